Background: an optimization exercise with open tools, aiming at small area. Do not read the settings as production practice. Where RTL was checked, it was by simulation tests only, not by an equivalence proof against the original. The runs stand in the order in which they began. Some may have run side by side, so a run need not build on the results above it, and the first need not be the original design. Not every run is shown, and edits may drop behaviour that the tests do not exercise. Only the layout flow was run in run 3; the RTL was not checked for function there. Power is estimated from default activity; no workload was simulated.

### flow/constraint.sdc
create_clock -name core_clock -period 8.0 [get_ports {clk}]
set_input_delay 1.6000 -clock core_clock [delete_from_list [all_inputs] [get_ports {clk}]]
set_output_delay 1.6000 -clock core_clock [all_outputs]
set_load 0.01 [all_outputs]
### flow/run.sh
#!/bin/bash
# synth_recipe.tcl (not shown) runs the flow's synth.tcl, then flattens the netlist and writes it again
# the make line also repeats each setting of config.mk as NAME=value (left out here)
make -C /OpenROAD-flow-scripts/flow DESIGN_CONFIG=/design/flow/config.mk WORK_HOME=/design/flow/orfs CLKGATE_MAP_FILE= SYNTH_SCRIPT=/design/flow/synth_recipe.tcl finish
### flow/design.v
`resetall
`default_nettype none
module pulse_merge #
(
    parameter INPUT_WIDTH = 2,
    parameter COUNT_WIDTH = 4
)
(
    input  wire                   clk,
    input  wire                   rst,
    input  wire [INPUT_WIDTH-1:0] pulse_in,
    output wire [COUNT_WIDTH-1:0] count_out,
    output wire                   pulse_out
);
reg [COUNT_WIDTH-1:0] count_reg, count_next;
reg pulse_reg, pulse_next;
assign count_out = count_reg;
assign pulse_out = pulse_reg;
integer i;
always @* begin
    count_next = count_reg;
    pulse_next = count_reg > 0;
    if (count_reg > 0) begin
        count_next = count_reg - 1;
    end
    for (i = 0; i < INPUT_WIDTH; i = i + 1) begin
        count_next = count_next + pulse_in[i];
    end
end
always @(posedge clk) begin
    if (rst) begin
        count_reg <= {COUNT_WIDTH{1'b0}};
        pulse_reg <= 1'b0;
    end else begin
        count_reg <= count_next;
        pulse_reg <= pulse_next;
    end
end
endmodule
`resetall
`resetall
`default_nettype none
module pcie_tlp_demux #
(
    parameter PORTS = 2,
    parameter TLP_DATA_WIDTH = 256,
    parameter TLP_STRB_WIDTH = TLP_DATA_WIDTH/32,
    parameter TLP_HDR_WIDTH = 128,
    parameter SEQ_NUM_WIDTH = 6,
    parameter IN_TLP_SEG_COUNT = 1,
    parameter OUT_TLP_SEG_COUNT = IN_TLP_SEG_COUNT,
    parameter FIFO_ENABLE = 1,
    parameter FIFO_DEPTH = 2048,
    parameter FIFO_WATERMARK = FIFO_DEPTH/2
)
(
    input  wire                                              clk,
    input  wire                                              rst,
    input  wire [TLP_DATA_WIDTH-1:0]                         in_tlp_data,
    input  wire [TLP_STRB_WIDTH-1:0]                         in_tlp_strb,
    input  wire [IN_TLP_SEG_COUNT*TLP_HDR_WIDTH-1:0]         in_tlp_hdr,
    input  wire [IN_TLP_SEG_COUNT*SEQ_NUM_WIDTH-1:0]         in_tlp_seq,
    input  wire [IN_TLP_SEG_COUNT*3-1:0]                     in_tlp_bar_id,
    input  wire [IN_TLP_SEG_COUNT*8-1:0]                     in_tlp_func_num,
    input  wire [IN_TLP_SEG_COUNT*4-1:0]                     in_tlp_error,
    input  wire [IN_TLP_SEG_COUNT-1:0]                       in_tlp_valid,
    input  wire [IN_TLP_SEG_COUNT-1:0]                       in_tlp_sop,
    input  wire [IN_TLP_SEG_COUNT-1:0]                       in_tlp_eop,
    output wire                                              in_tlp_ready,
    output wire [PORTS*TLP_DATA_WIDTH-1:0]                   out_tlp_data,
    output wire [PORTS*TLP_STRB_WIDTH-1:0]                   out_tlp_strb,
    output wire [PORTS*OUT_TLP_SEG_COUNT*TLP_HDR_WIDTH-1:0]  out_tlp_hdr,
    output wire [PORTS*OUT_TLP_SEG_COUNT*SEQ_NUM_WIDTH-1:0]  out_tlp_seq,
    output wire [PORTS*OUT_TLP_SEG_COUNT*3-1:0]              out_tlp_bar_id,
    output wire [PORTS*OUT_TLP_SEG_COUNT*8-1:0]              out_tlp_func_num,
    output wire [PORTS*OUT_TLP_SEG_COUNT*4-1:0]              out_tlp_error,
    output wire [PORTS*OUT_TLP_SEG_COUNT-1:0]                out_tlp_valid,
    output wire [PORTS*OUT_TLP_SEG_COUNT-1:0]                out_tlp_sop,
    output wire [PORTS*OUT_TLP_SEG_COUNT-1:0]                out_tlp_eop,
    input  wire [PORTS-1:0]                                  out_tlp_ready,
    output wire [IN_TLP_SEG_COUNT*TLP_HDR_WIDTH-1:0]         match_tlp_hdr,
    output wire [IN_TLP_SEG_COUNT*3-1:0]                     match_tlp_bar_id,
    output wire [IN_TLP_SEG_COUNT*8-1:0]                     match_tlp_func_num,
    input  wire                                              enable,
    input  wire [IN_TLP_SEG_COUNT-1:0]                       drop,
    input  wire [PORTS*IN_TLP_SEG_COUNT-1:0]                 select,
    output wire [PORTS-1:0]                                  fifo_half_full,
    output wire [PORTS-1:0]                                  fifo_watermark
);
parameter CL_PORTS = $clog2(PORTS);
parameter TLP_SEG_DATA_WIDTH = TLP_DATA_WIDTH / IN_TLP_SEG_COUNT;
parameter TLP_SEG_STRB_WIDTH = TLP_STRB_WIDTH / IN_TLP_SEG_COUNT;
parameter SEG_SEL_WIDTH = $clog2(IN_TLP_SEG_COUNT);
initial begin
    if (!FIFO_ENABLE && IN_TLP_SEG_COUNT != OUT_TLP_SEG_COUNT) begin
        $error("Error: Output FIFO must be enabled for segment count adaptation (instance %m)");
        $finish;
    end
    if (TLP_HDR_WIDTH != 128) begin
        $error("Error: TLP segment header width must be 128 (instance %m)");
        $finish;
    end
    if (TLP_STRB_WIDTH*32 != TLP_DATA_WIDTH) begin
        $error("Error: PCIe interface requires dword (32-bit) granularity (instance %m)");
        $finish;
    end
end
reg [CL_PORTS-1:0] select_reg, select_ctl, select_next;
reg drop_reg, drop_ctl, drop_next;
reg frame_reg, frame_ctl, frame_next;
reg [TLP_DATA_WIDTH-1:0] out_tlp_data_reg, out_tlp_data_next;
reg [TLP_STRB_WIDTH-1:0] out_tlp_strb_reg, out_tlp_strb_next;
reg [IN_TLP_SEG_COUNT*TLP_HDR_WIDTH-1:0] out_tlp_hdr_reg, out_tlp_hdr_next;
reg [IN_TLP_SEG_COUNT*SEQ_NUM_WIDTH-1:0] out_tlp_seq_reg, out_tlp_seq_next;
reg [IN_TLP_SEG_COUNT*3-1:0] out_tlp_bar_id_reg, out_tlp_bar_id_next;
reg [IN_TLP_SEG_COUNT*8-1:0] out_tlp_func_num_reg, out_tlp_func_num_next;
reg [IN_TLP_SEG_COUNT*4-1:0] out_tlp_error_reg, out_tlp_error_next;
reg [PORTS*IN_TLP_SEG_COUNT-1:0] out_tlp_valid_reg, out_tlp_valid_next;
reg [IN_TLP_SEG_COUNT-1:0] out_tlp_sop_reg, out_tlp_sop_next;
reg [IN_TLP_SEG_COUNT-1:0] out_tlp_eop_reg, out_tlp_eop_next;
wire [PORTS-1:0] out_tlp_ready_int;
assign in_tlp_ready = (!out_tlp_valid_reg || &out_tlp_ready_int) && enable;
assign match_tlp_hdr = in_tlp_hdr;
assign match_tlp_bar_id = in_tlp_bar_id;
assign match_tlp_func_num = in_tlp_func_num;
generate
genvar n;
if (1) begin
    assign out_tlp_data = {PORTS{out_tlp_data_reg}};
    assign out_tlp_strb = {PORTS{out_tlp_strb_reg}};
    assign out_tlp_hdr = {PORTS{out_tlp_hdr_reg}};
    assign out_tlp_seq = {PORTS{out_tlp_seq_reg}};
    assign out_tlp_bar_id = {PORTS{out_tlp_bar_id_reg}};
    assign out_tlp_func_num = {PORTS{out_tlp_func_num_reg}};
    assign out_tlp_error = {PORTS{out_tlp_error_reg}};
    assign out_tlp_valid = out_tlp_valid_reg;
    assign out_tlp_sop = {PORTS{out_tlp_sop_reg}};
    assign out_tlp_eop = {PORTS{out_tlp_eop_reg}};
    assign out_tlp_ready_int = out_tlp_ready;
    assign fifo_half_full = 0;
    assign fifo_watermark = 0;
end
endgenerate
integer seg, port;
always @* begin
    select_next = select_reg;
    drop_next = drop_reg;
    frame_next = frame_reg;
    out_tlp_data_next = out_tlp_data_reg;
    out_tlp_strb_next = out_tlp_strb_reg;
    out_tlp_hdr_next = out_tlp_hdr_reg;
    out_tlp_seq_next = out_tlp_seq_reg;
    out_tlp_bar_id_next = out_tlp_bar_id_reg;
    out_tlp_func_num_next = out_tlp_func_num_reg;
    out_tlp_error_next = out_tlp_error_reg;
    out_tlp_valid_next = out_tlp_valid_reg;
    for (port = 0; port < PORTS; port = port + 1) begin
        if (out_tlp_ready_int[port]) begin
            out_tlp_valid_next[IN_TLP_SEG_COUNT*port +: IN_TLP_SEG_COUNT] = 0;
        end
    end
    out_tlp_sop_next = out_tlp_sop_reg;
    out_tlp_eop_next = out_tlp_eop_reg;
    if (in_tlp_ready) begin
        out_tlp_data_next = in_tlp_data;
        out_tlp_strb_next = in_tlp_strb;
        out_tlp_hdr_next = in_tlp_hdr;
        out_tlp_seq_next = in_tlp_seq;
        out_tlp_bar_id_next = in_tlp_bar_id;
        out_tlp_func_num_next = in_tlp_func_num;
        out_tlp_error_next = in_tlp_error;
        out_tlp_sop_next = in_tlp_sop;
        out_tlp_eop_next = in_tlp_eop;
        for (seg = 0; seg < IN_TLP_SEG_COUNT; seg = seg + 1) begin
            if (in_tlp_valid[seg]) begin
                if (in_tlp_sop[seg]) begin
                    frame_next = 1'b1;
                    select_next = 0;
                    drop_next = 1'b1;
                    for (port = 0; port < PORTS; port = port + 1) begin
                        if (select[IN_TLP_SEG_COUNT*port + seg]) begin
                            select_next = port;
                            drop_next = 1'b0;
                        end
                    end
                    if (drop[seg]) begin
                        drop_next = 1'b1;
                    end
                end
                if (frame_next && !drop_next) begin
                    out_tlp_valid_next[IN_TLP_SEG_COUNT*select_next + seg] = 1'b1;
                end
                if (in_tlp_eop[seg]) begin
                    frame_next = 1'b0;
                    drop_next = 1'b0;
                end
            end
        end
    end
end
always @(posedge clk) begin
    select_reg <= select_next;
    drop_reg <= drop_next;
    frame_reg <= frame_next;
    out_tlp_data_reg <= out_tlp_data_next;
    out_tlp_strb_reg <= out_tlp_strb_next;
    out_tlp_hdr_reg <= out_tlp_hdr_next;
    out_tlp_seq_reg <= out_tlp_seq_next;
    out_tlp_bar_id_reg <= out_tlp_bar_id_next;
    out_tlp_func_num_reg <= out_tlp_func_num_next;
    out_tlp_error_reg <= out_tlp_error_next;
    out_tlp_valid_reg <= out_tlp_valid_next;
    out_tlp_sop_reg <= out_tlp_sop_next;
    out_tlp_eop_reg <= out_tlp_eop_next;
    if (rst) begin
        select_reg <= 0;
        drop_reg <= 1'b0;
        frame_reg <= 1'b0;
        out_tlp_valid_reg <= 0;
    end
end
endmodule
`resetall
`resetall
`default_nettype none
module pcie_axi_master_rd #
(
    parameter TLP_DATA_WIDTH = 256,
    parameter TLP_STRB_WIDTH = TLP_DATA_WIDTH/32,
    parameter TLP_HDR_WIDTH = 128,
    parameter TLP_SEG_COUNT = 1,
    parameter AXI_DATA_WIDTH = TLP_DATA_WIDTH,
    parameter AXI_ADDR_WIDTH = 64,
    parameter AXI_STRB_WIDTH = (AXI_DATA_WIDTH/8),
    parameter AXI_ID_WIDTH = 8,
    parameter AXI_MAX_BURST_LEN = 256,
    parameter TLP_FORCE_64_BIT_ADDR = 0
)
(
    input  wire                                    clk,
    input  wire                                    rst,
    input  wire [TLP_SEG_COUNT*TLP_HDR_WIDTH-1:0]  rx_req_tlp_hdr,
    input  wire [TLP_SEG_COUNT-1:0]                rx_req_tlp_valid,
    input  wire [TLP_SEG_COUNT-1:0]                rx_req_tlp_sop,
    input  wire [TLP_SEG_COUNT-1:0]                rx_req_tlp_eop,
    output wire                                    rx_req_tlp_ready,
    output wire [TLP_DATA_WIDTH-1:0]               tx_cpl_tlp_data,
    output wire [TLP_STRB_WIDTH-1:0]               tx_cpl_tlp_strb,
    output wire [TLP_SEG_COUNT*TLP_HDR_WIDTH-1:0]  tx_cpl_tlp_hdr,
    output wire [TLP_SEG_COUNT-1:0]                tx_cpl_tlp_valid,
    output wire [TLP_SEG_COUNT-1:0]                tx_cpl_tlp_sop,
    output wire [TLP_SEG_COUNT-1:0]                tx_cpl_tlp_eop,
    input  wire                                    tx_cpl_tlp_ready,
    output wire [AXI_ID_WIDTH-1:0]                 m_axi_arid,
    output wire [AXI_ADDR_WIDTH-1:0]               m_axi_araddr,
    output wire [7:0]                              m_axi_arlen,
    output wire [2:0]                              m_axi_arsize,
    output wire [1:0]                              m_axi_arburst,
    output wire                                    m_axi_arlock,
    output wire [3:0]                              m_axi_arcache,
    output wire [2:0]                              m_axi_arprot,
    output wire                                    m_axi_arvalid,
    input  wire                                    m_axi_arready,
    input  wire [AXI_ID_WIDTH-1:0]                 m_axi_rid,
    input  wire [AXI_DATA_WIDTH-1:0]               m_axi_rdata,
    input  wire [1:0]                              m_axi_rresp,
    input  wire                                    m_axi_rlast,
    input  wire                                    m_axi_rvalid,
    output wire                                    m_axi_rready,
    input  wire [15:0]                             completer_id,
    input  wire [2:0]                              max_payload_size,
    output wire                                    status_error_cor,
    output wire                                    status_error_uncor
);
parameter AXI_WORD_WIDTH = AXI_STRB_WIDTH;
parameter AXI_WORD_SIZE = AXI_DATA_WIDTH/AXI_WORD_WIDTH;
parameter AXI_BURST_SIZE = $clog2(AXI_STRB_WIDTH);
parameter AXI_MAX_BURST_SIZE = AXI_MAX_BURST_LEN*AXI_WORD_WIDTH;
parameter PAYLOAD_MAX = AXI_MAX_BURST_SIZE < 4096 ? $clog2(AXI_MAX_BURST_SIZE/128) : 5;
parameter TLP_DATA_WIDTH_BYTES = TLP_DATA_WIDTH/8;
parameter TLP_DATA_WIDTH_DWORDS = TLP_DATA_WIDTH/32;
parameter OFFSET_WIDTH = $clog2(TLP_DATA_WIDTH_DWORDS);
initial begin
    if (TLP_SEG_COUNT != 1) begin
        $error("Error: TLP segment count must be 1 (instance %m)");
        $finish;
    end
    if (TLP_HDR_WIDTH != 128) begin
        $error("Error: TLP segment header width must be 128 (instance %m)");
        $finish;
    end
    if (TLP_STRB_WIDTH*32 != TLP_DATA_WIDTH) begin
        $error("Error: PCIe interface requires dword (32-bit) granularity (instance %m)");
        $finish;
    end
    if (AXI_DATA_WIDTH != TLP_DATA_WIDTH) begin
        $error("Error: AXI interface width must match PCIe interface width (instance %m)");
        $finish;
    end
    if (AXI_STRB_WIDTH * 8 != AXI_DATA_WIDTH) begin
        $error("Error: AXI interface requires byte (8-bit) granularity (instance %m)");
        $finish;
    end
    if (AXI_MAX_BURST_LEN < 1 || AXI_MAX_BURST_LEN > 256) begin
        $error("Error: AXI_MAX_BURST_LEN must be between 1 and 256 (instance %m)");
        $finish;
    end
    if (AXI_MAX_BURST_SIZE < 128) begin
        $error("Error: AXI max burst size must be at least 128 bytes (instance %m)");
        $finish;
    end
end
localparam [2:0]
    TLP_FMT_3DW = 3'b000,
    TLP_FMT_4DW = 3'b001,
    TLP_FMT_3DW_DATA = 3'b010,
    TLP_FMT_4DW_DATA = 3'b011,
    TLP_FMT_PREFIX = 3'b100;
localparam [2:0]
    CPL_STATUS_SC  = 3'b000,  
    CPL_STATUS_UR  = 3'b001,  
    CPL_STATUS_CRS = 3'b010,  
    CPL_STATUS_CA  = 3'b100;  
localparam [1:0]
    AXI_STATE_IDLE = 2'd0,
    AXI_STATE_START = 2'd1,
    AXI_STATE_WAIT_END = 2'd2;
reg [1:0] axi_state_reg, axi_state_next;
localparam [1:0]
    TLP_STATE_IDLE = 2'd0,
    TLP_STATE_HEADER = 2'd1,
    TLP_STATE_TRANSFER = 2'd2,
    TLP_STATE_CPL = 2'd3;
reg [1:0] tlp_state_reg, tlp_state_next;
reg transfer_in_save;
reg tlp_cmd_ready;
reg [AXI_ADDR_WIDTH-1:0] axi_addr_reg, axi_addr_next;
reg [12:0] op_count_reg, op_count_next;
reg [10:0] op_dword_count_reg, op_dword_count_next;
reg [10:0] tlp_dword_count_reg, tlp_dword_count_next;
reg [3:0] first_be_reg, first_be_next;
reg [3:0] last_be_reg, last_be_next;
reg [6:0] tlp_lower_addr_reg, tlp_lower_addr_next;
reg [12:0] tlp_len_reg, tlp_len_next;
reg [OFFSET_WIDTH-1:0] offset_reg, offset_next;
reg [10:0] dword_count_reg, dword_count_next;
reg [9:0] input_cycle_count_reg, input_cycle_count_next;
reg [9:0] output_cycle_count_reg, output_cycle_count_next;
reg input_active_reg, input_active_next;
reg bubble_cycle_reg, bubble_cycle_next;
reg last_cycle_reg, last_cycle_next;
reg last_tlp_reg, last_tlp_next;
reg [2:0] status_reg, status_next;
reg [15:0] requester_id_reg, requester_id_next;
reg [9:0] tag_reg, tag_next;
reg [2:0] tc_reg, tc_next;
reg [2:0] attr_reg, attr_next;
reg [6:0] tlp_cmd_lower_addr_reg, tlp_cmd_lower_addr_next;
reg [12:0] tlp_cmd_byte_len_reg, tlp_cmd_byte_len_next;
reg [10:0] tlp_cmd_dword_len_reg, tlp_cmd_dword_len_next;
reg [9:0] tlp_cmd_input_cycle_len_reg, tlp_cmd_input_cycle_len_next;
reg [9:0] tlp_cmd_output_cycle_len_reg, tlp_cmd_output_cycle_len_next;
reg [OFFSET_WIDTH-1:0] tlp_cmd_offset_reg, tlp_cmd_offset_next;
reg [2:0] tlp_cmd_status_reg, tlp_cmd_status_next;
reg [15:0] tlp_cmd_requester_id_reg, tlp_cmd_requester_id_next;
reg [9:0] tlp_cmd_tag_reg, tlp_cmd_tag_next;
reg [2:0] tlp_cmd_tc_reg, tlp_cmd_tc_next;
reg [2:0] tlp_cmd_attr_reg, tlp_cmd_attr_next;
reg tlp_cmd_bubble_cycle_reg, tlp_cmd_bubble_cycle_next;
reg tlp_cmd_last_reg, tlp_cmd_last_next;
reg tlp_cmd_valid_reg, tlp_cmd_valid_next;
reg [10:0] max_payload_size_dw_reg;
reg [2:0] rx_req_tlp_hdr_fmt;
reg [4:0] rx_req_tlp_hdr_type;
reg [2:0] rx_req_tlp_hdr_tc;
reg rx_req_tlp_hdr_ln;
reg rx_req_tlp_hdr_th;
reg rx_req_tlp_hdr_td;
reg rx_req_tlp_hdr_ep;
reg [2:0] rx_req_tlp_hdr_attr;
reg [1:0] rx_req_tlp_hdr_at;
reg [10:0] rx_req_tlp_hdr_length;
reg [15:0] rx_req_tlp_hdr_requester_id;
reg [9:0] rx_req_tlp_hdr_tag;
reg [7:0] rx_req_tlp_hdr_last_be;
reg [7:0] rx_req_tlp_hdr_first_be;
reg [63:0] rx_req_tlp_hdr_addr;
reg [1:0] rx_req_tlp_hdr_ph;
reg [1:0] rx_req_first_be_offset;
reg [1:0] rx_req_last_be_offset;
reg [2:0] rx_req_single_dword_len;
reg [127:0] cpl_tlp_hdr;
reg rx_req_tlp_ready_reg, rx_req_tlp_ready_next;
reg [AXI_ADDR_WIDTH-1:0] m_axi_araddr_reg, m_axi_araddr_next;
reg [7:0] m_axi_arlen_reg, m_axi_arlen_next;
reg m_axi_arvalid_reg, m_axi_arvalid_next;
reg m_axi_rready_reg, m_axi_rready_next;
reg [AXI_DATA_WIDTH-1:0] save_axi_rdata_reg;
wire [AXI_DATA_WIDTH-1:0] shift_axi_rdata = {m_axi_rdata, save_axi_rdata_reg} >> ((AXI_STRB_WIDTH/4-offset_reg)*32);
reg status_error_cor_reg, status_error_cor_next;
reg status_error_uncor_reg, status_error_uncor_next;
reg  [TLP_DATA_WIDTH-1:0]               tx_cpl_tlp_data_int;
reg  [TLP_STRB_WIDTH-1:0]               tx_cpl_tlp_strb_int;
reg  [TLP_SEG_COUNT*TLP_HDR_WIDTH-1:0]  tx_cpl_tlp_hdr_int;
reg  [TLP_SEG_COUNT-1:0]                tx_cpl_tlp_valid_int;
reg  [TLP_SEG_COUNT-1:0]                tx_cpl_tlp_sop_int;
reg  [TLP_SEG_COUNT-1:0]                tx_cpl_tlp_eop_int;
reg                                     tx_cpl_tlp_ready_int_reg;
wire                                    tx_cpl_tlp_ready_int_early;
assign rx_req_tlp_ready = rx_req_tlp_ready_reg;
assign m_axi_arid = {AXI_ID_WIDTH{1'b0}};
assign m_axi_araddr = m_axi_araddr_reg;
assign m_axi_arlen = m_axi_arlen_reg;
assign m_axi_arsize = AXI_BURST_SIZE;
assign m_axi_arburst = 2'b01;
assign m_axi_arlock = 1'b0;
assign m_axi_arcache = 4'b0011;
assign m_axi_arprot = 3'b010;
assign m_axi_arvalid = m_axi_arvalid_reg;
assign m_axi_rready = m_axi_rready_reg;
assign status_error_cor = status_error_cor_reg;
assign status_error_uncor = status_error_uncor_reg;
always @* begin
    axi_state_next = AXI_STATE_IDLE;
    rx_req_tlp_ready_next = 1'b0;
    m_axi_araddr_next = m_axi_araddr_reg;
    m_axi_arlen_next = m_axi_arlen_reg;
    m_axi_arvalid_next = m_axi_arvalid_reg && !m_axi_arready;
    axi_addr_next = axi_addr_reg;
    op_count_next = op_count_reg;
    op_dword_count_next = op_dword_count_reg;
    tlp_dword_count_next = tlp_dword_count_reg;
    first_be_next = first_be_reg;
    last_be_next = last_be_reg;
    tlp_cmd_lower_addr_next = tlp_cmd_lower_addr_reg;
    tlp_cmd_byte_len_next = tlp_cmd_byte_len_reg;
    tlp_cmd_dword_len_next = tlp_cmd_dword_len_reg;
    tlp_cmd_input_cycle_len_next = tlp_cmd_input_cycle_len_reg;
    tlp_cmd_output_cycle_len_next = tlp_cmd_output_cycle_len_reg;
    tlp_cmd_offset_next = tlp_cmd_offset_reg;
    tlp_cmd_status_next = tlp_cmd_status_reg;
    tlp_cmd_requester_id_next = tlp_cmd_requester_id_reg;
    tlp_cmd_tag_next = tlp_cmd_tag_reg;
    tlp_cmd_attr_next = tlp_cmd_attr_reg;
    tlp_cmd_tc_next = tlp_cmd_tc_reg;
    tlp_cmd_bubble_cycle_next = tlp_cmd_bubble_cycle_reg;
    tlp_cmd_last_next = tlp_cmd_last_reg;
    tlp_cmd_valid_next = tlp_cmd_valid_reg && !tlp_cmd_ready;
    status_error_cor_next = 1'b0;
    status_error_uncor_next = 1'b0;
    rx_req_tlp_hdr_fmt = rx_req_tlp_hdr[127:125];  
    rx_req_tlp_hdr_type = rx_req_tlp_hdr[124:120];  
    rx_req_tlp_hdr_tag[9] = rx_req_tlp_hdr[119];  
    rx_req_tlp_hdr_tc = rx_req_tlp_hdr[118:116];  
    rx_req_tlp_hdr_tag[8] = rx_req_tlp_hdr[115];  
    rx_req_tlp_hdr_attr[2] = rx_req_tlp_hdr[114];  
    rx_req_tlp_hdr_ln = rx_req_tlp_hdr[113];  
    rx_req_tlp_hdr_th = rx_req_tlp_hdr[112];  
    rx_req_tlp_hdr_td = rx_req_tlp_hdr[111];  
    rx_req_tlp_hdr_ep = rx_req_tlp_hdr[110];  
    rx_req_tlp_hdr_attr[1:0] = rx_req_tlp_hdr[109:108];  
    rx_req_tlp_hdr_at = rx_req_tlp_hdr[107:106];  
    rx_req_tlp_hdr_length = {rx_req_tlp_hdr[105:96] == 0, rx_req_tlp_hdr[105:96]};  
    rx_req_tlp_hdr_requester_id = rx_req_tlp_hdr[95:80];  
    rx_req_tlp_hdr_tag[7:0] = rx_req_tlp_hdr[79:72];  
    rx_req_tlp_hdr_last_be = rx_req_tlp_hdr[71:68];  
    rx_req_tlp_hdr_first_be = rx_req_tlp_hdr[67:64];  
    if (rx_req_tlp_hdr_fmt[0] || TLP_FORCE_64_BIT_ADDR) begin
        rx_req_tlp_hdr_addr = {rx_req_tlp_hdr[63:2], 2'b00};  
        rx_req_tlp_hdr_ph = rx_req_tlp_hdr[1:0];  
    end else begin
        rx_req_tlp_hdr_addr = {rx_req_tlp_hdr[63:34], 2'b00};  
        rx_req_tlp_hdr_ph = rx_req_tlp_hdr[33:32];  
    end
    casez (rx_req_tlp_hdr_first_be)
        4'b0000: rx_req_single_dword_len = 3'd1;
        4'b0001: rx_req_single_dword_len = 3'd1;
        4'b0010: rx_req_single_dword_len = 3'd1;
        4'b0100: rx_req_single_dword_len = 3'd1;
        4'b1000: rx_req_single_dword_len = 3'd1;
        4'b0011: rx_req_single_dword_len = 3'd2;
        4'b0110: rx_req_single_dword_len = 3'd2;
        4'b1100: rx_req_single_dword_len = 3'd2;
        4'b01z1: rx_req_single_dword_len = 3'd3;
        4'b1z10: rx_req_single_dword_len = 3'd3;
        4'b1zz1: rx_req_single_dword_len = 3'd4;
        default: rx_req_single_dword_len = 3'd1;
    endcase
    casez (rx_req_tlp_hdr_first_be)
        4'b0000: rx_req_first_be_offset = 2'b00;
        4'bzzz1: rx_req_first_be_offset = 2'b00;
        4'bzz10: rx_req_first_be_offset = 2'b01;
        4'bz100: rx_req_first_be_offset = 2'b10;
        4'b1000: rx_req_first_be_offset = 2'b11;
        default: rx_req_first_be_offset = 2'b00;
    endcase
    casez (rx_req_tlp_hdr_last_be)
        4'b0000: rx_req_last_be_offset = 2'b00;
        4'b1zzz: rx_req_last_be_offset = 2'b00;
        4'b01zz: rx_req_last_be_offset = 2'b01;
        4'b001z: rx_req_last_be_offset = 2'b10;
        4'b0001: rx_req_last_be_offset = 2'b11;
        default: rx_req_last_be_offset = 2'b00;
    endcase
    case (axi_state_reg)
        AXI_STATE_IDLE: begin
            rx_req_tlp_ready_next = (!m_axi_arvalid_reg || m_axi_arready) && !tlp_cmd_valid_reg;
            axi_addr_next = {rx_req_tlp_hdr_addr[63:2], rx_req_first_be_offset};
            op_dword_count_next = rx_req_tlp_hdr_length;
            if (rx_req_tlp_hdr_length == 1) begin
                op_count_next = rx_req_single_dword_len;
            end else begin
                op_count_next = (rx_req_tlp_hdr_length << 2) - rx_req_first_be_offset - rx_req_last_be_offset;
            end
            first_be_next = rx_req_tlp_hdr_first_be;
            last_be_next = op_dword_count_next == 1 ? rx_req_tlp_hdr_first_be : rx_req_tlp_hdr_last_be;
            if (rx_req_tlp_ready && rx_req_tlp_valid && rx_req_tlp_sop) begin
                tlp_cmd_status_next = CPL_STATUS_SC;
                tlp_cmd_requester_id_next = rx_req_tlp_hdr_requester_id;
                tlp_cmd_tag_next = rx_req_tlp_hdr_tag;
                tlp_cmd_tc_next = rx_req_tlp_hdr_tc;
                tlp_cmd_attr_next = rx_req_tlp_hdr_attr;
                if (!rx_req_tlp_hdr_fmt[1] && rx_req_tlp_hdr_type == 5'b00000) begin
                    rx_req_tlp_ready_next = 1'b0;
                    axi_state_next = AXI_STATE_START;
                end else begin
                    if ((rx_req_tlp_hdr_fmt[0] && rx_req_tlp_hdr_type & 5'b11000 == 5'b10000) || (rx_req_tlp_hdr_fmt[1] && rx_req_tlp_hdr_type == 5'b00000)) begin
                        status_error_uncor_next = 1'b1;
                    end else if (!rx_req_tlp_hdr_fmt[0] && (rx_req_tlp_hdr_type == 5'b01010 || rx_req_tlp_hdr_type == 5'b01011)) begin
                        status_error_cor_next = 1'b1;
                    end else begin
                        status_error_cor_next = 1'b1;
                        tlp_cmd_status_next = CPL_STATUS_UR;
                        tlp_cmd_byte_len_next = 12'd0;
                        tlp_cmd_dword_len_next = 10'd0;
                        tlp_cmd_valid_next = 1'b1;
                    end
                    if (rx_req_tlp_eop) begin
                        axi_state_next = AXI_STATE_IDLE;
                    end else begin
                        rx_req_tlp_ready_next = 1'b1;
                        axi_state_next = AXI_STATE_WAIT_END;
                    end
                end
            end else begin
                axi_state_next = AXI_STATE_IDLE;
            end
        end
        AXI_STATE_START: begin
            if (!tlp_cmd_valid_reg && !m_axi_arvalid) begin
                if (op_dword_count_reg <= max_payload_size_dw_reg) begin
                    tlp_dword_count_next = op_dword_count_reg;
                    tlp_cmd_last_next = 1'b1;
                    axi_addr_next[AXI_ADDR_WIDTH-1:12] = axi_addr_reg[AXI_ADDR_WIDTH-1:12];
                    axi_addr_next[11:0] = 12'd0;
                end else begin
                    tlp_dword_count_next = max_payload_size_dw_reg - axi_addr_reg[6:2];
                    tlp_cmd_last_next = 1'b0;
                    axi_addr_next[AXI_ADDR_WIDTH-1:12] = axi_addr_reg[AXI_ADDR_WIDTH-1:12];
                    axi_addr_next[11:0] = {{axi_addr_reg[11:7], 5'd0} + max_payload_size_dw_reg, 2'b00};
                end
                op_count_next = op_count_reg - (tlp_dword_count_next << 2) + axi_addr_reg[1:0];
                op_dword_count_next = op_dword_count_reg - tlp_dword_count_next;
                tlp_cmd_input_cycle_len_next = (tlp_dword_count_next + axi_addr_reg[OFFSET_WIDTH+2-1:2] - 1) >> (AXI_BURST_SIZE-2);
                tlp_cmd_output_cycle_len_next = (tlp_dword_count_next - 1) >> (AXI_BURST_SIZE-2);
                tlp_cmd_lower_addr_next = axi_addr_reg;
                tlp_cmd_byte_len_next = op_count_reg;
                tlp_cmd_dword_len_next = tlp_dword_count_next;
                tlp_cmd_offset_next = -axi_addr_reg[OFFSET_WIDTH+2-1:2];
                tlp_cmd_bubble_cycle_next = axi_addr_reg[OFFSET_WIDTH+2-1:2] != 0;
                tlp_cmd_valid_next = 1'b1;
                m_axi_araddr_next = axi_addr_reg;
                m_axi_arlen_next = (tlp_dword_count_next + axi_addr_reg[OFFSET_WIDTH+2-1:2] - 1) >> (AXI_BURST_SIZE-2);
                m_axi_arvalid_next = 1;
                if (!tlp_cmd_last_next) begin
                    axi_state_next = AXI_STATE_START;
                end else begin
                    axi_state_next = AXI_STATE_IDLE;
                end
            end else begin
                axi_state_next = AXI_STATE_START;
            end
        end
        AXI_STATE_WAIT_END: begin
            rx_req_tlp_ready_next = 1'b1;
            if (rx_req_tlp_ready && rx_req_tlp_valid) begin
                if (rx_req_tlp_eop) begin
                    rx_req_tlp_ready_next = (!m_axi_arvalid_reg || m_axi_arready) && !tlp_cmd_valid_reg;
                    axi_state_next = AXI_STATE_IDLE;
                end else begin
                    axi_state_next = AXI_STATE_WAIT_END;
                end
            end else begin
                axi_state_next = AXI_STATE_WAIT_END;
            end
        end
    endcase
end
always @* begin
    tlp_state_next = TLP_STATE_IDLE;
    transfer_in_save = 1'b0;
    tlp_cmd_ready = 1'b0;
    m_axi_rready_next = 1'b0;
    tlp_lower_addr_next = tlp_lower_addr_reg;
    tlp_len_next = tlp_len_reg;
    dword_count_next = dword_count_reg;
    offset_next = offset_reg;
    input_cycle_count_next = input_cycle_count_reg;
    output_cycle_count_next = output_cycle_count_reg;
    input_active_next = input_active_reg;
    bubble_cycle_next = bubble_cycle_reg;
    last_cycle_next = last_cycle_reg;
    last_tlp_next = last_tlp_reg;
    status_next = status_reg;
    requester_id_next = requester_id_reg;
    tag_next = tag_reg;
    tc_next = tc_reg;
    attr_next = attr_reg;
    cpl_tlp_hdr[127:125] = (status_reg == CPL_STATUS_SC) ? TLP_FMT_3DW_DATA : TLP_FMT_3DW;  
    cpl_tlp_hdr[124:120] = 5'b01010;  
    cpl_tlp_hdr[119] = tag_reg[9];  
    cpl_tlp_hdr[118:116] = tc_reg;  
    cpl_tlp_hdr[115] = tag_reg[8];  
    cpl_tlp_hdr[114] = attr_reg[2];  
    cpl_tlp_hdr[113] = 1'b0;  
    cpl_tlp_hdr[112] = 1'b0;  
    cpl_tlp_hdr[111] = 1'b0;  
    cpl_tlp_hdr[110] = 1'b0;  
    cpl_tlp_hdr[109:108] = attr_reg[1:0];  
    cpl_tlp_hdr[107:106] = 2'b00;  
    cpl_tlp_hdr[105:96] = dword_count_reg;  
    cpl_tlp_hdr[95:80] = completer_id;  
    cpl_tlp_hdr[79:77] = status_reg;  
    cpl_tlp_hdr[76] = 1'b0;  
    cpl_tlp_hdr[75:64] = tlp_len_reg;  
    cpl_tlp_hdr[63:48] = requester_id_reg;  
    cpl_tlp_hdr[47:40] = tag_reg[7:0];  
    cpl_tlp_hdr[39] = 1'b0;
    cpl_tlp_hdr[38:32] = tlp_lower_addr_reg;  
    cpl_tlp_hdr[31:0] = 32'd0;
    tx_cpl_tlp_data_int = shift_axi_rdata;
    tx_cpl_tlp_strb_int = 0;
    tx_cpl_tlp_hdr_int = cpl_tlp_hdr;
    tx_cpl_tlp_valid_int = 0;
    tx_cpl_tlp_sop_int = 0;
    tx_cpl_tlp_eop_int = 0;
    case (tlp_state_reg)
        TLP_STATE_IDLE: begin
            m_axi_rready_next = 1'b0;
            tlp_lower_addr_next = tlp_cmd_lower_addr_reg;
            tlp_len_next = tlp_cmd_byte_len_reg;
            dword_count_next = tlp_cmd_dword_len_reg;
            offset_next = tlp_cmd_offset_reg;
            input_cycle_count_next = tlp_cmd_input_cycle_len_reg;
            output_cycle_count_next = tlp_cmd_output_cycle_len_reg;
            input_active_next = 1'b1;
            bubble_cycle_next = tlp_cmd_bubble_cycle_reg;
            last_cycle_next = tlp_cmd_output_cycle_len_reg == 0;
            last_tlp_next = tlp_cmd_last_reg;
            status_next = tlp_cmd_status_reg;
            requester_id_next = tlp_cmd_requester_id_reg;
            tag_next = tlp_cmd_tag_reg;
            tc_next = tlp_cmd_tc_reg;
            attr_next = tlp_cmd_attr_reg;
            if (tlp_cmd_valid_reg) begin
                tlp_cmd_ready = 1'b1;
                if (status_next == CPL_STATUS_SC) begin
                    m_axi_rready_next = tx_cpl_tlp_ready_int_early;
                    tlp_state_next = TLP_STATE_HEADER;
                end else begin
                    tlp_state_next = TLP_STATE_CPL;
                end
            end else begin
                tlp_state_next = TLP_STATE_IDLE;
            end
        end
        TLP_STATE_HEADER: begin
                m_axi_rready_next = tx_cpl_tlp_ready_int_early && input_active_reg;
                if (tx_cpl_tlp_ready_int_reg && ((m_axi_rready && m_axi_rvalid) || !input_active_reg)) begin
                    transfer_in_save = m_axi_rready && m_axi_rvalid;
                    if (bubble_cycle_reg) begin
                        if (input_active_reg) begin
                            input_cycle_count_next = input_cycle_count_reg - 1;
                            input_active_next = input_cycle_count_reg > 0;
                        end
                        bubble_cycle_next = 1'b0;
                        m_axi_rready_next = tx_cpl_tlp_ready_int_early && input_active_next;
                        tlp_state_next = TLP_STATE_HEADER;
                    end else begin
                        dword_count_next = dword_count_reg - TLP_STRB_WIDTH;
                        if (input_active_reg) begin
                            input_cycle_count_next = input_cycle_count_reg - 1;
                            input_active_next = input_cycle_count_reg > 0;
                        end
                        output_cycle_count_next = output_cycle_count_reg - 1;
                        last_cycle_next = output_cycle_count_next == 0;
                        tx_cpl_tlp_data_int = shift_axi_rdata;
                        if (dword_count_reg >= TLP_STRB_WIDTH) begin
                            tx_cpl_tlp_strb_int = {TLP_STRB_WIDTH{1'b1}};
                        end else begin
                            tx_cpl_tlp_strb_int = {TLP_STRB_WIDTH{1'b1}} >> (TLP_STRB_WIDTH - dword_count_reg);
                        end
                        tx_cpl_tlp_hdr_int = cpl_tlp_hdr;
                        tx_cpl_tlp_valid_int = 1'b1;
                        tx_cpl_tlp_sop_int = 1'b1;
                        tx_cpl_tlp_eop_int = 1'b0;
                        if (last_cycle_reg) begin
                            tx_cpl_tlp_eop_int = 1'b1;
                            tlp_lower_addr_next = tlp_cmd_lower_addr_reg;
                            tlp_len_next = tlp_cmd_byte_len_reg;
                            dword_count_next = tlp_cmd_dword_len_reg;
                            offset_next = tlp_cmd_offset_reg;
                            input_cycle_count_next = tlp_cmd_input_cycle_len_reg;
                            output_cycle_count_next = tlp_cmd_output_cycle_len_reg;
                            input_active_next = 1'b1;
                            bubble_cycle_next = tlp_cmd_bubble_cycle_reg;
                            last_cycle_next = tlp_cmd_output_cycle_len_reg == 0;
                            last_tlp_next = tlp_cmd_last_reg;
                            status_next = tlp_cmd_status_reg;
                            requester_id_next = tlp_cmd_requester_id_reg;
                            tag_next = tlp_cmd_tag_reg;
                            tc_next = tlp_cmd_tc_reg;
                            attr_next = tlp_cmd_attr_reg;
                            if (tlp_cmd_valid_reg) begin
                                tlp_cmd_ready = 1'b1;
                                m_axi_rready_next = tx_cpl_tlp_ready_int_early;
                                tlp_state_next = TLP_STATE_HEADER;
                            end else begin
                                m_axi_rready_next = 1'b0;
                                tlp_state_next = TLP_STATE_IDLE;
                            end
                        end else begin
                            m_axi_rready_next = tx_cpl_tlp_ready_int_early && input_active_next;
                            tlp_state_next = TLP_STATE_TRANSFER;
                        end
                    end
                end else begin
                    tlp_state_next = TLP_STATE_HEADER;
                end
        end
        TLP_STATE_TRANSFER: begin
            m_axi_rready_next = tx_cpl_tlp_ready_int_early && input_active_reg;
            if (tx_cpl_tlp_ready_int_reg && ((m_axi_rready && m_axi_rvalid) || !input_active_reg)) begin
                transfer_in_save = 1'b1;
                dword_count_next = dword_count_reg - AXI_STRB_WIDTH/4;
                if (input_active_reg) begin
                    input_cycle_count_next = input_cycle_count_reg - 1;
                    input_active_next = input_cycle_count_reg > 0;
                end
                output_cycle_count_next = output_cycle_count_reg - 1;
                last_cycle_next = output_cycle_count_next == 0;
                tx_cpl_tlp_data_int = shift_axi_rdata;
                if (dword_count_reg >= TLP_STRB_WIDTH) begin
                    tx_cpl_tlp_strb_int = {TLP_STRB_WIDTH{1'b1}};
                end else begin
                    tx_cpl_tlp_strb_int = {TLP_STRB_WIDTH{1'b1}} >> (TLP_STRB_WIDTH - dword_count_reg);
                end
                tx_cpl_tlp_hdr_int = cpl_tlp_hdr;
                tx_cpl_tlp_valid_int = 1'b1;
                tx_cpl_tlp_sop_int = 1'b0;
                tx_cpl_tlp_eop_int = 1'b0;
                if (last_cycle_reg) begin
                    tx_cpl_tlp_eop_int = 1'b1;
                    tlp_lower_addr_next = tlp_cmd_lower_addr_reg;
                    tlp_len_next = tlp_cmd_byte_len_reg;
                    dword_count_next = tlp_cmd_dword_len_reg;
                    offset_next = tlp_cmd_offset_reg;
                    input_cycle_count_next = tlp_cmd_input_cycle_len_reg;
                    output_cycle_count_next = tlp_cmd_output_cycle_len_reg;
                    input_active_next = 1'b1;
                    bubble_cycle_next = tlp_cmd_bubble_cycle_reg;
                    last_cycle_next = tlp_cmd_output_cycle_len_reg == 0;
                    last_tlp_next = tlp_cmd_last_reg;
                    status_next = tlp_cmd_status_reg;
                    requester_id_next = tlp_cmd_requester_id_reg;
                    tag_next = tlp_cmd_tag_reg;
                    tc_next = tlp_cmd_tc_reg;
                    attr_next = tlp_cmd_attr_reg;
                    if (tlp_cmd_valid_reg) begin
                        tlp_cmd_ready = 1'b1;
                        m_axi_rready_next = tx_cpl_tlp_ready_int_early;
                        tlp_state_next = TLP_STATE_HEADER;
                    end else begin
                        m_axi_rready_next = 1'b0;
                        tlp_state_next = TLP_STATE_IDLE;
                    end
                end else begin
                    m_axi_rready_next = tx_cpl_tlp_ready_int_early && input_active_next;
                    tlp_state_next = TLP_STATE_TRANSFER;
                end
            end else begin
                tlp_state_next = TLP_STATE_TRANSFER;
            end
        end
        TLP_STATE_CPL: begin
            tx_cpl_tlp_strb_int = 0;
            tx_cpl_tlp_hdr_int = cpl_tlp_hdr;
            tx_cpl_tlp_valid_int = 1'b1;
            tx_cpl_tlp_sop_int = 1'b1;
            tx_cpl_tlp_eop_int = 1'b1;
            if (tx_cpl_tlp_ready_int_reg) begin
                tlp_lower_addr_next = tlp_cmd_lower_addr_reg;
                tlp_len_next = tlp_cmd_byte_len_reg;
                dword_count_next = tlp_cmd_dword_len_reg;
                offset_next = tlp_cmd_offset_reg;
                input_cycle_count_next = tlp_cmd_input_cycle_len_reg;
                output_cycle_count_next = tlp_cmd_output_cycle_len_reg;
                input_active_next = 1'b1;
                bubble_cycle_next = tlp_cmd_bubble_cycle_reg;
                last_cycle_next = tlp_cmd_output_cycle_len_reg == 0;
                last_tlp_next = tlp_cmd_last_reg;
                status_next = tlp_cmd_status_reg;
                requester_id_next = tlp_cmd_requester_id_reg;
                tag_next = tlp_cmd_tag_reg;
                tc_next = tlp_cmd_tc_reg;
                attr_next = tlp_cmd_attr_reg;
                if (tlp_cmd_valid_reg) begin
                    tlp_cmd_ready = 1'b1;
                    m_axi_rready_next = tx_cpl_tlp_ready_int_early;
                    tlp_state_next = TLP_STATE_HEADER;
                end else begin
                    m_axi_rready_next = 1'b0;
                    tlp_state_next = TLP_STATE_IDLE;
                end
            end else begin
                tlp_state_next = TLP_STATE_CPL;
            end
        end
    endcase
end
always @(posedge clk) begin
    axi_state_reg <= axi_state_next;
    tlp_state_reg <= tlp_state_next;
    axi_addr_reg <= axi_addr_next;
    op_count_reg <= op_count_next;
    op_dword_count_reg <= op_dword_count_next;
    tlp_dword_count_reg <= tlp_dword_count_next;
    first_be_reg <= first_be_next;
    last_be_reg <= last_be_next;
    tlp_lower_addr_reg <= tlp_lower_addr_next;
    tlp_len_reg <= tlp_len_next;
    dword_count_reg <= dword_count_next;
    offset_reg <= offset_next;
    input_cycle_count_reg <= input_cycle_count_next;
    output_cycle_count_reg <= output_cycle_count_next;
    input_active_reg <= input_active_next;
    bubble_cycle_reg <= bubble_cycle_next;
    last_cycle_reg <= last_cycle_next;
    last_tlp_reg <= last_tlp_next;
    status_reg <= status_next;
    requester_id_reg <= requester_id_next;
    tag_reg <= tag_next;
    tc_reg <= tc_next;
    attr_reg <= attr_next;
    tlp_cmd_lower_addr_reg <= tlp_cmd_lower_addr_next;
    tlp_cmd_byte_len_reg <= tlp_cmd_byte_len_next;
    tlp_cmd_dword_len_reg <= tlp_cmd_dword_len_next;
    tlp_cmd_input_cycle_len_reg <= tlp_cmd_input_cycle_len_next;
    tlp_cmd_output_cycle_len_reg <= tlp_cmd_output_cycle_len_next;
    tlp_cmd_offset_reg <= tlp_cmd_offset_next;
    tlp_cmd_status_reg <= tlp_cmd_status_next;
    tlp_cmd_requester_id_reg <= tlp_cmd_requester_id_next;
    tlp_cmd_tag_reg <= tlp_cmd_tag_next;
    tlp_cmd_tc_reg <= tlp_cmd_tc_next;
    tlp_cmd_attr_reg <= tlp_cmd_attr_next;
    tlp_cmd_bubble_cycle_reg <= tlp_cmd_bubble_cycle_next;
    tlp_cmd_last_reg <= tlp_cmd_last_next;
    tlp_cmd_valid_reg <= tlp_cmd_valid_next;
    rx_req_tlp_ready_reg <= rx_req_tlp_ready_next;
    m_axi_araddr_reg <= m_axi_araddr_next;
    m_axi_arlen_reg <= m_axi_arlen_next;
    m_axi_arvalid_reg <= m_axi_arvalid_next;
    m_axi_rready_reg <= m_axi_rready_next;
    max_payload_size_dw_reg <= 11'd32 << (max_payload_size > PAYLOAD_MAX ? PAYLOAD_MAX : max_payload_size);
    status_error_cor_reg <= status_error_cor_next;
    status_error_uncor_reg <= status_error_uncor_next;
    if (transfer_in_save) begin
        save_axi_rdata_reg <= m_axi_rdata;
    end
    if (rst) begin
        axi_state_reg <= AXI_STATE_IDLE;
        tlp_state_reg <= TLP_STATE_IDLE;
        tlp_cmd_valid_reg <= 1'b0;
        rx_req_tlp_ready_reg <= 1'b0;
        m_axi_arvalid_reg <= 1'b0;
        m_axi_rready_reg <= 1'b0;
        status_error_cor_reg <= 1'b0;
        status_error_uncor_reg <= 1'b0;
    end
end
reg [TLP_DATA_WIDTH-1:0]               tx_cpl_tlp_data_reg;
reg [TLP_STRB_WIDTH-1:0]               tx_cpl_tlp_strb_reg;
reg [TLP_SEG_COUNT*TLP_HDR_WIDTH-1:0]  tx_cpl_tlp_hdr_reg;
reg [TLP_SEG_COUNT-1:0]                tx_cpl_tlp_valid_reg, tx_cpl_tlp_valid_next;
reg [TLP_SEG_COUNT-1:0]                tx_cpl_tlp_sop_reg;
reg [TLP_SEG_COUNT-1:0]                tx_cpl_tlp_eop_reg;
reg [TLP_DATA_WIDTH-1:0]               temp_tx_cpl_tlp_data_reg;
reg [TLP_STRB_WIDTH-1:0]               temp_tx_cpl_tlp_strb_reg;
reg [TLP_SEG_COUNT*TLP_HDR_WIDTH-1:0]  temp_tx_cpl_tlp_hdr_reg;
reg [TLP_SEG_COUNT-1:0]                temp_tx_cpl_tlp_valid_reg, temp_tx_cpl_tlp_valid_next;
reg [TLP_SEG_COUNT-1:0]                temp_tx_cpl_tlp_sop_reg;
reg [TLP_SEG_COUNT-1:0]                temp_tx_cpl_tlp_eop_reg;
reg store_axis_int_to_output;
reg store_axis_int_to_temp;
reg store_axis_temp_to_output;
assign tx_cpl_tlp_data   = tx_cpl_tlp_data_reg;
assign tx_cpl_tlp_strb   = tx_cpl_tlp_strb_reg;
assign tx_cpl_tlp_hdr    = tx_cpl_tlp_hdr_reg;
assign tx_cpl_tlp_valid  = tx_cpl_tlp_valid_reg;
assign tx_cpl_tlp_sop    = tx_cpl_tlp_sop_reg;
assign tx_cpl_tlp_eop    = tx_cpl_tlp_eop_reg;
assign tx_cpl_tlp_ready_int_early = tx_cpl_tlp_ready || (!temp_tx_cpl_tlp_valid_reg && !tx_cpl_tlp_valid_reg);
always @* begin
    tx_cpl_tlp_valid_next = tx_cpl_tlp_valid_reg;
    temp_tx_cpl_tlp_valid_next = temp_tx_cpl_tlp_valid_reg;
    store_axis_int_to_output = 1'b0;
    store_axis_int_to_temp = 1'b0;
    store_axis_temp_to_output = 1'b0;
    if (tx_cpl_tlp_ready_int_reg) begin
        if (tx_cpl_tlp_ready || !tx_cpl_tlp_valid_reg) begin
            tx_cpl_tlp_valid_next = tx_cpl_tlp_valid_int;
            store_axis_int_to_output = 1'b1;
        end else begin
            temp_tx_cpl_tlp_valid_next = tx_cpl_tlp_valid_int;
            store_axis_int_to_temp = 1'b1;
        end
    end else if (tx_cpl_tlp_ready) begin
        tx_cpl_tlp_valid_next = temp_tx_cpl_tlp_valid_reg;
        temp_tx_cpl_tlp_valid_next = 1'b0;
        store_axis_temp_to_output = 1'b1;
    end
end
always @(posedge clk) begin
    tx_cpl_tlp_valid_reg <= tx_cpl_tlp_valid_next;
    tx_cpl_tlp_ready_int_reg <= tx_cpl_tlp_ready_int_early;
    temp_tx_cpl_tlp_valid_reg <= temp_tx_cpl_tlp_valid_next;
    if (store_axis_int_to_output) begin
        tx_cpl_tlp_data_reg <= tx_cpl_tlp_data_int;
        tx_cpl_tlp_strb_reg <= tx_cpl_tlp_strb_int;
        tx_cpl_tlp_hdr_reg <= tx_cpl_tlp_hdr_int;
        tx_cpl_tlp_sop_reg <= tx_cpl_tlp_sop_int;
        tx_cpl_tlp_eop_reg <= tx_cpl_tlp_eop_int;
    end else if (store_axis_temp_to_output) begin
        tx_cpl_tlp_data_reg <= temp_tx_cpl_tlp_data_reg;
        tx_cpl_tlp_strb_reg <= temp_tx_cpl_tlp_strb_reg;
        tx_cpl_tlp_hdr_reg <= temp_tx_cpl_tlp_hdr_reg;
        tx_cpl_tlp_sop_reg <= temp_tx_cpl_tlp_sop_reg;
        tx_cpl_tlp_eop_reg <= temp_tx_cpl_tlp_eop_reg;
    end
    if (store_axis_int_to_temp) begin
        temp_tx_cpl_tlp_data_reg <= tx_cpl_tlp_data_int;
        temp_tx_cpl_tlp_strb_reg <= tx_cpl_tlp_strb_int;
        temp_tx_cpl_tlp_hdr_reg <= tx_cpl_tlp_hdr_int;
        temp_tx_cpl_tlp_sop_reg <= tx_cpl_tlp_sop_int;
        temp_tx_cpl_tlp_eop_reg <= tx_cpl_tlp_eop_int;
    end
    if (rst) begin
        tx_cpl_tlp_valid_reg <= 1'b0;
        tx_cpl_tlp_ready_int_reg <= 1'b0;
        temp_tx_cpl_tlp_valid_reg <= 1'b0;
    end
end
endmodule
`resetall
`resetall
`default_nettype none
module pcie_axi_master_wr #
(
    parameter TLP_DATA_WIDTH = 256,
    parameter TLP_HDR_WIDTH = 128,
    parameter TLP_SEG_COUNT = 1,
    parameter AXI_DATA_WIDTH = TLP_DATA_WIDTH,
    parameter AXI_ADDR_WIDTH = 64,
    parameter AXI_STRB_WIDTH = (AXI_DATA_WIDTH/8),
    parameter AXI_ID_WIDTH = 8,
    parameter AXI_MAX_BURST_LEN = 256,
    parameter TLP_FORCE_64_BIT_ADDR = 0
)
(
    input  wire                                    clk,
    input  wire                                    rst,
    input  wire [TLP_DATA_WIDTH-1:0]               rx_req_tlp_data,
    input  wire [TLP_SEG_COUNT*TLP_HDR_WIDTH-1:0]  rx_req_tlp_hdr,
    input  wire [TLP_SEG_COUNT-1:0]                rx_req_tlp_valid,
    input  wire [TLP_SEG_COUNT-1:0]                rx_req_tlp_sop,
    input  wire [TLP_SEG_COUNT-1:0]                rx_req_tlp_eop,
    output wire                                    rx_req_tlp_ready,
    output wire [AXI_ID_WIDTH-1:0]                 m_axi_awid,
    output wire [AXI_ADDR_WIDTH-1:0]               m_axi_awaddr,
    output wire [7:0]                              m_axi_awlen,
    output wire [2:0]                              m_axi_awsize,
    output wire [1:0]                              m_axi_awburst,
    output wire                                    m_axi_awlock,
    output wire [3:0]                              m_axi_awcache,
    output wire [2:0]                              m_axi_awprot,
    output wire                                    m_axi_awvalid,
    input  wire                                    m_axi_awready,
    output wire [AXI_DATA_WIDTH-1:0]               m_axi_wdata,
    output wire [AXI_STRB_WIDTH-1:0]               m_axi_wstrb,
    output wire                                    m_axi_wlast,
    output wire                                    m_axi_wvalid,
    input  wire                                    m_axi_wready,
    input  wire [AXI_ID_WIDTH-1:0]                 m_axi_bid,
    input  wire [1:0]                              m_axi_bresp,
    input  wire                                    m_axi_bvalid,
    output wire                                    m_axi_bready,
    output wire                                    status_error_uncor
);
parameter AXI_WORD_WIDTH = AXI_STRB_WIDTH;
parameter AXI_WORD_SIZE = AXI_DATA_WIDTH/AXI_WORD_WIDTH;
parameter AXI_BURST_SIZE = $clog2(AXI_STRB_WIDTH);
parameter AXI_MAX_BURST_SIZE = AXI_MAX_BURST_LEN*AXI_WORD_WIDTH;
parameter TLP_DATA_WIDTH_BYTES = TLP_DATA_WIDTH/8;
parameter TLP_DATA_WIDTH_DWORDS = TLP_DATA_WIDTH/32;
parameter OFFSET_WIDTH = $clog2(TLP_DATA_WIDTH_DWORDS);
parameter OUTPUT_FIFO_ADDR_WIDTH = 5;
initial begin
    if (TLP_SEG_COUNT != 1) begin
        $error("Error: TLP segment count must be 1 (instance %m)");
        $finish;
    end
    if (TLP_HDR_WIDTH != 128) begin
        $error("Error: TLP segment header width must be 128 (instance %m)");
        $finish;
    end
    if (AXI_DATA_WIDTH != TLP_DATA_WIDTH) begin
        $error("Error: AXI interface width must match PCIe interface width (instance %m)");
        $finish;
    end
    if (AXI_STRB_WIDTH * 8 != AXI_DATA_WIDTH) begin
        $error("Error: AXI interface requires byte (8-bit) granularity (instance %m)");
        $finish;
    end
    if (AXI_MAX_BURST_LEN < 1 || AXI_MAX_BURST_LEN > 256) begin
        $error("Error: AXI_MAX_BURST_LEN must be between 1 and 256 (instance %m)");
        $finish;
    end
end
localparam [2:0]
    TLP_FMT_3DW = 3'b000,
    TLP_FMT_4DW = 3'b001,
    TLP_FMT_3DW_DATA = 3'b010,
    TLP_FMT_4DW_DATA = 3'b011,
    TLP_FMT_PREFIX = 3'b100;
localparam [1:0]
    STATE_IDLE = 2'd0,
    STATE_TRANSFER = 2'd1,
    STATE_WAIT_END = 2'd2;
reg [1:0] state_reg, state_next;
reg [AXI_ADDR_WIDTH-1:0] axi_addr_reg, axi_addr_next;
reg [10:0] op_dword_count_reg, op_dword_count_next;
reg [10:0] tr_dword_count_reg, tr_dword_count_next;
reg [12:0] input_cycle_count_reg, input_cycle_count_next;
reg [12:0] output_cycle_count_reg, output_cycle_count_next;
reg input_active_reg, input_active_next;
reg first_cycle_reg, first_cycle_next;
reg last_cycle_reg, last_cycle_next;
reg [3:0] type_reg, type_next;
reg [3:0] first_be_reg, first_be_next;
reg [3:0] last_be_reg, last_be_next;
reg [OFFSET_WIDTH-1:0] offset_reg, offset_next;
reg [OFFSET_WIDTH-1:0] last_cycle_offset_reg, last_cycle_offset_next;
reg [2:0] rx_req_tlp_hdr_fmt;
reg [4:0] rx_req_tlp_hdr_type;
reg [2:0] rx_req_tlp_hdr_tc;
reg rx_req_tlp_hdr_ln;
reg rx_req_tlp_hdr_th;
reg rx_req_tlp_hdr_td;
reg rx_req_tlp_hdr_ep;
reg [2:0] rx_req_tlp_hdr_attr;
reg [1:0] rx_req_tlp_hdr_at;
reg [10:0] rx_req_tlp_hdr_length;
reg [15:0] rx_req_tlp_hdr_requester_id;
reg [9:0] rx_req_tlp_hdr_tag;
reg [7:0] rx_req_tlp_hdr_last_be;
reg [7:0] rx_req_tlp_hdr_first_be;
reg [63:0] rx_req_tlp_hdr_addr;
reg [1:0] rx_req_tlp_hdr_ph;
reg rx_req_tlp_ready_reg, rx_req_tlp_ready_next;
reg [AXI_ADDR_WIDTH-1:0] m_axi_awaddr_reg, m_axi_awaddr_next;
reg [7:0] m_axi_awlen_reg, m_axi_awlen_next;
reg m_axi_awvalid_reg, m_axi_awvalid_next;
reg [TLP_DATA_WIDTH-1:0] save_tlp_data_reg;
wire [TLP_DATA_WIDTH-1:0] shift_tlp_data = {rx_req_tlp_data, save_tlp_data_reg} >> ((TLP_DATA_WIDTH_DWORDS-offset_reg)*32);
reg status_error_uncor_reg, status_error_uncor_next;
reg  [AXI_DATA_WIDTH-1:0]  m_axi_wdata_int;
reg  [AXI_STRB_WIDTH-1:0]  m_axi_wstrb_int;
reg                        m_axi_wvalid_int;
reg                        m_axi_wlast_int;
wire                       m_axi_wready_int;
assign rx_req_tlp_ready = rx_req_tlp_ready_reg;
assign m_axi_awid = {AXI_ID_WIDTH{1'b0}};
assign m_axi_awaddr = m_axi_awaddr_reg;
assign m_axi_awlen = m_axi_awlen_reg;
assign m_axi_awsize = $clog2(AXI_STRB_WIDTH);
assign m_axi_awburst = 2'b01;
assign m_axi_awlock = 1'b0;
assign m_axi_awcache = 4'b0011;
assign m_axi_awprot = 3'b010;
assign m_axi_awvalid = m_axi_awvalid_reg;
assign m_axi_bready = 1'b1;
assign status_error_uncor = status_error_uncor_reg;
always @* begin
    state_next = STATE_IDLE;
    type_next = type_reg;
    axi_addr_next = axi_addr_reg;
    op_dword_count_next = op_dword_count_reg;
    tr_dword_count_next = tr_dword_count_reg;
    input_cycle_count_next = input_cycle_count_reg;
    output_cycle_count_next = output_cycle_count_reg;
    input_active_next = input_active_reg;
    first_cycle_next = first_cycle_reg;
    last_cycle_next = last_cycle_reg;
    first_be_next = first_be_reg;
    last_be_next = last_be_reg;
    offset_next = offset_reg;
    last_cycle_offset_next = last_cycle_offset_reg;
    rx_req_tlp_ready_next = 1'b0;
    m_axi_awaddr_next = m_axi_awaddr_reg;
    m_axi_awlen_next = m_axi_awlen_reg;
    m_axi_awvalid_next = m_axi_awvalid_reg && !m_axi_awready;
    m_axi_wdata_int = shift_tlp_data;
    m_axi_wstrb_int = {AXI_STRB_WIDTH{1'b1}};
    m_axi_wvalid_int = 1'b0;
    m_axi_wlast_int = 1'b0;
    status_error_uncor_next = 1'b0;
    rx_req_tlp_hdr_fmt = rx_req_tlp_hdr[127:125];  
    rx_req_tlp_hdr_type = rx_req_tlp_hdr[124:120];  
    rx_req_tlp_hdr_tag[9] = rx_req_tlp_hdr[119];  
    rx_req_tlp_hdr_tc = rx_req_tlp_hdr[118:116];  
    rx_req_tlp_hdr_tag[8] = rx_req_tlp_hdr[115];  
    rx_req_tlp_hdr_attr[2] = rx_req_tlp_hdr[114];  
    rx_req_tlp_hdr_ln = rx_req_tlp_hdr[113];  
    rx_req_tlp_hdr_th = rx_req_tlp_hdr[112];  
    rx_req_tlp_hdr_td = rx_req_tlp_hdr[111];  
    rx_req_tlp_hdr_ep = rx_req_tlp_hdr[110];  
    rx_req_tlp_hdr_attr[1:0] = rx_req_tlp_hdr[109:108];  
    rx_req_tlp_hdr_at = rx_req_tlp_hdr[107:106];  
    rx_req_tlp_hdr_length = {rx_req_tlp_hdr[105:96] == 0, rx_req_tlp_hdr[105:96]};  
    rx_req_tlp_hdr_requester_id = rx_req_tlp_hdr[95:80];  
    rx_req_tlp_hdr_tag[7:0] = rx_req_tlp_hdr[79:72];  
    rx_req_tlp_hdr_last_be = rx_req_tlp_hdr[71:68];  
    rx_req_tlp_hdr_first_be = rx_req_tlp_hdr[67:64];  
    if (rx_req_tlp_hdr_fmt[0] || TLP_FORCE_64_BIT_ADDR) begin
        rx_req_tlp_hdr_addr = {rx_req_tlp_hdr[63:2], 2'b00};  
        rx_req_tlp_hdr_ph = rx_req_tlp_hdr[1:0];  
    end else begin
        rx_req_tlp_hdr_addr = {rx_req_tlp_hdr[63:34], 2'b00};  
        rx_req_tlp_hdr_ph = rx_req_tlp_hdr[33:32];  
    end
    case (state_reg)
        STATE_IDLE: begin
            rx_req_tlp_ready_next = (!m_axi_awvalid_reg || m_axi_awready) && m_axi_wready_int;
            axi_addr_next = rx_req_tlp_hdr_addr;
            op_dword_count_next = rx_req_tlp_hdr_length;
            first_be_next = rx_req_tlp_hdr_first_be;
            last_be_next = op_dword_count_next == 1 ? rx_req_tlp_hdr_first_be : rx_req_tlp_hdr_last_be;
            if (rx_req_tlp_ready && rx_req_tlp_valid && rx_req_tlp_sop) begin
                if (op_dword_count_next <= AXI_MAX_BURST_SIZE/4) begin
                    tr_dword_count_next = op_dword_count_next;
                    m_axi_awlen_next = (tr_dword_count_next + axi_addr_next[OFFSET_WIDTH+2-1:2] - 1) >> (AXI_BURST_SIZE-2);
                end else begin
                    tr_dword_count_next = AXI_MAX_BURST_SIZE/4 - axi_addr_next[OFFSET_WIDTH+2-1:2];
                    m_axi_awlen_next = (tr_dword_count_next - 1) >> (AXI_BURST_SIZE-2);
                end
                m_axi_awaddr_next = axi_addr_next;
                offset_next = axi_addr_next >> 2;
                first_cycle_next = 1'b1;
                input_cycle_count_next = (tr_dword_count_next - 1) >> (AXI_BURST_SIZE-2);
                output_cycle_count_next = m_axi_awlen_next;
                last_cycle_offset_next = offset_next + tr_dword_count_next;
                last_cycle_next = output_cycle_count_next == 0;
                input_active_next = input_cycle_count_next != 0;
                axi_addr_next = axi_addr_next + (tr_dword_count_next << 2);
                op_dword_count_next = op_dword_count_next - tr_dword_count_next;
                if (rx_req_tlp_hdr_fmt[1] && rx_req_tlp_hdr_type == 5'b00000 && !rx_req_tlp_hdr_ep) begin
                    m_axi_awvalid_next = 1'b1;
                    rx_req_tlp_ready_next = 1'b0;
                    state_next = STATE_TRANSFER;
                end else begin
                    status_error_uncor_next = 1'b1;
                    if (rx_req_tlp_eop) begin
                        state_next = STATE_IDLE;
                    end else begin
                        rx_req_tlp_ready_next = 1'b1;
                        state_next = STATE_WAIT_END;
                    end
                end
            end
        end
        STATE_TRANSFER: begin
            rx_req_tlp_ready_next = m_axi_wready_int && input_active_reg && !first_cycle_reg;
            if ((rx_req_tlp_ready && rx_req_tlp_valid) || !input_active_reg || first_cycle_reg) begin
                if (first_cycle_reg) begin
                    m_axi_wdata_int = {save_tlp_data_reg, {TLP_DATA_WIDTH{1'b0}}} >> ((TLP_DATA_WIDTH_DWORDS-offset_reg)*32);
                    rx_req_tlp_ready_next = m_axi_wready_int && input_active_reg;
                end else begin
                    m_axi_wdata_int = shift_tlp_data;
                end
                if (first_cycle_reg) begin
                    m_axi_wstrb_int = {{AXI_STRB_WIDTH-4{1'b1}}, first_be_reg} << (offset_reg*4);
                end else begin
                    m_axi_wstrb_int = {AXI_STRB_WIDTH{1'b1}};
                end
                if (input_active_reg && !first_cycle_reg) begin
                    input_cycle_count_next = input_cycle_count_reg - 1;
                    input_active_next = input_cycle_count_next != 0;
                end
                output_cycle_count_next = output_cycle_count_reg - 1;
                last_cycle_next = output_cycle_count_next == 0;
                if (last_cycle_reg) begin
                    if (op_dword_count_reg == 0) begin
                        if (last_cycle_offset_reg > 0) begin
                            m_axi_wstrb_int = m_axi_wstrb_int & {last_be_reg, {AXI_STRB_WIDTH-4{1'b1}}} >> (AXI_STRB_WIDTH-last_cycle_offset_reg*4);
                        end else begin
                            m_axi_wstrb_int = m_axi_wstrb_int & {last_be_reg, {AXI_STRB_WIDTH-4{1'b1}}};
                        end
                    end
                    m_axi_wlast_int = 1'b1;
                end
                m_axi_wvalid_int = 1'b1;
                first_cycle_next = 1'b0;
                if (!last_cycle_reg) begin
                    rx_req_tlp_ready_next = m_axi_wready_int && input_active_next;
                    state_next = STATE_TRANSFER;
                end else if (op_dword_count_reg > 0) begin
                    if (op_dword_count_reg <= AXI_MAX_BURST_SIZE/4) begin
                        tr_dword_count_next = op_dword_count_reg;
                        m_axi_awlen_next = (tr_dword_count_next + axi_addr_reg[OFFSET_WIDTH+2-1:2] - 1) >> (AXI_BURST_SIZE-2);
                    end else begin
                        tr_dword_count_next = AXI_MAX_BURST_SIZE/4 - axi_addr_reg[OFFSET_WIDTH+2-1:2];
                        m_axi_awlen_next = (tr_dword_count_next - 1) >> (AXI_BURST_SIZE-2);
                    end
                    m_axi_awaddr_next = axi_addr_reg;
                    input_cycle_count_next = (tr_dword_count_next - offset_reg - 1) >> (AXI_BURST_SIZE-2);
                    output_cycle_count_next = m_axi_awlen_next;
                    last_cycle_offset_next = axi_addr_reg[OFFSET_WIDTH+2-1:2] + tr_dword_count_next;
                    last_cycle_next = output_cycle_count_next == 0;
                    input_active_next = input_cycle_count_next != 0;
                    axi_addr_next = axi_addr_reg + (tr_dword_count_next << 2);
                    op_dword_count_next = op_dword_count_reg - tr_dword_count_next;
                    m_axi_awvalid_next = 1'b1;
                    rx_req_tlp_ready_next = m_axi_wready_int && input_active_next;
                    state_next = STATE_TRANSFER;
                end else begin
                    rx_req_tlp_ready_next = (!m_axi_awvalid_reg || m_axi_awready) && m_axi_wready_int;
                    state_next = STATE_IDLE;
                end
            end else begin
                state_next = STATE_TRANSFER;
            end
        end
        STATE_WAIT_END: begin
            rx_req_tlp_ready_next = 1'b1;
            if (rx_req_tlp_ready && rx_req_tlp_valid) begin
                if (rx_req_tlp_eop) begin
                    rx_req_tlp_ready_next = (!m_axi_awvalid_reg || m_axi_awready) && m_axi_wready_int;
                    state_next = STATE_IDLE;
                end else begin
                    state_next = STATE_WAIT_END;
                end
            end else begin
                state_next = STATE_WAIT_END;
            end
        end
    endcase
end
always @(posedge clk) begin
    state_reg <= state_next;
    axi_addr_reg <= axi_addr_next;
    op_dword_count_reg <= op_dword_count_next;
    tr_dword_count_reg <= tr_dword_count_next;
    input_cycle_count_reg <= input_cycle_count_next;
    output_cycle_count_reg <= output_cycle_count_next;
    input_active_reg <= input_active_next;
    first_cycle_reg <= first_cycle_next;
    last_cycle_reg <= last_cycle_next;
    type_reg <= type_next;
    first_be_reg <= first_be_next;
    last_be_reg <= last_be_next;
    offset_reg <= offset_next;
    last_cycle_offset_reg <= last_cycle_offset_next;
    rx_req_tlp_ready_reg <= rx_req_tlp_ready_next;
    m_axi_awaddr_reg <= m_axi_awaddr_next;
    m_axi_awlen_reg <= m_axi_awlen_next;
    m_axi_awvalid_reg <= m_axi_awvalid_next;
    status_error_uncor_reg <= status_error_uncor_next;
    if (rx_req_tlp_ready && rx_req_tlp_valid) begin
        save_tlp_data_reg <= rx_req_tlp_data;
    end
    if (rst) begin
        state_reg <= STATE_IDLE;
        rx_req_tlp_ready_reg <= 1'b0;
        m_axi_awvalid_reg <= 1'b0;
        status_error_uncor_reg <= 1'b0;
    end
end
reg [AXI_DATA_WIDTH-1:0] m_axi_wdata_reg;
reg [AXI_STRB_WIDTH-1:0] m_axi_wstrb_reg;
reg                      m_axi_wlast_reg;
reg                      m_axi_wvalid_reg;
reg [OUTPUT_FIFO_ADDR_WIDTH+1-1:0] out_fifo_wr_ptr_reg;
reg [OUTPUT_FIFO_ADDR_WIDTH+1-1:0] out_fifo_rd_ptr_reg;
reg out_fifo_half_full_reg;
wire out_fifo_full = out_fifo_wr_ptr_reg == (out_fifo_rd_ptr_reg ^ {1'b1, {OUTPUT_FIFO_ADDR_WIDTH{1'b0}}});
wire out_fifo_empty = out_fifo_wr_ptr_reg == out_fifo_rd_ptr_reg;
(* ram_style = "distributed", ramstyle = "no_rw_check, mlab" *)
reg [AXI_DATA_WIDTH-1:0] out_fifo_wdata[2**OUTPUT_FIFO_ADDR_WIDTH-1:0];
(* ram_style = "distributed", ramstyle = "no_rw_check, mlab" *)
reg [AXI_STRB_WIDTH-1:0] out_fifo_wstrb[2**OUTPUT_FIFO_ADDR_WIDTH-1:0];
(* ram_style = "distributed", ramstyle = "no_rw_check, mlab" *)
reg                      out_fifo_wlast[2**OUTPUT_FIFO_ADDR_WIDTH-1:0];
assign m_axi_wready_int = !out_fifo_half_full_reg;
assign m_axi_wdata  = m_axi_wdata_reg;
assign m_axi_wstrb  = m_axi_wstrb_reg;
assign m_axi_wvalid = m_axi_wvalid_reg;
assign m_axi_wlast  = m_axi_wlast_reg;
always @(posedge clk) begin
    m_axi_wvalid_reg <= m_axi_wvalid_reg && !m_axi_wready;
    out_fifo_half_full_reg <= $unsigned(out_fifo_wr_ptr_reg - out_fifo_rd_ptr_reg) >= 2**(OUTPUT_FIFO_ADDR_WIDTH-1);
    if (!out_fifo_full && m_axi_wvalid_int) begin
        out_fifo_wdata[out_fifo_wr_ptr_reg[OUTPUT_FIFO_ADDR_WIDTH-1:0]] <= m_axi_wdata_int;
        out_fifo_wstrb[out_fifo_wr_ptr_reg[OUTPUT_FIFO_ADDR_WIDTH-1:0]] <= m_axi_wstrb_int;
        out_fifo_wlast[out_fifo_wr_ptr_reg[OUTPUT_FIFO_ADDR_WIDTH-1:0]] <= m_axi_wlast_int;
        out_fifo_wr_ptr_reg <= out_fifo_wr_ptr_reg + 1;
    end
    if (!out_fifo_empty && (!m_axi_wvalid_reg || m_axi_wready)) begin
        m_axi_wdata_reg <= out_fifo_wdata[out_fifo_rd_ptr_reg[OUTPUT_FIFO_ADDR_WIDTH-1:0]];
        m_axi_wstrb_reg <= out_fifo_wstrb[out_fifo_rd_ptr_reg[OUTPUT_FIFO_ADDR_WIDTH-1:0]];
        m_axi_wlast_reg <= out_fifo_wlast[out_fifo_rd_ptr_reg[OUTPUT_FIFO_ADDR_WIDTH-1:0]];
        m_axi_wvalid_reg <= 1'b1;
        out_fifo_rd_ptr_reg <= out_fifo_rd_ptr_reg + 1;
    end
    if (rst) begin
        out_fifo_wr_ptr_reg <= 0;
        out_fifo_rd_ptr_reg <= 0;
        m_axi_wvalid_reg <= 1'b0;
    end
end
endmodule
`resetall
`resetall
`timescale 1ns / 1ps
`default_nettype none
module pcie_axi_master #
(
    parameter TLP_DATA_WIDTH = 64,
    parameter TLP_STRB_WIDTH = TLP_DATA_WIDTH/32,
    parameter TLP_HDR_WIDTH = 128,
    parameter TLP_SEG_COUNT = 1,
    parameter AXI_DATA_WIDTH = TLP_DATA_WIDTH,
    parameter AXI_ADDR_WIDTH = 64,
    parameter AXI_STRB_WIDTH = (AXI_DATA_WIDTH/8),
    parameter AXI_ID_WIDTH = 8,
    parameter AXI_MAX_BURST_LEN = 256,
    parameter TLP_FORCE_64_BIT_ADDR = 0
)
(
    input  wire                                    clk,
    input  wire                                    rst,
    input  wire [TLP_DATA_WIDTH-1:0]               rx_req_tlp_data,
    input  wire [TLP_SEG_COUNT*TLP_HDR_WIDTH-1:0]  rx_req_tlp_hdr,
    input  wire [TLP_SEG_COUNT-1:0]                rx_req_tlp_valid,
    input  wire [TLP_SEG_COUNT-1:0]                rx_req_tlp_sop,
    input  wire [TLP_SEG_COUNT-1:0]                rx_req_tlp_eop,
    output wire                                    rx_req_tlp_ready,
    output wire [TLP_DATA_WIDTH-1:0]               tx_cpl_tlp_data,
    output wire [TLP_STRB_WIDTH-1:0]               tx_cpl_tlp_strb,
    output wire [TLP_SEG_COUNT*TLP_HDR_WIDTH-1:0]  tx_cpl_tlp_hdr,
    output wire [TLP_SEG_COUNT-1:0]                tx_cpl_tlp_valid,
    output wire [TLP_SEG_COUNT-1:0]                tx_cpl_tlp_sop,
    output wire [TLP_SEG_COUNT-1:0]                tx_cpl_tlp_eop,
    input  wire                                    tx_cpl_tlp_ready,
    output wire [AXI_ID_WIDTH-1:0]                 m_axi_awid,
    output wire [AXI_ADDR_WIDTH-1:0]               m_axi_awaddr,
    output wire [7:0]                              m_axi_awlen,
    output wire [2:0]                              m_axi_awsize,
    output wire [1:0]                              m_axi_awburst,
    output wire                                    m_axi_awlock,
    output wire [3:0]                              m_axi_awcache,
    output wire [2:0]                              m_axi_awprot,
    output wire                                    m_axi_awvalid,
    input  wire                                    m_axi_awready,
    output wire [AXI_DATA_WIDTH-1:0]               m_axi_wdata,
    output wire [AXI_STRB_WIDTH-1:0]               m_axi_wstrb,
    output wire                                    m_axi_wlast,
    output wire                                    m_axi_wvalid,
    input  wire                                    m_axi_wready,
    input  wire [AXI_ID_WIDTH-1:0]                 m_axi_bid,
    input  wire [1:0]                              m_axi_bresp,
    input  wire                                    m_axi_bvalid,
    output wire                                    m_axi_bready,
    output wire [AXI_ID_WIDTH-1:0]                 m_axi_arid,
    output wire [AXI_ADDR_WIDTH-1:0]               m_axi_araddr,
    output wire [7:0]                              m_axi_arlen,
    output wire [2:0]                              m_axi_arsize,
    output wire [1:0]                              m_axi_arburst,
    output wire                                    m_axi_arlock,
    output wire [3:0]                              m_axi_arcache,
    output wire [2:0]                              m_axi_arprot,
    output wire                                    m_axi_arvalid,
    input  wire                                    m_axi_arready,
    input  wire [AXI_ID_WIDTH-1:0]                 m_axi_rid,
    input  wire [AXI_DATA_WIDTH-1:0]               m_axi_rdata,
    input  wire [1:0]                              m_axi_rresp,
    input  wire                                    m_axi_rlast,
    input  wire                                    m_axi_rvalid,
    output wire                                    m_axi_rready,
    input  wire [15:0]                             completer_id,
    input  wire [2:0]                              max_payload_size,
    output wire                                    status_error_cor,
    output wire                                    status_error_uncor
);
wire [1:0] status_error_uncor_int;
wire [TLP_DATA_WIDTH-1:0]               read_rx_req_tlp_data;
wire [TLP_SEG_COUNT*TLP_HDR_WIDTH-1:0]  read_rx_req_tlp_hdr;
wire [TLP_SEG_COUNT-1:0]                read_rx_req_tlp_valid;
wire [TLP_SEG_COUNT-1:0]                read_rx_req_tlp_sop;
wire [TLP_SEG_COUNT-1:0]                read_rx_req_tlp_eop;
wire                                    read_rx_req_tlp_ready;
wire [TLP_DATA_WIDTH-1:0]               write_rx_req_tlp_data;
wire [TLP_SEG_COUNT*TLP_HDR_WIDTH-1:0]  write_rx_req_tlp_hdr;
wire [TLP_SEG_COUNT-1:0]                write_rx_req_tlp_valid;
wire [TLP_SEG_COUNT-1:0]                write_rx_req_tlp_sop;
wire [TLP_SEG_COUNT-1:0]                write_rx_req_tlp_eop;
wire                                    write_rx_req_tlp_ready;
wire [TLP_SEG_COUNT*TLP_HDR_WIDTH-1:0] match_tlp_hdr;
wire [TLP_SEG_COUNT*2-1:0] select;
generate
    genvar n;
    for (n = 0; n < TLP_SEG_COUNT; n = n + 1) begin
        assign select[n*2+1] = match_tlp_hdr[n*TLP_HDR_WIDTH+120 +: 8] == 8'b010_00000 ||
            match_tlp_hdr[n*TLP_HDR_WIDTH+120 +: 8] == 8'b011_00000;
        assign select[n*2+0] = !select[n*2+1];
    end
endgenerate
pcie_tlp_demux #(
    .PORTS(2),
    .TLP_DATA_WIDTH(TLP_DATA_WIDTH),
    .TLP_STRB_WIDTH(TLP_STRB_WIDTH),
    .TLP_HDR_WIDTH(TLP_HDR_WIDTH),
    .IN_TLP_SEG_COUNT(TLP_SEG_COUNT),
    .OUT_TLP_SEG_COUNT(TLP_SEG_COUNT),
    .FIFO_ENABLE(0)
)
pcie_tlp_demux_inst (
    .clk(clk),
    .rst(rst),
    .in_tlp_data(rx_req_tlp_data),
    .in_tlp_strb(0),
    .in_tlp_hdr(rx_req_tlp_hdr),
    .in_tlp_bar_id(0),
    .in_tlp_func_num(0),
    .in_tlp_error(0),
    .in_tlp_valid(rx_req_tlp_valid),
    .in_tlp_sop(rx_req_tlp_sop),
    .in_tlp_eop(rx_req_tlp_eop),
    .in_tlp_ready(rx_req_tlp_ready),
    .out_tlp_data({write_rx_req_tlp_data, read_rx_req_tlp_data}),
    .out_tlp_strb(),
    .out_tlp_hdr({write_rx_req_tlp_hdr, read_rx_req_tlp_hdr}),
    .out_tlp_bar_id(),
    .out_tlp_func_num(),
    .out_tlp_error(),
    .out_tlp_valid({write_rx_req_tlp_valid, read_rx_req_tlp_valid}),
    .out_tlp_sop({write_rx_req_tlp_sop, read_rx_req_tlp_sop}),
    .out_tlp_eop({write_rx_req_tlp_eop, read_rx_req_tlp_eop}),
    .out_tlp_ready({write_rx_req_tlp_ready, read_rx_req_tlp_ready}),
    .match_tlp_hdr(match_tlp_hdr),
    .match_tlp_bar_id(),
    .match_tlp_func_num(),
    .enable(1'b1),
    .drop({TLP_SEG_COUNT{1'b0}}),
    .select(select),
    .fifo_half_full(),
    .fifo_watermark()
);
pcie_axi_master_rd #(
    .TLP_DATA_WIDTH(TLP_DATA_WIDTH),
    .TLP_STRB_WIDTH(TLP_STRB_WIDTH),
    .TLP_HDR_WIDTH(TLP_HDR_WIDTH),
    .TLP_SEG_COUNT(TLP_SEG_COUNT),
    .AXI_DATA_WIDTH(AXI_DATA_WIDTH),
    .AXI_ADDR_WIDTH(AXI_ADDR_WIDTH),
    .AXI_STRB_WIDTH(AXI_STRB_WIDTH),
    .AXI_ID_WIDTH(AXI_ID_WIDTH),
    .AXI_MAX_BURST_LEN(AXI_MAX_BURST_LEN),
    .TLP_FORCE_64_BIT_ADDR(TLP_FORCE_64_BIT_ADDR)
)
pcie_axi_master_rd_inst (
    .clk(clk),
    .rst(rst),
    .rx_req_tlp_hdr(read_rx_req_tlp_hdr),
    .rx_req_tlp_valid(read_rx_req_tlp_valid),
    .rx_req_tlp_sop(read_rx_req_tlp_sop),
    .rx_req_tlp_eop(read_rx_req_tlp_eop),
    .rx_req_tlp_ready(read_rx_req_tlp_ready),
    .tx_cpl_tlp_data(tx_cpl_tlp_data),
    .tx_cpl_tlp_strb(tx_cpl_tlp_strb),
    .tx_cpl_tlp_hdr(tx_cpl_tlp_hdr),
    .tx_cpl_tlp_valid(tx_cpl_tlp_valid),
    .tx_cpl_tlp_sop(tx_cpl_tlp_sop),
    .tx_cpl_tlp_eop(tx_cpl_tlp_eop),
    .tx_cpl_tlp_ready(tx_cpl_tlp_ready),
    .m_axi_arid(m_axi_arid),
    .m_axi_araddr(m_axi_araddr),
    .m_axi_arlen(m_axi_arlen),
    .m_axi_arsize(m_axi_arsize),
    .m_axi_arburst(m_axi_arburst),
    .m_axi_arlock(m_axi_arlock),
    .m_axi_arcache(m_axi_arcache),
    .m_axi_arprot(m_axi_arprot),
    .m_axi_arvalid(m_axi_arvalid),
    .m_axi_arready(m_axi_arready),
    .m_axi_rid(m_axi_rid),
    .m_axi_rdata(m_axi_rdata),
    .m_axi_rresp(m_axi_rresp),
    .m_axi_rlast(m_axi_rlast),
    .m_axi_rvalid(m_axi_rvalid),
    .m_axi_rready(m_axi_rready),
    .completer_id(completer_id),
    .max_payload_size(max_payload_size),
    .status_error_cor(status_error_cor),
    .status_error_uncor(status_error_uncor_int[0])
);
pcie_axi_master_wr #(
    .TLP_DATA_WIDTH(TLP_DATA_WIDTH),
    .TLP_HDR_WIDTH(TLP_HDR_WIDTH),
    .TLP_SEG_COUNT(TLP_SEG_COUNT),
    .AXI_DATA_WIDTH(AXI_DATA_WIDTH),
    .AXI_ADDR_WIDTH(AXI_ADDR_WIDTH),
    .AXI_STRB_WIDTH(AXI_STRB_WIDTH),
    .AXI_ID_WIDTH(AXI_ID_WIDTH),
    .AXI_MAX_BURST_LEN(AXI_MAX_BURST_LEN),
    .TLP_FORCE_64_BIT_ADDR(TLP_FORCE_64_BIT_ADDR)
)
pcie_axi_master_wr_inst (
    .clk(clk),
    .rst(rst),
    .rx_req_tlp_data(write_rx_req_tlp_data),
    .rx_req_tlp_hdr(write_rx_req_tlp_hdr),
    .rx_req_tlp_valid(write_rx_req_tlp_valid),
    .rx_req_tlp_sop(write_rx_req_tlp_sop),
    .rx_req_tlp_eop(write_rx_req_tlp_eop),
    .rx_req_tlp_ready(write_rx_req_tlp_ready),
    .m_axi_awid(m_axi_awid),
    .m_axi_awaddr(m_axi_awaddr),
    .m_axi_awlen(m_axi_awlen),
    .m_axi_awsize(m_axi_awsize),
    .m_axi_awburst(m_axi_awburst),
    .m_axi_awlock(m_axi_awlock),
    .m_axi_awcache(m_axi_awcache),
    .m_axi_awprot(m_axi_awprot),
    .m_axi_awvalid(m_axi_awvalid),
    .m_axi_awready(m_axi_awready),
    .m_axi_wdata(m_axi_wdata),
    .m_axi_wstrb(m_axi_wstrb),
    .m_axi_wlast(m_axi_wlast),
    .m_axi_wvalid(m_axi_wvalid),
    .m_axi_wready(m_axi_wready),
    .m_axi_bid(m_axi_bid),
    .m_axi_bresp(m_axi_bresp),
    .m_axi_bvalid(m_axi_bvalid),
    .m_axi_bready(m_axi_bready),
    .status_error_uncor(status_error_uncor_int[1])
);
pulse_merge #(
    .INPUT_WIDTH(2),
    .COUNT_WIDTH(4)
)
status_error_uncor_pm_inst (
    .clk(clk),
    .rst(rst),
    .pulse_in(status_error_uncor_int),
    .count_out(),
    .pulse_out(status_error_uncor)
);
endmodule
`resetall
### flow/config.mk
export PLATFORM = sky130hd
export DESIGN_NAME = pcie_axi_master
export DESIGN_NICKNAME = pcie_axi_master
export VERILOG_FILES = /design/flow/design.v
export SDC_FILE = /design/flow/constraint.sdc
export NUM_CORES = 4
export LEC_CHECK = 0
export CAP_MARGIN = 20
export CORE_MARGIN = 2
export CORE_UTILIZATION = 40
export SLEW_MARGIN = 20
==> results of run 1 <==
## report_power, final
group,total [W],internal [W],switching (W),leakage (nW)
logic,0.00382,0.00183,0.00199,15.6
clock network,0.0166,0.00948,0.00711,5.63
registers,0.0210,0.0207,0.000286,33.3
total,0.0414,0.0320,0.00939,54.6
## layout make-up
type	count	area share (%)
clock inverter	203	1.075
tap	4751	3.550
timing repair buffer	834	5.004
antenna	8	0.01195
clock buffer	467	5.854
sequential	3534	63.09
inverter	114	0.2682
multi-input combinational	3568	21.15
## through the flow
| stage | hold slack (ns) | util (%) | instance area, sq um | setup slack, ns | total power (W) |
|---|---|---|---|---|---|
| 4_1_cts | 0.4131 | 47.07 | 167300 | 2.039 | 0.04180 |
| 3_3_place_gp | 0.4006 | 43.78 | 155600 | 2.077 | 0.02519 |
| 3_5_place_dp | 0.4045 | 43.80 | 155700 | 2.034 | 0.02526 |
| 6_report | 0.4153 | 47.12 | 167500 | 1.941 | 0.04143 |
| 2_1_floorplan | 0.4003 | - | 142900 | 1.209 | 0.02399 |
| 5_1_grt | 0.4208 | 47.12 | 167500 | 1.487 | 0.04284 |
## path summary, 6_finish.rpt
kind | from | endpoint | slack [ns] | cells after the start
min reg2reg | register | pcie_axi_master_rd_inst.requester_id_reg[1]$_DFFE_PP_ | 0.42 | 0
max | pcie_tlp_demux_inst.out_tlp_hdr_reg[100]$_DFFE_PN_ | pcie_axi_master_wr_inst.axi_addr_reg[63]$_DFFE_PP_ | 1.94 | 17
min | register | pcie_axi_master_rd_inst.requester_id_reg[1]$_DFFE_PP_ | 0.42 | 0
max reg2reg | pcie_tlp_demux_inst.out_tlp_hdr_reg[100]$_DFFE_PN_ | pcie_axi_master_wr_inst.axi_addr_reg[63]$_DFFE_PP_ | 1.94 | 17
## layer usage
metal  global-route usage [%]  part of all wire, %  vias to the layer above
li1                         -                    -                    31830
met1                    26.97                   40                    39440
met2                    35.13                   51                     2681
met3                    2.937                  6.3                      540
met4                    5.491                  2.8                        8
met5                        0                0.013                        -
## cell families after synthesis
kind of cell | count (synthesis) | share of synthesized area, %
flip-flops | 3534 | 74.11
AND/OR/NAND/NOR | 1367 | 4.470
multiplexers | 1030 | 13.83
AO/OA/AOI/OAI | 663 | 2.821
buffers and inverters | 575 | 1.831
XOR/XNOR | 280 | 1.726
adder cells (fa/ha/maj) | 133 | 1.209
other | 2 | 0.005268
## cell usage in the layout (no fill, tap or decap), types with 30 or more instances in the layout
| cell | count |
|---|---|
| a211oi_1 | 57 |
| buf_4 | 143 |
| a21o_1 | 32 |
| nor4_1 | 30 |
| edfxtp_1 | 3486 |
| xnor2_1 | 151 |
| nand3_1 | 110 |
| nor2_1 | 305 |
| and3_1 | 72 |
| buf_12 | 36 |
| nor2b_1 | 31 |
| nor2_4 | 34 |
| xor2_1 | 128 |
| dfxtp_1 | 43 |
| clkdlybuf4s50_1 | 648 |
| ha_1 | 125 |
| clkinv_2 | 52 |
| conb_1 | 95 |
| mux2_2 | 218 |
| mux2i_1 | 81 |
| nand2_1 | 524 |
| nor3_1 | 72 |
| clkinv_1 | 100 |
| a21oi_1 | 160 |
| mux4_2 | 730 |
| o21ai_0 | 185 |
| clkbuf_16 | 378 |
| clkbuf_1 | 88 |
| inv_1 | 109 |
==> results.json, run 1 <==
{
  "number_of_placed_instances_taps_included": 12800,
  "critical_path.top_delay_family": "compound AO/OA/AOI/OAI gates",
  "cts.reportedPaths.clkPinSlew_ns": 0.06,
  "cts_setup_buffers": 0,
  "grt_pass1_wl_mm": 539.3,
  "cts_max_level": 5,
  "timing.critical_path.buf_inv": 1,
  "clock_skew_ns": 0.07480,
  "status": "timing/DRC/antenna clean",
  "syn_avg_cell_area_sq_um": 18.80,
  "yosys_warnings": 8,
  "worst_pin_slew_ns": 1.338,
  "multi_input_comb_area_sq_mm": 0.03541,
  "port_buffers": 649,
  "worstHoldPathType": "reg -> reg",
  "p_leak_nw": 54.55,
  "worst_ep_required_time_ns": 8.62,
  "synth.top_cells.by_count": "3486 x edfxtp_1, 730 x mux4_2, 527 x nand2_1",
  "area_growth_syn_to_layout_pct": 17.48,
  "yosys.cell_count.top_type": "edfxtp_1",
  "final-setup-viol-count": 0,
  "power_density_mw_per_mm2": 247.4,
  "number_of_hold_repair_buffers_added_at_the_cts_stage": 0,
  "gr-usage-all-layers_pct": 20.36,
  "cpMostUsedCell": "o21a_1",
  "instances_no_fill": 13480,
  "report.final.hold_viol_count": 0,
  "slew_headroom_pct": 10.81,
  "die_h_um": 601.0,
  "antenna_found_initial": 20,
  "flip_flop_count_of_the_largest_register_after_layout": 2048,
  "dieWidth_um": 601.0,
  "core_region_area_sq_mm": 0.3554,
  "synth_async_sr_flop_share_pct": 0,
  "cp_slowest_stage_delay_ns": 0.64,
  "dp.final_hpwl_mm": 217.4,
  "clk_root_buffer_cell": "clkbuf_16",
  "detail_route.drc_violations": 0,
  "rsz0062_at_grt": "no",
  "synth-main-ff-cell": "edfxtp_1",
  "gp_congestion": 0.8764,
  "resize_count_post_cts": 0,
  "clock_sink_count": 3534,
  "synthDominantAreaCellType": "edfxtp_1",
  "floorplan.initialDensity_pct": 40.11,
  "clock_tree_from_tritoncts": "built",
  "highest_attainable_clock_frequency_mhz": 165.1,
  "cts_max_path_buffers": 4,
  "max_cap_violations": 0,
  "post-route-min-period_ns": 6.059,
  "tritoncts.num_buffers": 368,
  "slew_viol_final": 0,
  "slowest_library_cell_on_the_worst_path": "edfxtp_1",
  "post_synth_instance_area_sq_mm": 0.1426,
  "detail_route.first_pass.iterations": 6,
  "worstSetupEndpointType": "register",
  "grt_pass1_vias": 75420,
  "yosys-top-cells-area": "edfxtp_1 73%, mux4_2 12%, mux2_2 1.7%, nand2_1 1.4%, ha_1 1.1%",
  "worst_setup_path_start_kind": "register",
  "cp_max_fo": 12,
  "crit_chain": "nor4_4, nand4_1, nor2_2, xor2_2, nand2_1, o21a_1, ha_1, o21a_1, o21ai_0, o31ai_1, a31oi_1, a21boi_1, buf_4, o2111ai_1, nor3_1, nand3_1, o221ai_1",
  "timing.setup.tns_ns": 0,
  "worst_ep_arrival_time_ns": 6.68,
  "fillers": 29480,
  "layout-drive-gt1-share_pct": 20.32,
  "pin_count_of_the_biggest_net_entering_global_routing": 136,
  "die_area_sq_mm": 0.3612,
  "synth_edf_count": 3486,
  "layout_worst_path_cycle_share_pct": 75.73,
  "worst_path_class_setup": "reg -> reg",
  "synth.top_cell.area_share_pct": 73.43,
  "synth_sequential_area_ratio_pct": 74.11,
  "max-vdd-ir-drop_v": 0.0001868,
  "dr_total_vias": 74500,
  "route.final.wire_length_mm": 377.4,
  "wire_per_inst_um": 28.00,
  "ant_nets": 0,
  "synth_cells": 7584,
  "worst_skew_pair.late_latency_ns": 0.95,
  "final_nets": 8860,
  "final-seq-area_sq_mm": 0.1057,
  "placementRows": 219,
  "synth_seq_cells": 3534,
  "io-pin-count": 771,
  "yosys.cell_types.count": 99,
  "drt_iter0_drc": 7726,
  "grt_overflow_total": 0,
  "post_drt_via_cell_ratio": 5.527
}
==> run 2, diff against run 1 <==
==> flow/design.v (replaced) <==
`resetall
`default_nettype none
module pulse_merge
(
    input  wire clk,
    input  wire rst,
    input  wire pulse_in,
    output wire pulse_out
);
reg count_reg;
reg pulse_reg;
assign pulse_out = pulse_reg;
always @(posedge clk) begin
    if (rst) begin
        count_reg <= 1'b0;
        pulse_reg <= 1'b0;
    end else begin
        count_reg <= pulse_in;
        pulse_reg <= count_reg;
    end
end
endmodule
`resetall
`resetall
`default_nettype none
module pcie_tlp_demux #
(
    parameter PORTS = 2,
    parameter TLP_DATA_WIDTH = 256,
    parameter TLP_STRB_WIDTH = TLP_DATA_WIDTH/32,
    parameter TLP_HDR_WIDTH = 128,
    parameter SEQ_NUM_WIDTH = 6,
    parameter IN_TLP_SEG_COUNT = 1,
    parameter OUT_TLP_SEG_COUNT = IN_TLP_SEG_COUNT,
    parameter FIFO_ENABLE = 1,
    parameter FIFO_DEPTH = 2048,
    parameter FIFO_WATERMARK = FIFO_DEPTH/2
)
(
    input  wire                                              clk,
    input  wire                                              rst,
    input  wire [TLP_DATA_WIDTH-1:0]                         in_tlp_data,
    input  wire [TLP_STRB_WIDTH-1:0]                         in_tlp_strb,
    input  wire [IN_TLP_SEG_COUNT*TLP_HDR_WIDTH-1:0]         in_tlp_hdr,
    input  wire [IN_TLP_SEG_COUNT*SEQ_NUM_WIDTH-1:0]         in_tlp_seq,
    input  wire [IN_TLP_SEG_COUNT*3-1:0]                     in_tlp_bar_id,
    input  wire [IN_TLP_SEG_COUNT*8-1:0]                     in_tlp_func_num,
    input  wire [IN_TLP_SEG_COUNT*4-1:0]                     in_tlp_error,
    input  wire [IN_TLP_SEG_COUNT-1:0]                       in_tlp_valid,
    input  wire [IN_TLP_SEG_COUNT-1:0]                       in_tlp_sop,
    input  wire [IN_TLP_SEG_COUNT-1:0]                       in_tlp_eop,
    output wire                                              in_tlp_ready,
    output wire [PORTS*TLP_DATA_WIDTH-1:0]                   out_tlp_data,
    output wire [PORTS*TLP_STRB_WIDTH-1:0]                   out_tlp_strb,
    output wire [PORTS*OUT_TLP_SEG_COUNT*TLP_HDR_WIDTH-1:0]  out_tlp_hdr,
    output wire [PORTS*OUT_TLP_SEG_COUNT*SEQ_NUM_WIDTH-1:0]  out_tlp_seq,
    output wire [PORTS*OUT_TLP_SEG_COUNT*3-1:0]              out_tlp_bar_id,
    output wire [PORTS*OUT_TLP_SEG_COUNT*8-1:0]              out_tlp_func_num,
    output wire [PORTS*OUT_TLP_SEG_COUNT*4-1:0]              out_tlp_error,
    output wire [PORTS*OUT_TLP_SEG_COUNT-1:0]                out_tlp_valid,
    output wire [PORTS*OUT_TLP_SEG_COUNT-1:0]                out_tlp_sop,
    output wire [PORTS*OUT_TLP_SEG_COUNT-1:0]                out_tlp_eop,
    input  wire [PORTS-1:0]                                  out_tlp_ready,
    output wire [IN_TLP_SEG_COUNT*TLP_HDR_WIDTH-1:0]         match_tlp_hdr,
    output wire [IN_TLP_SEG_COUNT*3-1:0]                     match_tlp_bar_id,
    output wire [IN_TLP_SEG_COUNT*8-1:0]                     match_tlp_func_num,
    input  wire                                              enable,
    input  wire [IN_TLP_SEG_COUNT-1:0]                       drop,
    input  wire [PORTS*IN_TLP_SEG_COUNT-1:0]                 select,
    output wire [PORTS-1:0]                                  fifo_half_full,
    output wire [PORTS-1:0]                                  fifo_watermark
);
parameter CL_PORTS = $clog2(PORTS);
parameter TLP_SEG_DATA_WIDTH = TLP_DATA_WIDTH / IN_TLP_SEG_COUNT;
parameter TLP_SEG_STRB_WIDTH = TLP_STRB_WIDTH / IN_TLP_SEG_COUNT;
parameter SEG_SEL_WIDTH = $clog2(IN_TLP_SEG_COUNT);
initial begin
    if (!FIFO_ENABLE && IN_TLP_SEG_COUNT != OUT_TLP_SEG_COUNT) begin
        $error("Error: Output FIFO must be enabled for segment count adaptation (instance %m)");
        $finish;
    end
    if (TLP_HDR_WIDTH != 128) begin
        $error("Error: TLP segment header width must be 128 (instance %m)");
        $finish;
    end
    if (TLP_STRB_WIDTH*32 != TLP_DATA_WIDTH) begin
        $error("Error: PCIe interface requires dword (32-bit) granularity (instance %m)");
        $finish;
    end
end
reg [CL_PORTS-1:0] select_reg, select_ctl, select_next;
reg drop_reg, drop_ctl, drop_next;
reg frame_reg, frame_ctl, frame_next;
reg [TLP_DATA_WIDTH-1:0] out_tlp_data_reg, out_tlp_data_next;
reg [TLP_STRB_WIDTH-1:0] out_tlp_strb_reg, out_tlp_strb_next;
reg [IN_TLP_SEG_COUNT*TLP_HDR_WIDTH-1:0] out_tlp_hdr_reg, out_tlp_hdr_next;
reg [IN_TLP_SEG_COUNT*SEQ_NUM_WIDTH-1:0] out_tlp_seq_reg, out_tlp_seq_next;
reg [IN_TLP_SEG_COUNT*3-1:0] out_tlp_bar_id_reg, out_tlp_bar_id_next;
reg [IN_TLP_SEG_COUNT*8-1:0] out_tlp_func_num_reg, out_tlp_func_num_next;
reg [IN_TLP_SEG_COUNT*4-1:0] out_tlp_error_reg, out_tlp_error_next;
reg [PORTS*IN_TLP_SEG_COUNT-1:0] out_tlp_valid_reg, out_tlp_valid_next;
reg [IN_TLP_SEG_COUNT-1:0] out_tlp_sop_reg, out_tlp_sop_next;
reg [IN_TLP_SEG_COUNT-1:0] out_tlp_eop_reg, out_tlp_eop_next;
wire [PORTS-1:0] out_tlp_ready_int;
assign in_tlp_ready = (!out_tlp_valid_reg || &out_tlp_ready_int) && enable;
assign match_tlp_hdr = in_tlp_hdr;
assign match_tlp_bar_id = in_tlp_bar_id;
assign match_tlp_func_num = in_tlp_func_num;
generate
genvar n;
if (1) begin
    assign out_tlp_data = {PORTS{out_tlp_data_reg}};
    assign out_tlp_strb = {PORTS{out_tlp_strb_reg}};
    assign out_tlp_hdr = {PORTS{out_tlp_hdr_reg}};
    assign out_tlp_seq = {PORTS{out_tlp_seq_reg}};
    assign out_tlp_bar_id = {PORTS{out_tlp_bar_id_reg}};
    assign out_tlp_func_num = {PORTS{out_tlp_func_num_reg}};
    assign out_tlp_error = {PORTS{out_tlp_error_reg}};
    assign out_tlp_valid = out_tlp_valid_reg;
    assign out_tlp_sop = {PORTS{out_tlp_sop_reg}};
    assign out_tlp_eop = {PORTS{out_tlp_eop_reg}};
    assign out_tlp_ready_int = out_tlp_ready;
    assign fifo_half_full = 0;
    assign fifo_watermark = 0;
end
endgenerate
integer seg, port;
always @* begin
    select_next = select_reg;
    drop_next = drop_reg;
    frame_next = frame_reg;
    out_tlp_data_next = out_tlp_data_reg;
    out_tlp_strb_next = out_tlp_strb_reg;
    out_tlp_hdr_next = out_tlp_hdr_reg;
    out_tlp_seq_next = out_tlp_seq_reg;
    out_tlp_bar_id_next = out_tlp_bar_id_reg;
    out_tlp_func_num_next = out_tlp_func_num_reg;
    out_tlp_error_next = out_tlp_error_reg;
    out_tlp_valid_next = out_tlp_valid_reg;
    for (port = 0; port < PORTS; port = port + 1) begin
        if (out_tlp_ready_int[port]) begin
            out_tlp_valid_next[IN_TLP_SEG_COUNT*port +: IN_TLP_SEG_COUNT] = 0;
        end
    end
    out_tlp_sop_next = out_tlp_sop_reg;
    out_tlp_eop_next = out_tlp_eop_reg;
    if (in_tlp_ready) begin
        out_tlp_data_next = in_tlp_data;
        out_tlp_strb_next = in_tlp_strb;
        out_tlp_hdr_next = in_tlp_hdr;
        out_tlp_seq_next = in_tlp_seq;
        out_tlp_bar_id_next = in_tlp_bar_id;
        out_tlp_func_num_next = in_tlp_func_num;
        out_tlp_error_next = in_tlp_error;
        out_tlp_sop_next = in_tlp_sop;
        out_tlp_eop_next = in_tlp_eop;
        for (seg = 0; seg < IN_TLP_SEG_COUNT; seg = seg + 1) begin
            if (in_tlp_valid[seg]) begin
                if (in_tlp_sop[seg]) begin
                    frame_next = 1'b1;
                    select_next = 0;
                    drop_next = 1'b1;
                    for (port = 0; port < PORTS; port = port + 1) begin
                        if (select[IN_TLP_SEG_COUNT*port + seg]) begin
                            select_next = port;
                            drop_next = 1'b0;
                        end
                    end
                    if (drop[seg]) begin
                        drop_next = 1'b1;
                    end
                end
                if (frame_next && !drop_next) begin
                    out_tlp_valid_next[IN_TLP_SEG_COUNT*select_next + seg] = 1'b1;
                end
                if (in_tlp_eop[seg]) begin
                    frame_next = 1'b0;
                    drop_next = 1'b0;
                end
            end
        end
    end
end
always @(posedge clk) begin
    select_reg <= select_next;
    drop_reg <= drop_next;
    frame_reg <= frame_next;
    out_tlp_data_reg <= out_tlp_data_next;
    out_tlp_strb_reg <= out_tlp_strb_next;
    out_tlp_hdr_reg <= out_tlp_hdr_next;
    out_tlp_seq_reg <= out_tlp_seq_next;
    out_tlp_bar_id_reg <= out_tlp_bar_id_next;
    out_tlp_func_num_reg <= out_tlp_func_num_next;
    out_tlp_error_reg <= out_tlp_error_next;
    out_tlp_valid_reg <= out_tlp_valid_next;
    out_tlp_sop_reg <= out_tlp_sop_next;
    out_tlp_eop_reg <= out_tlp_eop_next;
    if (rst) begin
        select_reg <= 0;
        drop_reg <= 1'b0;
        frame_reg <= 1'b0;
        out_tlp_valid_reg <= 0;
    end
end
endmodule
`resetall
`resetall
`default_nettype none
module pcie_axi_master_rd #
(
    parameter TLP_DATA_WIDTH = 64,
    parameter TLP_STRB_WIDTH = TLP_DATA_WIDTH/32,
    parameter TLP_HDR_WIDTH = 128,
    parameter TLP_SEG_COUNT = 1,
    parameter AXI_DATA_WIDTH = TLP_DATA_WIDTH,
    parameter AXI_ADDR_WIDTH = 64,
    parameter AXI_STRB_WIDTH = (AXI_DATA_WIDTH/8),
    parameter AXI_ID_WIDTH = 8,
    parameter AXI_MAX_BURST_LEN = 256,
    parameter TLP_FORCE_64_BIT_ADDR = 0
)
(
    input  wire                                    clk,
    input  wire                                    rst,
    input  wire [TLP_SEG_COUNT*TLP_HDR_WIDTH-1:0]  rx_req_tlp_hdr,
    input  wire [TLP_SEG_COUNT-1:0]                rx_req_tlp_valid,
    input  wire [TLP_SEG_COUNT-1:0]                rx_req_tlp_sop,
    input  wire [TLP_SEG_COUNT-1:0]                rx_req_tlp_eop,
    output wire                                    rx_req_tlp_ready,
    output wire [TLP_DATA_WIDTH-1:0]               tx_cpl_tlp_data,
    output wire [TLP_STRB_WIDTH-1:0]               tx_cpl_tlp_strb,
    output wire [TLP_SEG_COUNT*TLP_HDR_WIDTH-1:0]  tx_cpl_tlp_hdr,
    output wire [TLP_SEG_COUNT-1:0]                tx_cpl_tlp_valid,
    output wire [TLP_SEG_COUNT-1:0]                tx_cpl_tlp_sop,
    output wire [TLP_SEG_COUNT-1:0]                tx_cpl_tlp_eop,
    input  wire                                    tx_cpl_tlp_ready,
    output wire [AXI_ID_WIDTH-1:0]                 m_axi_arid,
    output wire [AXI_ADDR_WIDTH-1:0]               m_axi_araddr,
    output wire [7:0]                              m_axi_arlen,
    output wire [2:0]                              m_axi_arsize,
    output wire [1:0]                              m_axi_arburst,
    output wire                                    m_axi_arlock,
    output wire [3:0]                              m_axi_arcache,
    output wire [2:0]                              m_axi_arprot,
    output wire                                    m_axi_arvalid,
    input  wire                                    m_axi_arready,
    input  wire [AXI_ID_WIDTH-1:0]                 m_axi_rid,
    input  wire [AXI_DATA_WIDTH-1:0]               m_axi_rdata,
    input  wire [1:0]                              m_axi_rresp,
    input  wire                                    m_axi_rlast,
    input  wire                                    m_axi_rvalid,
    output wire                                    m_axi_rready,
    input  wire [15:0]                             completer_id,
    input  wire [2:0]                              max_payload_size,
    output wire                                    status_error_cor,
    output wire                                    status_error_uncor
);
localparam [1:0]
    AXI_STATE_IDLE = 2'd0,
    AXI_STATE_START = 2'd1;
reg [1:0] axi_state_reg, axi_state_next;
localparam [1:0]
    TLP_STATE_IDLE = 2'd0,
    TLP_STATE_HEADER = 2'd1,
    TLP_STATE_TRANSFER = 2'd2;
reg [1:0] tlp_state_reg, tlp_state_next;
reg transfer_in_save;
reg tlp_cmd_ready;
reg [63:0] m_axi_araddr_reg, m_axi_araddr_next;
reg first_reg, first_next;
reg [12:0] op_count_reg, op_count_next;
reg [10:0] op_dword_count_reg, op_dword_count_next;
reg [6:0] tlp_lower_addr_reg, tlp_lower_addr_next;
reg [11:0] tlp_len_reg, tlp_len_next;
reg offset_reg, offset_next;
reg [10:0] dword_count_reg, dword_count_next;
reg [9:0] input_cycle_count_reg, input_cycle_count_next;
reg [9:0] output_cycle_count_reg, output_cycle_count_next;
reg input_active_reg, input_active_next;
reg bubble_cycle_reg, bubble_cycle_next;
reg last_cycle_reg, last_cycle_next;
reg [15:0] requester_id_reg, requester_id_next;
reg [9:0] tag_reg, tag_next;
reg [2:0] tc_reg, tc_next;
reg [2:0] attr_reg, attr_next;
reg [6:0] tlp_cmd_lower_addr_reg, tlp_cmd_lower_addr_next;
reg [11:0] tlp_cmd_byte_len_reg, tlp_cmd_byte_len_next;
reg [10:0] tlp_cmd_dword_len_reg, tlp_cmd_dword_len_next;
reg tlp_cmd_bubble_cycle_reg, tlp_cmd_bubble_cycle_next;
reg [15:0] tlp_cmd_requester_id_reg, tlp_cmd_requester_id_next;
reg [9:0] tlp_cmd_tag_reg, tlp_cmd_tag_next;
reg [2:0] tlp_cmd_tc_reg, tlp_cmd_tc_next;
reg [2:0] tlp_cmd_attr_reg, tlp_cmd_attr_next;
reg tlp_cmd_valid_reg, tlp_cmd_valid_next;
reg rx_req_tlp_ready_reg, rx_req_tlp_ready_next;
reg [7:0] m_axi_arlen_reg, m_axi_arlen_next;
reg m_axi_arvalid_reg, m_axi_arvalid_next;
reg m_axi_rready_reg, m_axi_rready_next;
reg [63:0] save_axi_rdata_reg;
wire [63:0] shift_axi_rdata = offset_reg ? {m_axi_rdata[31:0], save_axi_rdata_reg[63:32]} : m_axi_rdata;
wire [10:0] max_payload_size_dw = 11'd32 << (max_payload_size > 4 ? 3'd4 : max_payload_size);
wire        hdr_fmt0 = rx_req_tlp_hdr[125];
wire [9:0]  hdr_tag = {rx_req_tlp_hdr[119], rx_req_tlp_hdr[115], rx_req_tlp_hdr[79:72]};
wire [2:0]  hdr_tc = rx_req_tlp_hdr[118:116];
wire [2:0]  hdr_attr = {rx_req_tlp_hdr[114], rx_req_tlp_hdr[109:108]};
wire [10:0] hdr_length = {rx_req_tlp_hdr[105:96] == 0, rx_req_tlp_hdr[105:96]};
wire [15:0] hdr_requester_id = rx_req_tlp_hdr[95:80];
wire [3:0]  hdr_last_be = rx_req_tlp_hdr[71:68];
wire [3:0]  hdr_first_be = rx_req_tlp_hdr[67:64];
wire [63:2] hdr_addr = hdr_fmt0 ? rx_req_tlp_hdr[63:2] : {32'd0, rx_req_tlp_hdr[63:34]};
reg [1:0] first_be_offset;
reg [1:0] last_be_offset;
reg [2:0] single_dword_len;
reg [63:0] cur_addr;
reg [10:0] tlp_dword_count;
reg tlp_cmd_last;
reg [31:0] tmp;
reg  [63:0]  tx_cpl_tlp_data_int;
reg  [1:0]   tx_cpl_tlp_strb_int;
reg  [9:0]   tx_cpl_tlp_length_int;
reg          tx_cpl_tlp_valid_int;
reg          tx_cpl_tlp_sop_int;
reg          tx_cpl_tlp_eop_int;
reg          tx_cpl_tlp_ready_int_reg;
wire         tx_cpl_tlp_ready_int_early;
assign rx_req_tlp_ready = rx_req_tlp_ready_reg;
assign m_axi_arid = {AXI_ID_WIDTH{1'b0}};
assign m_axi_araddr = m_axi_araddr_reg;
assign m_axi_arlen = m_axi_arlen_reg;
assign m_axi_arsize = 3'd3;
assign m_axi_arburst = 2'b01;
assign m_axi_arlock = 1'b0;
assign m_axi_arcache = 4'b0011;
assign m_axi_arprot = 3'b010;
assign m_axi_arvalid = m_axi_arvalid_reg;
assign m_axi_rready = m_axi_rready_reg;
assign status_error_cor = 1'b0;
assign status_error_uncor = 1'b0;
always @* begin
    casez (hdr_first_be)
        4'b0000: single_dword_len = 3'd1;
        4'b0001: single_dword_len = 3'd1;
        4'b0010: single_dword_len = 3'd1;
        4'b0100: single_dword_len = 3'd1;
        4'b1000: single_dword_len = 3'd1;
        4'b0011: single_dword_len = 3'd2;
        4'b0110: single_dword_len = 3'd2;
        4'b1100: single_dword_len = 3'd2;
        4'b01z1: single_dword_len = 3'd3;
        4'b1z10: single_dword_len = 3'd3;
        4'b1zz1: single_dword_len = 3'd4;
        default: single_dword_len = 3'd1;
    endcase
    casez (hdr_first_be)
        4'b0000: first_be_offset = 2'b00;
        4'bzzz1: first_be_offset = 2'b00;
        4'bzz10: first_be_offset = 2'b01;
        4'bz100: first_be_offset = 2'b10;
        4'b1000: first_be_offset = 2'b11;
        default: first_be_offset = 2'b00;
    endcase
    casez (hdr_last_be)
        4'b0000: last_be_offset = 2'b00;
        4'b1zzz: last_be_offset = 2'b00;
        4'b01zz: last_be_offset = 2'b01;
        4'b001z: last_be_offset = 2'b10;
        4'b0001: last_be_offset = 2'b11;
        default: last_be_offset = 2'b00;
    endcase
end
always @* begin
    axi_state_next = AXI_STATE_IDLE;
    rx_req_tlp_ready_next = 1'b0;
    m_axi_araddr_next = m_axi_araddr_reg;
    first_next = first_reg;
    m_axi_arlen_next = m_axi_arlen_reg;
    m_axi_arvalid_next = m_axi_arvalid_reg && !m_axi_arready;
    op_count_next = op_count_reg;
    op_dword_count_next = op_dword_count_reg;
    tlp_cmd_lower_addr_next = tlp_cmd_lower_addr_reg;
    tlp_cmd_byte_len_next = tlp_cmd_byte_len_reg;
    tlp_cmd_dword_len_next = tlp_cmd_dword_len_reg;
    tlp_cmd_bubble_cycle_next = tlp_cmd_bubble_cycle_reg;
    tlp_cmd_requester_id_next = tlp_cmd_requester_id_reg;
    tlp_cmd_tag_next = tlp_cmd_tag_reg;
    tlp_cmd_tc_next = tlp_cmd_tc_reg;
    tlp_cmd_attr_next = tlp_cmd_attr_reg;
    tlp_cmd_valid_next = tlp_cmd_valid_reg && !tlp_cmd_ready;
    if (first_reg) begin
        cur_addr = m_axi_araddr_reg;
    end else begin
        cur_addr = {m_axi_araddr_reg[63:12], m_axi_araddr_reg[11:7] + max_payload_size_dw[9:5], 7'd0};
    end
    tlp_dword_count = 11'd0;
    tlp_cmd_last = 1'b0;
    tmp = 32'd0;
    case (axi_state_reg)
        AXI_STATE_IDLE: begin
            rx_req_tlp_ready_next = (!m_axi_arvalid_reg || m_axi_arready) && !tlp_cmd_valid_reg;
            if (rx_req_tlp_ready && rx_req_tlp_valid && rx_req_tlp_sop) begin
                m_axi_araddr_next = {hdr_addr[63:2], first_be_offset};
                first_next = 1'b1;
                op_dword_count_next = hdr_length;
                if (hdr_length == 1) begin
                    op_count_next = single_dword_len;
                end else begin
                    op_count_next = (hdr_length << 2) - first_be_offset - last_be_offset;
                end
                tlp_cmd_requester_id_next = hdr_requester_id;
                tlp_cmd_tag_next = hdr_tag;
                tlp_cmd_tc_next = hdr_tc;
                tlp_cmd_attr_next = hdr_attr;
                rx_req_tlp_ready_next = 1'b0;
                axi_state_next = AXI_STATE_START;
            end
        end
        AXI_STATE_START: begin
            if (!tlp_cmd_valid_reg && !m_axi_arvalid_reg) begin
                if (op_dword_count_reg <= max_payload_size_dw) begin
                    tlp_dword_count = op_dword_count_reg;
                    tlp_cmd_last = 1'b1;
                end else begin
                    tlp_dword_count = max_payload_size_dw - cur_addr[6:2];
                    tlp_cmd_last = 1'b0;
                end
                op_count_next = op_count_reg - (tlp_dword_count << 2) + cur_addr[1:0];
                op_dword_count_next = op_dword_count_reg - tlp_dword_count;
                tlp_cmd_lower_addr_next = cur_addr[6:0];
                tlp_cmd_byte_len_next = op_count_reg[11:0];
                tlp_cmd_dword_len_next = tlp_dword_count;
                tlp_cmd_bubble_cycle_next = cur_addr[2];
                tlp_cmd_valid_next = 1'b1;
                m_axi_araddr_next = cur_addr;
                first_next = 1'b0;
                tmp = (tlp_dword_count + cur_addr[2] - 1) >> 1;
                m_axi_arlen_next = tmp[7:0];
                m_axi_arvalid_next = 1'b1;
                if (!tlp_cmd_last) begin
                    axi_state_next = AXI_STATE_START;
                end else begin
                    axi_state_next = AXI_STATE_IDLE;
                end
            end else begin
                axi_state_next = AXI_STATE_START;
            end
        end
        default: begin
            axi_state_next = AXI_STATE_IDLE;
        end
    endcase
end
reg [10:0] tlp_cmd_dword_len_m1;
reg [9:0] tlp_cmd_input_cycle_len;
reg [9:0] tlp_cmd_output_cycle_len;
always @* begin
    tlp_cmd_dword_len_m1 = tlp_cmd_dword_len_reg - 1;
    tlp_cmd_output_cycle_len = tlp_cmd_dword_len_m1[10:1];
    tlp_cmd_input_cycle_len = tlp_cmd_bubble_cycle_reg ? tlp_cmd_dword_len_reg[10:1] : tlp_cmd_dword_len_m1[10:1];
end
always @* begin
    tlp_state_next = TLP_STATE_IDLE;
    transfer_in_save = 1'b0;
    tlp_cmd_ready = 1'b0;
    m_axi_rready_next = 1'b0;
    tlp_lower_addr_next = tlp_lower_addr_reg;
    tlp_len_next = tlp_len_reg;
    dword_count_next = dword_count_reg;
    offset_next = offset_reg;
    input_cycle_count_next = input_cycle_count_reg;
    output_cycle_count_next = output_cycle_count_reg;
    input_active_next = input_active_reg;
    bubble_cycle_next = bubble_cycle_reg;
    last_cycle_next = last_cycle_reg;
    requester_id_next = requester_id_reg;
    tag_next = tag_reg;
    tc_next = tc_reg;
    attr_next = attr_reg;
    tx_cpl_tlp_data_int = shift_axi_rdata;
    tx_cpl_tlp_strb_int = 2'b00;
    tx_cpl_tlp_valid_int = 1'b0;
    tx_cpl_tlp_sop_int = 1'b0;
    tx_cpl_tlp_eop_int = 1'b0;
    case (tlp_state_reg)
        TLP_STATE_IDLE: begin
            m_axi_rready_next = 1'b0;
            tlp_lower_addr_next = tlp_cmd_lower_addr_reg;
            tlp_len_next = tlp_cmd_byte_len_reg;
            dword_count_next = tlp_cmd_dword_len_reg;
            offset_next = tlp_cmd_bubble_cycle_reg;
            input_cycle_count_next = tlp_cmd_input_cycle_len;
            output_cycle_count_next = tlp_cmd_output_cycle_len;
            input_active_next = 1'b1;
            bubble_cycle_next = tlp_cmd_bubble_cycle_reg;
            last_cycle_next = tlp_cmd_output_cycle_len == 0;
            requester_id_next = tlp_cmd_requester_id_reg;
            tag_next = tlp_cmd_tag_reg;
            tc_next = tlp_cmd_tc_reg;
            attr_next = tlp_cmd_attr_reg;
            if (tlp_cmd_valid_reg) begin
                tlp_cmd_ready = 1'b1;
                m_axi_rready_next = tx_cpl_tlp_ready_int_early;
                tlp_state_next = TLP_STATE_HEADER;
            end else begin
                tlp_state_next = TLP_STATE_IDLE;
            end
        end
        TLP_STATE_HEADER, TLP_STATE_TRANSFER: begin
            m_axi_rready_next = tx_cpl_tlp_ready_int_early && input_active_reg;
            if (tx_cpl_tlp_ready_int_reg && ((m_axi_rready && m_axi_rvalid) || !input_active_reg)) begin
                transfer_in_save = tlp_state_reg == TLP_STATE_TRANSFER || (m_axi_rready && m_axi_rvalid);
                if (input_active_reg) begin
                    input_cycle_count_next = input_cycle_count_reg - 1;
                    input_active_next = input_cycle_count_reg != 0;
                end
                if (tlp_state_reg == TLP_STATE_HEADER && bubble_cycle_reg) begin
                    bubble_cycle_next = 1'b0;
                    m_axi_rready_next = tx_cpl_tlp_ready_int_early && input_active_next;
                    tlp_state_next = TLP_STATE_HEADER;
                end else begin
                    dword_count_next = dword_count_reg - 2;
                    output_cycle_count_next = output_cycle_count_reg - 1;
                    last_cycle_next = output_cycle_count_next == 0;
                    tx_cpl_tlp_data_int = shift_axi_rdata;
                    if (dword_count_reg >= 2) begin
                        tx_cpl_tlp_strb_int = 2'b11;
                    end else begin
                        tx_cpl_tlp_strb_int = 2'b11 >> (2 - dword_count_reg);
                    end
                    tx_cpl_tlp_valid_int = 1'b1;
                    tx_cpl_tlp_sop_int = tlp_state_reg == TLP_STATE_HEADER;
                    tx_cpl_tlp_eop_int = 1'b0;
                    if (last_cycle_reg) begin
                        tx_cpl_tlp_eop_int = 1'b1;
                        tlp_lower_addr_next = tlp_cmd_lower_addr_reg;
                        tlp_len_next = tlp_cmd_byte_len_reg;
                        dword_count_next = tlp_cmd_dword_len_reg;
                        offset_next = tlp_cmd_bubble_cycle_reg;
                        input_cycle_count_next = tlp_cmd_input_cycle_len;
                        output_cycle_count_next = tlp_cmd_output_cycle_len;
                        input_active_next = 1'b1;
                        bubble_cycle_next = tlp_cmd_bubble_cycle_reg;
                        last_cycle_next = tlp_cmd_output_cycle_len == 0;
                        requester_id_next = tlp_cmd_requester_id_reg;
                        tag_next = tlp_cmd_tag_reg;
                        tc_next = tlp_cmd_tc_reg;
                        attr_next = tlp_cmd_attr_reg;
                        if (tlp_cmd_valid_reg) begin
                            tlp_cmd_ready = 1'b1;
                            m_axi_rready_next = tx_cpl_tlp_ready_int_early;
                            tlp_state_next = TLP_STATE_HEADER;
                        end else begin
                            m_axi_rready_next = 1'b0;
                            tlp_state_next = TLP_STATE_IDLE;
                        end
                    end else begin
                        m_axi_rready_next = tx_cpl_tlp_ready_int_early && input_active_next;
                        tlp_state_next = TLP_STATE_TRANSFER;
                    end
                end
            end else begin
                tlp_state_next = tlp_state_reg;
            end
        end
        default: begin
            tlp_state_next = TLP_STATE_IDLE;
        end
    endcase
    tx_cpl_tlp_length_int = dword_count_reg[9:0];
end
always @(posedge clk) begin
    axi_state_reg <= axi_state_next;
    tlp_state_reg <= tlp_state_next;
    m_axi_araddr_reg <= m_axi_araddr_next;
    first_reg <= first_next;
    op_count_reg <= op_count_next;
    op_dword_count_reg <= op_dword_count_next;
    tlp_lower_addr_reg <= tlp_lower_addr_next;
    tlp_len_reg <= tlp_len_next;
    dword_count_reg <= dword_count_next;
    offset_reg <= offset_next;
    input_cycle_count_reg <= input_cycle_count_next;
    output_cycle_count_reg <= output_cycle_count_next;
    input_active_reg <= input_active_next;
    bubble_cycle_reg <= bubble_cycle_next;
    last_cycle_reg <= last_cycle_next;
    requester_id_reg <= requester_id_next;
    tag_reg <= tag_next;
    tc_reg <= tc_next;
    attr_reg <= attr_next;
    tlp_cmd_lower_addr_reg <= tlp_cmd_lower_addr_next;
    tlp_cmd_byte_len_reg <= tlp_cmd_byte_len_next;
    tlp_cmd_dword_len_reg <= tlp_cmd_dword_len_next;
    tlp_cmd_bubble_cycle_reg <= tlp_cmd_bubble_cycle_next;
    tlp_cmd_requester_id_reg <= tlp_cmd_requester_id_next;
    tlp_cmd_tag_reg <= tlp_cmd_tag_next;
    tlp_cmd_tc_reg <= tlp_cmd_tc_next;
    tlp_cmd_attr_reg <= tlp_cmd_attr_next;
    tlp_cmd_valid_reg <= tlp_cmd_valid_next;
    rx_req_tlp_ready_reg <= rx_req_tlp_ready_next;
    m_axi_arlen_reg <= m_axi_arlen_next;
    m_axi_arvalid_reg <= m_axi_arvalid_next;
    m_axi_rready_reg <= m_axi_rready_next;
    if (transfer_in_save) begin
        save_axi_rdata_reg <= m_axi_rdata;
    end
    if (rst) begin
        axi_state_reg <= AXI_STATE_IDLE;
        tlp_state_reg <= TLP_STATE_IDLE;
        tlp_cmd_valid_reg <= 1'b0;
        rx_req_tlp_ready_reg <= 1'b0;
        m_axi_arvalid_reg <= 1'b0;
        m_axi_rready_reg <= 1'b0;
    end
end
localparam OW = 1+1+2+10+7+12+16+10+3+3;
reg [63:0]   tx_cpl_tlp_data_reg;
reg [OW-1:0] tx_cpl_tlp_info_reg;
reg          tx_cpl_tlp_valid_reg, tx_cpl_tlp_valid_next;
reg [63:0]   temp_tx_cpl_tlp_data_reg;
reg [OW-1:0] temp_tx_cpl_tlp_info_reg;
reg          temp_tx_cpl_tlp_valid_reg, temp_tx_cpl_tlp_valid_next;
wire [OW-1:0] tx_cpl_tlp_info_int = {tx_cpl_tlp_sop_int, tx_cpl_tlp_eop_int, tx_cpl_tlp_strb_int,
    tx_cpl_tlp_length_int, tlp_lower_addr_reg, tlp_len_reg, requester_id_reg, tag_reg, tc_reg, attr_reg};
reg store_axis_int_to_output;
reg store_axis_int_to_temp;
reg store_axis_temp_to_output;
wire        o_sop, o_eop;
wire [1:0]  o_strb;
wire [9:0]  o_length;
wire [6:0]  o_lower_addr;
wire [11:0] o_byte_count;
wire [15:0] o_requester_id;
wire [9:0]  o_tag;
wire [2:0]  o_tc;
wire [2:0]  o_attr;
assign {o_sop, o_eop, o_strb, o_length, o_lower_addr, o_byte_count, o_requester_id, o_tag, o_tc, o_attr} = tx_cpl_tlp_info_reg;
assign tx_cpl_tlp_data   = tx_cpl_tlp_data_reg;
assign tx_cpl_tlp_strb   = o_strb;
assign tx_cpl_tlp_hdr    = {
    3'b010,              
    5'b01010,            
    o_tag[9],            
    o_tc,                
    o_tag[8],            
    o_attr[2],           
    1'b0,                
    1'b0,                
    1'b0,                
    1'b0,                
    o_attr[1:0],         
    2'b00,               
    o_length,            
    completer_id,        
    3'b000,              
    1'b0,                
    o_byte_count,        
    o_requester_id,      
    o_tag[7:0],          
    1'b0,
    o_lower_addr,        
    32'd0
};
assign tx_cpl_tlp_valid  = tx_cpl_tlp_valid_reg;
assign tx_cpl_tlp_sop    = o_sop;
assign tx_cpl_tlp_eop    = o_eop;
assign tx_cpl_tlp_ready_int_early = tx_cpl_tlp_ready || (!temp_tx_cpl_tlp_valid_reg && !tx_cpl_tlp_valid_reg);
always @* begin
    tx_cpl_tlp_valid_next = tx_cpl_tlp_valid_reg;
    temp_tx_cpl_tlp_valid_next = temp_tx_cpl_tlp_valid_reg;
    store_axis_int_to_output = 1'b0;
    store_axis_int_to_temp = 1'b0;
    store_axis_temp_to_output = 1'b0;
    if (tx_cpl_tlp_ready_int_reg) begin
        if (tx_cpl_tlp_ready || !tx_cpl_tlp_valid_reg) begin
            tx_cpl_tlp_valid_next = tx_cpl_tlp_valid_int;
            store_axis_int_to_output = 1'b1;
        end else begin
            temp_tx_cpl_tlp_valid_next = tx_cpl_tlp_valid_int;
            store_axis_int_to_temp = 1'b1;
        end
    end else if (tx_cpl_tlp_ready) begin
        tx_cpl_tlp_valid_next = temp_tx_cpl_tlp_valid_reg;
        temp_tx_cpl_tlp_valid_next = 1'b0;
        store_axis_temp_to_output = 1'b1;
    end
end
always @(posedge clk) begin
    tx_cpl_tlp_valid_reg <= tx_cpl_tlp_valid_next;
    tx_cpl_tlp_ready_int_reg <= tx_cpl_tlp_ready_int_early;
    temp_tx_cpl_tlp_valid_reg <= temp_tx_cpl_tlp_valid_next;
    if (store_axis_int_to_output) begin
        tx_cpl_tlp_data_reg <= tx_cpl_tlp_data_int;
        tx_cpl_tlp_info_reg <= tx_cpl_tlp_info_int;
    end else if (store_axis_temp_to_output) begin
        tx_cpl_tlp_data_reg <= temp_tx_cpl_tlp_data_reg;
        tx_cpl_tlp_info_reg <= temp_tx_cpl_tlp_info_reg;
    end
    if (store_axis_int_to_temp) begin
        temp_tx_cpl_tlp_data_reg <= tx_cpl_tlp_data_int;
        temp_tx_cpl_tlp_info_reg <= tx_cpl_tlp_info_int;
    end
    if (rst) begin
        tx_cpl_tlp_valid_reg <= 1'b0;
        tx_cpl_tlp_ready_int_reg <= 1'b0;
        temp_tx_cpl_tlp_valid_reg <= 1'b0;
    end
end
endmodule
`resetall
`resetall
`default_nettype none
module pcie_axi_master_wr #
(
    parameter TLP_DATA_WIDTH = 64,
    parameter TLP_HDR_WIDTH = 128,
    parameter TLP_SEG_COUNT = 1,
    parameter AXI_DATA_WIDTH = TLP_DATA_WIDTH,
    parameter AXI_ADDR_WIDTH = 64,
    parameter AXI_STRB_WIDTH = (AXI_DATA_WIDTH/8),
    parameter AXI_ID_WIDTH = 8,
    parameter AXI_MAX_BURST_LEN = 256,
    parameter TLP_FORCE_64_BIT_ADDR = 0
)
(
    input  wire                                    clk,
    input  wire                                    rst,
    input  wire [TLP_DATA_WIDTH-1:0]               rx_req_tlp_data,
    input  wire [TLP_SEG_COUNT*TLP_HDR_WIDTH-1:0]  rx_req_tlp_hdr,
    input  wire [TLP_SEG_COUNT-1:0]                rx_req_tlp_valid,
    input  wire [TLP_SEG_COUNT-1:0]                rx_req_tlp_sop,
    input  wire [TLP_SEG_COUNT-1:0]                rx_req_tlp_eop,
    output wire                                    rx_req_tlp_ready,
    output wire [AXI_ID_WIDTH-1:0]                 m_axi_awid,
    output wire [AXI_ADDR_WIDTH-1:0]               m_axi_awaddr,
    output wire [7:0]                              m_axi_awlen,
    output wire [2:0]                              m_axi_awsize,
    output wire [1:0]                              m_axi_awburst,
    output wire                                    m_axi_awlock,
    output wire [3:0]                              m_axi_awcache,
    output wire [2:0]                              m_axi_awprot,
    output wire                                    m_axi_awvalid,
    input  wire                                    m_axi_awready,
    output wire [AXI_DATA_WIDTH-1:0]               m_axi_wdata,
    output wire [AXI_STRB_WIDTH-1:0]               m_axi_wstrb,
    output wire                                    m_axi_wlast,
    output wire                                    m_axi_wvalid,
    input  wire                                    m_axi_wready,
    input  wire [AXI_ID_WIDTH-1:0]                 m_axi_bid,
    input  wire [1:0]                              m_axi_bresp,
    input  wire                                    m_axi_bvalid,
    output wire                                    m_axi_bready,
    output wire                                    status_error_uncor
);
localparam FIFO_DEPTH = 20;
localparam [1:0]
    STATE_IDLE = 2'd0,
    STATE_TRANSFER = 2'd1,
    STATE_WAIT_END = 2'd2;
reg [1:0] state_reg, state_next;
reg [10:0] op_dword_count_reg, op_dword_count_next;
reg [7:0] input_cycle_count_reg, input_cycle_count_next;
reg [7:0] output_cycle_count_reg, output_cycle_count_next;
reg input_active_reg, input_active_next;
reg first_cycle_reg, first_cycle_next;
reg last_cycle_reg, last_cycle_next;
reg [3:0] first_be_reg, first_be_next;
reg [3:0] last_be_reg, last_be_next;
reg offset_reg, offset_next;
reg last_cycle_offset_reg, last_cycle_offset_next;
reg rx_req_tlp_ready_reg, rx_req_tlp_ready_next;
reg [63:2] m_axi_awaddr_reg, m_axi_awaddr_next;
reg [7:0] m_axi_awlen_reg, m_axi_awlen_next;
reg m_axi_awvalid_reg, m_axi_awvalid_next;
reg [63:0] save_tlp_data_reg;
reg status_error_uncor_reg, status_error_uncor_next;
reg [10:0] tr_dword_count;
reg [31:0] tmp;
reg  [63:0] m_axi_wdata_int;
reg  [7:0]  m_axi_wstrb_int;
reg         m_axi_wvalid_int;
reg         m_axi_wlast_int;
wire        m_axi_wready_int;
wire        hdr_fmt0 = rx_req_tlp_hdr[125];
wire        hdr_ep = rx_req_tlp_hdr[110];
wire [10:0] hdr_length = {rx_req_tlp_hdr[105:96] == 0, rx_req_tlp_hdr[105:96]};
wire [3:0]  hdr_last_be = rx_req_tlp_hdr[71:68];
wire [3:0]  hdr_first_be = rx_req_tlp_hdr[67:64];
wire [63:2] hdr_addr = hdr_fmt0 ? rx_req_tlp_hdr[63:2] : {32'd0, rx_req_tlp_hdr[63:34]};
wire [63:2] next_addr = {m_axi_awaddr_reg[63:11] + 53'd1, m_axi_awaddr_reg[10:3], 1'b0};
assign rx_req_tlp_ready = rx_req_tlp_ready_reg;
assign m_axi_awid = {AXI_ID_WIDTH{1'b0}};
assign m_axi_awaddr = {m_axi_awaddr_reg, 2'b00};
assign m_axi_awlen = m_axi_awlen_reg;
assign m_axi_awsize = 3'd3;
assign m_axi_awburst = 2'b01;
assign m_axi_awlock = 1'b0;
assign m_axi_awcache = 4'b0011;
assign m_axi_awprot = 3'b010;
assign m_axi_awvalid = m_axi_awvalid_reg;
assign m_axi_bready = 1'b1;
assign status_error_uncor = status_error_uncor_reg;
always @* begin
    state_next = STATE_IDLE;
    op_dword_count_next = op_dword_count_reg;
    input_cycle_count_next = input_cycle_count_reg;
    output_cycle_count_next = output_cycle_count_reg;
    input_active_next = input_active_reg;
    first_cycle_next = first_cycle_reg;
    last_cycle_next = last_cycle_reg;
    first_be_next = first_be_reg;
    last_be_next = last_be_reg;
    offset_next = offset_reg;
    last_cycle_offset_next = last_cycle_offset_reg;
    rx_req_tlp_ready_next = 1'b0;
    m_axi_awaddr_next = m_axi_awaddr_reg;
    m_axi_awlen_next = m_axi_awlen_reg;
    m_axi_awvalid_next = m_axi_awvalid_reg && !m_axi_awready;
    m_axi_wdata_int = offset_reg ? {rx_req_tlp_data[31:0], save_tlp_data_reg[63:32]} : rx_req_tlp_data;
    m_axi_wstrb_int = 8'hff;
    m_axi_wvalid_int = 1'b0;
    m_axi_wlast_int = 1'b0;
    status_error_uncor_next = 1'b0;
    tr_dword_count = 11'd0;
    tmp = 32'd0;
    case (state_reg)
        STATE_IDLE: begin
            rx_req_tlp_ready_next = (!m_axi_awvalid_reg || m_axi_awready) && m_axi_wready_int;
            if (rx_req_tlp_ready && rx_req_tlp_valid && rx_req_tlp_sop) begin
                op_dword_count_next = hdr_length;
                first_be_next = hdr_first_be;
                last_be_next = hdr_length == 1 ? hdr_first_be : hdr_last_be;
                if (hdr_length <= 11'd512) begin
                    tr_dword_count = hdr_length;
                    tmp = (tr_dword_count + hdr_addr[2] - 1) >> 1;
                end else begin
                    tr_dword_count = 11'd512 - hdr_addr[2];
                    tmp = (tr_dword_count - 1) >> 1;
                end
                m_axi_awlen_next = tmp[7:0];
                m_axi_awaddr_next = hdr_addr;
                offset_next = hdr_addr[2];
                first_cycle_next = 1'b1;
                tmp = (tr_dword_count - 1) >> 1;
                input_cycle_count_next = tmp[7:0];
                output_cycle_count_next = m_axi_awlen_next;
                last_cycle_offset_next = hdr_addr[2] ^ tr_dword_count[0];
                last_cycle_next = m_axi_awlen_next == 0;
                input_active_next = tmp[12:0] != 0;
                op_dword_count_next = hdr_length - tr_dword_count;
                if (!hdr_ep) begin
                    m_axi_awvalid_next = 1'b1;
                    rx_req_tlp_ready_next = 1'b0;
                    state_next = STATE_TRANSFER;
                end else begin
                    status_error_uncor_next = 1'b1;
                    if (rx_req_tlp_eop) begin
                        state_next = STATE_IDLE;
                    end else begin
                        rx_req_tlp_ready_next = 1'b1;
                        state_next = STATE_WAIT_END;
                    end
                end
            end
        end
        STATE_TRANSFER: begin
            rx_req_tlp_ready_next = m_axi_wready_int && input_active_reg && !first_cycle_reg;
            if ((rx_req_tlp_ready && rx_req_tlp_valid) || !input_active_reg || first_cycle_reg) begin
                if (first_cycle_reg) begin
                    m_axi_wdata_int = offset_reg ? {save_tlp_data_reg[31:0], save_tlp_data_reg[63:32]} : save_tlp_data_reg;
                    rx_req_tlp_ready_next = m_axi_wready_int && input_active_reg;
                    m_axi_wstrb_int = offset_reg ? {first_be_reg, 4'b0000} : {4'b1111, first_be_reg};
                end
                if (input_active_reg && !first_cycle_reg) begin
                    input_cycle_count_next = input_cycle_count_reg - 1;
                    input_active_next = input_cycle_count_next != 0;
                end
                output_cycle_count_next = output_cycle_count_reg - 1;
                last_cycle_next = output_cycle_count_next == 0;
                if (last_cycle_reg) begin
                    if (op_dword_count_reg == 0) begin
                        if (last_cycle_offset_reg) begin
                            m_axi_wstrb_int = m_axi_wstrb_int & {4'b0000, last_be_reg};
                        end else begin
                            m_axi_wstrb_int = m_axi_wstrb_int & {last_be_reg, 4'b1111};
                        end
                    end
                    m_axi_wlast_int = 1'b1;
                end
                m_axi_wvalid_int = 1'b1;
                first_cycle_next = 1'b0;
                if (!last_cycle_reg) begin
                    rx_req_tlp_ready_next = m_axi_wready_int && input_active_next;
                    state_next = STATE_TRANSFER;
                end else if (op_dword_count_reg != 0) begin
                    if (op_dword_count_reg <= 11'd512) begin
                        tr_dword_count = op_dword_count_reg;
                    end else begin
                        tr_dword_count = 11'd512;
                    end
                    tmp = (tr_dword_count - 1) >> 1;
                    m_axi_awlen_next = tmp[7:0];
                    m_axi_awaddr_next = next_addr;
                    tmp = (tr_dword_count - offset_reg - 1) >> 1;
                    input_cycle_count_next = tmp[7:0];
                    output_cycle_count_next = m_axi_awlen_next;
                    last_cycle_offset_next = tr_dword_count[0];
                    last_cycle_next = m_axi_awlen_next == 0;
                    input_active_next = tmp[12:0] != 0;
                    op_dword_count_next = op_dword_count_reg - tr_dword_count;
                    m_axi_awvalid_next = 1'b1;
                    rx_req_tlp_ready_next = m_axi_wready_int && input_active_next;
                    state_next = STATE_TRANSFER;
                end else begin
                    rx_req_tlp_ready_next = (!m_axi_awvalid_reg || m_axi_awready) && m_axi_wready_int;
                    state_next = STATE_IDLE;
                end
            end else begin
                state_next = STATE_TRANSFER;
            end
        end
        STATE_WAIT_END: begin
            rx_req_tlp_ready_next = 1'b1;
            if (rx_req_tlp_ready && rx_req_tlp_valid) begin
                if (rx_req_tlp_eop) begin
                    rx_req_tlp_ready_next = (!m_axi_awvalid_reg || m_axi_awready) && m_axi_wready_int;
                    state_next = STATE_IDLE;
                end else begin
                    state_next = STATE_WAIT_END;
                end
            end else begin
                state_next = STATE_WAIT_END;
            end
        end
        default: begin
            state_next = STATE_IDLE;
        end
    endcase
end
always @(posedge clk) begin
    state_reg <= state_next;
    op_dword_count_reg <= op_dword_count_next;
    input_cycle_count_reg <= input_cycle_count_next;
    output_cycle_count_reg <= output_cycle_count_next;
    input_active_reg <= input_active_next;
    first_cycle_reg <= first_cycle_next;
    last_cycle_reg <= last_cycle_next;
    first_be_reg <= first_be_next;
    last_be_reg <= last_be_next;
    offset_reg <= offset_next;
    last_cycle_offset_reg <= last_cycle_offset_next;
    rx_req_tlp_ready_reg <= rx_req_tlp_ready_next;
    m_axi_awaddr_reg <= m_axi_awaddr_next;
    m_axi_awlen_reg <= m_axi_awlen_next;
    m_axi_awvalid_reg <= m_axi_awvalid_next;
    status_error_uncor_reg <= status_error_uncor_next;
    if (rx_req_tlp_ready && rx_req_tlp_valid) begin
        save_tlp_data_reg <= rx_req_tlp_data;
    end
    if (rst) begin
        state_reg <= STATE_IDLE;
        rx_req_tlp_ready_reg <= 1'b0;
        m_axi_awvalid_reg <= 1'b0;
        status_error_uncor_reg <= 1'b0;
    end
end
reg [63:0] m_axi_wdata_reg;
reg [7:0]  m_axi_wstrb_reg;
reg        m_axi_wlast_reg;
reg        m_axi_wvalid_reg;
reg [4:0] out_fifo_wr_ptr_reg;
reg [4:0] out_fifo_rd_ptr_reg;
reg [4:0] out_fifo_count_reg;
reg out_fifo_half_full_reg;
reg [72:0] out_fifo_mem [FIFO_DEPTH-1:0];
wire out_fifo_empty = out_fifo_count_reg == 0;
wire out_fifo_rd = !out_fifo_empty && (!m_axi_wvalid_reg || m_axi_wready);
assign m_axi_wready_int = !out_fifo_half_full_reg;
assign m_axi_wdata  = m_axi_wdata_reg;
assign m_axi_wstrb  = m_axi_wstrb_reg;
assign m_axi_wvalid = m_axi_wvalid_reg;
assign m_axi_wlast  = m_axi_wlast_reg;
integer i;
always @(posedge clk) begin
    for (i = 0; i < FIFO_DEPTH; i = i + 1) begin
        if (m_axi_wvalid_int && out_fifo_wr_ptr_reg == i) begin
            out_fifo_mem[i] <= {m_axi_wlast_int, m_axi_wstrb_int, m_axi_wdata_int};
        end
    end
end
always @(posedge clk) begin
    m_axi_wvalid_reg <= m_axi_wvalid_reg && !m_axi_wready;
    out_fifo_half_full_reg <= out_fifo_count_reg >= 16;
    if (m_axi_wvalid_int) begin
        out_fifo_wr_ptr_reg <= out_fifo_wr_ptr_reg == FIFO_DEPTH-1 ? 5'd0 : out_fifo_wr_ptr_reg + 5'd1;
    end
    out_fifo_count_reg <= out_fifo_count_reg + m_axi_wvalid_int - out_fifo_rd;
    if (out_fifo_rd) begin
        {m_axi_wlast_reg, m_axi_wstrb_reg, m_axi_wdata_reg} <= out_fifo_mem[out_fifo_rd_ptr_reg];
        m_axi_wvalid_reg <= 1'b1;
        out_fifo_rd_ptr_reg <= out_fifo_rd_ptr_reg == FIFO_DEPTH-1 ? 5'd0 : out_fifo_rd_ptr_reg + 5'd1;
    end
    if (rst) begin
        out_fifo_wr_ptr_reg <= 0;
        out_fifo_rd_ptr_reg <= 0;
        out_fifo_count_reg <= 0;
        m_axi_wvalid_reg <= 1'b0;
    end
end
endmodule
`resetall
`resetall
`timescale 1ns / 1ps
`default_nettype none
module pcie_axi_master #
(
    parameter TLP_DATA_WIDTH = 64,
    parameter TLP_STRB_WIDTH = TLP_DATA_WIDTH/32,
    parameter TLP_HDR_WIDTH = 128,
    parameter TLP_SEG_COUNT = 1,
    parameter AXI_DATA_WIDTH = TLP_DATA_WIDTH,
    parameter AXI_ADDR_WIDTH = 64,
    parameter AXI_STRB_WIDTH = (AXI_DATA_WIDTH/8),
    parameter AXI_ID_WIDTH = 8,
    parameter AXI_MAX_BURST_LEN = 256,
    parameter TLP_FORCE_64_BIT_ADDR = 0
)
(
    input  wire                                    clk,
    input  wire                                    rst,
    input  wire [TLP_DATA_WIDTH-1:0]               rx_req_tlp_data,
    input  wire [TLP_SEG_COUNT*TLP_HDR_WIDTH-1:0]  rx_req_tlp_hdr,
    input  wire [TLP_SEG_COUNT-1:0]                rx_req_tlp_valid,
    input  wire [TLP_SEG_COUNT-1:0]                rx_req_tlp_sop,
    input  wire [TLP_SEG_COUNT-1:0]                rx_req_tlp_eop,
    output wire                                    rx_req_tlp_ready,
    output wire [TLP_DATA_WIDTH-1:0]               tx_cpl_tlp_data,
    output wire [TLP_STRB_WIDTH-1:0]               tx_cpl_tlp_strb,
    output wire [TLP_SEG_COUNT*TLP_HDR_WIDTH-1:0]  tx_cpl_tlp_hdr,
    output wire [TLP_SEG_COUNT-1:0]                tx_cpl_tlp_valid,
    output wire [TLP_SEG_COUNT-1:0]                tx_cpl_tlp_sop,
    output wire [TLP_SEG_COUNT-1:0]                tx_cpl_tlp_eop,
    input  wire                                    tx_cpl_tlp_ready,
    output wire [AXI_ID_WIDTH-1:0]                 m_axi_awid,
    output wire [AXI_ADDR_WIDTH-1:0]               m_axi_awaddr,
    output wire [7:0]                              m_axi_awlen,
    output wire [2:0]                              m_axi_awsize,
    output wire [1:0]                              m_axi_awburst,
    output wire                                    m_axi_awlock,
    output wire [3:0]                              m_axi_awcache,
    output wire [2:0]                              m_axi_awprot,
    output wire                                    m_axi_awvalid,
    input  wire                                    m_axi_awready,
    output wire [AXI_DATA_WIDTH-1:0]               m_axi_wdata,
    output wire [AXI_STRB_WIDTH-1:0]               m_axi_wstrb,
    output wire                                    m_axi_wlast,
    output wire                                    m_axi_wvalid,
    input  wire                                    m_axi_wready,
    input  wire [AXI_ID_WIDTH-1:0]                 m_axi_bid,
    input  wire [1:0]                              m_axi_bresp,
    input  wire                                    m_axi_bvalid,
    output wire                                    m_axi_bready,
    output wire [AXI_ID_WIDTH-1:0]                 m_axi_arid,
    output wire [AXI_ADDR_WIDTH-1:0]               m_axi_araddr,
    output wire [7:0]                              m_axi_arlen,
    output wire [2:0]                              m_axi_arsize,
    output wire [1:0]                              m_axi_arburst,
    output wire                                    m_axi_arlock,
    output wire [3:0]                              m_axi_arcache,
    output wire [2:0]                              m_axi_arprot,
    output wire                                    m_axi_arvalid,
    input  wire                                    m_axi_arready,
    input  wire [AXI_ID_WIDTH-1:0]                 m_axi_rid,
    input  wire [AXI_DATA_WIDTH-1:0]               m_axi_rdata,
    input  wire [1:0]                              m_axi_rresp,
    input  wire                                    m_axi_rlast,
    input  wire                                    m_axi_rvalid,
    output wire                                    m_axi_rready,
    input  wire [15:0]                             completer_id,
    input  wire [2:0]                              max_payload_size,
    output wire                                    status_error_cor,
    output wire                                    status_error_uncor
);
wire [1:0] status_error_uncor_int;   
wire [TLP_DATA_WIDTH-1:0]               read_rx_req_tlp_data;
wire [TLP_SEG_COUNT*TLP_HDR_WIDTH-1:0]  read_rx_req_tlp_hdr;
wire [TLP_SEG_COUNT-1:0]                read_rx_req_tlp_valid;
wire [TLP_SEG_COUNT-1:0]                read_rx_req_tlp_sop;
wire [TLP_SEG_COUNT-1:0]                read_rx_req_tlp_eop;
wire                                    read_rx_req_tlp_ready;
wire [TLP_DATA_WIDTH-1:0]               write_rx_req_tlp_data;
wire [TLP_SEG_COUNT*TLP_HDR_WIDTH-1:0]  write_rx_req_tlp_hdr;
wire [TLP_SEG_COUNT-1:0]                write_rx_req_tlp_valid;
wire [TLP_SEG_COUNT-1:0]                write_rx_req_tlp_sop;
wire [TLP_SEG_COUNT-1:0]                write_rx_req_tlp_eop;
wire                                    write_rx_req_tlp_ready;
wire [TLP_SEG_COUNT*TLP_HDR_WIDTH-1:0] match_tlp_hdr;
wire [TLP_SEG_COUNT*2-1:0] select;
generate
    genvar n;
    for (n = 0; n < TLP_SEG_COUNT; n = n + 1) begin
        assign select[n*2+1] = match_tlp_hdr[n*TLP_HDR_WIDTH+126];
        assign select[n*2+0] = !select[n*2+1];
    end
endgenerate
pcie_tlp_demux #(
    .PORTS(2),
    .TLP_DATA_WIDTH(TLP_DATA_WIDTH),
    .TLP_STRB_WIDTH(TLP_STRB_WIDTH),
    .TLP_HDR_WIDTH(TLP_HDR_WIDTH),
    .IN_TLP_SEG_COUNT(TLP_SEG_COUNT),
    .OUT_TLP_SEG_COUNT(TLP_SEG_COUNT),
    .FIFO_ENABLE(0)
)
pcie_tlp_demux_inst (
    .clk(clk),
    .rst(rst),
    .in_tlp_data(rx_req_tlp_data),
    .in_tlp_strb(0),
    .in_tlp_hdr(rx_req_tlp_hdr),
    .in_tlp_bar_id(0),
    .in_tlp_func_num(0),
    .in_tlp_error(0),
    .in_tlp_valid(rx_req_tlp_valid),
    .in_tlp_sop(rx_req_tlp_sop),
    .in_tlp_eop(rx_req_tlp_eop),
    .in_tlp_ready(rx_req_tlp_ready),
    .out_tlp_data({write_rx_req_tlp_data, read_rx_req_tlp_data}),
    .out_tlp_strb(),
    .out_tlp_hdr({write_rx_req_tlp_hdr, read_rx_req_tlp_hdr}),
    .out_tlp_bar_id(),
    .out_tlp_func_num(),
    .out_tlp_error(),
    .out_tlp_valid({write_rx_req_tlp_valid, read_rx_req_tlp_valid}),
    .out_tlp_sop({write_rx_req_tlp_sop, read_rx_req_tlp_sop}),
    .out_tlp_eop({write_rx_req_tlp_eop, read_rx_req_tlp_eop}),
    .out_tlp_ready({write_rx_req_tlp_ready, read_rx_req_tlp_ready}),
    .match_tlp_hdr(match_tlp_hdr),
    .match_tlp_bar_id(),
    .match_tlp_func_num(),
    .enable(1'b1),
    .drop({TLP_SEG_COUNT{1'b0}}),
    .select(select),
    .fifo_half_full(),
    .fifo_watermark()
);
pcie_axi_master_rd #(
    .TLP_DATA_WIDTH(TLP_DATA_WIDTH),
    .TLP_STRB_WIDTH(TLP_STRB_WIDTH),
    .TLP_HDR_WIDTH(TLP_HDR_WIDTH),
    .TLP_SEG_COUNT(TLP_SEG_COUNT),
    .AXI_DATA_WIDTH(AXI_DATA_WIDTH),
    .AXI_ADDR_WIDTH(AXI_ADDR_WIDTH),
    .AXI_STRB_WIDTH(AXI_STRB_WIDTH),
    .AXI_ID_WIDTH(AXI_ID_WIDTH),
    .AXI_MAX_BURST_LEN(AXI_MAX_BURST_LEN),
    .TLP_FORCE_64_BIT_ADDR(TLP_FORCE_64_BIT_ADDR)
)
pcie_axi_master_rd_inst (
    .clk(clk),
    .rst(rst),
    .rx_req_tlp_hdr(read_rx_req_tlp_hdr),
    .rx_req_tlp_valid(read_rx_req_tlp_valid),
    .rx_req_tlp_sop(read_rx_req_tlp_sop),
    .rx_req_tlp_eop(read_rx_req_tlp_eop),
    .rx_req_tlp_ready(read_rx_req_tlp_ready),
    .tx_cpl_tlp_data(tx_cpl_tlp_data),
    .tx_cpl_tlp_strb(tx_cpl_tlp_strb),
    .tx_cpl_tlp_hdr(tx_cpl_tlp_hdr),
    .tx_cpl_tlp_valid(tx_cpl_tlp_valid),
    .tx_cpl_tlp_sop(tx_cpl_tlp_sop),
    .tx_cpl_tlp_eop(tx_cpl_tlp_eop),
    .tx_cpl_tlp_ready(tx_cpl_tlp_ready),
    .m_axi_arid(m_axi_arid),
    .m_axi_araddr(m_axi_araddr),
    .m_axi_arlen(m_axi_arlen),
    .m_axi_arsize(m_axi_arsize),
    .m_axi_arburst(m_axi_arburst),
    .m_axi_arlock(m_axi_arlock),
    .m_axi_arcache(m_axi_arcache),
    .m_axi_arprot(m_axi_arprot),
    .m_axi_arvalid(m_axi_arvalid),
    .m_axi_arready(m_axi_arready),
    .m_axi_rid(m_axi_rid),
    .m_axi_rdata(m_axi_rdata),
    .m_axi_rresp(m_axi_rresp),
    .m_axi_rlast(m_axi_rlast),
    .m_axi_rvalid(m_axi_rvalid),
    .m_axi_rready(m_axi_rready),
    .completer_id(completer_id),
    .max_payload_size(max_payload_size),
    .status_error_cor(status_error_cor),
    .status_error_uncor(status_error_uncor_int[0])
);
pcie_axi_master_wr #(
    .TLP_DATA_WIDTH(TLP_DATA_WIDTH),
    .TLP_HDR_WIDTH(TLP_HDR_WIDTH),
    .TLP_SEG_COUNT(TLP_SEG_COUNT),
    .AXI_DATA_WIDTH(AXI_DATA_WIDTH),
    .AXI_ADDR_WIDTH(AXI_ADDR_WIDTH),
    .AXI_STRB_WIDTH(AXI_STRB_WIDTH),
    .AXI_ID_WIDTH(AXI_ID_WIDTH),
    .AXI_MAX_BURST_LEN(AXI_MAX_BURST_LEN),
    .TLP_FORCE_64_BIT_ADDR(TLP_FORCE_64_BIT_ADDR)
)
pcie_axi_master_wr_inst (
    .clk(clk),
    .rst(rst),
    .rx_req_tlp_data(write_rx_req_tlp_data),
    .rx_req_tlp_hdr(write_rx_req_tlp_hdr),
    .rx_req_tlp_valid(write_rx_req_tlp_valid),
    .rx_req_tlp_sop(write_rx_req_tlp_sop),
    .rx_req_tlp_eop(write_rx_req_tlp_eop),
    .rx_req_tlp_ready(write_rx_req_tlp_ready),
    .m_axi_awid(m_axi_awid),
    .m_axi_awaddr(m_axi_awaddr),
    .m_axi_awlen(m_axi_awlen),
    .m_axi_awsize(m_axi_awsize),
    .m_axi_awburst(m_axi_awburst),
    .m_axi_awlock(m_axi_awlock),
    .m_axi_awcache(m_axi_awcache),
    .m_axi_awprot(m_axi_awprot),
    .m_axi_awvalid(m_axi_awvalid),
    .m_axi_awready(m_axi_awready),
    .m_axi_wdata(m_axi_wdata),
    .m_axi_wstrb(m_axi_wstrb),
    .m_axi_wlast(m_axi_wlast),
    .m_axi_wvalid(m_axi_wvalid),
    .m_axi_wready(m_axi_wready),
    .m_axi_bid(m_axi_bid),
    .m_axi_bresp(m_axi_bresp),
    .m_axi_bvalid(m_axi_bvalid),
    .m_axi_bready(m_axi_bready),
    .status_error_uncor(status_error_uncor_int[1])
);
pulse_merge
status_error_uncor_pm_inst (
    .clk(clk),
    .rst(rst),
    .pulse_in(status_error_uncor_int[1]),
    .pulse_out(status_error_uncor)
);
endmodule
`resetall
==> results.json, run 2 <==
{
  "cts_max_level": 5,
  "resize_count_post_cts": 0,
  "timing.hold.ws_ns": 0.4000,
  "final_common_cell": "edfxtp_1",
  "grt_pass1_vias": 55300,
  "synth.top_cell.area_share_pct": 75.33,
  "syn_avg_cell_area_sq_um": 16.35,
  "clk_root_buffer_cell": "clkbuf_16",
  "global_route.usage.met3_pct": 4.805,
  "global_route.usage.met1_pct": 30.55,
  "worstSetupEndpointType": "register",
  "cp_slowest_stage_delay_ns": 0.53,
  "globalRouteMet2Util_pct": 34.55,
  "power_frac_comb_pct": 13.7,
  "layout_worst_path_cycle_share_pct": 72.66,
  "synth-main-ff-cell": "edfxtp_1",
  "grt_pass1_wl_mm": 390.0,
  "detail_route.first_pass.iterations": 9,
  "highest_attainable_clock_frequency_mhz": 172.0,
  "drt_iter0_drc": 6828,
  "port_buffers": 606,
  "gr-usage-all-layers_pct": 21.81,
  "cts.reportedPaths.clkPinSlew_ns": 0.06,
  "synth_cells": 5901,
  "max-vdd-ir-drop_v": 0.0002722,
  "dr_total_vias": 56500,
  "critical_path.top_delay_family": "compound AO/OA/AOI/OAI gates",
  "worst_ep_required_time_ns": 8.64,
  "worst_ep_arrival_time_ns": 6.45,
  "worst_path_class_setup": "in -> reg",
  "fillers": 20340,
  "synth_async_sr_flop_share_pct": 0,
  "clock_tree_from_tritoncts": "built",
  "synth.top_cells.by_count": "2420 x edfxtp_1, 320 x nor2_1, 283 x a22oi_1",
  "pin_count_of_the_biggest_net_entering_global_routing": 130,
  "synthDominantAreaCellType": "edfxtp_1",
  "slowest_library_cell_on_the_worst_path": "o41ai_1",
  "final_nets": 7006,
  "gp_congestion": 0.8416,
  "worst_skew_pair.late_latency_ns": 0.94,
  "instances_no_fill": 9983,
  "core_region_area_sq_mm": 0.2401,
  "ant_nets": 0,
  "cts_max_path_buffers": 4,
  "worst_setup_path_start_kind": "input pin",
  "pwr-share-seq_pct": 47.8,
  "floorplan.initialDensity_pct": 40.18,
  "detail_route.drc_violations": 0,
  "timing.critical_path.buf_inv": 3,
  "flip_flop_count_of_the_largest_register_after_layout": 1460,
  "slew_headroom_pct": 19.65,
  "cpMostUsedCell": "ha_1",
  "post_drt_via_cell_ratio": 5.660,
  "dieWidth_um": 495.1,
  "cts_setup_buffers": 0,
  "synth_seq_cells": 2459,
  "rsz0062_at_grt": "no",
  "synth_edf_count": 2420,
  "cp_max_fo": 18,
  "dp.final_hpwl_mm": 157.9,
  "worst_pin_slew_ns": 1.205,
  "synth_sequential_area_ratio_pct": 76.14,
  "power_density_mw_per_mm2": 276.1,
  "final-seq-area_sq_mm": 0.07345,
  "die_area_sq_mm": 0.2451,
  "post-route-min-period_ns": 5.813,
  "max_cap_violations": 0,
  "grt_overflow_total": 0,
  "number_of_placed_instances_taps_included": 9499,
  "internal-power_w": 0.02365,
  "post_synth_instance_area_sq_mm": 0.09647,
  "clock_skew_ns": 0.07733,
  "grt-busiest-layer": "met2",
  "layout-drive-gt1-share_pct": 12.64,
  "antenna_found_initial": 28,
  "report.final.hold_viol_count": 0,
  "power.switching_fraction_pct": 25.55,
  "number_of_hold_repair_buffers_added_at_the_cts_stage": 0,
  "multi_input_comb_area_sq_mm": 0.02145,
  "worstHoldPathType": "reg -> reg",
  "yosys_warnings": 9,
  "crit_chain": "clkdlybuf4s50_1, or3_1, ha_1, o21ai_0, nand2_1, a221o_1, nand2_2, mux2_2, inv_1, ha_1, ha_1, inv_1, o21ai_0, a211oi_1, o41ai_1, and3_1, o31ai_2",
  "io-pin-count": 771,
  "route.final.wire_length_mm": 274.0,
  "wire_per_inst_um": 27.45,
  "placementRows": 180,
  "status": "timing/DRC/antenna clean",
  "area_growth_syn_to_layout_pct": 19.26,
  "layout_common_cells": "2420 x edfxtp_1, 605 x clkdlybuf4s50_1, 296 x nor2_1",
  "yosys.cell_types.count": 86,
  "clock_sink_count": 2459,
  "yosys.cell_count.top_type": "edfxtp_1",
  "die_h_um": 495.1,
  "final-setup-viol-count": 0,
  "power.clock.fraction_pct": 38.4,
  "power.net_switching_w": 0.008116,
  "p_leak_nw": 38.12,
  "yosys-top-cells-area": "edfxtp_1 75%, mux2_2 3.1%, a22oi_1 2.2%, a222oi_1 1.3%, ha_1 1.3%",
  "tritoncts.num_buffers": 280,
  "timing.setup.tns_ns": 0,
  "slew_viol_final": 0
}
## run 2: cell types whose count changed after synthesis, sizes merged, moves of 68 or more
cell    previous run  this run
edfxtp          3486      2420
a222oi             0       123
a22o               6        74
nand4             28       139
nand2            528       274
mux4             730         0
a221oi             4        87
a22oi             10       283
## run 2: metal layers
metal | vias to the layer above | routed length (um)
met5 | - | 135
met4 | 22 | 5644
met3 | 387 | 26540
met2 | 2680 | 127700
met1 | 28770 | 114100
li1 | 24650 | -
## run 2: area by class of cell
type / count / share of cell area, %
Sequential cell: 2459 / 63.84
Inverter: 100 / 0.3306
Tap cell: 3185 / 3.464
Clock buffer: 347 / 6.400
Timing Repair Buffer: 727 / 6.227
Clock inverter: 125 / 1.064
Multi-Input combinational cell: 3028 / 18.64
Antenna cell: 12 / 0.02610
## run 2: cell families after synthesis
group / share of synthesized area, %
simple gates: 6.128
fa+ha+maj: 1.375
buf+inv: 2.468
flops: 76.14
xor+xnor: 1.562
compound gates: 8.128
other cells: 0.007785
mux: 4.189
## run 2: power groups by stage
| stage | combinational, W | clock, W | sequential [W] |
|---|---|---|---|
| after CTS | 0.00440 | 0.0124 | 0.0152 |
| after detailed placement | 0.00438 | 0 | 0.0155 |
| after global routing | 0.00468 | 0.0129 | 0.0152 |
| after floorplan | 0.00212 | 0 | 0.0155 |
| final | 0.00437 | 0.0122 | 0.0152 |
| after global placement | 0.00432 | 0 | 0.0155 |
## run 2: per-stage QoR
step / power [W] / utilization [%] / setup slack [ns] / instance area (sq um)
floorplan: 0.01757 / - / 0.1686 / 96850
global placement: 0.01979 / 44.31 / 1.234 / 106400
detailed placement: 0.01986 / 44.32 / 1.280 / 106400
CTS: 0.03206 / 47.90 / 2.266 / 115000
global route: 0.03285 / 47.91 / 1.725 / 115000
finish: 0.03177 / 47.92 / 2.187 / 115000
## run 2: path summary, 6_finish.rpt
| path | start | endpoint | slack [ns] | depth (start not counted) |
|---|---|---|---|---|
| worst min-delay path | pcie_axi_master_wr_inst.out_fifo_count_reg[4]$_SDFF_PP0_ | pcie_axi_master_wr_inst.out_fifo_half_full_reg$_DFF_P_ | 0.40 | 0 |
| worst max-delay path | max_payload_size[0] | pcie_axi_master_rd_inst.op_count_reg[11]$_DFFE_PP_ | 2.19 | 17 |
| worst min register to register | pcie_axi_master_wr_inst.out_fifo_count_reg[4]$_SDFF_PP0_ | pcie_axi_master_wr_inst.out_fifo_half_full_reg$_DFF_P_ | 0.40 | 0 |
| worst max register to register | pcie_axi_master_rd_inst.op_dword_count_reg[5]$_DFFE_PP_ | pcie_axi_master_rd_inst.op_count_reg[11]$_DFFE_PP_ | 3.29 | 15 |
## run 2: worst reg2reg max path, stage by stage, from the launching register on
cell and delay (ns):
edfxtp_1 0.51, ha_1 0.34, o21ai_0 0.17, nand2_1 0.08, a221o_1 0.42, nand2_2 0.37, mux2_2 0.40, inv_1 0.17
ha_1 0.27, ha_1 0.29, inv_1 0.06, o21ai_0 0.35, a211oi_1 0.19, o41ai_1 0.53, and3_1 0.23, o31ai_2 0.06
==> run 3, diff against run 2 <==
--- a/flow/design.v
+++ b/flow/design.v
@@ -273,19 +273,17 @@
 reg [6:0] tlp_lower_addr_reg, tlp_lower_addr_next;
 reg [11:0] tlp_len_reg, tlp_len_next;
 reg offset_reg, offset_next;
-reg [10:0] dword_count_reg, dword_count_next;
-reg [9:0] input_cycle_count_reg, input_cycle_count_next;
-reg [9:0] output_cycle_count_reg, output_cycle_count_next;
-reg input_active_reg, input_active_next;
+reg [9:0] dword_count_reg, dword_count_next;
 reg bubble_cycle_reg, bubble_cycle_next;
-reg last_cycle_reg, last_cycle_next;
+wire last_cycle_reg = dword_count_reg <= 2;
+wire input_active_reg = !(offset_reg && !bubble_cycle_reg && dword_count_reg == 1);
 reg [15:0] requester_id_reg, requester_id_next;
 reg [9:0] tag_reg, tag_next;
 reg [2:0] tc_reg, tc_next;
 reg [2:0] attr_reg, attr_next;
 reg [6:0] tlp_cmd_lower_addr_reg, tlp_cmd_lower_addr_next;
 reg [11:0] tlp_cmd_byte_len_reg, tlp_cmd_byte_len_next;
-reg [10:0] tlp_cmd_dword_len_reg, tlp_cmd_dword_len_next;
+reg [9:0] tlp_cmd_dword_len_reg, tlp_cmd_dword_len_next;
 reg tlp_cmd_bubble_cycle_reg, tlp_cmd_bubble_cycle_next;
 reg [15:0] tlp_cmd_requester_id_reg, tlp_cmd_requester_id_next;
 reg [9:0] tlp_cmd_tag_reg, tlp_cmd_tag_next;
@@ -427,7 +425,7 @@
                 op_dword_count_next = op_dword_count_reg - tlp_dword_count;
                 tlp_cmd_lower_addr_next = cur_addr[6:0];
                 tlp_cmd_byte_len_next = op_count_reg[11:0];
-                tlp_cmd_dword_len_next = tlp_dword_count;
+                tlp_cmd_dword_len_next = tlp_dword_count[9:0];
                 tlp_cmd_bubble_cycle_next = cur_addr[2];
                 tlp_cmd_valid_next = 1'b1;
                 m_axi_araddr_next = cur_addr;
@@ -449,14 +447,6 @@
         end
     endcase
 end
-reg [10:0] tlp_cmd_dword_len_m1;
-reg [9:0] tlp_cmd_input_cycle_len;
-reg [9:0] tlp_cmd_output_cycle_len;
-always @* begin
-    tlp_cmd_dword_len_m1 = tlp_cmd_dword_len_reg - 1;
-    tlp_cmd_output_cycle_len = tlp_cmd_dword_len_m1[10:1];
-    tlp_cmd_input_cycle_len = tlp_cmd_bubble_cycle_reg ? tlp_cmd_dword_len_reg[10:1] : tlp_cmd_dword_len_m1[10:1];
-end
 always @* begin
     tlp_state_next = TLP_STATE_IDLE;
     transfer_in_save = 1'b0;
@@ -466,11 +456,7 @@
     tlp_len_next = tlp_len_reg;
     dword_count_next = dword_count_reg;
     offset_next = offset_reg;
-    input_cycle_count_next = input_cycle_count_reg;
-    output_cycle_count_next = output_cycle_count_reg;
-    input_active_next = input_active_reg;
     bubble_cycle_next = bubble_cycle_reg;
-    last_cycle_next = last_cycle_reg;
     requester_id_next = requester_id_reg;
     tag_next = tag_reg;
     tc_next = tc_reg;
@@ -487,11 +473,7 @@
             tlp_len_next = tlp_cmd_byte_len_reg;
             dword_count_next = tlp_cmd_dword_len_reg;
             offset_next = tlp_cmd_bubble_cycle_reg;
-            input_cycle_count_next = tlp_cmd_input_cycle_len;
-            output_cycle_count_next = tlp_cmd_output_cycle_len;
-            input_active_next = 1'b1;
             bubble_cycle_next = tlp_cmd_bubble_cycle_reg;
-            last_cycle_next = tlp_cmd_output_cycle_len == 0;
             requester_id_next = tlp_cmd_requester_id_reg;
             tag_next = tlp_cmd_tag_reg;
             tc_next = tlp_cmd_tc_reg;
@@ -508,18 +490,12 @@
             m_axi_rready_next = tx_cpl_tlp_ready_int_early && input_active_reg;
             if (tx_cpl_tlp_ready_int_reg && ((m_axi_rready && m_axi_rvalid) || !input_active_reg)) begin
                 transfer_in_save = tlp_state_reg == TLP_STATE_TRANSFER || (m_axi_rready && m_axi_rvalid);
-                if (input_active_reg) begin
-                    input_cycle_count_next = input_cycle_count_reg - 1;
-                    input_active_next = input_cycle_count_reg != 0;
-                end
                 if (tlp_state_reg == TLP_STATE_HEADER && bubble_cycle_reg) begin
                     bubble_cycle_next = 1'b0;
-                    m_axi_rready_next = tx_cpl_tlp_ready_int_early && input_active_next;
+                    m_axi_rready_next = tx_cpl_tlp_ready_int_early && dword_count_reg != 1;
                     tlp_state_next = TLP_STATE_HEADER;
                 end else begin
                     dword_count_next = dword_count_reg - 2;
-                    output_cycle_count_next = output_cycle_count_reg - 1;
-                    last_cycle_next = output_cycle_count_next == 0;
                     tx_cpl_tlp_data_int = shift_axi_rdata;
                     if (dword_count_reg >= 2) begin
                         tx_cpl_tlp_strb_int = 2'b11;
@@ -535,11 +511,7 @@
                         tlp_len_next = tlp_cmd_byte_len_reg;
                         dword_count_next = tlp_cmd_dword_len_reg;
                         offset_next = tlp_cmd_bubble_cycle_reg;
-                        input_cycle_count_next = tlp_cmd_input_cycle_len;
-                        output_cycle_count_next = tlp_cmd_output_cycle_len;
-                        input_active_next = 1'b1;
                         bubble_cycle_next = tlp_cmd_bubble_cycle_reg;
-                        last_cycle_next = tlp_cmd_output_cycle_len == 0;
                         requester_id_next = tlp_cmd_requester_id_reg;
                         tag_next = tlp_cmd_tag_reg;
                         tc_next = tlp_cmd_tc_reg;
@@ -553,7 +525,7 @@
                             tlp_state_next = TLP_STATE_IDLE;
                         end
                     end else begin
-                        m_axi_rready_next = tx_cpl_tlp_ready_int_early && input_active_next;
+                        m_axi_rready_next = tx_cpl_tlp_ready_int_early && !(offset_reg && dword_count_next == 1);
                         tlp_state_next = TLP_STATE_TRANSFER;
                     end
                 end
@@ -565,7 +537,7 @@
             tlp_state_next = TLP_STATE_IDLE;
         end
     endcase
-    tx_cpl_tlp_length_int = dword_count_reg[9:0];
+    tx_cpl_tlp_length_int = dword_count_reg;
 end
 always @(posedge clk) begin
     axi_state_reg <= axi_state_next;
@@ -578,11 +550,7 @@
     tlp_len_reg <= tlp_len_next;
     dword_count_reg <= dword_count_next;
     offset_reg <= offset_next;
-    input_cycle_count_reg <= input_cycle_count_next;
-    output_cycle_count_reg <= output_cycle_count_next;
-    input_active_reg <= input_active_next;
     bubble_cycle_reg <= bubble_cycle_next;
-    last_cycle_reg <= last_cycle_next;
     requester_id_reg <= requester_id_next;
     tag_reg <= tag_next;
     tc_reg <= tc_next;
@@ -771,7 +739,7 @@
 reg [63:2] m_axi_awaddr_reg, m_axi_awaddr_next;
 reg [7:0] m_axi_awlen_reg, m_axi_awlen_next;
 reg m_axi_awvalid_reg, m_axi_awvalid_next;
-reg [63:0] save_tlp_data_reg;
+reg [63:32] save_tlp_data_reg;
 reg status_error_uncor_reg, status_error_uncor_next;
 reg [10:0] tr_dword_count;
 reg [31:0] tmp;
@@ -780,6 +748,8 @@
 reg         m_axi_wvalid_int;
 reg         m_axi_wlast_int;
 wire        m_axi_wready_int;
+reg         fifo_data_we;
+reg         data_offset;
 wire        hdr_fmt0 = rx_req_tlp_hdr[125];
 wire        hdr_ep = rx_req_tlp_hdr[110];
 wire [10:0] hdr_length = {rx_req_tlp_hdr[105:96] == 0, rx_req_tlp_hdr[105:96]};
@@ -815,10 +785,11 @@
     m_axi_awaddr_next = m_axi_awaddr_reg;
     m_axi_awlen_next = m_axi_awlen_reg;
     m_axi_awvalid_next = m_axi_awvalid_reg && !m_axi_awready;
-    m_axi_wdata_int = offset_reg ? {rx_req_tlp_data[31:0], save_tlp_data_reg[63:32]} : rx_req_tlp_data;
+    data_offset = offset_reg;
     m_axi_wstrb_int = 8'hff;
     m_axi_wvalid_int = 1'b0;
     m_axi_wlast_int = 1'b0;
+    fifo_data_we = 1'b0;
     status_error_uncor_next = 1'b0;
     tr_dword_count = 11'd0;
     tmp = 32'd0;
@@ -847,7 +818,20 @@
                 last_cycle_next = m_axi_awlen_next == 0;
                 input_active_next = tmp[12:0] != 0;
                 op_dword_count_next = hdr_length - tr_dword_count;
+                data_offset = hdr_addr[2];
+                m_axi_wstrb_int = hdr_addr[2] ? {hdr_first_be, 4'b0000} : {4'b1111, hdr_first_be};
+                if (last_cycle_next) begin
+                    if (op_dword_count_next == 0) begin
+                        if (last_cycle_offset_next) begin
+                            m_axi_wstrb_int = m_axi_wstrb_int & {4'b0000, last_be_next};
+                        end else begin
+                            m_axi_wstrb_int = m_axi_wstrb_int & {last_be_next, 4'b1111};
+                        end
+                    end
+                    m_axi_wlast_int = 1'b1;
+                end
                 if (!hdr_ep) begin
+                    fifo_data_we = 1'b1;
                     m_axi_awvalid_next = 1'b1;
                     rx_req_tlp_ready_next = 1'b0;
                     state_next = STATE_TRANSFER;
@@ -866,9 +850,7 @@
             rx_req_tlp_ready_next = m_axi_wready_int && input_active_reg && !first_cycle_reg;
             if ((rx_req_tlp_ready && rx_req_tlp_valid) || !input_active_reg || first_cycle_reg) begin
                 if (first_cycle_reg) begin
-                    m_axi_wdata_int = offset_reg ? {save_tlp_data_reg[31:0], save_tlp_data_reg[63:32]} : save_tlp_data_reg;
                     rx_req_tlp_ready_next = m_axi_wready_int && input_active_reg;
-                    m_axi_wstrb_int = offset_reg ? {first_be_reg, 4'b0000} : {4'b1111, first_be_reg};
                 end
                 if (input_active_reg && !first_cycle_reg) begin
                     input_cycle_count_next = input_cycle_count_reg - 1;
@@ -887,6 +869,7 @@
                     m_axi_wlast_int = 1'b1;
                 end
                 m_axi_wvalid_int = 1'b1;
+                fifo_data_we = !first_cycle_reg;
                 first_cycle_next = 1'b0;
                 if (!last_cycle_reg) begin
                     rx_req_tlp_ready_next = m_axi_wready_int && input_active_next;
@@ -954,7 +937,7 @@
     m_axi_awvalid_reg <= m_axi_awvalid_next;
     status_error_uncor_reg <= status_error_uncor_next;
     if (rx_req_tlp_ready && rx_req_tlp_valid) begin
-        save_tlp_data_reg <= rx_req_tlp_data;
+        save_tlp_data_reg <= rx_req_tlp_data[63:32];
     end
     if (rst) begin
         state_reg <= STATE_IDLE;
@@ -980,9 +963,12 @@
 assign m_axi_wvalid = m_axi_wvalid_reg;
 assign m_axi_wlast  = m_axi_wlast_reg;
 integer i;
+always @* begin
+    m_axi_wdata_int = data_offset ? {rx_req_tlp_data[31:0], save_tlp_data_reg[63:32]} : rx_req_tlp_data;
+end
 always @(posedge clk) begin
     for (i = 0; i < FIFO_DEPTH; i = i + 1) begin
-        if (m_axi_wvalid_int && out_fifo_wr_ptr_reg == i) begin
+        if (fifo_data_we && out_fifo_wr_ptr_reg == i) begin
             out_fifo_mem[i] <= {m_axi_wlast_int, m_axi_wstrb_int, m_axi_wdata_int};
         end
     end
==> flow/flow/run.sh (new file) <==
#!/bin/bash
set -e
cp standard.sh standard_sh.txt
export CTS_ARGS="-sink_clustering_enable -repair_clock_nets -dont_use_dummy_load"
export BUFFER_PORTS_ARGS="-buffer_cell sky130_fd_sc_hd__buf_1"
bash standard.sh > standard.log 2>&1
==> flow/standard.sh (new file) <==
#!/bin/bash
# synth_recipe.tcl (not shown) runs the flow's synth.tcl, then flattens the netlist and writes it again
# the make line also repeats each setting of config.mk as NAME=value (left out here)
make -C /OpenROAD-flow-scripts/flow DESIGN_CONFIG=/design/flow/config.mk WORK_HOME=/design/flow/orfs CLKGATE_MAP_FILE= SYNTH_SCRIPT=/design/flow/synth_recipe.tcl "${@:-finish}"
removed: flow/run.sh
==> results.json, run 3 <==
{
  "status": "timing/DRC/antenna clean",
  "final_common_cell": "edfxtp_1",
  "timing.setup.tns_ns": 0,
  "antenna_found_initial": 38,
  "post_synth_instance_area_sq_mm": 0.09303,
  "worst_path_class_setup": "reg -> reg",
  "final-setup-viol-count": 0,
  "cts.reportedPaths.clkPinSlew_ns": 0.06,
  "clock_skew_ns": 0.09435,
  "layout-drive-gt1-share_pct": 11.25,
  "cts_setup_buffers": 0,
  "port_buffers": 606,
  "yosys.cell_types.count": 84,
  "synth_seq_cells": 2399,
  "report.final.hold_viol_count": 0,
  "layout_common_cells": "2359 x edfxtp_1, 605 x buf_1, 264 x mux2_2",
  "dp.final_hpwl_mm": 146.7,
  "synth.top_cell.area_share_pct": 76.15,
  "grt_overflow_total": 0,
  "synth_cells": 5462,
  "cts_max_level": 4,
  "highest_attainable_clock_frequency_mhz": 171.9,
  "area_growth_syn_to_layout_pct": 12.68,
  "core_region_area_sq_mm": 0.2319,
  "power_density_mw_per_mm2": 276.9,
  "worst_pin_slew_ns": 1.143,
  "detail_route.first_pass.iterations": 9,
  "dieWidth_um": 486.3,
  "worstSetupEndpointType": "register",
  "cts_max_path_buffers": 3,
  "post_drt_via_cell_ratio": 5.816,
  "grt_pass1_wl_mm": 371.7,
  "worst_setup_path_start_kind": "register",
  "max_cap_violations": 0,
  "synth-main-ff-cell": "edfxtp_1",
  "p_leak_nw": 33.47,
  "instances_no_fill": 9163,
  "tritoncts.num_buffers": 239,
  "gr-usage-all-layers_pct": 21.46,
  "yosys.cell_count.top_type": "edfxtp_1",
  "number_of_placed_instances_taps_included": 8910,
  "clock_tree_from_tritoncts": "built",
  "worst_ep_arrival_time_ns": 6.28,
  "io-pin-count": 771,
  "synth_sequential_area_ratio_pct": 77.01,
  "flip_flop_count_of_the_largest_register_after_layout": 1460,
  "final_nets": 6516,
  "resize_count_post_cts": 0,
  "totalPowerFinal_w": 0.02903,
  "syn_avg_cell_area_sq_um": 17.03,
  "cp_max_fo": 20,
  "slew_viol_final": 0,
  "die_area_sq_mm": 0.2364,
  "pin_count_of_the_biggest_net_entering_global_routing": 131,
  "floorplan.initialDensity_pct": 40.12,
  "drt_iter0_drc": 6688,
  "worst_skew_pair.late_latency_ns": 0.89,
  "synth_edf_count": 2359,
  "yosys_warnings": 9,
  "wire_per_inst_um": 28.39,
  "dr_total_vias": 53290,
  "post-route-min-period_ns": 5.817,
  "synth.top_cells.by_count": "2359 x edfxtp_1, 264 x mux2_2, 252 x clkbuf_1",
  "synth_async_sr_flop_share_pct": 0,
  "gp_congestion": 0.8435,
  "number_of_hold_repair_buffers_added_at_the_cts_stage": 0,
  "layout_worst_path_cycle_share_pct": 72.71,
  "die_h_um": 486.3,
  "rsz0062_at_grt": "no",
  "yosys-top-cells-area": "edfxtp_1 76%, mux2_2 3.2%, a22oi_1 2.0%, a222oi_1 2.0%, ha_1 1.3%",
  "grt_pass1_vias": 52780,
  "worstHoldPathType": "reg -> reg",
  "route.final.wire_length_mm": 260.2,
  "worst_ep_required_time_ns": 8.46,
  "placementRows": 177,
  "max-vdd-ir-drop_v": 0.0003481,
  "r2r_slack_ns": 2.18,
  "ant_nets": 0,
  "detail_route.drc_violations": 0,
  "clock_sink_count": 2399,
  "clk_root_buffer_cell": "clkbuf_16",
  "synthDominantAreaCellType": "edfxtp_1",
  "slew_headroom_pct": 23.81
}
==> run 3: changes by cell type in the layout (fill, tap and decap cells not counted), moves of 39 or more <==
cell | before | now
a21oi_1 | 156 | 117
a222oi_1 | 123 | 184
buf_1 | 0 | 605
clkbuf_1 | 61 | 0
clkbuf_16 | 284 | 239
clkdlybuf4s50_1 | 605 | 0
clkinv_2 | 45 | 0
edfxtp_1 | 2420 | 2359
nand2_1 | 270 | 211
nor2_1 | 296 | 165
nor3_1 | 98 | 52
o22a_1 | 16 | 73
==> run 3: where the power goes <==
part	total (W)	internal, W	leakage [nW]	switching, W
clock network	0.00945	0.00517	2.95	0.00427
registers	0.0153	0.0150	22.4	0.000299
logic	0.00424	0.00123	8.13	0.00300
total	0.0290	0.0215	33.5	0.00757
==> run 3: area by class of cell <==
type                    instances  area [sq um]
flip-flops and latches       2399         71640
well taps                    3043          3807
diodes                         14         35.03
fillers                     19920        127000
multi-input cells            2667         19830
clock buffers                 239          5981
inverters                      93         354.1
repair buffers                708          3174
==> run 3: final timing paths <==
path	startpoint	to	depth (start not counted)
setup reg to reg	pcie_tlp_demux_inst.out_tlp_hdr_reg[101]$_DFFE_PN_	pcie_axi_master_wr_inst.out_fifo_mem[5][67]$_DFFE_PP_	14
hold reg to reg	pcie_axi_master_rd_inst.tlp_cmd_lower_addr_reg[0]$_DFFE_PP_	pcie_axi_master_rd_inst.tlp_lower_addr_reg[0]$_DFFE_PP_	0
setup / recovery	pcie_tlp_demux_inst.out_tlp_hdr_reg[101]$_DFFE_PN_	pcie_axi_master_wr_inst.out_fifo_mem[5][67]$_DFFE_PP_	14
hold / removal	pcie_axi_master_rd_inst.tlp_cmd_lower_addr_reg[0]$_DFFE_PP_	pcie_axi_master_rd_inst.tlp_lower_addr_reg[0]$_DFFE_PP_	0
==> run 3: metal layers <==
| metal | track usage [%] | wire length, um |
|---|---|---|
| met5 | 0 | 141 |
| met4 | 5.838 | 6530 |
| met3 | 4.390 | 22810 |
| met1 | 28.52 | 104000 |
| met2 | 35.79 | 126700 |
==> run 3: critical path, stage by stage (launching register included) <==
cell      delay [ns]
edfxtp_1        0.64
or4_1           0.72
nor2_1          0.19
a21oi_1         0.08
o21ai_0         0.67
ha_1            0.28
inv_1           0.06
fa_1            0.44
a21oi_1         0.22
o221ai_1        0.18
nand2_1         0.10
xnor2_1         0.09
or4_4           0.56
nor4_4          0.66
a31oi_2         0.51
==> run 3: stage by stage <==
step	cell area [sq um]	worst slack, ns	utilization [%]	hold slack [ns]
floorplan	93400	0.1686	-	0.4003
global placement	98770	1.562	42.60	0.3857
detailed placement	98810	1.520	42.61	0.3914
CTS	104800	2.223	45.19	0.3910
global route	104800	1.791	45.20	0.4015
finish	104800	2.183	45.21	0.3869
==> run 3: cells by family (layout without fill, tap and decap cells) <==
logic type | after synthesis | count (layout) | share of synthesized area (%)
AOI/OAI and AO/OA | 1051 | 1051 | 8.558
xor gates and xnor gates | 147 | 147 | 1.400
adders and majority gates | 102 | 102 | 1.410
buffers and inverters | 493 | 1040 | 2.472
DFF | 2399 | 2399 | 77.01
muxes | 343 | 343 | 4.046
other | 2 | 113 | 0.008073
and+or+nand+nor | 925 | 925 | 5.100
==> run 4, diff against run 3 <==
--- a/flow/design.v
+++ b/flow/design.v
@@ -580,20 +580,19 @@
         m_axi_rready_reg <= 1'b0;
     end
 end
-localparam OW = 1+1+2+10+7+12+16+10+3+3;
+localparam OW = 1+10+7+12+16+10+3+3;
 reg [63:0]   tx_cpl_tlp_data_reg;
 reg [OW-1:0] tx_cpl_tlp_info_reg;
 reg          tx_cpl_tlp_valid_reg, tx_cpl_tlp_valid_next;
 reg [63:0]   temp_tx_cpl_tlp_data_reg;
 reg [OW-1:0] temp_tx_cpl_tlp_info_reg;
 reg          temp_tx_cpl_tlp_valid_reg, temp_tx_cpl_tlp_valid_next;
-wire [OW-1:0] tx_cpl_tlp_info_int = {tx_cpl_tlp_sop_int, tx_cpl_tlp_eop_int, tx_cpl_tlp_strb_int,
+wire [OW-1:0] tx_cpl_tlp_info_int = {tx_cpl_tlp_sop_int,
     tx_cpl_tlp_length_int, tlp_lower_addr_reg, tlp_len_reg, requester_id_reg, tag_reg, tc_reg, attr_reg};
 reg store_axis_int_to_output;
 reg store_axis_int_to_temp;
 reg store_axis_temp_to_output;
-wire        o_sop, o_eop;
-wire [1:0]  o_strb;
+wire        o_sop;
 wire [9:0]  o_length;
 wire [6:0]  o_lower_addr;
 wire [11:0] o_byte_count;
@@ -601,9 +600,9 @@
 wire [9:0]  o_tag;
 wire [2:0]  o_tc;
 wire [2:0]  o_attr;
-assign {o_sop, o_eop, o_strb, o_length, o_lower_addr, o_byte_count, o_requester_id, o_tag, o_tc, o_attr} = tx_cpl_tlp_info_reg;
+assign {o_sop, o_length, o_lower_addr, o_byte_count, o_requester_id, o_tag, o_tc, o_attr} = tx_cpl_tlp_info_reg;
 assign tx_cpl_tlp_data   = tx_cpl_tlp_data_reg;
-assign tx_cpl_tlp_strb   = o_strb;
+assign tx_cpl_tlp_strb   = {o_length >= 2, o_length != 0};
 assign tx_cpl_tlp_hdr    = {
     3'b010,              
     5'b01010,            
@@ -630,7 +629,7 @@
 };
 assign tx_cpl_tlp_valid  = tx_cpl_tlp_valid_reg;
 assign tx_cpl_tlp_sop    = o_sop;
-assign tx_cpl_tlp_eop    = o_eop;
+assign tx_cpl_tlp_eop    = o_length <= 2;
 assign tx_cpl_tlp_ready_int_early = tx_cpl_tlp_ready || (!temp_tx_cpl_tlp_valid_reg && !tx_cpl_tlp_valid_reg);
 always @* begin
     tx_cpl_tlp_valid_next = tx_cpl_tlp_valid_reg;
@@ -947,19 +946,41 @@
     end
 end
 reg [63:0] m_axi_wdata_reg;
-reg [7:0]  m_axi_wstrb_reg;
+reg [5:0]  m_axi_wstrb_reg;
 reg        m_axi_wlast_reg;
 reg        m_axi_wvalid_reg;
 reg [4:0] out_fifo_wr_ptr_reg;
 reg [4:0] out_fifo_rd_ptr_reg;
 reg [4:0] out_fifo_count_reg;
 reg out_fifo_half_full_reg;
-reg [72:0] out_fifo_mem [FIFO_DEPTH-1:0];
+reg [70:0] out_fifo_mem [FIFO_DEPTH-1:0];
+reg [2:0] strb_first, strb_last;
+integer k;
+always @* begin
+    strb_first = 3'd7;
+    strb_last = 3'd0;
+    for (k = 7; k >= 0; k = k - 1) begin
+        if (m_axi_wstrb_int[k]) begin
+            strb_first = k;
+        end
+    end
+    for (k = 0; k < 8; k = k + 1) begin
+        if (m_axi_wstrb_int[k]) begin
+            strb_last = k;
+        end
+    end
+end
+reg [7:0] wstrb_out;
+always @* begin
+    for (k = 0; k < 8; k = k + 1) begin
+        wstrb_out[k] = k >= m_axi_wstrb_reg[5:3] && k <= m_axi_wstrb_reg[2:0];
+    end
+end
 wire out_fifo_empty = out_fifo_count_reg == 0;
 wire out_fifo_rd = !out_fifo_empty && (!m_axi_wvalid_reg || m_axi_wready);
 assign m_axi_wready_int = !out_fifo_half_full_reg;
 assign m_axi_wdata  = m_axi_wdata_reg;
-assign m_axi_wstrb  = m_axi_wstrb_reg;
+assign m_axi_wstrb  = wstrb_out;
 assign m_axi_wvalid = m_axi_wvalid_reg;
 assign m_axi_wlast  = m_axi_wlast_reg;
 integer i;
@@ -969,7 +990,7 @@
 always @(posedge clk) begin
     for (i = 0; i < FIFO_DEPTH; i = i + 1) begin
         if (fifo_data_we && out_fifo_wr_ptr_reg == i) begin
-            out_fifo_mem[i] <= {m_axi_wlast_int, m_axi_wstrb_int, m_axi_wdata_int};
+            out_fifo_mem[i] <= {m_axi_wlast_int, strb_first, strb_last, m_axi_wdata_int};
         end
     end
 end
==> flow/flow/run.sh (replaced) <==
#!/bin/bash
set -e
export CTS_ARGS="-sink_clustering_enable -repair_clock_nets -dont_use_dummy_load -sink_clustering_size 25 -sink_clustering_max_diameter 100"
export BUFFER_PORTS_ARGS="-buffer_cell sky130_fd_sc_hd__buf_1"
bash standard.sh > standard.log 2>&1
==> results.json, run 4 <==
{
  "clock_skew_ns": 0.1135,
  "ant_nets": 0,
  "post_drt_via_cell_ratio": 5.818,
  "cts_max_level": 3,
  "layout_common_cells": "2311 x edfxtp_1, 605 x buf_1, 258 x mux2_2",
  "clk_root_buffer_cell": "clkbuf_16",
  "report.final.hold_viol_count": 0,
  "max-vdd-ir-drop_v": 0.0004572,
  "number_of_hold_repair_buffers_added_at_the_cts_stage": 0,
  "synthDominantAreaCellType": "edfxtp_1",
  "worst_ep_arrival_time_ns": 7.44,
  "yosys_warnings": 9,
  "flip_flop_count_of_the_largest_register_after_layout": 1420,
  "tritoncts.num_buffers": 110,
  "synth_edf_count": 2311,
  "slew_viol_final": 0,
  "dr_total_vias": 52400,
  "highest_attainable_clock_frequency_mhz": 142.1,
  "detail_route.drc_violations": 0,
  "post_synth_fa_ha_maj_area_fraction_pct": 1.328,
  "synth.top_cells.by_count": "2311 x edfxtp_1, 258 x mux2_2, 238 x clkbuf_1",
  "syn_avg_cell_area_sq_um": 16.80,
  "gp_congestion": 0.8536,
  "clock_tree_from_tritoncts": "built",
  "core_region_area_sq_mm": 0.2277,
  "worst_path_class_setup": "reg -> reg",
  "final-setup-viol-count": 0,
  "detail_route.first_pass.iterations": 9,
  "antenna_found_initial": 27,
  "die_area_sq_mm": 0.2333,
  "cts_setup_buffers": 0,
  "final_common_cell": "edfxtp_1",
  "fillers": 20000,
  "yosys-top-cells-area": "edfxtp_1 76%, mux2_2 3.2%, a22oi_1 1.8%, a22o_1 1.8%, a221oi_1 1.7%",
  "muxShareOfSynthArea_pct": 3.722,
  "synth_seq_cells": 2351,
  "die_h_um": 483.0,
  "post-route-min-period_ns": 7.037,
  "floorplan.initialDensity_pct": 40.30,
  "timing.hold.ws_ns": 0.3758,
  "gr-usage-all-layers_pct": 20.97,
  "synth_sequential_area_ratio_pct": 76.48,
  "dieWidth_um": 483.0,
  "synth_top_family_by_area": "compound AO/OA/AOI/OAI gates",
  "synth_async_sr_flop_share_pct": 0,
  "p_leak_nw": 31.89,
  "post_synth_instance_area_sq_mm": 0.09178,
  "multi_input_comb_area_sq_mm": 0.01998,
  "timing.setup.tns_ns": 0,
  "worstSetupEndpointType": "register",
  "layout_worst_path_cycle_share_pct": 87.96,
  "drt_iter0_drc": 6089,
  "slew_headroom_pct": 24.22,
  "layout-drive-gt1-share_pct": 9.432,
  "final-seq-area_sq_mm": 0.07020,
  "grt_pass1_vias": 51110,
  "worst_pin_slew_ns": 1.134,
  "totalPowerFinal_w": 0.02544,
  "synth-compound-area-share_pct": 9.486,
  "max_cap_violations": 0,
  "cp_max_fo": 20,
  "post_synth_and_or_nand_nor_area_fraction_pct": 4.996,
  "cts_max_path_buffers": 3,
  "placementRows": 175,
  "worst_ep_required_time_ns": 8.40,
  "clock_sink_count": 2351,
  "io-pin-count": 771,
  "rsz0062_at_grt": "no",
  "synth_cells": 5462,
  "final_util_pct": 44.09,
  "worstHoldPathType": "reg -> reg",
  "worst_skew_pair.late_latency_ns": 0.81,
  "area_growth_syn_to_layout_pct": 9.389,
  "yosys.cell_types.count": 93,
  "route.final.wire_length_mm": 254.3,
  "wire_per_inst_um": 28.23,
  "cts.reportedPaths.clkPinSlew_ns": 0.10,
  "pin_count_of_the_biggest_net_entering_global_routing": 127,
  "yosys.cell_count.top_type": "edfxtp_1",
  "worst_setup_path_start_kind": "register",
  "synth_xor_xnor_area_share_pct": 1.423,
  "final_nets": 6394,
  "resize_count_post_cts": 0,
  "synth.top_cell.area_share_pct": 75.61,
  "power_density_mw_per_mm2": 253.3,
  "grt_overflow_total": 0,
  "dp.final_hpwl_mm": 145.3,
  "grt_pass1_wl_mm": 362.5,
  "status": "timing/DRC/antenna clean",
  "port_buffers": 606,
  "synth-main-ff-cell": "edfxtp_1"
}
[run 4: final cells by class]
type                    count  share of cell area (%)
inverters                 104                  0.3901
diodes                      8                 0.01994
clock buffers             110                   2.742
flip-flops and latches   2351                   69.92
well taps                3009                   3.750
repair buffers            717                   3.271
multi-input cells        2708                   19.91
[run 4: critical path, cell delays in order, from the launching register on]
cell and delay [ns]:
edfxtp_1 0.68, nor4_2 0.67, a31oi_1 0.27, a21o_2 0.36, nand2_1 0.34, o21ai_0 0.27, inv_1 0.11, ha_1 0.22
inv_1 0.06, ha_1 0.28, a21o_1 0.19, a41oi_1 0.30, nand2_1 0.14, or3_4 0.42, o31a_1 0.31, or4b_4 0.56
nor3_4 0.29, nand3_1 0.14, a21o_1 0.25, nor3b_2 0.83
[run 4: power breakdown]
part | internal, W | switching (W) | total, W
clock network | 0.00245 | 0.00364 | 0.00609
registers | 0.0146 | 0.000295 | 0.0149
logic | 0.00129 | 0.00312 | 0.00441
[run 4: per-layer routing]
layer	track usage [%]	up-vias	share of wire, %
met3	3.243	298	7.8
met2	34.56	2336	48
met5	0	-	0.056
met4	4.858	24	2.3
met1	29.29	27140	42
li1	-	22600	-
[run 4: kinds of logic (layout without fill, tap and decap cells)]
| family | after synthesis | in the layout |
|---|---|---|
| flip-flops | 2351 | 2351 |
| XOR/XNOR | 147 | 147 |
| other | 2 | 107 |
| multiplexers | 309 | 309 |
| AND/OR/NAND/NOR | 917 | 917 |
| buffers and inverters | 500 | 931 |
| adder cells (fa/ha/maj) | 95 | 95 |
| AO/OA/AOI/OAI | 1141 | 1141 |
[run 4: worst paths after layout]
check	endpoint	slack, ns	cells past startpoint	startpoint
worst max-delay path	pcie_axi_master_wr_inst.out_fifo_mem[15][69]$_DFFE_PP_	0.96	19	pcie_tlp_demux_inst.out_tlp_hdr_reg[101]$_DFFE_PN_
worst min-delay path	pcie_axi_master_wr_inst.save_tlp_data_reg[62]$_DFFE_PP_	0.38	0	pcie_tlp_demux_inst.out_tlp_data_reg[62]$_DFFE_PN_
worst max register to register	pcie_axi_master_wr_inst.out_fifo_mem[15][69]$_DFFE_PP_	0.96	19	pcie_tlp_demux_inst.out_tlp_hdr_reg[101]$_DFFE_PN_
worst min register to register	pcie_axi_master_wr_inst.save_tlp_data_reg[62]$_DFFE_PP_	0.38	0	pcie_tlp_demux_inst.out_tlp_data_reg[62]$_DFFE_PN_
[run 4: metrics by stage]
step                      area, sq um  cells  setup WS (ns)
after CTS                      100400   8999          1.028
final                          100400   9007         0.9631
after global placement          97580   8887          1.058
after detailed placement        97620   8889          1.087
after floorplan                 92150   5559         0.3830
after global routing           100400   9004         0.4082
==> run 5, diff against run 4 <==
--- a/flow/design.v
+++ b/flow/design.v
@@ -88,9 +88,6 @@
         $finish;
     end
 end
-reg [CL_PORTS-1:0] select_reg, select_ctl, select_next;
-reg drop_reg, drop_ctl, drop_next;
-reg frame_reg, frame_ctl, frame_next;
 reg [TLP_DATA_WIDTH-1:0] out_tlp_data_reg, out_tlp_data_next;
 reg [TLP_STRB_WIDTH-1:0] out_tlp_strb_reg, out_tlp_strb_next;
 reg [IN_TLP_SEG_COUNT*TLP_HDR_WIDTH-1:0] out_tlp_hdr_reg, out_tlp_hdr_next;
@@ -126,9 +123,6 @@
 endgenerate
 integer seg, port;
 always @* begin
-    select_next = select_reg;
-    drop_next = drop_reg;
-    frame_next = frame_reg;
     out_tlp_data_next = out_tlp_data_reg;
     out_tlp_strb_next = out_tlp_strb_reg;
     out_tlp_hdr_next = out_tlp_hdr_reg;
@@ -155,36 +149,17 @@
         out_tlp_sop_next = in_tlp_sop;
         out_tlp_eop_next = in_tlp_eop;
         for (seg = 0; seg < IN_TLP_SEG_COUNT; seg = seg + 1) begin
-            if (in_tlp_valid[seg]) begin
-                if (in_tlp_sop[seg]) begin
-                    frame_next = 1'b1;
-                    select_next = 0;
-                    drop_next = 1'b1;
-                    for (port = 0; port < PORTS; port = port + 1) begin
-                        if (select[IN_TLP_SEG_COUNT*port + seg]) begin
-                            select_next = port;
-                            drop_next = 1'b0;
-                        end
-                    end
-                    if (drop[seg]) begin
-                        drop_next = 1'b1;
+            if (in_tlp_valid[seg] && !drop[seg]) begin
+                for (port = 0; port < PORTS; port = port + 1) begin
+                    if (select[IN_TLP_SEG_COUNT*port + seg]) begin
+                        out_tlp_valid_next[IN_TLP_SEG_COUNT*port + seg] = 1'b1;
                     end
                 end
-                if (frame_next && !drop_next) begin
-                    out_tlp_valid_next[IN_TLP_SEG_COUNT*select_next + seg] = 1'b1;
-                end
-                if (in_tlp_eop[seg]) begin
-                    frame_next = 1'b0;
-                    drop_next = 1'b0;
-                end
             end
         end
     end
 end
 always @(posedge clk) begin
-    select_reg <= select_next;
-    drop_reg <= drop_next;
-    frame_reg <= frame_next;
     out_tlp_data_reg <= out_tlp_data_next;
     out_tlp_strb_reg <= out_tlp_strb_next;
     out_tlp_hdr_reg <= out_tlp_hdr_next;
@@ -196,9 +171,6 @@
     out_tlp_sop_reg <= out_tlp_sop_next;
     out_tlp_eop_reg <= out_tlp_eop_next;
     if (rst) begin
-        select_reg <= 0;
-        drop_reg <= 1'b0;
-        frame_reg <= 1'b0;
         out_tlp_valid_reg <= 0;
     end
 end
@@ -297,7 +269,6 @@
 reg [63:0] save_axi_rdata_reg;
 wire [63:0] shift_axi_rdata = offset_reg ? {m_axi_rdata[31:0], save_axi_rdata_reg[63:32]} : m_axi_rdata;
 wire [10:0] max_payload_size_dw = 11'd32 << (max_payload_size > 4 ? 3'd4 : max_payload_size);
-wire        hdr_fmt0 = rx_req_tlp_hdr[125];
 wire [9:0]  hdr_tag = {rx_req_tlp_hdr[119], rx_req_tlp_hdr[115], rx_req_tlp_hdr[79:72]};
 wire [2:0]  hdr_tc = rx_req_tlp_hdr[118:116];
 wire [2:0]  hdr_attr = {rx_req_tlp_hdr[114], rx_req_tlp_hdr[109:108]};
@@ -305,7 +276,7 @@
 wire [15:0] hdr_requester_id = rx_req_tlp_hdr[95:80];
 wire [3:0]  hdr_last_be = rx_req_tlp_hdr[71:68];
 wire [3:0]  hdr_first_be = rx_req_tlp_hdr[67:64];
-wire [63:2] hdr_addr = hdr_fmt0 ? rx_req_tlp_hdr[63:2] : {32'd0, rx_req_tlp_hdr[63:34]};
+wire [63:2] hdr_addr = rx_req_tlp_hdr[63:2];   
 reg [1:0] first_be_offset;
 reg [1:0] last_be_offset;
 reg [2:0] single_dword_len;
@@ -749,12 +720,11 @@
 wire        m_axi_wready_int;
 reg         fifo_data_we;
 reg         data_offset;
-wire        hdr_fmt0 = rx_req_tlp_hdr[125];
 wire        hdr_ep = rx_req_tlp_hdr[110];
 wire [10:0] hdr_length = {rx_req_tlp_hdr[105:96] == 0, rx_req_tlp_hdr[105:96]};
 wire [3:0]  hdr_last_be = rx_req_tlp_hdr[71:68];
 wire [3:0]  hdr_first_be = rx_req_tlp_hdr[67:64];
-wire [63:2] hdr_addr = hdr_fmt0 ? rx_req_tlp_hdr[63:2] : {32'd0, rx_req_tlp_hdr[63:34]};
+wire [63:2] hdr_addr = rx_req_tlp_hdr[63:2];   
 wire [63:2] next_addr = {m_axi_awaddr_reg[63:11] + 53'd1, m_axi_awaddr_reg[10:3], 1'b0};
 assign rx_req_tlp_ready = rx_req_tlp_ready_reg;
 assign m_axi_awid = {AXI_ID_WIDTH{1'b0}};
@@ -1102,6 +1072,8 @@
 wire                                    write_rx_req_tlp_ready;
 wire [TLP_SEG_COUNT*TLP_HDR_WIDTH-1:0] match_tlp_hdr;
 wire [TLP_SEG_COUNT*2-1:0] select;
+wire [127:0] rx_req_tlp_hdr_addr = {rx_req_tlp_hdr[127:64],
+    rx_req_tlp_hdr[125] ? rx_req_tlp_hdr[63:2] : {32'd0, rx_req_tlp_hdr[63:34]}, 2'b00};
 generate
     genvar n;
     for (n = 0; n < TLP_SEG_COUNT; n = n + 1) begin
@@ -1123,7 +1095,7 @@
     .rst(rst),
     .in_tlp_data(rx_req_tlp_data),
     .in_tlp_strb(0),
-    .in_tlp_hdr(rx_req_tlp_hdr),
+    .in_tlp_hdr(rx_req_tlp_hdr_addr),
     .in_tlp_bar_id(0),
     .in_tlp_func_num(0),
     .in_tlp_error(0),
==> flow/flow/run.sh (replaced) <==
#!/bin/bash
set -e
export CTS_ARGS="-sink_clustering_enable -repair_clock_nets -dont_use_dummy_load -sink_clustering_size 16 -sink_clustering_max_diameter 70 -buf_list sky130_fd_sc_hd__clkbuf_8"
export BUFFER_PORTS_ARGS="-buffer_cell sky130_fd_sc_hd__buf_1"
bash standard.sh > standard.log 2>&1
--- a/flow/config.mk
+++ b/flow/config.mk
@@ -7,5 +7,5 @@
 export LEC_CHECK = 0
 export CAP_MARGIN = 20
 export CORE_MARGIN = 2
-export CORE_UTILIZATION = 40
+export CORE_UTILIZATION = 60
 export SLEW_MARGIN = 20
==> results.json, run 5 <==
{
  "synthDominantAreaCellType": "edfxtp_1",
  "synth_sequential_area_ratio_pct": 76.48,
  "placementRows": 143,
  "dr_total_vias": 52280,
  "worst_path_class_setup": "reg -> reg",
  "synth.top_cell.area_share_pct": 75.67,
  "antenna_found_initial": 12,
  "grt_overflow_total": 0,
  "worstHoldPathType": "reg -> reg",
  "ant_nets": 0,
  "max-vdd-ir-drop_v": 0.0004142,
  "worstSetupEndpointType": "register",
  "die_area_sq_mm": 0.1559,
  "timing.setup.tns_ns": 0,
  "detailed_place.area_sq_mm": 0.09615,
  "floorplan.initialDensity_pct": 60.34,
  "flip_flop_count_of_the_largest_register_after_layout": 1420,
  "resize_count_post_cts": 0,
  "cts_max_path_buffers": 3,
  "pin_count_of_the_biggest_net_entering_global_routing": 119,
  "cp_max_fo": 20,
  "worst_pin_slew_ns": 1.177,
  "route.final.wire_length_mm": 244.5,
  "cts_max_level": 4,
  "synth.top_cells.by_count": "2310 x edfxtp_1, 292 x mux2_2, 259 x nand2_1",
  "die_h_um": 394.9,
  "drt_iter0_drc": 6302,
  "rsz0062_at_grt": "no",
  "wire_per_inst_um": 30.16,
  "area_growth_syn_to_layout_pct": 7.472,
  "status": "timing/DRC/antenna clean",
  "clk_root_buffer_cell": "clkbuf_8",
  "p_leak_nw": 31.79,
  "synth-main-ff-cell": "edfxtp_1",
  "tritoncts.num_buffers": 170,
  "gp_congestion": 0.8479,
  "number_of_hold_repair_buffers_added_at_the_cts_stage": 0,
  "synth_async_sr_flop_share_pct": 0,
  "post_synth_instance_area_sq_mm": 0.09167,
  "slew_headroom_pct": 21.32,
  "detail_route.drc_violations": 0,
  "clock_tree_from_tritoncts": "built",
  "layout_worst_path_cycle_share_pct": 85.68,
  "report.final.hold_viol_count": 0,
  "post_drt_via_cell_ratio": 6.450,
  "final_nets": 6472,
  "grt_pass1_vias": 50410,
  "worst_skew_pair.late_latency_ns": 0.93,
  "io-pin-count": 771,
  "slew_viol_final": 0,
  "yosys_warnings": 9,
  "core_region_area_sq_mm": 0.1519,
  "cts_setup_buffers": 0,
  "synth_seq_cells": 2347,
  "worst_ep_required_time_ns": 8.46,
  "final-setup-viol-count": 0,
  "power_density_mw_per_mm2": 254.7,
  "dieWidth_um": 394.9,
  "synth_edf_count": 2310,
  "highest_attainable_clock_frequency_mhz": 145.9,
  "final_cell_area_sq_mm": 0.09851,
  "final_common_cell": "edfxtp_1",
  "yosys.cell_types.count": 79,
  "port_buffers": 606,
  "max_cap_violations": 0,
  "cts.reportedPaths.clkPinSlew_ns": 0.09,
  "layout_common_cells": "2310 x edfxtp_1, 604 x buf_1, 292 x mux2_2",
  "post-route-min-period_ns": 6.854,
  "layout-drive-gt1-share_pct": 10.61,
  "syn_avg_cell_area_sq_um": 16.74,
  "gr-usage-all-layers_pct": 30.90,
  "yosys.cell_count.top_type": "edfxtp_1",
  "dp.final_hpwl_mm": 137.1,
  "worst_setup_path_start_kind": "register",
  "clock_sink_count": 2347,
  "detail_route.first_pass.iterations": 8,
  "synth_cells": 5477,
  "grt_pass1_wl_mm": 350.4,
  "worst_ep_arrival_time_ns": 7.32,
  "yosys-top-cells-area": "edfxtp_1 76%, mux2_2 3.6%, a22oi_1 1.8%, a22o_1 1.7%, a221oi_1 1.7%",
  "clock_skew_ns": 0.1497
}
==> run 5: path summary, 6_finish.rpt <==
path | from | to | slack [ns] | cells after the start
min reg2reg | pcie_tlp_demux_inst.out_tlp_hdr_reg[95]$_DFFE_PN_ | register | 0.39 | 0
max reg2reg | pcie_tlp_demux_inst.out_tlp_hdr_reg[98]$_DFFE_PN_ | pcie_axi_master_wr_inst.out_fifo_mem[14][69]$_DFFE_PP_ | 1.15 | 18
max | pcie_tlp_demux_inst.out_tlp_hdr_reg[98]$_DFFE_PN_ | pcie_axi_master_wr_inst.out_fifo_mem[14][69]$_DFFE_PP_ | 1.15 | 18
min | pcie_tlp_demux_inst.out_tlp_hdr_reg[95]$_DFFE_PN_ | register | 0.39 | 0
==> run 5: cell families after synthesis <==
kind of cell / count (synthesis) / synth area share (%)
adder cells (fa/ha/maj): 96 / 1.340
buffers and inverters: 495 / 2.516
AND/OR/NAND/NOR: 981 / 5.366
multiplexers: 305 / 3.729
other: 2 / 0.008193
flip-flops: 2347 / 76.48
XOR/XNOR: 150 / 1.433
AO/OA/AOI/OAI: 1101 / 9.126
==> run 5: layer usage <==
metal  up-vias  wire, um  part of all wire (%)  track usage [%]
li1      22600         -                     -                -
met1     26670     99880                    41            44.43
met2      2665    116700                    48            49.79
met3       344     21850                   8.9            5.326
met4         4      5978                   2.4            7.579
met5         -        27                 0.011                0
==> run 5: power breakdown <==
group | switching, W | internal [W]
Combinational | 0.00314 | 0.00135
Sequential | 0.000316 | 0.0148
Clock | 0.00355 | 0.00190
Total | 0.00701 | 0.0181
==> run 5: area by class of cell <==
cell class	instances	area, sq um
multi-input combinational	2732	19970
tap	2030	2540
timing repair buffer	717	3152
clock buffer	170	2340
fill	10830	53390
inverter	102	385.4
antenna	8	20.02
sequential	2347	70110
==> run 5: per-stage QoR <==
step / setup slack, ns / utilization (%) / std cells / total power, W / hold slack, ns
4_1_cts: 1.225 / 64.84 / 8098 / 0.02520 / 0.3895
5_1_grt: 0.8111 / 64.84 / 8101 / 0.02600 / 0.4037
3_5_place_dp: 1.236 / 63.30 / 7928 / 0.01988 / 0.3860
3_3_place_gp: 1.258 / 63.29 / 7928 / 0.01982 / 0.3814
2_1_floorplan: 0.1454 / - / 5574 / 0.01805 / 0.4003
6_report: 1.146 / 64.85 / 8106 / 0.02509 / 0.3944
==> run 5: worst max-delay path: stages (launching register included) <==
cell and delay, ns:
edfxtp_1 0.69, or4_1 0.68, or4_4 0.56, nand2_1 0.19, and2_1 0.42, nand2b_1 0.32
ha_1 0.26, inv_1 0.08, ha_1 0.24, and2_1 0.19, a21oi_1 0.16, a21oi_1 0.17
or4_1 0.53, o311ai_1 0.13, nor4b_4 0.37, nand3_2 0.26, o21ai_1 0.20, o221ai_1 0.19
nor3b_2 0.87
==> run 6, diff against run 5 <==
--- a/flow/config.mk
+++ b/flow/config.mk
@@ -5,7 +5,7 @@
 export SDC_FILE = /design/flow/constraint.sdc
 export NUM_CORES = 4
 export LEC_CHECK = 0
-export CAP_MARGIN = 20
+export CAP_MARGIN = 5
 export CORE_MARGIN = 2
 export CORE_UTILIZATION = 60
-export SLEW_MARGIN = 20
+export SLEW_MARGIN = 5
==> results.json, run 6 <==
{
  "highest_attainable_clock_frequency_mhz": 144.3,
  "power_density_mw_per_mm2": 255.0,
  "layout_worst_path_cycle_share_pct": 86.61,
  "clk_root_buffer_cell": "clkbuf_8",
  "yosys_warnings": 9,
  "pin_count_of_the_biggest_net_entering_global_routing": 119,
  "clock_sink_count": 2347,
  "detail_route.wirelength.met1_mm": 98.25,
  "post-route-min-period_ns": 6.928,
  "power.switching_fraction_pct": 28.00,
  "worst_pin_slew_ns": 1.197,
  "drt_iter0_drc": 6717,
  "placementRows": 143,
  "route.final.wire_length_mm": 245.0,
  "met3RoutedLength_mm": 23.50,
  "yosys.cell_count.top_type": "edfxtp_1",
  "power_frac_comb_pct": 17.9,
  "timing.critical_path.buf_inv": 1,
  "dieWidth_um": 394.9,
  "gr-usage-all-layers_pct": 30.93,
  "synth-main-ff-cell": "edfxtp_1",
  "worstSetupEndpointType": "register",
  "number_of_hold_repair_buffers_added_at_the_cts_stage": 0,
  "gp_congestion": 0.8479,
  "wire_per_inst_um": 30.22,
  "synth_cells": 5477,
  "final-setup-viol-count": 0,
  "critical_path.top_delay_family": "simple AND/OR/NAND/NOR gates",
  "final_util_pct": 64.85,
  "cts_max_level": 4,
  "synth.top_cells.by_count": "2310 x edfxtp_1, 292 x mux2_2, 259 x nand2_1",
  "timing.setup.tns_ns": 0,
  "floorplan.initialDensity_pct": 60.34,
  "slew_viol_final": 0,
  "grt_pass1_vias": 50210,
  "crit_chain": "or4_1, or4_4, nand2_1, and2_1, nand2b_1, ha_1, inv_1, ha_1, and2_1, a21oi_1, a21oi_1, or4_1, o311ai_1, nor4b_4, nand3_2, o21ai_1, o221ai_1, nor3b_2",
  "grt_overflow_total": 0,
  "route.top_layer_used": "met5",
  "status": "timing/DRC/antenna clean",
  "max-vdd-ir-drop_v": 0.0004404,
  "clock_tree_from_tritoncts": "built",
  "layout-drive-gt1-share_pct": 10.61,
  "rsz0062_at_grt": "no",
  "max_cap_violations": 0,
  "synth_sequential_area_ratio_pct": 76.48,
  "number_of_placed_instances_taps_included": 7928,
  "flip_flop_count_of_the_largest_register_after_layout": 1420,
  "p_leak_nw": 31.79,
  "slowest_library_cell_on_the_worst_path": "nor3b_2",
  "multi_input_comb_area_sq_mm": 0.01997,
  "cts.reportedPaths.clkPinSlew_ns": 0.09,
  "power.net_switching_w": 0.007034,
  "pwr-share-seq_pct": 60.3,
  "port_buffers": 606,
  "worst_skew_pair.late_latency_ns": 0.93,
  "fillers": 10860,
  "io-pin-count": 771,
  "worst_ep_arrival_time_ns": 7.37,
  "syn_avg_cell_area_sq_um": 16.74,
  "internal-power_w": 0.01808,
  "detail_route.first_pass.iterations": 6,
  "final-seq-area_sq_mm": 0.07011,
  "power.clock.fraction_pct": 21.8,
  "resize_count_post_cts": 0,
  "synth_edf_count": 2310,
  "antenna_found_initial": 15,
  "grt_pass1_wl_mm": 348.9,
  "cp_slowest_stage_delay_ns": 0.89,
  "worst_setup_path_start_kind": "register",
  "ant_nets": 0,
  "worstHoldPathType": "reg -> reg",
  "worst_ep_required_time_ns": 8.44,
  "cts_max_path_buffers": 3,
  "yosys-top-cells-area": "edfxtp_1 76%, mux2_2 3.6%, a22oi_1 1.8%, a22o_1 1.7%, a221oi_1 1.7%",
  "yosys.cell_types.count": 79,
  "cts_setup_buffers": 0,
  "core_region_area_sq_mm": 0.1519,
  "synth.top_cell.area_share_pct": 75.67,
  "synthDominantAreaCellType": "edfxtp_1",
  "clock_skew_ns": 0.1481,
  "post_drt_via_cell_ratio": 6.456,
  "instances_no_fill": 8107,
  "wl_met2_mm": 115.2,
  "synth_seq_cells": 2347,
  "layout_common_cells": "2310 x edfxtp_1, 604 x buf_1, 292 x mux2_2",
  "area_growth_syn_to_layout_pct": 7.470,
  "synth_async_sr_flop_share_pct": 0,
  "final_nets": 6472,
  "final_common_cell": "edfxtp_1",
  "report.final.hold_viol_count": 0,
  "post_synth_instance_area_sq_mm": 0.09167,
  "dp.final_hpwl_mm": 137.2,
  "die_area_sq_mm": 0.1559,
  "dr_total_vias": 52340,
  "worst_path_class_setup": "reg -> reg",
  "die_h_um": 394.9,
  "slew_headroom_pct": 19.17,
  "tritoncts.num_buffers": 170,
  "detail_route.drc_violations": 0,
  "cp_max_fo": 20
}
==> run 6: path summary, 6_finish.rpt <==
check                                                     from                                                endpoint  slack, ns  cells past startpoint
min reg2reg  pcie_tlp_demux_inst.out_tlp_hdr_reg[95]$_DFFE_PN_                                                register       0.37                      0
max reg2reg  pcie_tlp_demux_inst.out_tlp_hdr_reg[98]$_DFFE_PN_  pcie_axi_master_wr_inst.out_fifo_mem[16][69]$_DFFE_PP_       1.07                     18
max          pcie_tlp_demux_inst.out_tlp_hdr_reg[98]$_DFFE_PN_  pcie_axi_master_wr_inst.out_fifo_mem[16][69]$_DFFE_PP_       1.07                     18
min          pcie_tlp_demux_inst.out_tlp_hdr_reg[95]$_DFFE_PN_                                                register       0.37                      0
==> run 6: per-stage QoR <==
stage               total power [W]  hold slack (ns)  setup slack (ns)  area (sq um)
global placement            0.01982           0.3814             1.258         96150
detailed placement          0.01988           0.3860             1.093         96150
floorplan                   0.01805           0.4003            0.1454         92030
CTS                         0.02520           0.3646             1.143         98490
global route                0.02602           0.3883            0.7479         98500
finish                      0.02512           0.3743             1.072         98510
==> run 6: power groups by stage <==
stage	registers, W	clock network (W)	logic [W]
floorplan	0.0154	0	0.00262
CTS	0.0151	0.00557	0.00449
detailed placement	0.0154	0	0.00446
global route	0.0152	0.00597	0.00485
finish	0.0151	0.00547	0.00450
global placement	0.0154	0	0.00441
==> run 6: worst register-to-register path: cells and delay by family, from the launching register on <==
family / cells / cell delay [ns]
AO/OA/AOI/OAI: 5 / 0.88
adder cells (fa/ha/maj): 2 / 0.51
buffers and inverters: 1 / 0.08
AND/OR/NAND/NOR: 10 / 4.41
flip-flops: 1 / 0.69
==> run 6: layout make-up <==
| class | count | share of cell area (%) |
|---|---|---|
| Clock buffer | 170 | 2.375 |
| Timing Repair Buffer | 717 | 3.196 |
| Multi-Input combinational cell | 2732 | 20.27 |
| Antenna cell | 9 | 0.02286 |
| Tap cell | 2030 | 2.578 |
| Sequential cell | 2347 | 71.17 |
| Inverter | 102 | 0.3912 |
==> run 6: per-layer routing <==
metal / global-route usage [%] / vias up
met5: 0.1539 / -
met1: 44.00 / 26550
met4: 9.828 / 8
li1: - / 22580
met3: 6.123 / 416
met2: 48.71 / 2792
==> run 6: logic make-up (layout without fill, tap and decap cells) <==
family          after synthesis  count (layout)  synth area share (%)
xor+xnor                    150             150                 1.433
mux                         305             305                 3.729
simple gates                981             981                 5.366
fa+ha+maj                    96              96                 1.340
flops                      2347            2347                 76.48
other cells                   2             108              0.008193
buf+inv                     495             989                 2.516
compound gates             1101            1101                 9.126
==> run 7, diff against run 6 <==
--- a/flow/design.v
+++ b/flow/design.v
@@ -240,7 +240,10 @@
 reg tlp_cmd_ready;
 reg [63:0] m_axi_araddr_reg, m_axi_araddr_next;
 reg first_reg, first_next;
-reg [12:0] op_count_reg, op_count_next;
+reg op_single_reg, op_single_next;
+reg [2:0] op_single_len_reg, op_single_len_next;
+reg [1:0] op_last_be_offset_reg, op_last_be_offset_next;
+reg [12:0] op_count;
 reg [10:0] op_dword_count_reg, op_dword_count_next;
 reg [6:0] tlp_lower_addr_reg, tlp_lower_addr_next;
 reg [11:0] tlp_len_reg, tlp_len_next;
@@ -344,7 +347,9 @@
     first_next = first_reg;
     m_axi_arlen_next = m_axi_arlen_reg;
     m_axi_arvalid_next = m_axi_arvalid_reg && !m_axi_arready;
-    op_count_next = op_count_reg;
+    op_single_next = op_single_reg;
+    op_single_len_next = op_single_len_reg;
+    op_last_be_offset_next = op_last_be_offset_reg;
     op_dword_count_next = op_dword_count_reg;
     tlp_cmd_lower_addr_next = tlp_cmd_lower_addr_reg;
     tlp_cmd_byte_len_next = tlp_cmd_byte_len_reg;
@@ -360,6 +365,11 @@
     end else begin
         cur_addr = {m_axi_araddr_reg[63:12], m_axi_araddr_reg[11:7] + max_payload_size_dw[9:5], 7'd0};
     end
+    if (op_single_reg) begin
+        op_count = op_single_len_reg;
+    end else begin
+        op_count = {op_dword_count_reg, 2'b00} - op_last_be_offset_reg - cur_addr[1:0];
+    end
     tlp_dword_count = 11'd0;
     tlp_cmd_last = 1'b0;
     tmp = 32'd0;
@@ -370,11 +380,9 @@
                 m_axi_araddr_next = {hdr_addr[63:2], first_be_offset};
                 first_next = 1'b1;
                 op_dword_count_next = hdr_length;
-                if (hdr_length == 1) begin
-                    op_count_next = single_dword_len;
-                end else begin
-                    op_count_next = (hdr_length << 2) - first_be_offset - last_be_offset;
-                end
+                op_single_next = hdr_length == 1;
+                op_single_len_next = single_dword_len;
+                op_last_be_offset_next = last_be_offset;
                 tlp_cmd_requester_id_next = hdr_requester_id;
                 tlp_cmd_tag_next = hdr_tag;
                 tlp_cmd_tc_next = hdr_tc;
@@ -392,10 +400,9 @@
                     tlp_dword_count = max_payload_size_dw - cur_addr[6:2];
                     tlp_cmd_last = 1'b0;
                 end
-                op_count_next = op_count_reg - (tlp_dword_count << 2) + cur_addr[1:0];
                 op_dword_count_next = op_dword_count_reg - tlp_dword_count;
                 tlp_cmd_lower_addr_next = cur_addr[6:0];
-                tlp_cmd_byte_len_next = op_count_reg[11:0];
+                tlp_cmd_byte_len_next = op_count[11:0];
                 tlp_cmd_dword_len_next = tlp_dword_count[9:0];
                 tlp_cmd_bubble_cycle_next = cur_addr[2];
                 tlp_cmd_valid_next = 1'b1;
@@ -515,7 +522,9 @@
     tlp_state_reg <= tlp_state_next;
     m_axi_araddr_reg <= m_axi_araddr_next;
     first_reg <= first_next;
-    op_count_reg <= op_count_next;
+    op_single_reg <= op_single_next;
+    op_single_len_reg <= op_single_len_next;
+    op_last_be_offset_reg <= op_last_be_offset_next;
     op_dword_count_reg <= op_dword_count_next;
     tlp_lower_addr_reg <= tlp_lower_addr_next;
     tlp_len_reg <= tlp_len_next;
--- a/flow/config.mk
+++ b/flow/config.mk
@@ -5,7 +5,7 @@
 export SDC_FILE = /design/flow/constraint.sdc
 export NUM_CORES = 4
 export LEC_CHECK = 0
-export CAP_MARGIN = 5
+export CAP_MARGIN = 20
 export CORE_MARGIN = 2
 export CORE_UTILIZATION = 60
-export SLEW_MARGIN = 5
+export SLEW_MARGIN = 20
==> results.json, run 7 <==
{
  "status": "timing/DRC/antenna clean",
  "yosys_warnings": 9,
  "cts.reportedPaths.clkPinSlew_ns": 0.10,
  "placementRows": 142,
  "dp.final_hpwl_mm": 135.6,
  "area_growth_syn_to_layout_pct": 7.445,
  "worst_setup_path_start_kind": "register",
  "instances_no_fill": 8029,
  "timing.hold.ws_ns": 0.3907,
  "clock_skew_ns": 0.1029,
  "synth_edf_count": 2304,
  "gr-usage-all-layers_pct": 30.98,
  "p_leak_nw": 30.93,
  "worst_path_class_setup": "reg -> reg",
  "yosys.cell_count.top_type": "edfxtp_1",
  "worstSetupEndpointType": "register",
  "grt_pass1_vias": 49970,
  "number_of_hold_repair_buffers_added_at_the_cts_stage": 0,
  "grt_pass1_wl_mm": 348.8,
  "final_cell_area_sq_mm": 0.09773,
  "cts_setup_buffers": 0,
  "yosys.cell_types.count": 84,
  "wire_per_inst_um": 30.42,
  "post-route-min-period_ns": 6.464,
  "post_synth_instance_area_sq_mm": 0.09096,
  "r2r_slack_ns": 1.54,
  "flip_flop_count_of_the_largest_register_after_layout": 1420,
  "number_of_placed_instances_taps_included": 7850,
  "post_drt_via_cell_ratio": 6.496,
  "route.final.wire_length_mm": 244.2,
  "dieWidth_um": 393.4,
  "floorplan.initialDensity_pct": 60.59,
  "report.final.hold_viol_count": 0,
  "dr_total_vias": 52150,
  "worst_ep_required_time_ns": 8.58,
  "core_region_area_sq_mm": 0.1501,
  "layout_worst_path_cycle_share_pct": 80.80,
  "slew_headroom_pct": 22.06,
  "gp_congestion": 0.8726,
  "tritoncts.num_buffers": 169,
  "worst_ep_arrival_time_ns": 7.04,
  "synth_cells": 5437,
  "port_buffers": 606,
  "slew_viol_final": 0,
  "power_density_mw_per_mm2": 254.0,
  "grt_overflow_total": 0,
  "detailed_place.area_sq_mm": 0.09536,
  "pin_count_of_the_biggest_net_entering_global_routing": 127,
  "synth.top_cell.area_share_pct": 76.06,
  "final_common_cell": "edfxtp_1",
  "min_delay_worst_endpoint": "pcie_axi_master_rd_inst.tlp_cmd_attr_reg[0]$_DFFE_PP_",
  "yosys-top-cells-area": "edfxtp_1 76%, a22oi_1 4.5%, mux2_2 3.7%, nand3_1 1.2%, clkbuf_1 1.0%",
  "max_cap_violations": 0,
  "layout_common_cells": "2304 x edfxtp_1, 604 x buf_1, 540 x a22oi_1",
  "io-pin-count": 771,
  "cts_max_level": 4,
  "detail_route.first_pass.iterations": 7,
  "synth_async_sr_flop_share_pct": 0,
  "rsz0062_at_grt": "no",
  "hold_path_depth": 0,
  "resize_count_post_cts": 0,
  "synthDominantAreaCellType": "edfxtp_1",
  "timing.reg2reg.worst_path_depth": 14,
  "worst_setup_path_startpoint": "pcie_tlp_demux_inst.out_tlp_hdr_reg[98]$_DFFE_PN_",
  "drt_iter0_drc": 6968,
  "highest_attainable_clock_frequency_mhz": 154.7,
  "cts_max_path_buffers": 3,
  "synth_sequential_area_ratio_pct": 76.88,
  "antenna_found_initial": 13,
  "clock_sink_count": 2341,
  "die_area_sq_mm": 0.1547,
  "timing.setup.tns_ns": 0,
  "hold_path_startpoint": "pcie_tlp_demux_inst.out_tlp_hdr_reg[108]$_DFFE_PN_",
  "detail_route.drc_violations": 0,
  "startpoint_of_the_worst_slack_reg_to_reg_timing_path": "pcie_tlp_demux_inst.out_tlp_hdr_reg[98]$_DFFE_PN_",
  "cp_max_fo": 20,
  "layout-drive-gt1-share_pct": 10.73,
  "syn_avg_cell_area_sq_um": 16.73,
  "worstHoldPathType": "reg -> reg",
  "reg2reg_to": "pcie_axi_master_wr_inst.out_fifo_mem[8][69]$_DFFE_PP_",
  "final-setup-viol-count": 0,
  "synth_seq_cells": 2341,
  "clk_root_buffer_cell": "clkbuf_8",
  "synth.top_cells.by_count": "2304 x edfxtp_1, 540 x a22oi_1, 296 x mux2_2",
  "synth-main-ff-cell": "edfxtp_1",
  "ant_nets": 0,
  "clock_tree_from_tritoncts": "built",
  "max-vdd-ir-drop_v": 0.0002410,
  "worst_skew_pair.late_latency_ns": 0.93,
  "final_nets": 6388,
  "worst_pin_slew_ns": 1.169,
  "die_h_um": 393.4
}
## run 7: cell count changes after synthesis, sizes merged, moves of 13 or more
| cell | previous run | this run |
|---|---|---|
| a22oi | 218 | 540 |
| a22o | 183 | 18 |
| a221oi | 179 | 20 |
| nand3 | 111 | 212 |
| o32a | 1 | 70 |
| o22a | 60 | 1 |
| nand2 | 259 | 217 |
| xnor2 | 92 | 60 |
| ha | 91 | 72 |
| nor2 | 184 | 166 |
| xor2 | 58 | 76 |
| nand2b | 31 | 15 |
| and2 | 62 | 49 |
| o21ai | 148 | 135 |
## run 7: worst max path at each step
stage / to / slack [ns] / depth (start not counted)
after floorplan: register / 0.34 / 3
after global placement: pcie_axi_master_wr_inst.out_fifo_mem[13][65]$_DFFE_PP_ / 1.54 / 14
after detailed placement: pcie_axi_master_wr_inst.out_fifo_mem[5][65]$_DFFE_PP_ / 1.38 / 14
after CTS: pcie_axi_master_wr_inst.out_fifo_mem[0][65]$_DFFE_PP_ / 1.36 / 14
after global routing: pcie_axi_master_wr_inst.out_fifo_mem[8][69]$_DFFE_PP_ / 1.01 / 14
final: pcie_axi_master_wr_inst.out_fifo_mem[8][69]$_DFFE_PP_ / 1.54 / 14
## run 7: cell families after synthesis
family                   Yosys count  synth area share (%)
flip-flops                      2341                 76.88
AO/OA/AOI/OAI                   1099                 8.923
buffers and inverters            492                 2.523
AND/OR/NAND/NOR                  981                 5.438
other                              2              0.008257
XOR/XNOR                         136                 1.318
adder cells (fa/ha/maj)           76                 1.078
multiplexers                     310                 3.832
## run 7: area by class of cell
class	count	area [sq um]
clock buffers	169	2326
multi-input cells	2701	19500
flip-flops and latches	2341	69930
fillers	10740	52400
diodes	10	25.02
inverters	93	354.1
well taps	2016	2522
repair buffers	699	3075
## run 7: metrics by stage
step / utilization [%] / setup WS [ns] / total power (W)
global route: 65.09 / 1.006 / 0.02564
floorplan: - / 0.3391 / 0.01780
CTS: 65.06 / 1.362 / 0.02486
finish: 65.10 / 1.536 / 0.02483
global placement: 63.51 / 1.539 / 0.01950
detailed placement: 63.52 / 1.385 / 0.01955
## run 7: where the power goes
group	switching (W)	total (W)	internal, W
sequential	0.000359	0.0151	0.0148
clock	0.00357	0.00546	0.00189
combinational	0.00297	0.00425	0.00128
total	0.00690	0.0248	0.0179
## run 7: layer usage
metal	vias up	routed length, um	global-route usage, %
met5	-	27	0
met4	4	5593	7.459
met3	354	26720	5.819
met2	2881	113300	48.36
met1	26500	98570	45.70
li1	22410	-	-
## run 7: critical path: stages, from the launching register on
cell,delay (ns)
edfxtp_1,0.63
nor4_4,0.55
nand3_1,0.29
xnor2_1,0.71
and2_1,0.43
a21oi_1,0.11
ha_1,0.41
a21o_1,0.28
or3_1,0.36
a221oi_1,0.40
nand3_1,0.14
a211oi_2,0.61
nor4b_1,0.33
a21oi_1,0.23
nor3b_4,0.70
==> run 8, diff against run 7 <==
--- a/flow/config.mk
+++ b/flow/config.mk
@@ -7,5 +7,5 @@
 export LEC_CHECK = 0
 export CAP_MARGIN = 20
 export CORE_MARGIN = 2
-export CORE_UTILIZATION = 60
+export CORE_UTILIZATION = 70
 export SLEW_MARGIN = 20
==> results.json, run 8 <==
{
  "cts_max_path_buffers": 3,
  "yosys-top-cells-area": "edfxtp_1 76%, a22oi_1 4.5%, mux2_2 3.7%, nand3_1 1.2%, clkbuf_1 1.0%",
  "final-setup-viol-count": 0,
  "synth.top_cells.by_count": "2304 x edfxtp_1, 540 x a22oi_1, 296 x mux2_2",
  "power_frac_comb_pct": 17.1,
  "layout-drive-gt1-share_pct": 10.79,
  "clk_root_buffer_cell": "clkbuf_8",
  "tritoncts.num_buffers": 169,
  "slew_viol_final": 0,
  "gp_congestion": 0.8672,
  "cts_max_level": 4,
  "worst_pin_slew_ns": 1.226,
  "yosys_warnings": 9,
  "synthDominantAreaCellType": "edfxtp_1",
  "max_cap_violations": 0,
  "status": "timing/DRC/antenna clean",
  "synth_edf_count": 2304,
  "report.final.hold_viol_count": 0,
  "worst_skew_pair.late_latency_ns": 0.96,
  "post-route-min-period_ns": 6.796,
  "rsz0062_at_grt": "no",
  "floorplan.initialDensity_pct": 70.43,
  "synth.top_cell.area_share_pct": 76.06,
  "highest_attainable_clock_frequency_mhz": 147.1,
  "slew_headroom_pct": 18.25,
  "detail_route.first_pass.iterations": 6,
  "io-pin-count": 771,
  "synth_async_sr_flop_share_pct": 0,
  "synth_cells": 5437,
  "resize_count_post_cts": 0,
  "wire_per_inst_um": 30.43,
  "cp_max_fo": 20,
  "grt_pass1_vias": 50320,
  "power.clock.fraction_pct": 21.8,
  "power.switching_fraction_pct": 27.40,
  "grt_pass1_wl_mm": 337.1,
  "clock_skew_ns": 0.1069,
  "startpoint_of_the_worst_slack_reg_to_reg_timing_path": "pcie_tlp_demux_inst.out_tlp_hdr_reg[99]$_DFFE_PN_",
  "final_critical_path_setup_slack_ns": 1.204,
  "pin_count_of_the_biggest_net_entering_global_routing": 120,
  "final_common_cell": "edfxtp_1",
  "number_of_placed_instances_taps_included": 7578,
  "drt_iter0_drc": 7973,
  "dr_total_vias": 52910,
  "clock_sink_count": 2341,
  "internal-power_w": 0.01792,
  "post_drt_via_cell_ratio": 6.813,
  "synth-main-ff-cell": "edfxtp_1",
  "die_area_sq_mm": 0.1328,
  "flip_flop_count_of_the_largest_register_after_layout": 1420,
  "final_nets": 6392,
  "synth_seq_cells": 2341,
  "cts.reportedPaths.clkPinSlew_ns": 0.10,
  "dp.final_hpwl_mm": 134.2,
  "clock_tree_from_tritoncts": "built",
  "area_growth_syn_to_layout_pct": 7.088,
  "cts_setup_buffers": 0,
  "post_synth_instance_area_sq_mm": 0.09096,
  "ant_nets": 0,
  "worst_ep_arrival_time_ns": 7.33,
  "worst_setup_path_startpoint": "pcie_tlp_demux_inst.out_tlp_hdr_reg[99]$_DFFE_PN_",
  "hold_path_startpoint": "pcie_axi_master_rd_inst.tlp_cmd_attr_reg[2]$_DFFE_PP_",
  "instances_no_fill": 7766,
  "worst_path_class_setup": "reg -> reg",
  "port_buffers": 606,
  "worst_ep_required_time_ns": 8.53,
  "antenna_found_initial": 16,
  "fillers": 7842,
  "layout_worst_path_cycle_share_pct": 84.95,
  "pwr-share-seq_pct": 61.2,
  "dp_slack_ns": 1.464,
  "worstHoldPathType": "reg -> reg",
  "totalPowerFinal_w": 0.02469,
  "worstSetupEndpointType": "register",
  "route.final.wire_length_mm": 236.3,
  "synth_sequential_area_ratio_pct": 76.88,
  "core_region_area_sq_mm": 0.1292,
  "power_density_mw_per_mm2": 253.4,
  "grt_overflow_total": 0,
  "max-vdd-ir-drop_v": 0.0002583,
  "yosys.cell_types.count": 84,
  "layout_common_cells": "2304 x edfxtp_1, 604 x buf_1, 540 x a22oi_1",
  "yosys.cell_count.top_type": "edfxtp_1",
  "placementRows": 132,
  "gr-usage-all-layers_pct": 35.38,
  "syn_avg_cell_area_sq_um": 16.73,
  "dieWidth_um": 364.5,
  "number_of_hold_repair_buffers_added_at_the_cts_stage": 0,
  "detail_route.drc_violations": 0,
  "timing.setup.tns_ns": 0,
  "p_leak_nw": 30.93,
  "die_h_um": 364.5,
  "worst_setup_path_start_kind": "register",
  "power.net_switching_w": 0.006763
}
[run 8: metrics by stage]
| step | hold WS (ns) | utilization, % | cell area [sq um] |
|---|---|---|---|
| CTS | 0.4011 | 75.35 | 97320 |
| global route | 0.4102 | 75.41 | 97390 |
| detailed placement | 0.4045 | 73.55 | 94990 |
| global placement | 0.4006 | 73.54 | 94980 |
| floorplan | 0.4003 | - | 91330 |
| finish | 0.4104 | 75.42 | 97400 |
[run 8: worst max-delay path, stage by stage, from the launching register on]
cell      delay, ns
edfxtp_1       0.66
nor4_4         0.50
nand3_1        0.30
xnor2_1        0.69
and2_1         0.42
a21o_1         0.16
inv_1          0.07
ha_1           0.33
nand2_1        0.07
nor4_1         0.76
nor2_1         0.23
nand3b_1       0.24
a211oi_2       0.64
a31oi_1        0.27
o21bai_1       0.27
nor3b_2        0.84
[run 8: power groups by stage]
stage	Sequential, W	Clock, W	Combinational, W
after floorplan	0.0153	0	0.00246
after global placement	0.0153	0	0.00402
after detailed placement	0.0154	0	0.00410
after CTS	0.0151	0.00543	0.00413
after global routing	0.0151	0.00583	0.00450
final	0.0151	0.00537	0.00421
[run 8: logic make-up (layout without fill, tap and decap cells)]
family / count (synthesis) / in the layout / share of synthesized area [%]
xor+xnor: 136 / 136 / 1.318
buf+inv: 492 / 965 / 2.523
simple gates: 981 / 981 / 5.438
other cells: 2 / 116 / 0.008257
compound gates: 1099 / 1099 / 8.923
mux: 310 / 310 / 3.832
flops: 2341 / 2341 / 76.88
fa+ha+maj: 76 / 76 / 1.078
[run 8: layout make-up]
cell class	instances	area (sq um)	area share (%)
Multi-Input combinational cell	2701	19480	20.00
Tap cell	1742	2180	2.238
Clock buffer	169	2326	2.388
Antenna cell	17	42.54	0.04367
Sequential cell	2341	69930	71.79
Timing Repair Buffer	703	3092	3.174
Inverter	93	352.8	0.3622
[run 8: worst paths after layout]
check	end	slack [ns]	cells past startpoint
worst max-delay path	pcie_axi_master_wr_inst.out_fifo_mem[5][69]$_DFFE_PP_	1.20	15
worst min register to register	pcie_axi_master_rd_inst.attr_reg[2]$_DFFE_PP_	0.41	0
worst max register to register	pcie_axi_master_wr_inst.out_fifo_mem[5][69]$_DFFE_PP_	1.20	15
worst min-delay path	pcie_axi_master_rd_inst.attr_reg[2]$_DFFE_PP_	0.41	0
[run 8: per-layer routing]
| layer | vias to the layer above | track usage, % | part of all wire [%] |
|---|---|---|---|
| li1 | 22430 | - | - |
| met1 | 26470 | 50.85 | 38 |
| met4 | 6 | 12.05 | 3.3 |
| met3 | 426 | 7.722 | 13 |
| met5 | - | 0 | 0.015 |
| met2 | 3576 | 54.79 | 47 |
==> run 9, diff against run 8 <==
==> flow/flow/run.sh (replaced) <==
#!/bin/bash
set -e
export CTS_ARGS="-sink_clustering_enable -repair_clock_nets -dont_use_dummy_load -sink_clustering_size 16 -sink_clustering_max_diameter 70 -buf_list sky130_fd_sc_hd__clkbuf_8"
export BUFFER_PORTS_ARGS="-buffer_cell sky130_fd_sc_hd__buf_1"
export SKIP_REPAIR_TIE_FANOUT=1
bash standard.sh > standard.log 2>&1
--- a/flow/config.mk
+++ b/flow/config.mk
@@ -7,5 +7,5 @@
 export LEC_CHECK = 0
 export CAP_MARGIN = 20
 export CORE_MARGIN = 2
-export CORE_UTILIZATION = 70
+export CORE_UTILIZATION = 60
 export SLEW_MARGIN = 20
==> results.json, run 9 <==
{
  "timing.hold.ws_ns": 0.3894,
  "layout-drive-gt1-share_pct": 11.10,
  "hold_path_depth": 0,
  "dr_total_vias": 51930,
  "timing.reg2reg.worst_path_depth": 14,
  "timing.setup.tns_ns": 0,
  "ant_nets": 0,
  "die_h_um": 393.4,
  "cts_max_level": 4,
  "grt_pass1_wl_mm": 353.2,
  "route.final.wire_length_mm": 249.0,
  "cts_setup_buffers": 0,
  "cp_max_fo": 20,
  "antenna_found_initial": 21,
  "pin_count_of_the_biggest_net_entering_global_routing": 127,
  "yosys-top-cells-area": "edfxtp_1 76%, a22oi_1 4.5%, mux2_2 3.7%, nand3_1 1.2%, clkbuf_1 1.0%",
  "slew_headroom_pct": 26.28,
  "highest_attainable_clock_frequency_mhz": 152.7,
  "worstSetupEndpointType": "register",
  "reg2reg_to": "pcie_axi_master_wr_inst.out_fifo_mem[7][69]$_DFFE_PP_",
  "wire_per_inst_um": 31.33,
  "multi_input_comb_area_sq_mm": 0.01912,
  "startpoint_of_the_worst_slack_reg_to_reg_timing_path": "pcie_tlp_demux_inst.out_tlp_hdr_reg[98]$_DFFE_PN_",
  "synth_sequential_area_ratio_pct": 76.88,
  "timing.critical_path.buf_inv": 0,
  "gp_congestion": 0.8650,
  "cp_slowest_stage_delay_ns": 0.72,
  "post_drt_via_cell_ratio": 6.534,
  "dieWidth_um": 393.4,
  "port_buffers": 606,
  "post-route-min-period_ns": 6.547,
  "synthDominantAreaCellType": "edfxtp_1",
  "layout_worst_path_cycle_share_pct": 81.84,
  "worst_skew_pair.late_latency_ns": 0.94,
  "worst_ep_arrival_time_ns": 7.13,
  "clk_root_buffer_cell": "clkbuf_8",
  "worst_pin_slew_ns": 1.103,
  "p_leak_nw": 30.70,
  "drt_iter0_drc": 7090,
  "clock_tree_from_tritoncts": "built",
  "final_nets": 6306,
  "synth.top_cells.by_count": "2304 x edfxtp_1, 540 x a22oi_1, 296 x mux2_2",
  "clock_sink_count": 2341,
  "fillers": 10820,
  "status": "timing/DRC/antenna clean",
  "synth_async_sr_flop_share_pct": 0,
  "worst_setup_path_start_kind": "register",
  "synth_cells": 5437,
  "number_of_hold_repair_buffers_added_at_the_cts_stage": 0,
  "yosys_warnings": 9,
  "cts_max_path_buffers": 3,
  "synth.top_cell.area_share_pct": 76.06,
  "dp.final_hpwl_mm": 139.7,
  "final-setup-viol-count": 0,
  "crit_chain": "nor4_4, nand3_1, xnor2_1, and2_1, a21oi_1, ha_1, a21oi_1, nor3_1, a311oi_1, nand3_1, a211oi_2, nor4b_1, a21oi_1, nor3b_4",
  "hold_path_startpoint": "pcie_tlp_demux_inst.out_tlp_hdr_reg[92]$_DFFE_PN_",
  "grt_pass1_vias": 49900,
  "gr-usage-all-layers_pct": 31.63,
  "placementRows": 142,
  "yosys.cell_count.top_type": "edfxtp_1",
  "final_common_cell": "edfxtp_1",
  "slew_viol_final": 0,
  "critical_path.top_delay_family": "simple AND/OR/NAND/NOR gates",
  "worst_ep_required_time_ns": 8.59,
  "area_growth_syn_to_layout_pct": 7.164,
  "rsz0062_at_grt": "no",
  "synth_seq_cells": 2341,
  "power_density_mw_per_mm2": 254.6,
  "yosys.cell_types.count": 84,
  "synth_edf_count": 2304,
  "max_cap_violations": 0,
  "worst_path_class_setup": "reg -> reg",
  "grt_overflow_total": 0,
  "r2r_slack_ns": 1.45,
  "slowest_library_cell_on_the_worst_path": "nor3b_4",
  "cpMostUsedCell": "a21oi_1",
  "syn_avg_cell_area_sq_um": 16.73,
  "max-vdd-ir-drop_v": 0.0004432,
  "worstHoldPathType": "reg -> reg",
  "report.final.hold_viol_count": 0,
  "die_area_sq_mm": 0.1547,
  "synth-main-ff-cell": "edfxtp_1",
  "floorplan.initialDensity_pct": 60.59,
  "layout_common_cells": "2304 x edfxtp_1, 604 x buf_1, 540 x a22oi_1",
  "detail_route.drc_violations": 0,
  "post_synth_instance_area_sq_mm": 0.09096,
  "core_region_area_sq_mm": 0.1501,
  "cts.reportedPaths.clkPinSlew_ns": 0.10,
  "detail_route.first_pass.iterations": 6,
  "resize_count_post_cts": 0,
  "clock_skew_ns": 0.1005,
  "flip_flop_count_of_the_largest_register_after_layout": 1420,
  "io-pin-count": 771,
  "tritoncts.num_buffers": 170,
  "final-seq-area_sq_mm": 0.06993
}
[run 9: cell families (layout without fill, tap and decap cells)]
logic type | after synthesis | in the layout | share of synthesized area [%]
mux | 310 | 310 | 3.832
fa+ha+maj | 76 | 76 | 1.078
simple gates | 981 | 981 | 5.438
flops | 2341 | 2341 | 76.88
xor+xnor | 136 | 136 | 1.318
compound gates | 1099 | 1099 | 8.923
other cells | 2 | 13 | 0.008257
buf+inv | 492 | 976 | 2.523
[run 9: area by class of cell]
| class | instances | area share (%) |
|---|---|---|
| clock buffers | 170 | 2.400 |
| well taps | 2016 | 2.588 |
| multi-input cells | 2604 | 19.61 |
| inverters | 93 | 0.3633 |
| flip-flops and latches | 2341 | 71.74 |
| repair buffers | 713 | 3.266 |
| diodes | 11 | 0.02824 |
[run 9: through the flow]
stage          utilization [%]  total power, W  instance area (sq um)  worst slack, ns  std cells
3_3_place_gp             63.30         0.01950                  95040            1.560       7765
5_1_grt                  64.92         0.02569                  97460            1.096       7943
3_5_place_dp             63.34         0.01956                  95090            1.409       7767
6_report                 64.93         0.02482                  97470            1.453       7948
4_1_cts                  64.90         0.02487                  97430            1.381       7937
2_1_floorplan                -         0.01780                  90960           0.3391       5437
[run 9: worst max-delay path by stage]
stage,startpoint,end,slack (ns),cells after the start
6_report,pcie_tlp_demux_inst.out_tlp_hdr_reg[98]$_DFFE_PN_,pcie_axi_master_wr_inst.out_fifo_mem[7][69]$_DFFE_PP_,1.45,14
5_1_grt,pcie_tlp_demux_inst.out_tlp_hdr_reg[98]$_DFFE_PN_,pcie_axi_master_wr_inst.out_fifo_mem[2][69]$_DFFE_PP_,1.10,14
4_1_cts,pcie_tlp_demux_inst.out_tlp_hdr_reg[98]$_DFFE_PN_,pcie_axi_master_wr_inst.out_fifo_mem[2][69]$_DFFE_PP_,1.38,14
3_5_place_dp,pcie_tlp_demux_inst.out_tlp_hdr_reg[98]$_DFFE_PN_,pcie_axi_master_wr_inst.out_fifo_mem[12][65]$_DFFE_PP_,1.41,15
3_3_place_gp,pcie_tlp_demux_inst.out_tlp_hdr_reg[98]$_DFFE_PN_,pcie_axi_master_wr_inst.out_fifo_mem[9][69]$_DFFE_PP_,1.56,14
2_1_floorplan,tx_cpl_tlp_ready,register,0.34,3
[run 9: worst reg2reg max path, stage by stage, from the launching register on]
cell and delay, ns:
edfxtp_1 0.65, nor4_4 0.55, nand3_1 0.33, xnor2_1 0.62, and2_1 0.45, a21oi_1 0.08
ha_1 0.41, a21oi_1 0.52, nor3_1 0.10, a311oi_1 0.39, nand3_1 0.18, a211oi_2 0.64
nor4b_1 0.35, a21oi_1 0.23, nor3b_4 0.72
[run 9: power breakdown]
group	total [W]	switching [W]	internal, W	leakage [nW]
combinational	0.00422	0.00294	0.00128	7.77
clock	0.00547	0.00356	0.00190	1.22
sequential	0.0151	0.000377	0.0148	21.7
total	0.0248	0.00688	0.0179	30.7
[run 9: layer usage]
metal	global-route usage [%]	wire length [um]	vias up
li1	-	-	22350
met1	45.41	99310	26390
met2	49.50	116500	2850
met3	6.911	26540	334
met4	8.695	6616	12
met5	0	62	-

## re-timing with driven ports
In the flow no input, the clock included, has a driving cell. The finished layouts below were timed again as built, in two steps. Step 1 sets driving cells, clkbuf_16 on the clock port and buf_2 on the other inputs (assumed; they add their load-dependent delay and slew). Step 2 also shifts input and output timing later by t, the mid clock arrival at the registers, as if the neighbouring blocks saw the same clock. Three values: ideal ports, drivers, drivers and shift; two values: the first two.
run | t, ns | slack for setup (ns) | worst register clock-pin slew, ns
run 1 | 1.015 | 1.941 / 1.941 / 1.941 | 0.07 / 0.07
run 2 | 0.992 | 2.187 / 2.246 / 1.255 | 0.07 / 0.07
run 3 | 0.932 | 2.183 / 2.183 / 1.493 | 0.06 / 0.06
run 4 | 0.841 | 0.963 / 0.963 / 0.963 | 0.10 / 0.10
run 5 | 0.933 | 1.146 / 1.146 / 1.146 | 0.11 / 0.11
run 6 | 0.941 | 1.072 / 1.072 / 1.072 | 0.11 / 0.11
run 7 | 0.953 | 1.536 / 1.536 / 1.536 | 0.10 / 0.10
run 8 | 0.972 | 1.204 / 1.204 / 1.204 | 0.11 / 0.11
run 9 | 0.982 | 1.453 / 1.453 / 1.453 | 0.11 / 0.11
After both steps setup and hold are still met in every run listed. For run 2, which loses most, drivers alone change the setup slack by +0.059 ns; drivers and shift together by -0.932 ns.
